What follows belongs to an exercise in optimizing a design on an open flow for small area; a production flow would make more cautious choices.
Only simulation tests tie the RTL to the original design; equivalence was not proved.
The runs stand in the order in which they began. Some may have run side by side, so a run need not build on the results above it, and the first need not be the original design.
The series may have gaps, and a smaller design here may also do less where the tests do not look.
The clock cells of runs 7 to 13 come from the design's own scripts or RTL, not from TritonCTS.
The flow treats the clock pin as an ideal source. Dropping or thinning the clock tree relies on that and would not hold on a real chip.
Power and IR drop assume default switching activity.

==> design.v <==
`timescale 1ns / 1ps
module baudGenerator
#(
	parameter PRESCALERS = 8,
	parameter WORD = 16
 )
(
	input wire clk_i, rst_i,
	input wire en_i,
	input wire[WORD-1:0] baud_i,
	output reg baudClk_o,
	output wire baudTick_o
);
reg[WORD-1:0] baudCount;
wire baudDone;
assign baudDone = (baudCount == 0);
assign baudTick_o = en_i & baudDone & ~baudClk_o;
always @ (posedge clk_i or posedge rst_i) begin
	if (rst_i) begin
		baudClk_o	<= 0;
		baudCount	<= 0;
	end
	else begin
		casez({baudDone, en_i})
			2'b?0: begin	 
				baudCount <= baud_i;
				baudClk_o <= 0;
			end
			2'b01: begin
				baudCount <= baudCount - 1'b1;
			end
			2'b11: begin
				baudCount <= baud_i;
				baudClk_o <= ~baudClk_o;
			end
		endcase
	end
end
endmodule
`timescale 1ns / 1ps
module fifo 
#(
	parameter WORD = 8,
	parameter DEPTH = 8
 )
(
	input wire clk_i, rst_i,
	input wire wr_i, rd_i,
	input wire[WORD-1:0] data_i,
	output reg full_o, empty_o,
	output reg[$clog2(DEPTH)-1:0] fill_o,
	output reg[WORD-1:0] data_o
);
reg[$clog2(DEPTH)-1:0] rd, wr;
reg[WORD-1:0] buffer[0:DEPTH-1];
wire[$clog2(DEPTH)-1:0] nextWr, nextWrAhead, nextRd;
assign nextWr = wr + 1'b1;
assign nextWrAhead = wr + 2'b10;
assign nextRd = rd + 1'b1;
integer i;
always @ (posedge clk_i, posedge rst_i) begin
	if (rst_i) begin
		data_o <= {WORD{1'b1}};
		for (i = 0; i < DEPTH; i = i + 1)
			buffer[i] <= {WORD{1'b1}};
	end
	else begin
		data_o <= buffer[rd];
		buffer[wr] <= data_i;
	end
end
always @ (posedge clk_i, posedge rst_i) begin
	if (rst_i) begin
		rd 		<= 0;
		wr 		<= 0;
	end
	else begin
		if (wr_i & !full_o)
			wr <= nextWr;
		if (rd_i  & !empty_o)
			rd <= nextRd;
	end
end
always @ (posedge clk_i, posedge rst_i) begin
	if (rst_i) begin
		full_o  <= 0;
		empty_o <= 1;
		fill_o <= 0;
	end
	else begin
		casez({wr_i, rd_i, full_o, empty_o})
		4'b01?0: begin	 
			full_o  <= 1'b0;
			empty_o <= (nextRd == wr);
			fill_o <= fill_o - 1'b1;
		end
		4'b100?: begin	 
			full_o <= (nextWrAhead == rd);
			empty_o <= 1'b0;
			fill_o <= fill_o + 1'b1;
		end
		4'b11?1: begin	 
			full_o  <= 1'b0;
			empty_o <= 1'b0;
			fill_o <= fill_o + 1'b1;
		end
		4'b11?0: begin	 
			full_o  <= full_o;
			empty_o <= 1'b0;
		end
		default: begin 
		end
		endcase
	end
end
endmodule
`timescale 1ns / 1ps
module uartTX
#(
	parameter BAUD_WORD = 16
 )
(
	input wire clk_i, rst_i,
	input wire[BAUD_WORD-1:0] baud_i,
	input wire wr_i,
	input wire[7:0] data_i,
	output reg txDat_o, txEn_o, rdy_o, done_o
);
localparam SHIFT_W = 10;
reg[1:0] state, nextState;
wire[7:0] data_r;
wire full, empty;
reg fifoRd;
wire baudClk, baudTick;
baudGenerator baudGen (
	.clk_i     (clk_i),
	.rst_i     (rst_i),
	.en_i      (1'b1),
	.baud_i    (baud_i),
	.baudClk_o (baudClk),
	.baudTick_o(baudTick)
);
fifo FifoBuffer (
	.clk_i  (clk_i),
	.rst_i  (rst_i),
	.wr_i   (wr_i),
	.rd_i   (fifoRd),
	.data_i (data_i),
	.full_o (full),
	.empty_o(empty),
	.fill_o (),
	.data_o (data_r)
);
reg holdEn, shiftEn;
reg[3:0] bitCounter_r;
reg[SHIFT_W-1:0] hold_r, shift_r;
localparam [1:0] IDLE = 2'd0, SETUP_HOLD = 2'd1, START_SEND = 2'd2, DATA_SEND = 2'd3;
always @ (*) begin
	shiftEn = 0;
	txEn_o 	= 0;
	fifoRd  = 0;
	holdEn 	= 0;
	nextState = IDLE;
	case (state)
		IDLE: begin
			if (~empty) 
				nextState = SETUP_HOLD;
			else
				nextState = IDLE;
		end
		SETUP_HOLD: begin
			fifoRd = 1;
			holdEn = 1;
			nextState = START_SEND;
		end
		START_SEND: begin
			shiftEn = 1;
			if (~done_o)
				nextState = DATA_SEND;
			else
				nextState = START_SEND;
		end
		DATA_SEND: begin
			txEn_o 	= 1;
			casez ({done_o, empty})
				2'b0?:
					nextState = DATA_SEND;
				2'b10:
					nextState = SETUP_HOLD;
				2'b11:
					nextState = IDLE;
			endcase
		end
		default: begin
		  nextState = IDLE;
		end
	endcase  
end
always @ (posedge clk_i or posedge rst_i) begin
	if (rst_i) begin
		state 	<= IDLE;
		hold_r	<= {SHIFT_W{1'b1}};
	end
	else begin
		state 	<= nextState;
		if (holdEn)
			hold_r	<= {1'b1, data_r, 1'b0};
	end
end
always @ (*) begin
	txDat_o = shift_r[0];
	done_o	= (bitCounter_r == 0);
	rdy_o 	= ~full;
end
always @ (posedge clk_i or posedge rst_i) begin
	if (rst_i) begin
		bitCounter_r 	<= 0;
		shift_r			<= {SHIFT_W{1'b1}};
	end
	else if (baudTick) begin
		if (done_o) begin
			if (shiftEn) begin
				shift_r 		<= hold_r;
				bitCounter_r 	<= SHIFT_W;
			end
		end
		else begin
			shift_r <= {1'b1, shift_r[SHIFT_W-1:1]};
			bitCounter_r <= bitCounter_r - 1'b1;
		end
	end
end
endmodule
`timescale 1ns / 1ps
module uartRX
#(
	parameter BAUD_WORD = 16
 )
(
	input wire clk_i, rst_i,
	input wire[BAUD_WORD-1:0] baud_i,
	input wire dat_i, rd_i,
	output wire datEn_o, full_o, holdEn_o,
	output wire[7:0] dat_o,
	output reg[7:0] holdReg_o,
	output reg[1:0] status_o, 
	output reg baudEn_o, empty_o, rx_o
);
reg shiftEn, loadEn;
wire empty;
reg[7:0] shiftReg;
reg[3:0] count;
reg baudEn;
wire baudClk, baudTick;
baudGenerator baudGen (
	.clk_i      (clk_i),
	.rst_i      (rst_i),
	.en_i       (baudEn),
	.baud_i     (baud_i),
	.baudClk_o  (baudClk),
	.baudTick_o (baudTick)
);
fifo FifoBuffer (
	.clk_i  (clk_i),
	.rst_i  (rst_i),
	.wr_i   (loadEn),
	.rd_i   (rd_i),
	.data_i (shiftReg),
	.full_o (full_o),
	.empty_o(empty),
	.fill_o (),
	.data_o (dat_o)
);
assign datEn_o = ~empty;
assign holdEn_o = loadEn;
wire start = ~dat_i;
wire stop = dat_i;
wire done = (count == 0);
localparam [1:0] IDLE = 2'd0, RECV = 2'd1, STOP_RECV = 2'd2, LOAD = 2'd3;
reg[1:0] state, nextState;
always @ (*) begin
	status_o = state; 
	baudEn_o =  baudEn;
	empty_o = empty;
	rx_o = dat_i;
end
always @ (*) begin
	shiftEn = 0;
	loadEn = 0;
	baudEn = 0;
	nextState = IDLE;
	case (state)
		IDLE: begin
			if (start)
				nextState = RECV;
			else
				nextState = IDLE;
		end
		RECV: begin
			baudEn = 1;
			if (done && stop)
				nextState = STOP_RECV;
			else
				nextState = RECV;
		end
		STOP_RECV: begin
			baudEn = 1;
			if (~done)
				nextState = LOAD;
			else
				nextState = STOP_RECV;
		end
		LOAD: begin
			loadEn = 1;
			nextState = IDLE;
		end
	endcase  
end
always @ (posedge clk_i or posedge rst_i) begin
	if (rst_i) begin
		state <= IDLE;
		holdReg_o <= 8'hFF;
	end
	else begin
		state <= nextState;
		if (loadEn)
			holdReg_o <= shiftReg;
	end
end 
always @ (posedge clk_i, posedge rst_i) begin
	if (rst_i) begin
		count <= 0;
		shiftReg <= 8'hFF;
	end
	else if (loadEn) begin
		count <= 0;
	end
	else if (baudTick) begin
		if (~done) begin
			shiftReg <= {dat_i, shiftReg[7:1]};
			count <= count - 1'b1;
		end
		else begin
		  count <= 8;
		end
	end
end
endmodule 
`timescale 1ns / 1ps
module uart 
#(
    parameter CLK_RATE = 100000000,
    parameter BAUD_RATE = 115200
 )
(
    input wire clk_i, rst_i,
    input wire rx_i,
    output wire tx_o,
    output wire[7:0] data_o,
    output wire[1:0] status_o, 
    output wire baudEn_o, empty_o, rx_o
);
wire rxRdy, txRdy;
wire wr = rxRdy;
wire rd = rxRdy & txRdy;
localparam [15:0] BAUD_VAL = CLK_RATE/(BAUD_RATE*2)-1;
uartTX tx (
    .clk_i  (clk_i),
    .rst_i  (rst_i),
    .baud_i (BAUD_VAL),
    .wr_i   (rxRdy),
    .data_i (data_o),
    .txDat_o(tx_o),
    .txEn_o (),
    .rdy_o  (txRdy),
    .done_o ()
);
uartRX rx (
    .clk_i    (clk_i),
    .rst_i    (rst_i),
    .baud_i   (BAUD_VAL),
    .dat_i    (rx_i),
    .rd_i     (rd),
    .datEn_o  (rxRdy),
    .full_o   (),
    .holdEn_o (),
    .dat_o    (data_o),
    .holdReg_o(),
    .status_o (status_o),
    .baudEn_o (baudEn_o),
    .empty_o  (empty_o),
    .rx_o     (rx_o)
);
endmodule
==> run.sh <==
#!/bin/bash
# synth_recipe.tcl (not shown) runs the flow's synth.tcl, then flattens the netlist and writes it again
# the make line also repeats each setting of config.mk as NAME=value (left out here)
make -C /OpenROAD-flow-scripts/flow DESIGN_CONFIG=/design/flow/config.mk WORK_HOME=/design/flow/orfs CLKGATE_MAP_FILE= SYNTH_SCRIPT=/design/flow/synth_recipe.tcl finish
==> config.mk <==
export PLATFORM = sky130hd
export DESIGN_NAME = uart
export DESIGN_NICKNAME = uart
export VERILOG_FILES = /design/flow/design.v
export SDC_FILE = /design/flow/constraint.sdc
export NUM_CORES = 4
export LEC_CHECK = 0
export CAP_MARGIN = 20
export CORE_MARGIN = 2
export CORE_UTILIZATION = 40
export SLEW_MARGIN = 20
==> constraint.sdc <==
create_clock -name core_clock -period 10.0 [get_ports {clk_i}]
set_input_delay 2.0000 -clock core_clock [delete_from_list [all_inputs] [get_ports {clk_i}]]
set_output_delay 2.0000 -clock core_clock [all_outputs]
set_load 0.01 [all_outputs]
==> results of run 1 <==
## metal layers
layer | wire (um) | track usage | share of wire | up-vias
met5 | 0 | 0 | 0 | -
met4 | 513 | 0.04423 | 0.024 | 0
met3 | 624 | 0.02562 | 0.029 | 39
met2 | 10630 | 0.2711 | 0.49 | 78
met1 | 9950 | 0.2090 | 0.46 | 3345
li1 | - | - | - | 3067
## power by group through the flow
stage	logic (mW)	registers (mW)	clock network, mW
4_1_cts	0.213	0.986	1.04
3_3_place_gp	0.211	1.00	0
3_5_place_dp	0.212	1.00	0
2_1_floorplan	0.153	0.993	0
6_report	0.208	0.987	1.01
5_1_grt	0.233	0.989	1.09
## final cells by class
cell class                 count  share of cell area
multi-input combinational    548              0.3707
sequential                   232              0.4936
clock buffer                  37             0.06176
tap                          341             0.03498
clock inverter                13             0.01426
timing repair buffer          18             0.01436
inverter                      30             0.01026
## worst paths after layout
kind | startpoint | to | cells after the start
max | rx_i | rx_o | 2
min | tx.FifoBuffer.data_o[4]$_DFF_PP1_ | tx.hold_r[5]$_DFFE_PP1N_ | 2
max reg2reg | tx.FifoBuffer.rd[2]$_DFFE_PP0N_ | tx.FifoBuffer.data_o[6]$_DFF_PP1_ | 5
min reg2reg | tx.FifoBuffer.data_o[4]$_DFF_PP1_ | tx.hold_r[5]$_DFFE_PP1N_ | 2
max in group asynchronous | rst_i | tx.baudGen.baudCount[4]$_DFF_PP0_ | 3
min in group asynchronous | rst_i | rx.baudGen.baudCount[10]$_DFF_PP0_ | 2
## sequential cells by signal, indices dropped and copies added, names as in the netlist, 2 cells and up, named ones only
name,cells
rx.FifoBuffer.buffer,64
tx.FifoBuffer.buffer,64
rx.baudGen.baudCount,16
tx.baudGen.baudCount,16
tx.hold_r,9
tx.shift_r,9
rx.FifoBuffer.data_o,8
rx.shiftReg,8
tx.FifoBuffer.data_o,8
rx.count,4
tx.bitCounter_r,4
rx.FifoBuffer.rd,3
rx.FifoBuffer.wr,3
tx.FifoBuffer.rd,3
tx.FifoBuffer.wr,3
tx.state,2
## Yosys cell counts (5+ instances only)
library cell and number:
dfstp_2 172, mux2_2 160, nand2_1 73, dfrtp_1 60, nor2_1 56, ha_1 37, inv_1 30, a21oi_1 28
clkbuf_1 28, xor2_1 21, a222oi_1 16, a221oi_1 14, o21ai_0 13, xnor2_1 12, nand3_1 9, mux2_4 7
a41oi_1 6, buf_1 6, nand2b_1 6, nand4_1 6, nor2b_1 6, nor3_1 6, a31oi_1 5, o31ai_1 5
## worst min-delay path: stages, from the launching register on
cell and delay (ns):
dfstp_2 0.36, nand2_1 0.04, nand2_1 0.04
## through the flow
stage                     utilization  setup WS, ns
after floorplan                     -         1.923
after CTS                      0.4562         4.915
after global placement         0.4215         4.929
after detailed placement       0.4215         4.917
after global routing           0.4564         4.874
final                          0.4564         4.911
## logic make-up (layout without fill, tap and decap cells)
group	after synthesis	count (layout)	synth area share
DFF	232	232	0.5577
and+or+nand+nor	197	197	0.09410
muxes	170	170	0.1794
AOI/OAI and AO/OA	111	111	0.07521
buffers and inverters	66	98	0.02399
adders and majority gates	37	37	0.04288
xor gates and xnor gates	33	33	0.02677
==> out/results.ini, run 1 <==
[route]
viasPerCell=5.356
vias=6529
drt_iter0_drc=345
first_pass_iters=5
drt-total-wl_um=21720
drc=0
antenna_left=0
wl_per_cell_um=17.82

[worst_setup_path]
crit_fanout=4
arrival_ns=3.09
cp.buffers_inverters=2
crit_top_cell=clkdlybuf4s50_1
path_class=input pin to primary output
path_delay_family=buffers and inverters
cp-start-kind=input pin
cp.required_ns=8.00
max_stage_delay_ns=0.56
cpMaxStageDelayCell=clkdlybuf4s50_1
path_cells=clkdlybuf4s50_1 -> clkdlybuf4s50_1
rrSetupSlack_ns=7.30
worst_setup_path_end_kind=primary output

[final_layout]
final_cells=1219
final_nets=897
fillCellCount=2381
final_area_um2=12200
drive_above_1_share=0.4510
synthToLayoutAreaGrowth_pct=12.97
multi_input_area_um2=4522
layout_commonest_cell=dfstp_2
n_antenna_cell=0
mostFrequentLayoutCells=dfstp_2 (172), mux2_2 (160), nand2_1 (73), dfrtp_1 (60), nor2_1 (56)
ff_latch_area_um2=6021

[synth]
yosysWarnings=5
dominantRegCellSynth=dfstp_2
ys_seq_area_frac=0.5577
netlist.area_leader.share=0.4186
synth_top_area_cell=dfstp_2
synth_fp_nets=886
synth_top_cells_by_area=dfstp_2 (42%), mux2_2 (17%), dfrtp_1 (14%)
yosys_register_bits=232
ys_async_sr_fraction=1.000
synth_edf_count=0
syn_avg_cell_area_um2=12.76
synth_cell_type_count=54
synthesis.instances=846
syn-cell-area_um2=10800

[floorplanning]
dieArea_um2=28320
num_rows=60
initial_core_util=0.4040
die_height_um=168.3
die_w_um=168.3
ios=17
coreArea_um2=26730

[grt]
antenna_found_initial=0
grt_pass1_wl_um=36300
first_global_vias=6764
globalRouteTotalUtil=0.1585
grt_max_degree=153
grt.overflow.total=0

[power_and_ir_drop]
power_mw=2.208
peakVddDrop_mv=0.1067
power.leakage_nw=5.078
p_int_mw=1.673
switchingPower_uw=535.0
power_frac_clock=0.459
p_seq_frac=0.447
powerDensity_nw_per_um2=181.1
p_comb_frac=0.094
switching_share=0.2423

[sta]
rsz0062_at_grt=no
holdWs_ns=0.4469
hold_violations=0
post-route-min-period_ns=5.089
setup_violations=0
max_slew_margin=0.3517
max_freq_mhz=196.5
finalCritPeriodShare=0.5089
slew_violations=0
finalSetupTns_ns=0
clock_skew_ns=0.01943
worstMarginPinSlew_ns=0.9725

[cts]
clk_latency_ns=0.53
cts-root-buf=clkbuf_16
cts_tree=yes
clockBufferDepth=3
post-cts-setup-buffer-count=0
clock_sinks=232
numCtsBuffers=27
cts_hold_buf=0
ctsHtreeMaxLevel=1
post_cts_resize_count=0
clkSlewWorstSetupHoldPaths_ns=0.06

[place]
hpwlAfterDp_um=13670
post_dp_cell_area_um2=11260
portBuffers=16
dp_cells=1169
globalplace.congestion=0.7381

[outcome]
status=timing/DRC/antenna clean

[job]
maxCapViolations=0

[hold_path]
hold_class=flip-flop to flip-flop

==> run 2: changes to the inputs <==
==> design.v (replaced) <==
`timescale 1ns / 1ps
module baudGenerator
#(
	parameter RX = 0
 )
(
	input wire clk_i, rst_i,
	input wire en_i,
	output wire tick_o
);
localparam [9:0] W = 10'b0001011100;
localparam [9:0] E = 10'b0001011011;
reg[9:0] s;
wire hit = (s[8:0] == W[8:0]);
wire[9:0] nxt = {s[8:0], s[9] ^ s[6] ^ hit};
generate
	if (RX) begin : g_rx
		always @ (posedge clk_i) begin
			if (en_i)
				s <= nxt;
			else
				s <= E;
		end
		assign tick_o = en_i & hit;
	end
	else begin : g_tx
		always @ (posedge clk_i or posedge rst_i) begin
			if (rst_i)
				s <= W;
			else
				s <= nxt;
		end
		assign tick_o = hit;
	end
endgenerate
endmodule
`timescale 1ns / 1ps
module fifo
(
	input wire clk_i, rst_i,
	input wire wr_i, rd_i,
	input wire[7:0] data_i,
	output reg full_o,
	output wire empty_o,
	output reg[7:0] data_o
);
reg[2:0] d;
reg[7:0] s[0:6];
assign empty_o = (d == 3'd0) & ~full_o;
wire wrOk = wr_i & ~full_o;
wire rdOk = rd_i & ~empty_o;
integer i;
always @ (posedge clk_i) begin
	if (wrOk) begin
		s[0] <= data_i;
		for (i = 1; i < 7; i = i + 1)
			s[i] <= s[i-1];
	end
end
always @ (*) begin
	case (d)
		3'd0: data_o = data_i;
		3'd1: data_o = s[0];
		3'd2: data_o = s[1];
		3'd3: data_o = s[2];
		3'd4: data_o = s[3];
		3'd5: data_o = s[4];
		3'd6: data_o = s[5];
		default: data_o = s[6];
	endcase
end
always @ (posedge clk_i, posedge rst_i) begin
	if (rst_i) begin
		d <= 0;
		full_o <= 0;
	end
	else begin
		d <= d + {2'b00, wrOk} - {2'b00, rdOk};
		if (wr_i & ~rd_i)
			full_o <= full_o | (d == 3'd6);
		else if (~wr_i & rd_i & ~empty_o)
			full_o <= 1'b0;
	end
end
endmodule
`timescale 1ns / 1ps
module uartTX
(
	input wire clk_i, rst_i,
	input wire wr_i,
	input wire[7:0] data_i,
	output wire txDat_o, rdy_o
);
localparam [1:0] IDLE = 2'd0, SETUP_HOLD = 2'd1, START_SEND = 2'd2, DATA_SEND = 2'd3;
reg[1:0] state, nextState;
reg[9:0] sh;
wire baudTick;
wire full, empty;
wire[7:0] rdData;
baudGenerator #(.RX(0)) baudGen (
	.clk_i  (clk_i),
	.rst_i  (rst_i),
	.en_i   (1'b1),
	.tick_o (baudTick)
);
fifo FifoBuffer (
	.clk_i  (clk_i),
	.rst_i  (rst_i),
	.wr_i   (wr_i),
	.rd_i   (state == SETUP_HOLD),
	.data_i (data_i),
	.full_o (full),
	.empty_o(empty),
	.data_o (rdData)
);
wire done = (sh == 10'd0);
wire sending = (state == DATA_SEND);
wire load = ((state == IDLE) | (sending & done)) & ~empty;
always @ (*) begin
	case (state)
		IDLE:       nextState = empty ? IDLE : SETUP_HOLD;
		SETUP_HOLD: nextState = START_SEND;
		START_SEND: nextState = baudTick ? DATA_SEND : START_SEND;
		default:    nextState = load ? SETUP_HOLD : DATA_SEND;
	endcase
end
always @ (posedge clk_i or posedge rst_i) begin
	if (rst_i)
		state <= IDLE;
	else
		state <= nextState;
end
always @ (posedge clk_i) begin
	if (load)
		sh <= {1'b1, rdData, 1'b0};
	else if (sending & baudTick)
		sh <= {1'b0, sh[9:1]};
end
assign txDat_o = ~sending | done | sh[0];
assign rdy_o = ~full;
endmodule
`timescale 1ns / 1ps
module uartRX
(
	input wire clk_i, rst_i,
	input wire dat_i, txFull_i,
	output wire datEn_o,
	output reg[7:0] dat_o,
	output reg[1:0] status_o,
	output wire baudEn_o, empty_o, rx_o
);
localparam [1:0] IDLE = 2'd0, RECV = 2'd1, STOP_RECV = 2'd2, LOAD = 2'd3;
reg[1:0] nextState;
reg[3:0] count;
reg[7:0] srD;
reg shiftD, bitD;
reg nonEmpty, keepD;
wire baudTick;
wire baudEn = status_o[0] ^ status_o[1];
wire done = (count == 4'd0);
baudGenerator #(.RX(1)) baudGen (
	.clk_i  (clk_i),
	.rst_i  (rst_i),
	.en_i   (baudEn),
	.tick_o (baudTick)
);
always @ (*) begin
	case (status_o)
		IDLE:      nextState = dat_i ? IDLE : RECV;
		RECV:      nextState = (done & dat_i) ? STOP_RECV : RECV;
		STOP_RECV: nextState = done ? STOP_RECV : LOAD;
		default:   nextState = IDLE;
	endcase
end
always @ (posedge clk_i or posedge rst_i) begin
	if (rst_i)
		status_o <= IDLE;
	else
		status_o <= nextState;
end
always @ (posedge clk_i) begin
	if (status_o == IDLE)
		count <= 4'd0;
	else if (baudTick)
		count <= done ? 4'd8 : count - 1'b1;
end
always @ (posedge clk_i) begin
	bitD <= dat_i;
end
wire keep = nonEmpty & txFull_i;
always @ (posedge clk_i or posedge rst_i) begin
	if (rst_i) begin
		shiftD <= 1'b0;
		srD <= 8'hFF;
		nonEmpty <= 1'b0;
		keepD <= 1'b0;
		dat_o <= 8'hFF;
	end
	else begin
		shiftD <= baudTick & ~done;
		if (shiftD)
			srD <= {bitD, srD[7:1]};
		nonEmpty <= (status_o == LOAD) | keep;
		keepD <= keep;
		if (~keepD)
			dat_o <= srD;
	end
end
assign datEn_o = nonEmpty;
assign baudEn_o = baudEn;
assign empty_o = ~nonEmpty;
assign rx_o = dat_i;
endmodule
`timescale 1ns / 1ps
module uart 
(
    input wire clk_i, rst_i,
    input wire rx_i,
    output wire tx_o,
    output wire[7:0] data_o,
    output wire[1:0] status_o, 
    output wire baudEn_o, empty_o, rx_o
);
wire rxRdy, txRdy;
uartTX tx (
    .clk_i  (clk_i),
    .rst_i  (rst_i),
    .wr_i   (rxRdy),
    .data_i (data_o),
    .txDat_o(tx_o),
    .rdy_o  (txRdy)
);
uartRX rx (
    .clk_i    (clk_i),
    .rst_i    (rst_i),
    .dat_i    (rx_i),
    .txFull_i (~txRdy),
    .datEn_o  (rxRdy),
    .dat_o    (data_o),
    .status_o (status_o),
    .baudEn_o (baudEn_o),
    .empty_o  (empty_o),
    .rx_o     (rx_o)
);
endmodule
==> out/results.ini, run 2 <==
[final_layout]
drive_above_1_share=0.2466  ; was 0.4510
final_cells=508  ; was 1219
synthToLayoutAreaGrowth_pct=17.84  ; was 12.97%
layout_commonest_cell=edfxtp_1  ; was dfstp_2
final_nets=366  ; was 897
n_antenna_cell=0  ; unchanged
mostFrequentLayoutCells=edfxtp_1 (64), dfstp_2 (20), inv_1 (18), o21ai_0 (18)  ; was dfstp_2 (172), mux2_2 (160), nand2_1 (73), dfrtp_1 (60), nor2_1 (56)
largest_reg_flops=56
regMostFlops=tx.FifoBuffer.s

[synth]
synth_top_area_cell=edfxtp_1  ; was dfstp_2
synthesis.instances=327  ; was 846
syn-cell-area_um2=4761  ; was 10800 um^2
syn_avg_cell_area_um2=14.56  ; was 12.76 um^2
ys_async_sr_fraction=0.3136  ; was 1.000
dominantRegCellSynth=edfxtp_1  ; was dfstp_2
netlist.area_leader.share=0.4037  ; was 0.4186
synth_common_cells=edfxtp_1 (64), dfstp_2 (20), inv_1 (19)  ; was dfstp_2 (172), mux2_2 (160), nand2_1 (73)
yosysWarnings=6  ; was 5
synth_edf_count=64  ; was 0
synth_top_cells_by_area=edfxtp_1 (40%), dfstp_2 (11%), dfrtp_1 (8.9%)  ; was dfstp_2 (42%), mux2_2 (17%), dfrtp_1 (14%)
synth_fp_nets=341  ; was 886
yosysMostFrequentCell=edfxtp_1  ; was dfstp_2
yosys_register_bits=118  ; was 232
ys_seq_area_frac=0.6749  ; was 0.5577
synth_cell_type_count=49  ; was 54

[worst_setup_path]
arrival_ns=3.07  ; was 3.09 ns
cp.required_ns=8.00  ; about the same
cp-start-kind=input pin  ; unchanged
worst_setup_path_end_kind=primary output  ; unchanged
path_class=input pin to primary output  ; unchanged
path_depth=2  ; unchanged
max_stage_delay_ns=0.56  ; about the same
cp.buffers_inverters=2  ; unchanged
path_delay_family=buffers and inverters  ; unchanged
path_cells=clkdlybuf4s50_1 -> clkdlybuf4s50_1  ; unchanged
crit_top_cell=clkdlybuf4s50_1  ; unchanged
cpMaxStageDelayCell=clkdlybuf4s50_1  ; unchanged
ff2ff_path_depth=4  ; was 5
crit_fanout=4  ; unchanged

[power_and_ir_drop]
power.leakage_nw=2.079  ; was 5.078 nW
power_frac_clock=0.368  ; was 0.459
p_comb_frac=0.207  ; was 0.094
switching_share=0.2791  ; was 0.2423
p_seq_frac=0.425  ; was 0.447
p_int_mw=1.086  ; was 1.673 mW
powerDensity_nw_per_um2=268.6  ; was 181.1 nW/um^2
peakVddDrop_mv=0.1972  ; was 0.1067 mV
switchingPower_uw=420.6  ; was 535.0 uW

[place]
dp_cells=476  ; was 1169
hpwlAfterDp_um=5230  ; was 13670 um
globalplace.congestion=0.7044  ; was 0.7381
portBuffers=16  ; unchanged

[grt]
antenna_found_initial=0  ; unchanged
globalRouteTotalUtil=0.1417  ; was 0.1585
first_global_vias=2757  ; was 6764
grt_max_degree=57  ; was 153
grt.overflow.total=0  ; unchanged
grt_pass1_wl_um=13940  ; was 36300 um

[route]
first_pass_iters=15  ; was 5
drt_iter0_drc=188  ; was 345
wl_per_cell_um=16.26  ; was 17.82 um
drc=0  ; unchanged
viasPerCell=5.317  ; was 5.356
vias=2701  ; was 6529
drt-total-wl_um=8260  ; was 21720 um
antenna_left=0  ; unchanged

[cts]
clkSlewWorstSetupHoldPaths_ns=0.05  ; was 0.06 ns
clock_sinks=118  ; was 232
cts_tree=yes  ; unchanged
numCtsBuffers=17  ; was 27
cts_hold_buf=0  ; unchanged
clk_latency_ns=0.40  ; was 0.53 ns
ctsHtreeMaxLevel=4  ; was 1
cts-root-buf=clkbuf_16  ; unchanged
post_cts_resize_count=0  ; unchanged
post-cts-setup-buffer-count=0  ; unchanged
clockBufferDepth=2  ; was 3

[sta]
worstMarginPinSlew_ns=0.8747  ; was 0.9725 ns
finalSetupTns_ns=0  ; unchanged
rsz0062_at_grt=no  ; unchanged
clock_skew_ns=0.007204  ; was 0.01943 ns
hold_violations=0  ; unchanged
finalCritPeriodShare=0.5070  ; was 0.5089
max_slew_margin=0.4157  ; was 0.3517
max_freq_mhz=197.2  ; was 196.5 MHz
post-route-min-period_ns=5.070  ; was 5.089 ns
holdWs_ns=0.3670  ; was 0.4469 ns
slew_violations=0  ; unchanged
setup_violations=0  ; unchanged

[job]
maxCapViolations=0  ; unchanged

[floorplanning]
coreArea_um2=11520  ; was 26730 um^2
die_height_um=113.1  ; was 168.3 um
die_w_um=113.1  ; was 168.3 um
ios=17  ; unchanged
dieArea_um2=12790  ; was 28320 um^2
num_rows=39  ; was 60
initial_core_util=0.4134  ; was 0.4040

[hold_path]
holdPathStages=0  ; was 2
hold_class=flip-flop to flip-flop  ; unchanged

[outcome]
status=timing/DRC/antenna clean  ; unchanged

-- run 2: cell types whose count changed after synthesis, moves of 11 or more --
cell      delta
clkbuf_1    -25
nand2_1     -62
dfrtp_1     -43
inv_1       -11
ha_1        -27
a21oi_1     -25
nor2_1      -45
dfstp_2    -152
mux2_2     -143
a222oi_1    -16
dfxtp_1     +17
xor2_1      -20
buf_2       +11
edfxtp_1    +64
-- run 2: power by group through the flow --
stage | combinational [mW] | clock [mW] | sequential, mW
2_1_floorplan | 0.244 | 0 | 0.626
3_3_place_gp | 0.307 | 0 | 0.646
3_5_place_dp | 0.312 | 0 | 0.648
4_1_cts | 0.315 | 0.570 | 0.641
5_1_grt | 0.345 | 0.593 | 0.650
6_report | 0.312 | 0.554 | 0.641
-- run 2: logic make-up (layout without fill, tap and decap cells) --
kind of cell / count (synthesis) / count (layout) / share of synthesized area
AOI/OAI and AO/OA: 59 / 59 / 0.09278
xor gates and xnor gates: 5 / 5 / 0.009198
adders and majority gates: 11 / 11 / 0.03049
buffers and inverters: 34 / 72 / 0.03049
DFF: 118 / 118 / 0.6749
muxes: 25 / 25 / 0.06229
and+or+nand+nor: 75 / 75 / 0.09987
-- run 2: final timing paths --
check	start	slack, ns	to
max reg2reg	tx.FifoBuffer.d[0]$_DFF_PP0_	7.29	tx.sh[6]$_DFFE_PP_
max in group asynchronous	rst_i	7.61	rx.dat_o[1]$_DFFE_PP1N_
min in group asynchronous	rst_i	2.02	tx.baudGen.s[0]$_DFF_PP0_
min	tx.baudGen.s[0]$_DFF_PP0_	0.37	tx.baudGen.s[1]$_DFF_PP0_
min reg2reg	tx.baudGen.s[0]$_DFF_PP0_	0.37	tx.baudGen.s[1]$_DFF_PP0_
max	rx_i	4.93	rx_o
-- run 2: area by class of cell --
class                      instances  area (um^2)
clock buffer                      19        432.9
multi-input combinational        175         1403
clock inverter                    13        113.9
inverter                          19        71.32
tap                              143        178.9
fill                            1016         5906
sequential                       118         3213
timing repair buffer              21        197.7
-- run 2: metrics by stage --
step           power [mW]  instance area, um^2  setup slack [ns]  utilization
3_5_place_dp       0.9605                 5064             4.945       0.4397
5_1_grt             1.588                 5610             4.900       0.4872
4_1_cts             1.526                 5610             4.933       0.4872
6_report            1.507                 5610             4.930       0.4872
3_3_place_gp       0.9529                 5064             4.937       0.4397
2_1_floorplan      0.8701                 4761             5.881            -
-- run 2: routing by layer --
metal | routed length [um] | vias to the layer above | share of wire | track usage
li1 | - | 1292 | - | -
met1 | 4028 | 1341 | 0.49 | 0.1972
met2 | 3790 | 52 | 0.46 | 0.2012
met3 | 288 | 16 | 0.035 | 0.04124
met4 | 152 | 0 | 0.018 | 0.07561
met5 | 0 | - | 0 | 0
==> run 3: changes to the inputs <==
--- a/design.v
+++ b/design.v
@@ -42,44 +42,51 @@
 	input wire[7:0] data_i,
 	output reg full_o,
 	output wire empty_o,
-	output reg[7:0] data_o
-);
-reg[2:0] d;
-reg[7:0] s[0:6];
-assign empty_o = (d == 3'd0) & ~full_o;
-wire wrOk = wr_i & ~full_o;
-wire rdOk = rd_i & ~empty_o;
+	output wire capture_o,
+	output wire[7:0] cap_data_o
+);
+reg[2:0] rd, wr, ph;
+reg pending;
+reg[7:0] ring[0:7];
+wire[2:0] nextPh = ph + 1'b1;
+wire[2:0] nextWr = wr + 1'b1;
+wire[2:0] nextWrAhead = wr + 2'b10;
+wire[2:0] nextRd = rd + 1'b1;
+assign empty_o = (rd == wr) & ~full_o;
 integer i;
 always @ (posedge clk_i) begin
-	if (wrOk) begin
-		s[0] <= data_i;
-		for (i = 1; i < 7; i = i + 1)
-			s[i] <= s[i-1];
-	end
-end
-always @ (*) begin
-	case (d)
-		3'd0: data_o = data_i;
-		3'd1: data_o = s[0];
-		3'd2: data_o = s[1];
-		3'd3: data_o = s[2];
-		3'd4: data_o = s[3];
-		3'd5: data_o = s[4];
-		3'd6: data_o = s[5];
-		default: data_o = s[6];
-	endcase
-end
+	ring[0] <= ring[7];
+	ring[1] <= (ph == wr) ? data_i : ring[0];
+	for (i = 2; i < 8; i = i + 1)
+		ring[i] <= ring[i-1];
+end
+assign capture_o = pending & (nextPh == rd);
+assign cap_data_o = ring[0];
 always @ (posedge clk_i, posedge rst_i) begin
 	if (rst_i) begin
-		d <= 0;
-		full_o <= 0;
+		rd 		<= 0;
+		wr 		<= 0;
+		ph 		<= 0;
+		full_o  <= 0;
+		pending <= 0;
 	end
 	else begin
-		d <= d + {2'b00, wrOk} - {2'b00, rdOk};
-		if (wr_i & ~rd_i)
-			full_o <= full_o | (d == 3'd6);
-		else if (~wr_i & rd_i & ~empty_o)
-			full_o <= 1'b0;
+		ph <= nextPh;
+		if (wr_i & !full_o)
+			wr <= nextWr;
+		if (rd_i & !empty_o)
+			rd <= nextRd;
+		if (rd_i)
+			pending <= 1'b1;
+		else if (capture_o)
+			pending <= 1'b0;
+		casez({wr_i, rd_i, full_o, empty_o})
+		4'b01?0: full_o <= 1'b0;                      
+		4'b100?: full_o <= (nextWrAhead == rd);       
+		4'b11?1: full_o <= 1'b0;                      
+		default: begin
+		end
+		endcase
 	end
 end
 endmodule
@@ -96,7 +103,8 @@
 reg[9:0] sh;
 wire baudTick;
 wire full, empty;
-wire[7:0] rdData;
+wire capture;
+wire[7:0] capData;
 baudGenerator #(.RX(0)) baudGen (
 	.clk_i  (clk_i),
 	.rst_i  (rst_i),
@@ -111,7 +119,8 @@
 	.data_i (data_i),
 	.full_o (full),
 	.empty_o(empty),
-	.data_o (rdData)
+	.capture_o (capture),
+	.cap_data_o(capData)
 );
 wire done = (sh == 10'd0);
 wire sending = (state == DATA_SEND);
@@ -131,10 +140,18 @@
 		state <= nextState;
 end
 always @ (posedge clk_i) begin
-	if (load)
-		sh <= {1'b1, rdData, 1'b0};
+	if (load) begin
+		sh[9] <= 1'b1;
+		sh[0] <= 1'b0;
+	end
+	else if (sending & baudTick) begin
+		sh[9] <= 1'b0;
+		sh[0] <= sh[1];
+	end
+	if (capture)
+		sh[8:1] <= capData;
 	else if (sending & baudTick)
-		sh <= {1'b0, sh[9:1]};
+		sh[8:1] <= sh[9:2];
 end
 assign txDat_o = ~sending | done | sh[0];
 assign rdy_o = ~full;
@@ -158,6 +175,7 @@
 wire baudTick;
 wire baudEn = status_o[0] ^ status_o[1];
 wire done = (count == 4'd0);
+wire keep = nonEmpty & txFull_i;
 baudGenerator #(.RX(1)) baudGen (
 	.clk_i  (clk_i),
 	.rst_i  (rst_i),
@@ -186,14 +204,13 @@
 end
 always @ (posedge clk_i) begin
 	bitD <= dat_i;
-end
-wire keep = nonEmpty & txFull_i;
+	keepD <= keep;
+end
 always @ (posedge clk_i or posedge rst_i) begin
 	if (rst_i) begin
 		shiftD <= 1'b0;
 		srD <= 8'hFF;
 		nonEmpty <= 1'b0;
-		keepD <= 1'b0;
 		dat_o <= 8'hFF;
 	end
 	else begin
@@ -201,7 +218,6 @@
 		if (shiftD)
 			srD <= {bitD, srD[7:1]};
 		nonEmpty <= (status_o == LOAD) | keep;
-		keepD <= keep;
 		if (~keepD)
 			dat_o <= srD;
 	end
==> flow/run.sh (new file) <==
#!/bin/bash
# Standard synthesis, then the standard layout (standard.sh) with three
# changes that only affect buffers, not the design's logic or registers:
#  - port buffers use sky130_fd_sc_hd__buf_1 (instead of the resizer's pick);
#  - clock tree built from sky130_fd_sc_hd__clkbuf_4 without dummy loads;
#  - power recovery (downsizing off the critical paths) after global route.
# Each step's output goes to its own log here; ORFS's per-step logs are under
# orfs/logs/.
set -uo pipefail
bash standard.sh synth > synth.log 2>&1 || exit 1
bash standard.sh \
  'CTS_ARGS=-sink_clustering_enable -repair_clock_nets -dont_use_dummy_load -buf_list sky130_fd_sc_hd__clkbuf_4 -root_buf sky130_fd_sc_hd__clkbuf_4' \
  'BUFFER_PORTS_ARGS=-buffer_cell sky130_fd_sc_hd__buf_1' \
  RECOVER_POWER=100 \
  finish > layout.log 2>&1
==> standard.sh (new file) <==
#!/bin/bash
# synth_recipe.tcl (not shown) runs the flow's synth.tcl, then flattens the netlist and writes it again
# the make line also repeats each setting of config.mk as NAME=value (left out here)
make -C /OpenROAD-flow-scripts/flow DESIGN_CONFIG=/design/flow/config.mk WORK_HOME=/design/flow/orfs CLKGATE_MAP_FILE= SYNTH_SCRIPT=/design/flow/synth_recipe.tcl "${@:-finish}"
removed: run.sh
==> out/results.ini, run 3 <==
[worst_setup_path]
crit_top_cell=buf_1  ; was clkdlybuf4s50_1
path_delay_family=buffers and inverters  ; unchanged
max_stage_delay_ns=0.17  ; was 0.56 ns
cpMaxStageDelayCell=buf_1  ; was clkdlybuf4s50_1
arrival_ns=2.31  ; was 3.07 ns
cp-start-kind=input pin  ; unchanged
crit_fanout=4  ; unchanged
cp.buffers_inverters=2  ; unchanged
worst_setup_path_end_kind=primary output  ; unchanged
path_cells=buf_1 -> buf_1  ; was clkdlybuf4s50_1 -> clkdlybuf4s50_1
path_class=input pin to primary output  ; unchanged
cp.required_ns=8.00  ; about the same

[sta]
clock_skew_ns=0.04093  ; was 0.007204 ns
max_slew_margin=-0.5013  ; was 0.4157
rsz0062_at_grt=no  ; unchanged
holdWs_ns=0.2994  ; was 0.3670 ns
setup_violations=0  ; unchanged
setup_ws_ns=5.691  ; was 4.930 ns
slew_violations=44  ; was 0
hold_violations=0  ; unchanged
finalCritPeriodShare=0.4309  ; was 0.5070
max_freq_mhz=232.0  ; was 197.2 MHz
worstMarginPinSlew_ns=2.252  ; was 0.8747 ns
post-route-min-period_ns=4.309  ; was 5.070 ns
finalSetupTns_ns=0  ; unchanged

[cts]
clkSlewWorstSetupHoldPaths_ns=0.12  ; was 0.05 ns
clock_sinks=133  ; was 118
clk_latency_ns=0.49  ; was 0.40 ns
ctsHtreeMaxLevel=4  ; unchanged
cts_tree=yes  ; unchanged
numCtsBuffers=17  ; unchanged
post_cts_resize_count=0  ; unchanged
post-cts-setup-buffer-count=0  ; unchanged
cts_hold_buf=0  ; unchanged
cts-root-buf=clkbuf_4  ; was clkbuf_16
clockBufferDepth=2  ; unchanged

[place]
hpwlAfterDp_um=3820  ; was 5230 um
globalplace.congestion=0.7223  ; was 0.7044
dp_cells=435  ; was 476
post_dp_cell_area_um2=4389  ; was 5064 um^2
portBuffers=16  ; unchanged
dp_slack_ns=5.690  ; was 4.945 ns

[route]
drc=0  ; unchanged
antenna_left=0  ; unchanged
drt_iter0_drc=65  ; was 188
drt-total-wl_um=5747  ; was 8260 um
first_pass_iters=4  ; was 15
wl_per_cell_um=12.71  ; was 16.26 um
viasPerCell=4.531  ; was 5.317
vias=2048  ; was 2701

[job]
maxCapViolations=1  ; was 0

[power_and_ir_drop]
powerDensity_nw_per_um2=207.0  ; was 268.6 nW/um^2
power.leakage_nw=1.879  ; was 2.079 nW
power_uw=932.4  ; was 1.507 mW
peakVddDrop_mv=0.1070  ; was 0.1972 mV

[synth]
synth_edf_count=8  ; was 64
synth_top_cells_by_area=dfxtp_1 (39%), dfrtp_1 (14%), dfstp_2 (13%)  ; was edfxtp_1 (40%), dfstp_2 (11%), dfrtp_1 (8.9%)
synth_cell_type_count=37  ; was 49
synth_common_cells=dfxtp_1 (82), mux2_2 (34), dfrtp_1 (23)  ; was edfxtp_1 (64), dfstp_2 (20), inv_1 (19)
ys_async_sr_fraction=0.3233  ; was 0.3136
syn-cell-area_um2=4170  ; was 4761 um^2
dominantRegCellSynth=dfxtp_1  ; was edfxtp_1
yosys_register_bits=133  ; was 118
netlist.area_leader.share=0.3936  ; was 0.4037
yosysMostFrequentCell=dfxtp_1  ; was edfxtp_1
yosysWarnings=6  ; unchanged
synth_top_area_cell=dfxtp_1  ; was edfxtp_1
synth_fp_nets=300  ; was 341
synthesis.instances=286  ; was 327
ys_seq_area_frac=0.7153  ; was 0.6749
syn_avg_cell_area_um2=14.58  ; was 14.56 um^2

[grt]
antenna_found_initial=0  ; unchanged
grt.overflow.total=0  ; unchanged
first_global_vias=2072  ; was 2757
globalRouteTotalUtil=0.1156  ; was 0.1417
grt_max_degree=44  ; was 57
grt_pass1_wl_um=9715  ; was 13940 um

[final_layout]
layout_commonest_cell=dfxtp_1  ; was edfxtp_1
drive_above_1_share=0.1962  ; was 0.2466
regMostFlops=tx.FifoBuffer.ring  ; was tx.FifoBuffer.s
final_cells=452  ; was 508
synthToLayoutAreaGrowth_pct=8.011  ; was 17.84%
ff_latch_area_um2=2983  ; was 3213 um^2
final_util=0.4403  ; was 0.4872
final_area_um2=4504  ; was 5610 um^2
multi_input_area_um2=1115  ; was 1403 um^2
n_antenna_cell=0  ; unchanged
largest_reg_flops=64  ; was 56
fillCellCount=934  ; was 1016
final_nets=332  ; was 366
mostFrequentLayoutCells=dfxtp_1 (82), mux2_2 (34), dfrtp_1 (23), clkbuf_4 (17), buf_1 (16)  ; was edfxtp_1 (64), dfstp_2 (20), inv_1 (18), o21ai_0 (18)

[floorplanning]
die_w_um=106.1  ; was 113.1 um
num_rows=37  ; was 39
ios=17  ; unchanged
initial_core_util=0.4076  ; was 0.4134
die_height_um=106.1  ; was 113.1 um
coreArea_um2=10230  ; was 11520 um^2
dieArea_um2=11260  ; was 12790 um^2

[outcome]
status=complete, but fails checks  ; was timing/DRC/antenna clean
so_faults=max-capacitance violations, max-slew violations

[hold_path]
hold_class=flip-flop to flip-flop  ; unchanged

==> run 3: changes by cell type after synthesis, moves of 11 or more <==
cell	change
edfxtp_1	-56
o21ai_0	-15
dfxtp_1	+65
mux2_2	+17
buf_2	-11
==> run 3: power by group <==
part / total [mW] / switching (mW) / internal, mW
clock: 0.224 / 0.146 / 0.0779
sequential: 0.592 / 0.0254 / 0.566
combinational: 0.117 / 0.0658 / 0.0510
total: 0.932 / 0.237 / 0.695
==> run 3: layer usage <==
layer	GRT usage	part of all wire	routed length, um
met5	0	0	0
met4	0.05639	0.013	74
met3	0.05886	0.036	205
met2	0.1712	0.46	2624
met1	0.1390	0.49	2842
==> run 3: cell type report <==
cell class              instances  share of cell area
well taps                     136             0.03778
inverters                      12             0.01000
multi-input cells             137              0.2475
repair buffers                 17             0.01417
flip-flops and latches        133              0.6622
clock buffers                  17             0.02833
==> run 3: logic make-up after synthesis <==
logic type               synth area share
multiplexers                      0.09661
buffers and inverters             0.01530
XOR/XNOR                          0.03780
AO/OA/AOI/OAI                     0.02580
flip-flops                         0.7153
AND/OR/NAND/NOR                   0.07621
adder cells (fa/ha/maj)           0.03300
==> run 3: path summary, 6_finish.rpt <==
| kind | endpoint | cells past startpoint | startpoint | slack, ns |
|---|---|---|---|---|
| max | rx_o | 2 | rx_i | 5.69 |
| min | tx.FifoBuffer.ring[2][3]$_DFF_P_ | 0 | tx.FifoBuffer.ring[1][3]$_DFF_P_ | 0.30 |
| max reg2reg | tx.sh[6]$_DFFE_PP_ | 5 | tx.FifoBuffer.ph[0]$_DFF_PP0_ | 7.78 |
| min reg2reg | tx.FifoBuffer.ring[2][3]$_DFF_P_ | 0 | tx.FifoBuffer.ring[1][3]$_DFF_P_ | 0.30 |
| max in group asynchronous | tx.baudGen.s[5]$_DFF_PP0_ | 3 | rst_i | 6.39 |
| min in group asynchronous | rx.shiftD$_DFF_PP0_ | 3 | rst_i | 2.30 |
==> run 4: changes to the inputs <==
--- a/design.v
+++ b/design.v
@@ -169,8 +169,7 @@
 localparam [1:0] IDLE = 2'd0, RECV = 2'd1, STOP_RECV = 2'd2, LOAD = 2'd3;
 reg[1:0] nextState;
 reg[3:0] count;
-reg[7:0] srD;
-reg shiftD, bitD;
+reg shift1, shift2, bit1, bit2;
 reg nonEmpty, keepD;
 wire baudTick;
 wire baudEn = status_o[0] ^ status_o[1];
@@ -203,23 +202,23 @@
 		count <= done ? 4'd8 : count - 1'b1;
 end
 always @ (posedge clk_i) begin
-	bitD <= dat_i;
+	bit1 <= dat_i;
+	bit2 <= bit1;
 	keepD <= keep;
 end
 always @ (posedge clk_i or posedge rst_i) begin
 	if (rst_i) begin
-		shiftD <= 1'b0;
-		srD <= 8'hFF;
+		shift1 <= 1'b0;
+		shift2 <= 1'b0;
 		nonEmpty <= 1'b0;
 		dat_o <= 8'hFF;
 	end
 	else begin
-		shiftD <= baudTick & ~done;
-		if (shiftD)
-			srD <= {bitD, srD[7:1]};
+		shift1 <= baudTick & ~done;
+		shift2 <= shift1;
 		nonEmpty <= (status_o == LOAD) | keep;
-		if (~keepD)
-			dat_o <= srD;
+		if (shift2 & ~keepD)
+			dat_o <= {bit2, dat_o[7:1]};
 	end
 end
 assign datEn_o = nonEmpty;
==> flow/run.sh (replaced) <==
#!/bin/bash
# Standard synthesis, then the standard layout (standard.sh) with three
# changes that only affect buffers, not the design's logic or registers:
#  - port buffers use sky130_fd_sc_hd__buf_1 (instead of the resizer's pick);
#  - clock tree built from sky130_fd_sc_hd__clkbuf_4 without dummy loads;
# Each step's output goes to its own log here; ORFS's per-step logs are under
# orfs/logs/.
set -uo pipefail
bash standard.sh synth > synth.log 2>&1 || exit 1
bash standard.sh \
  'CTS_ARGS=-sink_clustering_enable -repair_clock_nets -dont_use_dummy_load -buf_list sky130_fd_sc_hd__clkbuf_4 -root_buf sky130_fd_sc_hd__clkbuf_4' \
  'BUFFER_PORTS_ARGS=-buffer_cell sky130_fd_sc_hd__buf_1' \
  finish > layout.log 2>&1
==> out/results.ini, run 4 <==
[route]
first_pass_iters=5  ; was 4
met1_length_um=2653  ; was 2842 um
wl_met2_um=2468  ; was 2624 um
maxUsedRoutingLayer=met4  ; unchanged
wl_met3_um=194  ; was 205 um
drt-total-wl_um=5386  ; was 5747 um
drc=0  ; unchanged
viasPerCell=4.449  ; was 4.531
wl_per_cell_um=12.47  ; was 12.71 um
vias=1922  ; was 2048
drt_iter0_drc=50  ; was 65
antenna_left=0  ; unchanged

[synth]
syn-cell-area_um2=3910  ; was 4170 um^2
syn_avg_cell_area_um2=14.59  ; was 14.58 um^2
yosys_register_bits=127  ; was 133
yosysWarnings=6  ; unchanged
yosys.area_share.adder=0.03520  ; was 0.03300
yosysMostFrequentCell=dfxtp_1  ; unchanged
synth_top_family_by_area=simple AND/OR/NAND/NOR gates  ; was multiplexers
synth_cell_type_count=39  ; was 37
yosys.area_share.simple=0.08320  ; was 0.07621
synth_fp_nets=282  ; was 300
synth-compound-area-share=0.02720  ; was 0.02580
dominantRegCellSynth=dfxtp_1  ; unchanged
synth_common_cells=dfxtp_1 (83), mux2_2 (26), dfrtp_1 (24)  ; was dfxtp_1 (82), mux2_2 (34), dfrtp_1 (23)
ys_seq_area_frac=0.7206  ; was 0.7153
netlist.area_leader.share=0.4250  ; was 0.3936
synth_top_cells_by_area=dfxtp_1 (42%), dfrtp_1 (15%), dfstp_2 (8.1%)  ; was dfxtp_1 (39%), dfrtp_1 (14%), dfstp_2 (13%)
ys_async_sr_fraction=0.2835  ; was 0.3233
synth_edf_count=8  ; unchanged
synthesis.instances=268  ; was 286
synth_xor_area_frac=0.04032  ; was 0.03780
synth_top_area_cell=dfxtp_1  ; unchanged
muxShareOfSynthArea=0.08000  ; was 0.09661

[worst_setup_path]
worstReg2RegStart=rx.status_o[1]$_DFF_PP0_  ; was tx.FifoBuffer.ph[0]$_DFF_PP0_
path_delay_family=buffers and inverters  ; unchanged
arrival_ns=2.34  ; was 2.31 ns
cp-start-kind=input pin  ; unchanged
max_stage_delay_ns=0.17  ; about the same
worst_setup_path_end_kind=primary output  ; unchanged
path_class=input pin to primary output  ; unchanged
path_cells=buf_1 -> buf_1  ; unchanged
crit_top_cell=buf_1  ; unchanged
cp.required_ns=8.00  ; about the same
startpoint=rx_i  ; unchanged
cpMaxStageDelayCell=buf_1  ; unchanged
cp.buffers_inverters=2  ; unchanged
crit_fanout=5  ; was 4

[place]
portBuffers=16  ; unchanged
dp_cells=415  ; was 435
globalplace.congestion=0.7068  ; was 0.7223
hpwlAfterDp_um=3573  ; was 3820 um

[final_layout]
n_antenna_cell=0  ; unchanged
largest_reg_flops=64  ; unchanged
fillCellCount=911  ; was 934
regMostFlops=tx.FifoBuffer.ring  ; unchanged
ff_latch_area_um2=2818  ; was 2983 um^2
final_nets=315  ; was 332
layout_commonest_cell=dfxtp_1  ; unchanged
synthToLayoutAreaGrowth_pct=8.864  ; was 8.011%
multi_input_area_um2=1040  ; was 1115 um^2
mostFrequentLayoutCells=dfxtp_1 (83), mux2_2 (26), dfrtp_1 (24), clkbuf_4 (17), buf_1 (16)  ; was dfxtp_1 (82), mux2_2 (34), dfrtp_1 (23), clkbuf_4 (17), buf_1 (16)
drive_above_1_share=0.1940  ; was 0.1962
final_cells=432  ; was 452

[hold_path]
hold_path.startpoint=tx.FifoBuffer.ring[4][4]$_DFF_P_  ; was tx.FifoBuffer.ring[1][3]$_DFF_P_
hold_class=flip-flop to flip-flop  ; unchanged

[sta]
finalCritPeriodShare=0.4345  ; was 0.4309
finalSetupTns_ns=0  ; unchanged
slew_violations=0  ; was 44
worstMarginPinSlew_ns=0.8284  ; was 2.252 ns
setup_violations=0  ; unchanged
rsz0062_at_grt=no  ; unchanged
holdWs_ns=0.3004  ; was 0.2994 ns
clock_skew_ns=0.04368  ; was 0.04093 ns
max_freq_mhz=230.2  ; was 232.0 MHz
post-route-min-period_ns=4.345  ; was 4.309 ns
max_slew_margin=0.4466  ; was -0.5013
hold_violations=0  ; unchanged

[grt]
antenna_found_initial=0  ; unchanged
grt_pass1_wl_um=9246  ; was 9715 um
first_global_vias=1933  ; was 2072
grt.overflow.total=0  ; unchanged
globalRouteTotalUtil=0.1183  ; was 0.1156
grt_max_degree=37  ; was 44

[cts]
clockBufferDepth=2  ; unchanged
numCtsBuffers=17  ; unchanged
clock_sinks=127  ; was 133
cts_tree=yes  ; unchanged
post_cts_resize_count=0  ; unchanged
clkSlewWorstSetupHoldPaths_ns=0.12  ; about the same
post-cts-setup-buffer-count=0  ; unchanged
cts_hold_buf=0  ; unchanged
ctsHtreeMaxLevel=4  ; unchanged
clk_latency_ns=0.48  ; was 0.49 ns
cts-root-buf=clkbuf_4  ; unchanged

[outcome]
status=timing/DRC/antenna clean  ; was complete, but fails checks

[power_and_ir_drop]
power.leakage_nw=1.754  ; was 1.879 nW
peakVddDrop_mv=0.09203  ; was 0.1070 mV
power_uw=900.8  ; was 932.4 uW
powerDensity_nw_per_um2=211.6  ; was 207.0 nW/um^2

[floorplanning]
ios=17  ; unchanged
num_rows=36  ; was 37
die_w_um=102.9  ; was 106.1 um
die_height_um=102.9  ; was 106.1 um
coreArea_um2=9639  ; was 10230 um^2
initial_core_util=0.4056  ; was 0.4076
dieArea_um2=10580  ; was 11260 um^2

[job]
maxCapViolations=0  ; was 1

## run 4: cell types whose count changed after synthesis, sizes merged, moves of 2 or more
cell / delta
dfstp: -8
mux2: -8
inv: -2
nand2: -2
or3: -2
## run 4: kinds of logic after synthesis
family / Yosys count
muxes: 28
buffers and inverters: 13
adders and majority gates: 11
DFF: 127
AOI/OAI and AO/OA: 16
xor gates and xnor gates: 18
and+or+nand+nor: 55
## run 4: path summary, 6_finish.rpt
path                                               endpoint  slack, ns  cells after the start
min in group asynchronous          rx.status_o[1]$_DFF_PP0_       1.60                      3
min reg2reg                tx.FifoBuffer.ring[5][4]$_DFF_P_       0.30                      0
min                        tx.FifoBuffer.ring[5][4]$_DFF_P_       0.30                      0
max reg2reg                        rx.count[1]$_SDFFE_PN0P_       7.76                      6
max                                                    rx_o       5.66                      2
max in group asynchronous         tx.baudGen.s[2]$_DFF_PP1_       8.00                      3
## run 4: area by class of cell
cell class	count	area share
Inverter	10	0.008818
Timing Repair Buffer	17	0.01587
Clock buffer	17	0.02998
Multi-Input combinational cell	128	0.2443
Tap cell	133	0.03909
Sequential cell	127	0.6620
## run 4: where the power goes
| group | switching, mW | internal (mW) | total, mW |
|---|---|---|---|
| combinational | 0.0622 | 0.0548 | 0.117 |
| clock | 0.140 | 0.0779 | 0.218 |
| sequential | 0.0236 | 0.542 | 0.566 |
## run 4: metal layers
metal  vias to the layer above  track usage
li1                        965            -
met1                       928       0.1521
met2                        23       0.1745
met3                         6      0.05356
met4                         0      0.04858
met5                         -            0
## run 4: through the flow
| stage | setup slack, ns | util | cell area (um^2) |
|---|---|---|---|
| 6_report | 5.655 | 0.4416 | 4257 |
| 3_3_place_gp | 5.680 | 0.4283 | 4129 |
| 2_1_floorplan | 5.881 | - | 3910 |
| 5_1_grt | 5.627 | 0.4416 | 4257 |
| 3_5_place_dp | 5.651 | 0.4283 | 4129 |
| 4_1_cts | 5.651 | 0.4416 | 4257 |
==> run 5: changes to the inputs <==
--- a/design.v
+++ b/design.v
@@ -6,12 +6,14 @@
 (
 	input wire clk_i, rst_i,
 	input wire en_i,
-	output wire tick_o
+	output wire tick_o,
+	output wire tick2_o
 );
 localparam [9:0] W = 10'b0001011100;
 localparam [9:0] E = 10'b0001011011;
 reg[9:0] s;
 wire hit = (s[8:0] == W[8:0]);
+assign tick2_o = ({s[9:2], s[0]} == 9'b01011100_0);
 wire[9:0] nxt = {s[8:0], s[9] ^ s[6] ^ hit};
 generate
 	if (RX) begin : g_rx
@@ -45,48 +47,39 @@
 	output wire capture_o,
 	output wire[7:0] cap_data_o
 );
-reg[2:0] rd, wr, ph;
+reg[2:0] d, q;
 reg pending;
 reg[7:0] ring[0:7];
-wire[2:0] nextPh = ph + 1'b1;
-wire[2:0] nextWr = wr + 1'b1;
-wire[2:0] nextWrAhead = wr + 2'b10;
-wire[2:0] nextRd = rd + 1'b1;
-assign empty_o = (rd == wr) & ~full_o;
+assign empty_o = (d == 3'd0) & ~full_o;
+wire wrOk = wr_i & ~full_o;
+wire rdOk = rd_i & ~empty_o;
 integer i;
 always @ (posedge clk_i) begin
 	ring[0] <= ring[7];
-	ring[1] <= (ph == wr) ? data_i : ring[0];
+	ring[1] <= (q == 3'd0) ? data_i : ring[0];
 	for (i = 2; i < 8; i = i + 1)
 		ring[i] <= ring[i-1];
 end
-assign capture_o = pending & (nextPh == rd);
+assign capture_o = pending & (q == ~d);
 assign cap_data_o = ring[0];
 always @ (posedge clk_i, posedge rst_i) begin
 	if (rst_i) begin
-		rd 		<= 0;
-		wr 		<= 0;
-		ph 		<= 0;
-		full_o  <= 0;
+		d <= 0;
+		q <= 0;
+		full_o <= 0;
 		pending <= 0;
 	end
 	else begin
-		ph <= nextPh;
-		if (wr_i & !full_o)
-			wr <= nextWr;
-		if (rd_i & !empty_o)
-			rd <= nextRd;
+		d <= d + {2'b00, wrOk} - {2'b00, rdOk};
+		q <= q + {2'b00, ~wrOk};
+		if (wr_i & ~rd_i)
+			full_o <= full_o | (d == 3'd6);
+		else if (~wr_i & rd_i & ~empty_o)
+			full_o <= 1'b0;
 		if (rd_i)
 			pending <= 1'b1;
 		else if (capture_o)
 			pending <= 1'b0;
-		casez({wr_i, rd_i, full_o, empty_o})
-		4'b01?0: full_o <= 1'b0;                      
-		4'b100?: full_o <= (nextWrAhead == rd);       
-		4'b11?1: full_o <= 1'b0;                      
-		default: begin
-		end
-		endcase
 	end
 end
 endmodule
@@ -109,7 +102,8 @@
 	.clk_i  (clk_i),
 	.rst_i  (rst_i),
 	.en_i   (1'b1),
-	.tick_o (baudTick)
+	.tick_o (baudTick),
+	.tick2_o()
 );
 fifo FifoBuffer (
 	.clk_i  (clk_i),
@@ -169,17 +163,19 @@
 localparam [1:0] IDLE = 2'd0, RECV = 2'd1, STOP_RECV = 2'd2, LOAD = 2'd3;
 reg[1:0] nextState;
 reg[3:0] count;
-reg shift1, shift2, bit1, bit2;
+reg bit1, bit2;
 reg nonEmpty, keepD;
-wire baudTick;
+wire baudTick, baud2;
 wire baudEn = status_o[0] ^ status_o[1];
-wire done = (count == 4'd0);
+wire done = ~count[3] & ~count[2] & ~count[0];
+wire[3:0] nextCount = {count[2:0], ~(count[3] ^ count[2]) ^ (count[3] & count[0])};
 wire keep = nonEmpty & txFull_i;
 baudGenerator #(.RX(1)) baudGen (
 	.clk_i  (clk_i),
 	.rst_i  (rst_i),
 	.en_i   (baudEn),
-	.tick_o (baudTick)
+	.tick_o (baudTick),
+	.tick2_o(baud2)
 );
 always @ (*) begin
 	case (status_o)
@@ -199,8 +195,9 @@
 	if (status_o == IDLE)
 		count <= 4'd0;
 	else if (baudTick)
-		count <= done ? 4'd8 : count - 1'b1;
-end
+		count <= nextCount;
+end
+wire shift2 = baudEn & baud2 & ~(count[0] & ~count[1] & ~count[3]);
 always @ (posedge clk_i) begin
 	bit1 <= dat_i;
 	bit2 <= bit1;
@@ -208,14 +205,10 @@
 end
 always @ (posedge clk_i or posedge rst_i) begin
 	if (rst_i) begin
-		shift1 <= 1'b0;
-		shift2 <= 1'b0;
 		nonEmpty <= 1'b0;
 		dat_o <= 8'hFF;
 	end
 	else begin
-		shift1 <= baudTick & ~done;
-		shift2 <= shift1;
 		nonEmpty <= (status_o == LOAD) | keep;
 		if (shift2 & ~keepD)
 			dat_o <= {bit2, dat_o[7:1]};
--- a/flow/run.sh
+++ b/flow/run.sh
@@ -1,8 +1,8 @@
 #!/bin/bash
-# Standard synthesis, then the standard layout (standard.sh) with three
+# Standard synthesis, then the standard layout (standard.sh) with two
 # changes that only affect buffers, not the design's logic or registers:
 #  - port buffers use sky130_fd_sc_hd__buf_1 (instead of the resizer's pick);
-#  - clock tree built from sky130_fd_sc_hd__clkbuf_4 without dummy loads;
+#  - clock tree built from sky130_fd_sc_hd__clkbuf_4 without dummy loads.
 # Each step's output goes to its own log here; ORFS's per-step logs are under
 # orfs/logs/.
 set -uo pipefail
==> out/results.ini, run 5 <==
[synth]
synth_edf_count=8  ; unchanged
synth_top_cells_by_area=dfxtp_1 (43%), dfrtp_1 (12%), dfstp_2 (8.2%)  ; was dfxtp_1 (42%), dfrtp_1 (15%), dfstp_2 (8.1%)
syn_avg_cell_area_um2=14.57  ; was 14.59 um^2
dominantRegCellSynth=dfxtp_1  ; unchanged
yosys_register_bits=122  ; was 127
synthesis.instances=265  ; was 268
synth_top_area_cell=dfxtp_1  ; unchanged
yosysWarnings=6  ; unchanged
synth_fp_nets=283  ; was 282
synth_common_cells=dfxtp_1 (83), mux2_2 (25), dfrtp_1 (19)  ; was dfxtp_1 (83), mux2_2 (26), dfrtp_1 (24)
synth_cell_type_count=50  ; was 39
netlist.area_leader.share=0.4305  ; was 0.4250
ys_async_sr_fraction=0.2541  ; was 0.2835
yosysMostFrequentCell=dfxtp_1  ; unchanged
ys_seq_area_frac=0.6976  ; was 0.7206
syn-cell-area_um2=3860  ; was 3910 um^2

[cts]
cts-root-buf=clkbuf_4  ; unchanged
cts_hold_buf=0  ; unchanged
post-cts-setup-buffer-count=0  ; unchanged
numCtsBuffers=17  ; unchanged
ctsHtreeMaxLevel=4  ; unchanged
clkSlewWorstSetupHoldPaths_ns=0.12  ; about the same
clock_sinks=122  ; was 127
clk_latency_ns=0.48  ; about the same
clockBufferDepth=2  ; unchanged
post_cts_resize_count=0  ; unchanged
cts_tree=yes  ; unchanged

[sta]
setup_ws_ns=5.710  ; was 5.655 ns
worstMarginPinSlew_ns=0.7030  ; was 0.8284 ns
finalCritPeriodShare=0.4290  ; was 0.4345
slew_violations=0  ; unchanged
hold_violations=0  ; unchanged
setup_violations=0  ; unchanged
finalSetupTns_ns=0  ; unchanged
rsz0062_at_grt=no  ; unchanged
clock_skew_ns=0.04132  ; was 0.04368 ns
max_freq_mhz=233.1  ; was 230.2 MHz
max_slew_margin=0.5270  ; was 0.4466
post-route-min-period_ns=4.290  ; was 4.345 ns

[power_and_ir_drop]
p_int_uw=675.6  ; was 675.1 uW
p_seq_frac=0.618  ; was 0.628
power_frac_clock=0.227  ; was 0.242
peakVddDrop_mv=0.1061  ; was 0.09203 mV
power.leakage_nw=1.685  ; was 1.754 nW
switchingPower_uw=257.0  ; was 225.7 uW
powerDensity_nw_per_um2=222.0  ; was 211.6 nW/um^2
switching_share=0.2756  ; was 0.2505
p_comb_frac=0.155  ; was 0.130

[worst_setup_path]
cpMaxStageDelayCell=buf_1  ; unchanged
worstReg2RegStart=tx.FifoBuffer.d[1]$_DFF_PP0_  ; was rx.status_o[1]$_DFF_PP0_
crit_fanout=4  ; was 5
path_depth=2  ; unchanged
cp.required_ns=8.00  ; about the same
ff2ff_path_depth=7  ; was 6
worst_setup_path_end_kind=primary output  ; unchanged
path_class=input pin to primary output  ; unchanged
rrSetupSlack_ns=7.64  ; was 7.76 ns
path_delay_family=buffers and inverters  ; unchanged
timing.rr.end=tx.FifoBuffer.d[2]$_DFF_PP0_  ; was rx.count[1]$_SDFFE_PN0P_
path_cells=buf_1 -> buf_1  ; unchanged
crit_top_cell=buf_1  ; unchanged
arrival_ns=2.29  ; was 2.34 ns
max_stage_delay_ns=0.17  ; about the same
cp-start-kind=input pin  ; unchanged
cp.buffers_inverters=2  ; unchanged

[grt]
grt_pass1_wl_um=9156  ; was 9246 um
grt.overflow.total=0  ; unchanged
globalRouteTotalUtil=0.1186  ; was 0.1183
first_global_vias=1989  ; was 1933
grt_max_degree=32  ; was 37
antenna_found_initial=0  ; unchanged

[hold_path]
hold_path.startpoint=tx.FifoBuffer.ring[4][5]$_DFF_P_  ; was tx.FifoBuffer.ring[4][4]$_DFF_P_
holdPathStages=0  ; unchanged
min_to=tx.FifoBuffer.ring[5][5]$_DFF_P_  ; was tx.FifoBuffer.ring[5][4]$_DFF_P_
hold_class=flip-flop to flip-flop  ; unchanged

[floorplanning]
num_rows=35  ; was 36
coreArea_um2=9284  ; was 9639 um^2
dieArea_um2=10450  ; was 10580 um^2
die_w_um=102.2  ; was 102.9 um
die_height_um=102.2  ; was 102.9 um
ios=17  ; unchanged
initial_core_util=0.4158  ; was 0.4056

[outcome]
status=timing/DRC/antenna clean  ; unchanged

[place]
portBuffers=16  ; unchanged
globalplace.congestion=0.7407  ; was 0.7068
dp_slack_ns=5.707  ; was 5.651 ns
hpwlAfterDp_um=3663  ; was 3573 um

[final_layout]
regMostFlops=tx.FifoBuffer.ring  ; unchanged
final_nets=316  ; was 315
n_antenna_cell=0  ; unchanged
final_util=0.4524  ; was 0.4416
synthToLayoutAreaGrowth_pct=8.817  ; was 8.864%
mostFrequentLayoutCells=dfxtp_1 (83), mux2_2 (25), dfrtp_1 (19), clkbuf_4 (17)  ; was dfxtp_1 (83), mux2_2 (26), dfrtp_1 (24), clkbuf_4 (17), buf_1 (16)
ff_latch_area_um2=2693  ; was 2818 um^2
drive_above_1_share=0.2061  ; was 0.1940
fillCellCount=900  ; was 911
largest_reg_flops=64  ; unchanged
layout_commonest_cell=dfxtp_1  ; unchanged
multi_input_area_um2=1091  ; was 1040 um^2

[job]
maxCapViolations=0  ; unchanged

[route]
first_pass_iters=4  ; was 5
wl_per_cell_um=12.94  ; was 12.47 um
drc=0  ; unchanged
drt-total-wl_um=5500  ; was 5386 um
antenna_left=0  ; unchanged
viasPerCell=4.666  ; was 4.449
vias=1983  ; was 1922
drt_iter0_drc=32  ; was 50

## run 5: stage by stage
stage               area (um^2)  hold WS [ns]  std cells  power (mW)
floorplan                  3860        0.3096        265      0.6942
global placement           4073        0.3098        408      0.7299
detailed placement         4073        0.3121        408      0.7337
CTS                        4200        0.2938        425      0.9496
global route               4200        0.2879        425      0.9938
finish                     4200        0.2940        425      0.9327
## run 5: cell families (layout without fill, tap and decap cells)
| kind of cell | count (synthesis) | count (layout) | share of synthesized area |
|---|---|---|---|
| AOI/OAI and AO/OA | 25 | 25 | 0.04765 |
| xor gates and xnor gates | 8 | 8 | 0.01815 |
| adders and majority gates | 15 | 15 | 0.05057 |
| buffers and inverters | 19 | 50 | 0.01977 |
| DFF | 122 | 122 | 0.6976 |
| muxes | 25 | 25 | 0.07293 |
| and+or+nand+nor | 51 | 51 | 0.09335 |
## run 5: final cells by class
class,instances,area share
Sequential cell,122,0.6410
Tap cell,129,0.03843
Multi-Input combinational cell,124,0.2598
Clock buffer,17,0.03038
Inverter,16,0.01430
Timing Repair Buffer,17,0.01609
## run 5: how the worst max path moves through the flow
stage	start	end	slack (ns)
after global routing	rx_i	rx_o	5.67
after detailed placement	rx_i	rx_o	5.71
after floorplan	rx_i	rx_o	5.88
after CTS	rx_i	rx_o	5.70
final	rx_i	rx_o	5.71
after global placement	rx_i	rx_o	5.71
## run 5: layer usage
layer / GRT usage / up-vias / routed length [um]
met5: 0 / - / 0
met4: 0.05641 / 0 / 36
met3: 0.05540 / 4 / 177
met2: 0.1731 / 16 / 2495
met1: 0.1493 / 984 / 2791
li1: - / 979 / -
## run 5: power groups by stage
| stage | Combinational (mW) | Clock (mW) | Sequential, mW |
|---|---|---|---|
| 2_1_floorplan | 0.118 | 0 | 0.576 |
| 3_5_place_dp | 0.148 | 0 | 0.586 |
| 3_3_place_gp | 0.144 | 0 | 0.586 |
| 6_report | 0.145 | 0.212 | 0.576 |
| 5_1_grt | 0.166 | 0.245 | 0.582 |
| 4_1_cts | 0.148 | 0.225 | 0.577 |
==> run 6: changes to the inputs <==
--- a/design.v
+++ b/design.v
@@ -91,7 +91,7 @@
 	input wire[7:0] data_i,
 	output wire txDat_o, rdy_o
 );
-localparam [1:0] IDLE = 2'd0, SETUP_HOLD = 2'd1, START_SEND = 2'd2, DATA_SEND = 2'd3;
+localparam [1:0] IDLE = 2'b00, SETUP_HOLD = 2'b01, START_SEND = 2'b11, DATA_SEND = 2'b10;
 reg[1:0] state, nextState;
 reg[9:0] sh;
 wire baudTick;
@@ -157,16 +157,17 @@
 	input wire dat_i, txFull_i,
 	output wire datEn_o,
 	output reg[7:0] dat_o,
-	output reg[1:0] status_o,
+	output wire[1:0] status_o,
 	output wire baudEn_o, empty_o, rx_o
 );
-localparam [1:0] IDLE = 2'd0, RECV = 2'd1, STOP_RECV = 2'd2, LOAD = 2'd3;
-reg[1:0] nextState;
+localparam [1:0] IDLE = 2'b00, RECV = 2'b10, STOP_RECV = 2'b11, LOAD = 2'b01;
+reg[1:0] state, nextState;
 reg[3:0] count;
 reg bit1, bit2;
 reg nonEmpty, keepD;
 wire baudTick, baud2;
-wire baudEn = status_o[0] ^ status_o[1];
+wire baudEn = state[1];
+assign status_o = {state[0], state[1] ^ state[0]};
 wire done = ~count[3] & ~count[2] & ~count[0];
 wire[3:0] nextCount = {count[2:0], ~(count[3] ^ count[2]) ^ (count[3] & count[0])};
 wire keep = nonEmpty & txFull_i;
@@ -178,7 +179,7 @@
 	.tick2_o(baud2)
 );
 always @ (*) begin
-	case (status_o)
+	case (state)
 		IDLE:      nextState = dat_i ? IDLE : RECV;
 		RECV:      nextState = (done & dat_i) ? STOP_RECV : RECV;
 		STOP_RECV: nextState = done ? STOP_RECV : LOAD;
@@ -187,12 +188,12 @@
 end
 always @ (posedge clk_i or posedge rst_i) begin
 	if (rst_i)
-		status_o <= IDLE;
+		state <= IDLE;
 	else
-		status_o <= nextState;
-end
-always @ (posedge clk_i) begin
-	if (status_o == IDLE)
+		state <= nextState;
+end
+always @ (posedge clk_i) begin
+	if (state == IDLE)
 		count <= 4'd0;
 	else if (baudTick)
 		count <= nextCount;
@@ -209,7 +210,7 @@
 		dat_o <= 8'hFF;
 	end
 	else begin
-		nonEmpty <= (status_o == LOAD) | keep;
+		nonEmpty <= (state == LOAD) | keep;
 		if (shift2 & ~keepD)
 			dat_o <= {bit2, dat_o[7:1]};
 	end
==> out/results.ini, run 6 <==
[grt]
first_global_vias=1837  ; was 1989
grt.overflow.total=0  ; unchanged
globalRouteTotalUtil=0.1166  ; was 0.1186
antenna_found_initial=0  ; unchanged
grt_max_degree=32  ; unchanged
grt_pass1_wl_um=8776  ; was 9156 um

[cts]
post_cts_resize_count=0  ; unchanged
cts_tree=yes  ; unchanged
clock_sinks=122  ; unchanged
cts_hold_buf=0  ; unchanged
cts-root-buf=clkbuf_4  ; unchanged
clkSlewWorstSetupHoldPaths_ns=0.09  ; was 0.12 ns
clk_latency_ns=0.49  ; was 0.48 ns
post-cts-setup-buffer-count=0  ; unchanged
ctsHtreeMaxLevel=4  ; unchanged
clockBufferDepth=2  ; unchanged
numCtsBuffers=17  ; unchanged

[outcome]
status=timing/DRC/antenna clean  ; unchanged

[place]
dp_cells=376  ; was 408
portBuffers=16  ; unchanged
globalplace.congestion=0.7284  ; was 0.7407
post_dp_cell_area_um2=3897  ; was 4073 um^2
hpwlAfterDp_um=3341  ; was 3663 um

[worst_setup_path]
path_cells=buf_1 -> buf_1  ; unchanged
crit_top_cell=buf_1  ; unchanged
max_stage_delay_ns=0.18  ; was 0.17 ns
cp-start-kind=input pin  ; unchanged
worst_setup_path_end_kind=primary output  ; unchanged
cp.required_ns=8.00  ; about the same
rrSetupSlack_ns=7.77  ; was 7.64 ns
timing.rr.end=tx.FifoBuffer.d[2]$_DFF_PP0_  ; unchanged
worstReg2RegStart=tx.FifoBuffer.d[1]$_DFF_PP0_  ; unchanged
path_class=input pin to primary output  ; unchanged
startpoint=rx_i  ; unchanged
cpMaxStageDelayCell=buf_1  ; unchanged
arrival_ns=2.34  ; was 2.29 ns
path_delay_family=buffers and inverters  ; unchanged
crit_fanout=4  ; unchanged
ff2ff_path_depth=8  ; was 7
cp.buffers_inverters=2  ; unchanged

[floorplanning]
ios=17  ; unchanged
initial_core_util=0.4065  ; was 0.4158
num_rows=35  ; unchanged
die_height_um=100.2  ; was 102.2 um
dieArea_um2=10040  ; was 10450 um^2
coreArea_um2=9109  ; was 9284 um^2
die_w_um=100.2  ; was 102.2 um

[sta]
max_slew_margin=0.5195  ; was 0.5270
max_freq_mhz=230.4  ; was 233.1 MHz
clock_skew_ns=0.04277  ; was 0.04132 ns
worstMarginPinSlew_ns=0.7168  ; was 0.7030 ns
slew_violations=0  ; unchanged
setup_violations=0  ; unchanged
rsz0062_at_grt=no  ; unchanged
holdWs_ns=0.3062  ; was 0.2940 ns
finalSetupTns_ns=0  ; unchanged
post-route-min-period_ns=4.341  ; was 4.290 ns
finalCritPeriodShare=0.4341  ; was 0.4290
hold_violations=0  ; unchanged

[synth]
synth_edf_count=8  ; unchanged
yosysWarnings=6  ; unchanged
syn_avg_cell_area_um2=14.81  ; was 14.57 um^2
synth_common_cells=dfxtp_1 (83), mux2_2 (24), dfrtp_1 (19)  ; was dfxtp_1 (83), mux2_2 (25), dfrtp_1 (19)
synthesis.instances=250  ; was 265
yosys_register_bits=122  ; unchanged
synth_fp_nets=263  ; was 283
synth_top_cells_by_area=dfxtp_1 (45%), dfrtp_1 (13%), dfstp_2 (8.5%)  ; was dfxtp_1 (43%), dfrtp_1 (12%), dfstp_2 (8.2%)
ys_async_sr_fraction=0.2541  ; unchanged
netlist.area_leader.share=0.4488  ; was 0.4305
yosysMostFrequentCell=dfxtp_1  ; unchanged
syn-cell-area_um2=3702  ; was 3860 um^2
synth_top_area_cell=dfxtp_1  ; unchanged
ys_seq_area_frac=0.7273  ; was 0.6976
synth_cell_type_count=39  ; was 50
dominantRegCellSynth=dfxtp_1  ; unchanged

[route]
vias=1836  ; was 1983
drt_iter0_drc=44  ; was 32
first_pass_iters=4  ; unchanged
drt-total-wl_um=4999  ; was 5500 um
drc=0  ; unchanged
wl_per_cell_um=12.72  ; was 12.94 um
viasPerCell=4.672  ; was 4.666
antenna_left=0  ; unchanged

[final_layout]
largest_reg_flops=64  ; unchanged
final_cells=393  ; was 425
layout_commonest_cell=dfxtp_1  ; unchanged
regMostFlops=tx.FifoBuffer.ring  ; unchanged
n_antenna_cell=0  ; unchanged
mostFrequentLayoutCells=dfxtp_1 (83), mux2_2 (24), dfrtp_1 (19), clkbuf_4 (17), buf_1 (16)  ; was dfxtp_1 (83), mux2_2 (25), dfrtp_1 (19), clkbuf_4 (17)
final_nets=297  ; was 316
final_area_um2=4025  ; was 4200 um^2
synthToLayoutAreaGrowth_pct=8.719  ; was 8.817%
drive_above_1_share=0.2234  ; was 0.2061

[power_and_ir_drop]
power.leakage_nw=1.676  ; was 1.685 nW
power_uw=935.9  ; was 932.7 uW
powerDensity_nw_per_um2=232.5  ; was 222.0 nW/um^2
peakVddDrop_mv=0.1032  ; was 0.1061 mV

[hold_path]
hold_class=flip-flop to flip-flop  ; unchanged
min_to=tx.FifoBuffer.ring[5][6]$_DFF_P_  ; was tx.FifoBuffer.ring[5][5]$_DFF_P_
hold_path.startpoint=tx.FifoBuffer.ring[4][6]$_DFF_P_  ; was tx.FifoBuffer.ring[4][5]$_DFF_P_
holdPathStages=0  ; unchanged

[job]
maxCapViolations=0  ; unchanged

-- run 6: cell types whose count changed after synthesis, sizes merged, moves of 2 or more --
cell     change
nor2        +10
ha           -5
inv          -4
mux2i        +4
a21oi        -3
nand2        +3
o31ai        -3
a31oi        -2
a41oi        -2
nand2b       -2
nand4bb      -2
nor4         -2
o21bai       -2
-- run 6: cell type report --
type / instances / area (um^2)
fillers: 868 / 5084
flip-flops and latches: 122 / 2693
multi-input cells: 114 / 953.4
well taps: 111 / 138.9
clock buffers: 17 / 127.6
repair buffers: 17 / 67.56
inverters: 12 / 45.04
-- run 6: through the flow --
stage / utilization / setup slack, ns
floorplan: - / 5.881
global placement: 0.4279 / 5.643
detailed placement: 0.4279 / 5.643
CTS: 0.4419 / 5.638
global route: 0.4419 / 5.614
finish: 0.4419 / 5.659
-- run 6: power by group --
group / total (mW) / internal [mW] / leakage [nW] / switching, mW
clock network: 0.211 / 0.0776 / 0.0782 / 0.133
registers: 0.587 / 0.537 / 1.10 / 0.0493
logic: 0.138 / 0.0660 / 0.496 / 0.0721
total: 0.936 / 0.681 / 1.68 / 0.255
-- run 6: cells by family (layout without fill, tap and decap cells) --
logic type      Yosys count  in the layout  share of synthesized area
buf+inv                  14             46                    0.01521
flops                   122            122                     0.7273
simple gates             56             56                    0.09598
compound gates           11             11                    0.02062
xor+xnor                  9              9                    0.02129
mux                      28             28                    0.08381
fa+ha+maj                10             10                    0.03582
-- run 6: how the worst max path moves through the flow --
stage	slack, ns	cells after the start	to
after floorplan	5.88	1	rx_o
after global placement	5.64	2	rx_o
after detailed placement	5.64	2	rx_o
after CTS	5.64	2	rx_o
after global routing	5.61	2	rx_o
final	5.66	2	rx_o
-- run 6: per-layer routing --
layer,global-route usage,vias to the layer above,share of wire
met5,0,-,0
met4,0.06006,0,0.019
met3,0.05641,10,0.037
met2,0.1621,19,0.44
met1,0.1505,894,0.50
li1,-,913,-
==> run 7: changes to the inputs <==
==> flow/run.sh (replaced) <==
#!/bin/bash
# Standard synthesis, then the standard layout (standard.sh) with two
# changes that only affect buffers, not the design's logic or registers:
#  - port buffers use sky130_fd_sc_hd__buf_1 (instead of the resizer's pick);
#  - the clock tree is built by hand (flow/mycts.tcl, run by ORFS's cts.tcl
#    before clock_tree_synthesis, which it then skips): the clock port drives
#    4 sky130_fd_sc_hd__clkbuf_16, each driving one cluster of flip-flops.
# Each step's output goes to its own log here; ORFS's per-step logs are under
# orfs/logs/.
set -uo pipefail
here=$(pwd)
bash standard.sh synth > synth.log 2>&1 || exit 1
bash standard.sh \
  'BUFFER_PORTS_ARGS=-buffer_cell sky130_fd_sc_hd__buf_1' \
  PRE_CTS_TCL=$here/flow/mycts.tcl CLK_LEAVES=4 CLK_LEAF_CELL=sky130_fd_sc_hd__clkbuf_16 \
  finish > layout.log 2>&1
==> flow/mycts.tcl (new file) <==
set nleaf $::env(CLK_LEAVES)
set leaf_cell $::env(CLK_LEAF_CELL)
set block [ord::get_db_block]
set pts {}
foreach pin [get_pins -of_objects [get_nets clk_i] -filter "direction==input"] {
  set bb [[[sta::sta_to_db_pin $pin] getInst] getBBox]
  set x [expr {([$bb xMin] + [$bb xMax]) / 2.0}]
  set y [expr {([$bb yMin] + [$bb yMax]) / 2.0}]
  lappend pts [list $pin $x $y]
}
set n [llength $pts]
puts "manual clock tree: $n sinks, $nleaf leaves of $leaf_cell"
# k-means, seeded by sorting on x+y
set sorted [lsort -real -index 1 $pts]
set centers {}
for {set k 0} {$k < $nleaf} {incr k} {
  set p [lindex $sorted [expr {int(($k + 0.5) * $n / $nleaf)}]]
  lappend centers [list [lindex $p 1] [lindex $p 2]]
}
for {set iter 0} {$iter < 50} {incr iter} {
  set groups {}
  for {set k 0} {$k < $nleaf} {incr k} { lappend groups {} }
  foreach p $pts {
    set best -1; set bd 1e30
    for {set k 0} {$k < $nleaf} {incr k} {
      set c [lindex $centers $k]
      set d [expr {abs([lindex $p 1] - [lindex $c 0]) + abs([lindex $p 2] - [lindex $c 1])}]
      if {$d < $bd} { set bd $d; set best $k }
    }
    lset groups $best [concat [lindex $groups $best] [list $p]]
  }
  set newc {}
  for {set k 0} {$k < $nleaf} {incr k} {
    set g [lindex $groups $k]
    if {[llength $g] == 0} { lappend newc [lindex $centers $k]; continue }
    set sx 0; set sy 0
    foreach p $g { set sx [expr {$sx + [lindex $p 1]}]; set sy [expr {$sy + [lindex $p 2]}] }
    lappend newc [list [expr {$sx / [llength $g]}] [expr {$sy / [llength $g]}]]
  }
  set centers $newc
}
set dbu [$block getDbUnitsPerMicron]
for {set k 0} {$k < $nleaf} {incr k} {
  set g [lindex $groups $k]
  if {[llength $g] == 0} continue
  set loads {}
  foreach p $g { lappend loads [lindex $p 0] }
  set c [lindex $centers $k]
  set loc [list [expr {[lindex $c 0] / $dbu}] [expr {[lindex $c 1] / $dbu}]]
  puts "leaf $k: [llength $g] sinks at $loc"
  set buf [insert_buffer -buffer_cell $leaf_cell -net clk_i -load_pins $loads \
    -location $loc -buffer_name clkleaf_$k -net_name clknet_leaf_$k]
  if {$buf eq "NULL"} { error "leaf buffer $k not inserted" }
  [[[sta::sta_to_db_inst $buf] findITerm X] getNet] setSigType CLOCK
}
set_propagated_clock [all_clocks]
rename clock_tree_synthesis {}
proc clock_tree_synthesis {args} { puts "clock tree built by hand; TritonCTS skipped" }
==> out/results.ini, run 7 <==
[route]
antenna_left=0  ; unchanged
drc=0  ; unchanged
vias=1757  ; was 1836
drt_iter0_drc=38  ; was 44
first_pass_iters=3  ; was 4
drt-total-wl_um=4917  ; was 4999 um
viasPerCell=4.624  ; was 4.672
wl_per_cell_um=12.94  ; was 12.72 um

[synth]
muxShareOfSynthArea=0.08381  ; unchanged
netlist.area_leader.share=0.4488  ; unchanged
ys_async_sr_fraction=0.2541  ; unchanged
synth_edf_count=8  ; unchanged
synth_top_area_cell=dfxtp_1  ; unchanged
yosys.area_share.simple=0.09598  ; unchanged
yosys_register_bits=122  ; unchanged
syn_avg_cell_area_um2=14.81  ; unchanged
synth_top_cells_by_area=dfxtp_1 (45%), dfrtp_1 (13%), dfstp_2 (8.5%)  ; unchanged
synth_fp_nets=263  ; unchanged
synth_cell_type_count=39  ; unchanged
ys_seq_area_frac=0.7273  ; unchanged
yosys.area_share.adder=0.03582  ; unchanged
yosysMostFrequentCell=dfxtp_1  ; unchanged
synth_common_cells=dfxtp_1 (83), mux2_2 (24), dfrtp_1 (19)  ; unchanged
yosysWarnings=6  ; unchanged
dominantRegCellSynth=dfxtp_1  ; unchanged
synth_top_family_by_area=simple AND/OR/NAND/NOR gates  ; unchanged
synthesis.instances=250  ; unchanged
synth-compound-area-share=0.02062  ; unchanged
syn-cell-area_um2=3702  ; unchanged
synth_xor_area_frac=0.02129  ; unchanged

[worst_setup_path]
arrival_ns=2.34  ; about the same
crit_top_cell=buf_1  ; unchanged
cpMaxStageDelayCell=buf_1  ; unchanged
rrSetupSlack_ns=7.77  ; about the same
crit_fanout=4  ; unchanged
worst_setup_path_end_kind=primary output  ; unchanged
path_class=input pin to primary output  ; unchanged
cp.required_ns=8.00  ; about the same
cp.buffers_inverters=2  ; unchanged
path_delay_family=buffers and inverters  ; unchanged
path_cells=buf_1 -> buf_1  ; unchanged
max_stage_delay_ns=0.18  ; about the same
cp-start-kind=input pin  ; unchanged

[sta]
finalSetupTns_ns=0  ; unchanged
setup_violations=0  ; unchanged
slew_violations=0  ; unchanged
max_slew_margin=0.5191  ; was 0.5195
clock_skew_ns=0.02936  ; was 0.04277 ns
worstMarginPinSlew_ns=0.7174  ; was 0.7168 ns
rsz0062_at_grt=no  ; unchanged
post-route-min-period_ns=4.341  ; about the same
max_freq_mhz=230.4  ; about the same
holdWs_ns=0.3383  ; was 0.3062 ns
setup_ws_ns=5.659  ; about the same
finalCritPeriodShare=0.4341  ; about the same
hold_violations=0  ; unchanged

[cts]
post_cts_resize_count=0  ; unchanged
cts_hold_buf=0  ; unchanged
clk_latency_ns=0.17  ; was 0.49 ns
post-cts-setup-buffer-count=0  ; unchanged
clkSlewWorstSetupHoldPaths_ns=0.11  ; was 0.09 ns

[floorplanning]
num_rows=35  ; unchanged
ios=17  ; unchanged
die_height_um=100.2  ; unchanged
coreArea_um2=9109  ; unchanged
die_w_um=100.2  ; unchanged
initial_core_util=0.4065  ; unchanged
dieArea_um2=10040  ; unchanged

[outcome]
status=timing/DRC/antenna clean  ; unchanged

[grt]
grt.overflow.total=0  ; unchanged
grt_max_degree=37  ; was 32
first_global_vias=1717  ; was 1837
antenna_found_initial=0  ; unchanged
grt_pass1_wl_um=8424  ; was 8776 um
globalRouteTotalUtil=0.09926  ; was 0.1166

[place]
globalplace.congestion=0.7284  ; unchanged
portBuffers=16  ; unchanged
dp_slack_ns=5.643  ; unchanged
hpwlAfterDp_um=3341  ; unchanged

[power_and_ir_drop]
switchingPower_uw=235.2  ; was 254.8 uW
p_comb_frac=0.152  ; was 0.148
p_int_uw=677.7  ; was 681.1 uW
switching_share=0.2576  ; was 0.2723
powerDensity_nw_per_um2=228.4  ; was 232.5 nW/um^2
power.leakage_nw=1.647  ; was 1.676 nW
peakVddDrop_mv=0.1140  ; was 0.1032 mV
power_frac_clock=0.206  ; was 0.226
p_seq_frac=0.643  ; was 0.627

[hold_path]
hold_class=flip-flop to flip-flop  ; unchanged

[job]
maxCapViolations=0  ; unchanged

[final_layout]
layout_commonest_cell=dfxtp_1  ; unchanged
final_nets=284  ; was 297
mostFrequentLayoutCells=dfxtp_1 (83), mux2_2 (24), dfrtp_1 (19), buf_1 (16), nor2_1 (13)  ; was dfxtp_1 (83), mux2_2 (24), dfrtp_1 (19), clkbuf_4 (17), buf_1 (16)
n_antenna_cell=0  ; unchanged
synthToLayoutAreaGrowth_pct=7.976  ; was 8.719%
drive_above_1_share=0.1859  ; was 0.2234
largest_reg_flops=64  ; unchanged
regMostFlops=tx.FifoBuffer.ring  ; unchanged

-- run 7: changes by cell type in the layout (fill, tap and decap cells not counted) --
cell / previous run / this run
clkbuf_4: 17 / 0
clkbuf_16: 0 / 4
-- run 7: final timing paths --
path / to / cells after the start / start
setup / recovery: rx_o / 2 / rx_i
min in group asynchronous: rx.state[1]$_DFF_PP0_ / 3 / rst_i
hold reg to reg: tx.FifoBuffer.ring[2][7]$_DFF_P_ / 0 / tx.FifoBuffer.ring[1][7]$_DFF_P_
hold / removal: tx.FifoBuffer.ring[2][7]$_DFF_P_ / 0 / tx.FifoBuffer.ring[1][7]$_DFF_P_
setup reg to reg: tx.FifoBuffer.d[2]$_DFF_PP0_ / 8 / tx.FifoBuffer.d[0]$_DFF_PP0_
max in group asynchronous: tx.baudGen.s[6]$_DFF_PP1_ / 3 / rst_i
-- run 7: area by class of cell, without the clock buffers --
class | count | area [um^2]
fillers | 859 | 5111
repair buffers | 17 | 67.56
multi-input cells | 114 | 953.4
inverters | 12 | 45.04
well taps | 111 | 138.9
flip-flops and latches | 122 | 2693
-- run 7: cells by family after synthesis --
| family | after synthesis |
|---|---|
| AND/OR/NAND/NOR | 56 |
| adder cells (fa/ha/maj) | 10 |
| XOR/XNOR | 9 |
| flip-flops | 122 |
| multiplexers | 28 |
| buffers and inverters | 14 |
| AO/OA/AOI/OAI | 11 |
-- run 7: metal layers --
metal | vias to the layer above | global-route usage | wire [um]
li1 | 878 | - | -
met1 | 864 | 0.1505 | 2565
met2 | 9 | 0.1575 | 2137
met3 | 6 | 0.01323 | 145
met4 | 0 | 0.01159 | 70
met5 | - | 0 | 0
-- run 7: through the flow --
stage | instance area, um^2 | util | std cells | total power [mW]
after floorplan | 3702 | - | 250 | 0.6992
after global placement | 3897 | 0.4279 | 376 | 0.7324
after detailed placement | 3897 | 0.4279 | 376 | 0.7391
after CTS | 3998 | 0.4389 | 380 | 0.9213
after global routing | 3998 | 0.4389 | 380 | 0.9619
final | 3998 | 0.4389 | 380 | 0.9129
-- run 7: power by group through the flow --
stage / clock network (mW) / logic [mW] / registers (mW)
CTS: 0.192 / 0.141 / 0.588
finish: 0.188 / 0.138 / 0.587
global placement: 0 / 0.136 / 0.597
floorplan: 0 / 0.116 / 0.583
detailed placement: 0 / 0.142 / 0.597
global route: 0.208 / 0.159 / 0.594
==> run 8: changes to the inputs <==
--- a/design.v
+++ b/design.v
@@ -162,12 +162,13 @@
 );
 localparam [1:0] IDLE = 2'b00, RECV = 2'b10, STOP_RECV = 2'b11, LOAD = 2'b01;
 reg[1:0] state, nextState;
+reg stat0;
 reg[3:0] count;
 reg bit1, bit2;
 reg nonEmpty, keepD;
 wire baudTick, baud2;
 wire baudEn = state[1];
-assign status_o = {state[0], state[1] ^ state[0]};
+assign status_o = {state[0], stat0};
 wire done = ~count[3] & ~count[2] & ~count[0];
 wire[3:0] nextCount = {count[2:0], ~(count[3] ^ count[2]) ^ (count[3] & count[0])};
 wire keep = nonEmpty & txFull_i;
@@ -187,10 +188,14 @@
 	endcase
 end
 always @ (posedge clk_i or posedge rst_i) begin
-	if (rst_i)
+	if (rst_i) begin
 		state <= IDLE;
-	else
+		stat0 <= 1'b0;
+	end
+	else begin
 		state <= nextState;
+		stat0 <= (nextState == RECV) | (nextState == LOAD);
+	end
 end
 always @ (posedge clk_i) begin
 	if (state == IDLE)
==> out/results.ini, run 8 <==
[outcome]
status=timing/DRC/antenna clean  ; unchanged

[synth]
synth_fp_nets=255  ; was 263
syn_avg_cell_area_um2=14.97  ; was 14.81 um^2
netlist.area_leader.share=0.4512  ; was 0.4488
synthesis.instances=246  ; was 250
yosysMostFrequentCell=dfxtp_1  ; unchanged
synth_edf_count=8  ; unchanged
yosysWarnings=6  ; unchanged
ys_async_sr_fraction=0.2602  ; was 0.2541
yosys_register_bits=123  ; was 122
synth_top_area_cell=dfxtp_1  ; unchanged
ys_seq_area_frac=0.7380  ; was 0.7273
syn-cell-area_um2=3682  ; was 3702 um^2
synth_common_cells=dfxtp_1 (83), mux2_2 (24), dfrtp_1 (20)  ; was dfxtp_1 (83), mux2_2 (24), dfrtp_1 (19)
dominantRegCellSynth=dfxtp_1  ; unchanged
synth_top_cells_by_area=dfxtp_1 (45%), dfrtp_1 (14%), dfstp_2 (8.6%)  ; was dfxtp_1 (45%), dfrtp_1 (13%), dfstp_2 (8.5%)
synth_cell_type_count=40  ; was 39

[route]
wl_per_cell_um=12.55  ; was 12.94 um
drt_iter0_drc=55  ; was 38
drc=0  ; unchanged
drt-total-wl_um=4705  ; was 4917 um
antenna_left=0  ; unchanged
viasPerCell=4.571  ; was 4.624
vias=1714  ; was 1757
first_pass_iters=4  ; was 3

[cts]
clkSlewWorstSetupHoldPaths_ns=0.10  ; was 0.11 ns
cts_hold_buf=0  ; unchanged
clk_latency_ns=0.19  ; was 0.17 ns
post-cts-setup-buffer-count=0  ; unchanged
post_cts_resize_count=0  ; unchanged

[sta]
finalSetupTns_ns=0  ; unchanged
setup_violations=0  ; unchanged
worstMarginPinSlew_ns=0.7573  ; was 0.7174 ns
rsz0062_at_grt=no  ; unchanged
slew_violations=0  ; unchanged
max_slew_margin=0.4924  ; was 0.5191
finalCritPeriodShare=0.4382  ; was 0.4341
max_freq_mhz=228.2  ; was 230.4 MHz
setup_ws_ns=5.618  ; was 5.659 ns
clock_skew_ns=0.03792  ; was 0.02936 ns
post-route-min-period_ns=4.382  ; was 4.341 ns
hold_violations=0  ; unchanged

[floorplanning]
initial_core_util=0.4062  ; was 0.4065
die_height_um=99.95  ; was 100.2 um
num_rows=35  ; unchanged
coreArea_um2=9065  ; was 9109 um^2
die_w_um=99.95  ; was 100.2 um
dieArea_um2=9989  ; was 10040 um^2
ios=17  ; unchanged

[worst_setup_path]
cp.buffers_inverters=2  ; unchanged
path_class=input pin to primary output  ; unchanged
worst_setup_path_end_kind=primary output  ; unchanged
crit_fanout=5  ; was 4
crit_top_cell=buf_1  ; unchanged
arrival_ns=2.38  ; was 2.34 ns
max_stage_delay_ns=0.20  ; was 0.18 ns
path_cells=buf_1 -> buf_1  ; unchanged
path_delay_family=buffers and inverters  ; unchanged
cp.required_ns=8.00  ; about the same
cpMaxStageDelayCell=buf_1  ; unchanged
cp-start-kind=input pin  ; unchanged

[final_layout]
layout_commonest_cell=dfxtp_1  ; unchanged
regMostFlops=tx.FifoBuffer.ring  ; unchanged
synthToLayoutAreaGrowth_pct=7.815  ; was 7.976%
mostFrequentLayoutCells=dfxtp_1 (83), mux2_2 (24), dfrtp_1 (20), buf_1 (16)  ; was dfxtp_1 (83), mux2_2 (24), dfrtp_1 (19), buf_1 (16), nor2_1 (13)
fillCellCount=832  ; was 859
final_nets=275  ; was 284
largest_reg_flops=64  ; unchanged
n_antenna_cell=0  ; unchanged
drive_above_1_share=0.1894  ; was 0.1859

[place]
globalplace.congestion=0.7316  ; was 0.7284
hpwlAfterDp_um=3336  ; was 3341 um
dp_slack_ns=5.606  ; was 5.643 ns
portBuffers=16  ; unchanged

[job]
maxCapViolations=0  ; unchanged

[grt]
globalRouteTotalUtil=0.09863  ; was 0.09926
first_global_vias=1714  ; was 1717
grt_pass1_wl_um=8362  ; was 8424 um
grt.overflow.total=0  ; unchanged
antenna_found_initial=0  ; unchanged
grt_max_degree=38  ; was 37

[hold_path]
hold_class=flip-flop to flip-flop  ; unchanged

-- run 8: cell count changes in the layout (fill, tap and decap cells not counted), moves of 2 or more --
cell	previous run	this run
inv_1	12	10
a21o_1	1	3
nand2b_1	7	5
ha_1	9	5
nor3b_1	0	2
-- run 8: logic make-up after synthesis --
logic type,after synthesis,synth area share
adders and majority gates,6,0.02243
AOI/OAI and AO/OA,13,0.02379
and+or+nand+nor,53,0.09208
xor gates and xnor gates,9,0.02141
buffers and inverters,13,0.01529
DFF,123,0.7380
muxes,29,0.08699
-- run 8: worst paths after layout --
path	start	to	slack, ns	cells past startpoint
worst max-delay path	rx_i	rx_o	5.62	2
worst min-delay path	tx.FifoBuffer.ring[3][2]$_DFF_P_	tx.FifoBuffer.ring[4][2]$_DFF_P_	0.32	0
worst max register to register	tx.FifoBuffer.full_o$_DFFE_PP0P_	tx.FifoBuffer.d[2]$_DFF_PP0_	7.76	8
worst min register to register	tx.FifoBuffer.ring[3][2]$_DFF_P_	tx.FifoBuffer.ring[4][2]$_DFF_P_	0.32	0
max in group asynchronous	rst_i	rx.dat_o[2]$_DFFE_PP1P_	7.79	3
min in group asynchronous	rst_i	rx.stat0$_DFF_PP0_	1.84	3
-- run 8: metrics by stage --
step                hold WS, ns    util  instances  instance area (um^2)
CTS                      0.3275  0.4380        375                  3970
detailed placement       0.3121  0.4269        371                  3870
global placement         0.3104  0.4269        371                  3870
floorplan                0.3096       -        246                  3682
global route             0.3325  0.4380        375                  3970
finish                   0.3199  0.4380        375                  3970
-- run 8: layout make-up, without the clock buffers --
type | instances | area, um^2 | share of cell area
multi-input cells | 110 | 908.4 | 0.2288
flip-flops and latches | 123 | 2718 | 0.6845
repair buffers | 17 | 67.56 | 0.01702
inverters | 10 | 37.54 | 0.009455
well taps | 111 | 138.9 | 0.03498
-- run 8: per-layer routing --
layer	vias to the layer above	wire length [um]	GRT usage
met5	-	0	0
met4	0	51	0.008430
met3	5	112	0.009053
met2	7	2103	0.1564
met1	843	2437	0.1542
li1	859	-	-
-- run 8: worst reg2reg max path, stage by stage (launching register included) --
cell and delay, ns:
dfrtp_1 0.43, nor4_1 0.44, nor2_1 0.11, ha_1 0.29, inv_1 0.04, ha_1 0.18
fa_1 0.38, xnor2_1 0.17, xnor2_1 0.13
Power of run 8 is not shown: the default activity estimate is doubtful for this run.
==> run 9: changes to the inputs <==
==> flow/run.sh (replaced) <==
#!/bin/bash
# Standard synthesis, then the standard layout (standard.sh) with two
# changes that only affect buffers, not the design's logic or registers:
#  - port buffers use sky130_fd_sc_hd__buf_1 (instead of the resizer's pick);
#  - the clock tree is built by hand (flow/mycts.tcl, run by ORFS's cts.tcl
#    before clock_tree_synthesis, which it then skips): the clock port drives
#    4 sky130_fd_sc_hd__buf_12, each driving one cluster of about a quarter
#    of the flip-flops.
# Each step's output goes to its own log here; ORFS's per-step logs are under
# orfs/logs/.
set -uo pipefail
here=$(pwd)
bash standard.sh synth > synth.log 2>&1 || exit 1
bash standard.sh \
  'BUFFER_PORTS_ARGS=-buffer_cell sky130_fd_sc_hd__buf_1' \
  PRE_CTS_TCL=$here/flow/mycts.tcl CLK_LEAVES=4 CLK_LEAF_CELL=sky130_fd_sc_hd__buf_12 \
  finish > layout.log 2>&1
--- a/flow/mycts.tcl
+++ b/flow/mycts.tcl
@@ -17,17 +17,35 @@
   set p [lindex $sorted [expr {int(($k + 0.5) * $n / $nleaf)}]]
   lappend centers [list [lindex $p 1] [lindex $p 2]]
 }
+# balanced k-means: each cluster takes at most ceil(n / nleaf) sinks, assigned
+# greedily in order of distance to the cluster centres
+set cap [expr {($n + $nleaf - 1) / $nleaf}]
 for {set iter 0} {$iter < 50} {incr iter} {
+  set pairs {}
+  set i 0
+  foreach p $pts {
+    for {set k 0} {$k < $nleaf} {incr k} {
+      set c [lindex $centers $k]
+      lappend pairs [list [expr {abs([lindex $p 1] - [lindex $c 0]) + abs([lindex $p 2] - [lindex $c 1])}] $i $k]
+    }
+    incr i
+  }
+  set pairs [lsort -real -index 0 $pairs]
+  set owner [lrepeat $n -1]
+  set sizes [lrepeat $nleaf 0]
+  foreach pr $pairs {
+    lassign $pr d i k
+    if {[lindex $owner $i] >= 0 || [lindex $sizes $k] >= $cap} continue
+    lset owner $i $k
+    lset sizes $k [expr {[lindex $sizes $k] + 1}]
+  }
   set groups {}
   for {set k 0} {$k < $nleaf} {incr k} { lappend groups {} }
+  set i 0
   foreach p $pts {
-    set best -1; set bd 1e30
-    for {set k 0} {$k < $nleaf} {incr k} {
-      set c [lindex $centers $k]
-      set d [expr {abs([lindex $p 1] - [lindex $c 0]) + abs([lindex $p 2] - [lindex $c 1])}]
-      if {$d < $bd} { set bd $d; set best $k }
-    }
-    lset groups $best [concat [lindex $groups $best] [list $p]]
+    set k [lindex $owner $i]
+    lset groups $k [concat [lindex $groups $k] [list $p]]
+    incr i
   }
   set newc {}
   for {set k 0} {$k < $nleaf} {incr k} {
@@ -53,6 +71,17 @@
   if {$buf eq "NULL"} { error "leaf buffer $k not inserted" }
   [[[sta::sta_to_db_inst $buf] findITerm X] getNet] setSigType CLOCK
 }
+if {[info exists ::env(CLK_ROOT_CELL)] && $::env(CLK_ROOT_CELL) ne ""} {
+  # one root buffer between the clock port and the leaf buffers, at their centre
+  set loads [get_pins -of_objects [get_nets clk_i] -filter "direction==input"]
+  set sx 0; set sy 0
+  foreach c $centers { set sx [expr {$sx + [lindex $c 0]}]; set sy [expr {$sy + [lindex $c 1]}] }
+  set loc [list [expr {$sx / $nleaf / $dbu}] [expr {$sy / $nleaf / $dbu}]]
+  set buf [insert_buffer -buffer_cell $::env(CLK_ROOT_CELL) -net clk_i -load_pins $loads \
+    -location $loc -buffer_name clkroot -net_name clknet_root]
+  if {$buf eq "NULL"} { error "root buffer not inserted" }
+  [[[sta::sta_to_db_inst $buf] findITerm X] getNet] setSigType CLOCK
+}
 set_propagated_clock [all_clocks]
 rename clock_tree_synthesis {}
 proc clock_tree_synthesis {args} { puts "clock tree built by hand; TritonCTS skipped" }
==> out/results.ini, run 9 <==
[synth]
synth_top_area_cell=dfxtp_1  ; unchanged
yosysMostFrequentCell=dfxtp_1  ; unchanged
synth_cell_type_count=40  ; unchanged
yosys.area_share.adder=0.02243  ; unchanged
synth_top_cells_by_area=dfxtp_1 (45%), dfrtp_1 (14%), dfstp_2 (8.6%)  ; unchanged
syn_avg_cell_area_um2=14.97  ; unchanged
syn-cell-area_um2=3682  ; unchanged
synth_top_family_by_area=simple AND/OR/NAND/NOR gates  ; unchanged
ys_async_sr_fraction=0.2602  ; unchanged
synth_edf_count=8  ; unchanged
yosys.area_share.simple=0.09208  ; unchanged
muxShareOfSynthArea=0.08699  ; unchanged
synth_xor_area_frac=0.02141  ; unchanged
dominantRegCellSynth=dfxtp_1  ; unchanged
yosys_register_bits=123  ; unchanged
yosysWarnings=6  ; unchanged
ys_seq_area_frac=0.7380  ; unchanged
synth_fp_nets=255  ; unchanged
synth_common_cells=dfxtp_1 (83), mux2_2 (24), dfrtp_1 (20)  ; unchanged
synth-compound-area-share=0.02379  ; unchanged
netlist.area_leader.share=0.4512  ; unchanged
synthesis.instances=246  ; unchanged

[cts]
clk_latency_ns=0.15  ; was 0.19 ns
post_cts_resize_count=0  ; unchanged
clkSlewWorstSetupHoldPaths_ns=0.12  ; was 0.10 ns
cts_hold_buf=0  ; unchanged
post-cts-setup-buffer-count=0  ; unchanged

[floorplanning]
num_rows=35  ; unchanged
initial_core_util=0.4062  ; unchanged
ios=17  ; unchanged
dieArea_um2=9989  ; unchanged
die_w_um=99.95  ; unchanged
coreArea_um2=9065  ; unchanged
die_height_um=99.95  ; unchanged

[outcome]
status=timing/DRC/antenna clean  ; unchanged

[route]
viasPerCell=4.584  ; was 4.571
wl_per_cell_um=12.82  ; was 12.55 um
antenna_left=0  ; unchanged
drt_iter0_drc=69  ; was 55
first_pass_iters=4  ; unchanged
drt-total-wl_um=4808  ; was 4705 um
drc=0  ; unchanged
vias=1719  ; was 1714

[job]
maxCapViolations=0  ; unchanged

[worst_setup_path]
cp.required_ns=8.00  ; about the same
cp.buffers_inverters=2  ; unchanged
cp-start-kind=input pin  ; unchanged
ff2ff_path_depth=8  ; unchanged
path_cells=buf_1 -> buf_1  ; unchanged
path_delay_family=buffers and inverters  ; unchanged
max_stage_delay_ns=0.19  ; was 0.20 ns
cpMaxStageDelayCell=buf_1  ; unchanged
path_depth=2  ; unchanged
crit_fanout=5  ; unchanged
crit_top_cell=buf_1  ; unchanged
path_class=input pin to primary output  ; unchanged
worst_setup_path_end_kind=primary output  ; unchanged
arrival_ns=2.37  ; was 2.38 ns

[final_layout]
regMostFlops=tx.FifoBuffer.ring  ; unchanged
largest_reg_flops=64  ; unchanged
layout_commonest_cell=dfxtp_1  ; unchanged
n_antenna_cell=0  ; unchanged
synthToLayoutAreaGrowth_pct=7.272  ; was 7.815%
final_nets=275  ; unchanged
fillCellCount=830  ; was 832
mostFrequentLayoutCells=dfxtp_1 (83), mux2_2 (24), dfrtp_1 (20), buf_1 (16)  ; unchanged
drive_above_1_share=0.1894  ; unchanged

[grt]
grt_pass1_wl_um=8487  ; was 8362 um
globalRouteTotalUtil=0.1009  ; was 0.09863
grt.overflow.total=0  ; unchanged
first_global_vias=1740  ; was 1714
grt_max_degree=33  ; was 38
antenna_found_initial=0  ; unchanged

[sta]
setup_violations=0  ; unchanged
rsz0062_at_grt=no  ; unchanged
hold_violations=0  ; unchanged
finalCritPeriodShare=0.4368  ; was 0.4382
worstMarginPinSlew_ns=0.7389  ; was 0.7573 ns
max_slew_margin=0.5047  ; was 0.4924
max_freq_mhz=228.9  ; was 228.2 MHz
slew_violations=0  ; unchanged
finalSetupTns_ns=0  ; unchanged
clock_skew_ns=0.01561  ; was 0.03792 ns
post-route-min-period_ns=4.368  ; was 4.382 ns

[place]
portBuffers=16  ; unchanged
globalplace.congestion=0.7316  ; unchanged
hpwlAfterDp_um=3336  ; unchanged

[hold_path]
hold_class=flip-flop to flip-flop  ; unchanged
holdPathStages=0  ; unchanged

run 9: layout make-up, without the clock buffers:
class / count / area [um^2] / share of cell area
timing repair buffer: 17 / 67.56 / 0.01710
inverter: 10 / 37.54 / 0.009503
sequential: 123 / 2718 / 0.6880
tap: 111 / 138.9 / 0.03516
multi-input combinational: 110 / 908.4 / 0.2300
run 9: path summary, 6_finish.rpt:
| kind | to | slack, ns | start |
|---|---|---|---|
| hold reg to reg | tx.FifoBuffer.ring[0][6]$_DFF_P_ | 0.32 | tx.FifoBuffer.ring[7][6]$_DFF_P_ |
| hold / removal | tx.FifoBuffer.ring[0][6]$_DFF_P_ | 0.32 | tx.FifoBuffer.ring[7][6]$_DFF_P_ |
| min in group asynchronous | rx.stat0$_DFF_PP0_ | 1.87 | rst_i |
| max in group asynchronous | rx.dat_o[3]$_DFFE_PP1P_ | 7.78 | rst_i |
| setup / recovery | rx_o | 5.63 | rx_i |
| setup reg to reg | tx.FifoBuffer.d[2]$_DFF_PP0_ | 7.76 | tx.FifoBuffer.full_o$_DFFE_PP0P_ |
run 9: kinds of logic after synthesis:
| group | count (synthesis) |
|---|---|
| DFF | 123 |
| AOI/OAI and AO/OA | 13 |
| and+or+nand+nor | 53 |
| buffers and inverters | 13 |
| xor gates and xnor gates | 9 |
| adders and majority gates | 6 |
| muxes | 29 |
run 9: per-stage QoR:
stage                     std cells  area, um^2  utilization  setup WS [ns]  hold WS, ns
after floorplan                 246        3682            -          5.881       0.3096
after global placement          371        3870       0.4269          5.613       0.3104
after detailed placement        371        3870       0.4269          5.606       0.3121
after CTS                       375        3950       0.4357          5.602       0.3246
after global routing            375        3950       0.4357          5.554       0.3343
final                           375        3950       0.4357          5.632       0.3235
run 9: routing by layer:
layer,up-vias,part of all wire,global-route usage
met5,-,0,0
met4,0,0.012,0.009484
met2,7,0.45,0.1622
li1,858,-,-
met1,848,0.51,0.1546
met3,6,0.027,0.01045
Power of run 9 is not shown: the default activity estimate is doubtful for this run.
==> run 10: changes to the inputs <==
--- a/design.v
+++ b/design.v
@@ -165,13 +165,13 @@
 reg stat0;
 reg[3:0] count;
 reg bit1, bit2;
-reg nonEmpty, keepD;
+reg empty;
 wire baudTick, baud2;
 wire baudEn = state[1];
 assign status_o = {state[0], stat0};
 wire done = ~count[3] & ~count[2] & ~count[0];
 wire[3:0] nextCount = {count[2:0], ~(count[3] ^ count[2]) ^ (count[3] & count[0])};
-wire keep = nonEmpty & txFull_i;
+wire keep = ~empty & txFull_i;
 baudGenerator #(.RX(1)) baudGen (
 	.clk_i  (clk_i),
 	.rst_i  (rst_i),
@@ -207,22 +207,21 @@
 always @ (posedge clk_i) begin
 	bit1 <= dat_i;
 	bit2 <= bit1;
-	keepD <= keep;
 end
 always @ (posedge clk_i or posedge rst_i) begin
 	if (rst_i) begin
-		nonEmpty <= 1'b0;
+		empty <= 1'b1;
 		dat_o <= 8'hFF;
 	end
 	else begin
-		nonEmpty <= (state == LOAD) | keep;
-		if (shift2 & ~keepD)
+		empty <= (state != LOAD) & ~keep;
+		if (shift2 & ~keep)
 			dat_o <= {bit2, dat_o[7:1]};
 	end
 end
-assign datEn_o = nonEmpty;
+assign datEn_o = ~empty;
 assign baudEn_o = baudEn;
-assign empty_o = ~nonEmpty;
+assign empty_o = empty;
 assign rx_o = dat_i;
 endmodule
 `timescale 1ns / 1ps
==> out/results.ini, run 10 <==
[outcome]
status=timing/DRC/antenna clean  ; unchanged

[sta]
finalSetupTns_ns=0  ; unchanged
max_freq_mhz=231.0  ; was 228.9 MHz
rsz0062_at_grt=no  ; unchanged
worstMarginPinSlew_ns=0.7111  ; was 0.7389 ns
hold_violations=0  ; unchanged
post-route-min-period_ns=4.329  ; was 4.368 ns
finalCritPeriodShare=0.4329  ; was 0.4368
max_slew_margin=0.5233  ; was 0.5047
setup_violations=0  ; unchanged
clock_skew_ns=0.01168  ; was 0.01561 ns
slew_violations=0  ; unchanged

[cts]
post_cts_resize_count=0  ; unchanged
post-cts-setup-buffer-count=0  ; unchanged
clk_latency_ns=0.15  ; about the same
clkSlewWorstSetupHoldPaths_ns=0.11  ; was 0.12 ns
cts_hold_buf=0  ; unchanged

[synth]
ys_seq_area_frac=0.7407  ; was 0.7380
synth_common_cells=dfxtp_1 (82), dfrtp_1 (19), mux2_2 (16)  ; was dfxtp_1 (83), mux2_2 (24), dfrtp_1 (20)
yosys_register_bits=122  ; was 123
synth_top_area_cell=dfxtp_1  ; unchanged
synth_top_cells_by_area=dfxtp_1 (45%), dfrtp_1 (13%), dfstp_2 (9.4%)  ; was dfxtp_1 (45%), dfrtp_1 (14%), dfstp_2 (8.6%)
yosysWarnings=6  ; unchanged
syn_avg_cell_area_um2=14.87  ; was 14.97 um^2
yosysMostFrequentCell=dfxtp_1  ; unchanged
synth_cell_type_count=41  ; was 40
dominantRegCellSynth=dfxtp_1  ; unchanged
synth_edf_count=8  ; unchanged
netlist.area_leader.share=0.4505  ; was 0.4512
synth_fp_nets=254  ; was 255
syn-cell-area_um2=3643  ; was 3682 um^2
synthesis.instances=245  ; was 246
ys_async_sr_fraction=0.2623  ; was 0.2602

[worst_setup_path]
crit_top_cell=buf_1  ; unchanged
ff2ff_path_depth=8  ; unchanged
path_delay_family=buffers and inverters  ; unchanged
arrival_ns=2.33  ; was 2.37 ns
rrSetupSlack_ns=7.77  ; was 7.76 ns
worst_setup_path_end_kind=primary output  ; unchanged
max_stage_delay_ns=0.17  ; was 0.19 ns
cpMaxStageDelayCell=buf_1  ; unchanged
cp.required_ns=8.00  ; about the same
cp.buffers_inverters=2  ; unchanged
path_cells=buf_1 -> buf_1  ; unchanged
cp-start-kind=input pin  ; unchanged
path_depth=2  ; unchanged
crit_fanout=5  ; unchanged
path_class=input pin to primary output  ; unchanged

[route]
wl_per_cell_um=12.98  ; was 12.82 um
first_pass_iters=4  ; unchanged
vias=1705  ; was 1719
drc=0  ; unchanged
wl_met3_um=129  ; was 128 um
maxUsedRoutingLayer=met4  ; unchanged
met1_length_um=2335  ; was 2441 um
viasPerCell=4.608  ; was 4.584
antenna_left=0  ; unchanged
drt_iter0_drc=47  ; was 69
wl_met2_um=2287  ; was 2179 um
drt-total-wl_um=4802  ; was 4808 um

[hold_path]
holdPathStages=0  ; unchanged
hold_class=flip-flop to flip-flop  ; unchanged

[final_layout]
final_cells=370  ; was 375
mostFrequentLayoutCells=dfxtp_1 (82), dfrtp_1 (19), mux2_2 (16), buf_1 (16), dfstp_2 (13)  ; was dfxtp_1 (83), mux2_2 (24), dfrtp_1 (20), buf_1 (16)
final_nets=273  ; was 275
layout_commonest_cell=dfxtp_1  ; unchanged
drive_above_1_share=0.1450  ; was 0.1894
synthToLayoutAreaGrowth_pct=7.108  ; was 7.272%
final_util=0.4453  ; was 0.4357
n_antenna_cell=0  ; unchanged
largest_reg_flops=64  ; unchanged
regMostFlops=tx.FifoBuffer.ring  ; unchanged

[grt]
grt_pass1_wl_um=8342  ; was 8487 um
antenna_found_initial=0  ; unchanged
grt.overflow.total=0  ; unchanged
first_global_vias=1771  ; was 1740
globalRouteTotalUtil=0.1004  ; was 0.1009
grt_max_degree=33  ; unchanged

[place]
globalplace.congestion=0.7495  ; was 0.7316
portBuffers=16  ; unchanged
dp_cells=366  ; was 371
hpwlAfterDp_um=3400  ; was 3336 um

[floorplanning]
die_w_um=99.44  ; was 99.95 um
coreArea_um2=8763  ; was 9065 um^2
initial_core_util=0.4158  ; was 0.4062
ios=17  ; unchanged
dieArea_um2=9888  ; was 9989 um^2
num_rows=34  ; was 35
die_height_um=99.44  ; was 99.95 um

[job]
maxCapViolations=0  ; unchanged

-- run 10: cell count changes after synthesis, moves of 2 or more --
cell,delta
and2_1,-2
mux2_1,+8
mux2_2,-8
nand2_1,+2
nand4_2,-2
nor2_1,-2
nor4bb_1,+2
-- run 10: path summary, 6_finish.rpt --
kind / startpoint / end
min: tx.FifoBuffer.ring[6][7]$_DFF_P_ / tx.FifoBuffer.ring[7][7]$_DFF_P_
max reg2reg: tx.FifoBuffer.full_o$_DFFE_PP0P_ / tx.FifoBuffer.d[2]$_DFF_PP0_
max: rx_i / rx_o
min reg2reg: tx.FifoBuffer.ring[6][7]$_DFF_P_ / tx.FifoBuffer.ring[7][7]$_DFF_P_
max in group asynchronous: rst_i / rx.dat_o[2]$_DFFE_PP1P_
min in group asynchronous: rst_i / tx.baudGen.s[5]$_DFF_PP0_
-- run 10: logic make-up after synthesis --
| group | share of synthesized area |
|---|---|
| simple gates | 0.08585 |
| compound gates | 0.02438 |
| flops | 0.7407 |
| fa+ha+maj | 0.02267 |
| xor+xnor | 0.02164 |
| buf+inv | 0.01682 |
| mux | 0.08791 |
-- run 10: metal layers --
layer  GRT usage  vias up
met5           0        -
met4    0.008430        0
met3     0.01265        3
met2      0.1700        7
met1      0.1452      839
li1            -      856
-- run 10: final cells by class, without the clock buffers --
class                      instances  area (um^2)
fill                             803         4861
inverter                          10        37.54
multi-input combinational        109        883.3
sequential                       122         2699
tap                              108        135.1
timing repair buffer              17        67.56
-- run 10: per-stage QoR --
stage | hold slack, ns | setup WS [ns] | cell area, um^2
finish | 0.3342 | 5.671 | 3902
global route | 0.3429 | 5.624 | 3902
CTS | 0.3369 | 5.664 | 3902
detailed placement | 0.3121 | 5.663 | 3822
global placement | 0.3096 | 5.683 | 3822
floorplan | 0.3096 | 5.881 | 3643
Power of run 10 is not shown: the default activity estimate is doubtful for this run.
==> run 11: changes to the inputs <==
--- a/design.v
+++ b/design.v
@@ -67,7 +67,6 @@
 		d <= 0;
 		q <= 0;
 		full_o <= 0;
-		pending <= 0;
 	end
 	else begin
 		d <= d + {2'b00, wrOk} - {2'b00, rdOk};
@@ -76,11 +75,13 @@
 			full_o <= full_o | (d == 3'd6);
 		else if (~wr_i & rd_i & ~empty_o)
 			full_o <= 1'b0;
-		if (rd_i)
-			pending <= 1'b1;
-		else if (capture_o)
-			pending <= 1'b0;
-	end
+	end
+end
+always @ (posedge clk_i) begin
+	if (rd_i)
+		pending <= 1'b1;
+	else if (capture_o)
+		pending <= 1'b0;
 end
 endmodule
 `timescale 1ns / 1ps
@@ -164,7 +165,7 @@
 reg[1:0] state, nextState;
 reg stat0;
 reg[3:0] count;
-reg bit1, bit2;
+reg bitT;
 reg empty;
 wire baudTick, baud2;
 wire baudEn = state[1];
@@ -205,8 +206,8 @@
 end
 wire shift2 = baudEn & baud2 & ~(count[0] & ~count[1] & ~count[3]);
 always @ (posedge clk_i) begin
-	bit1 <= dat_i;
-	bit2 <= bit1;
+	if (baudTick)
+		bitT <= dat_i;
 end
 always @ (posedge clk_i or posedge rst_i) begin
 	if (rst_i) begin
@@ -216,7 +217,7 @@
 	else begin
 		empty <= (state != LOAD) & ~keep;
 		if (shift2 & ~keep)
-			dat_o <= {bit2, dat_o[7:1]};
+			dat_o <= {bitT, dat_o[7:1]};
 	end
 end
 assign datEn_o = ~empty;
==> out/results.ini, run 11 <==
[worst_setup_path]
path_class=input pin to primary output  ; unchanged
cp.required_ns=8.00  ; about the same
path_delay_family=buffers and inverters  ; unchanged
crit_top_cell=buf_1  ; unchanged
cp.buffers_inverters=2  ; unchanged
worst_setup_path_end_kind=primary output  ; unchanged
worstReg2RegStart=tx.FifoBuffer.full_o$_DFFE_PP0P_  ; unchanged
max_stage_delay_ns=0.19  ; was 0.17 ns
cp-start-kind=input pin  ; unchanged
crit_fanout=5  ; unchanged
startpoint=rx_i  ; unchanged
cpMaxStageDelayCell=buf_1  ; unchanged
path_cells=buf_1 -> buf_1  ; unchanged
arrival_ns=2.36  ; was 2.33 ns

[floorplanning]
ios=17  ; unchanged
die_w_um=99.20  ; was 99.44 um
initial_core_util=0.4136  ; was 0.4158
coreArea_um2=8763  ; unchanged
die_height_um=99.20  ; was 99.44 um
num_rows=34  ; unchanged
dieArea_um2=9840  ; was 9888 um^2

[route]
antenna_left=0  ; unchanged
drt-total-wl_um=4676  ; was 4802 um
drt_iter0_drc=57  ; was 47
viasPerCell=4.512  ; was 4.608
wl_per_cell_um=12.67  ; was 12.98 um
drc=0  ; unchanged
first_pass_iters=4  ; unchanged
vias=1665  ; was 1705

[synth]
yosysWarnings=6  ; unchanged
ys_async_sr_fraction=0.2562  ; was 0.2623
yosysMostFrequentCell=dfxtp_1  ; unchanged
syn-cell-area_um2=3625  ; was 3643 um^2
ys_seq_area_frac=0.7404  ; was 0.7407
dominantRegCellSynth=dfxtp_1  ; unchanged
synth_top_area_cell=dfxtp_1  ; unchanged
synth_edf_count=9  ; was 8
syn_avg_cell_area_um2=14.92  ; was 14.87 um^2
synth_fp_nets=252  ; was 254
synthesis.instances=243  ; was 245
netlist.area_leader.share=0.4474  ; was 0.4505
yosys_register_bits=121  ; was 122
synth_cell_type_count=42  ; was 41
synth_common_cells=dfxtp_1 (81), mux2_2 (24), dfrtp_1 (18)  ; was dfxtp_1 (82), dfrtp_1 (19), mux2_2 (16)
synth_top_cells_by_area=dfxtp_1 (45%), dfrtp_1 (12%), dfstp_2 (9.4%)  ; was dfxtp_1 (45%), dfrtp_1 (13%), dfstp_2 (9.4%)

[sta]
worstMarginPinSlew_ns=0.7530  ; was 0.7111 ns
finalCritPeriodShare=0.4365  ; was 0.4329
max_slew_margin=0.4953  ; was 0.5233
finalSetupTns_ns=0  ; unchanged
slew_violations=0  ; unchanged
setup_violations=0  ; unchanged
rsz0062_at_grt=no  ; unchanged
max_freq_mhz=229.1  ; was 231.0 MHz
hold_violations=0  ; unchanged
post-route-min-period_ns=4.365  ; was 4.329 ns
clock_skew_ns=0.01275  ; was 0.01168 ns

[place]
hpwlAfterDp_um=3237  ; was 3400 um
portBuffers=16  ; unchanged
globalplace.congestion=0.7529  ; was 0.7495

[grt]
grt_pass1_wl_um=8217  ; was 8342 um
first_global_vias=1679  ; was 1771
grt.overflow.total=0  ; unchanged
grt_max_degree=32  ; was 33
antenna_found_initial=0  ; unchanged
globalRouteTotalUtil=0.09895  ; was 0.1004

[final_layout]
drive_above_1_share=0.1877  ; was 0.1450
n_antenna_cell=0  ; unchanged
regMostFlops=tx.FifoBuffer.ring  ; unchanged
mostFrequentLayoutCells=dfxtp_1 (81), mux2_2 (24), dfrtp_1 (18), buf_1 (16), dfstp_2 (13)  ; was dfxtp_1 (82), dfrtp_1 (19), mux2_2 (16), buf_1 (16), dfstp_2 (13)
layout_commonest_cell=dfxtp_1  ; unchanged
fillCellCount=798  ; was 803
final_nets=272  ; was 273
synthToLayoutAreaGrowth_pct=7.283  ; was 7.108%
largest_reg_flops=64  ; unchanged

[job]
maxCapViolations=0  ; unchanged

[hold_path]
hold_path.startpoint=tx.FifoBuffer.ring[7][3]$_DFF_P_  ; was tx.FifoBuffer.ring[6][7]$_DFF_P_
hold_class=flip-flop to flip-flop  ; unchanged

[cts]
cts_hold_buf=0  ; unchanged
clkSlewWorstSetupHoldPaths_ns=0.11  ; about the same
clk_latency_ns=0.14  ; was 0.15 ns
post-cts-setup-buffer-count=0  ; unchanged
post_cts_resize_count=0  ; unchanged

[outcome]
status=timing/DRC/antenna clean  ; unchanged

## run 11: cell type report, without the clock buffers
type                    instances  area (um^2)  area share
inverters                      11        41.29     0.01062
multi-input cells             108        880.8      0.2265
flip-flops and latches        121         2684      0.6902
well taps                     108        135.1     0.03475
repair buffers                 17        67.56     0.01737
## run 11: cells by family after synthesis
| group | synth area share |
|---|---|
| buf+inv | 0.01657 |
| compound gates | 0.02831 |
| simple gates | 0.08457 |
| mux | 0.08561 |
| fa+ha+maj | 0.02278 |
| flops | 0.7404 |
| xor+xnor | 0.02175 |
## run 11: final timing paths
check	endpoint	slack, ns	cells past startpoint
worst max-delay path	rx_o	5.64	2
worst min-delay path	tx.FifoBuffer.ring[0][3]$_DFF_P_	0.33	0
worst max register to register	tx.FifoBuffer.d[2]$_DFF_PP0_	7.79	8
worst min register to register	tx.FifoBuffer.ring[0][3]$_DFF_P_	0.33	0
max in group asynchronous	rx.dat_o[5]$_DFFE_PP1P_	7.79	3
min in group asynchronous	tx.FifoBuffer.d[1]$_DFF_PP0_	1.88	3
## run 11: metal layers
metal	vias up	GRT usage	share of wire	wire (um)
met5	-	0	0	0
met1	798	0.1485	0.51	2364
met3	6	0.01124	0.028	133
met2	9	0.1596	0.45	2088
li1	852	-	-	-
met4	0	0.01370	0.019	90
## run 11: through the flow
| stage | util | worst slack, ns | std cells | instance area (um^2) | hold slack [ns] |
|---|---|---|---|---|---|
| 2_1_floorplan | - | 5.881 | 243 | 3625 | 0.3096 |
| 3_3_place_gp | 0.4346 | 5.637 | 365 | 3809 | 0.3097 |
| 3_5_place_dp | 0.4346 | 5.637 | 365 | 3809 | 0.3121 |
| 4_1_cts | 0.4437 | 5.626 | 369 | 3889 | 0.3292 |
| 5_1_grt | 0.4437 | 5.604 | 369 | 3889 | 0.3379 |
| 6_report | 0.4437 | 5.635 | 369 | 3889 | 0.3288 |
Power of run 11 is not shown: the default activity estimate is doubtful for this run.
==> run 12: changes to the inputs <==
--- a/design.v
+++ b/design.v
@@ -40,33 +40,37 @@
 module fifo
 (
 	input wire clk_i, rst_i,
-	input wire wr_i, rd_i,
+	input wire wr_i, rd_i, hold_i,
 	input wire[7:0] data_i,
 	output reg full_o,
 	output wire empty_o,
-	output wire capture_o,
-	output wire[7:0] cap_data_o
+	output wire sendFull_o,
+	output wire fetch_o,
+	output wire[7:0] fetch_data_o
 );
 reg[2:0] d, q;
-reg pending;
+reg lastPend;
 reg[7:0] ring[0:7];
 assign empty_o = (d == 3'd0) & ~full_o;
+assign sendFull_o = (d == 3'd7);
 wire wrOk = wr_i & ~full_o;
 wire rdOk = rd_i & ~empty_o;
+wire inject = ((q == 3'd0) & ~hold_i) | ((q == 3'd7) & lastPend);
 integer i;
 always @ (posedge clk_i) begin
 	ring[0] <= ring[7];
-	ring[1] <= (q == 3'd0) ? data_i : ring[0];
+	ring[1] <= inject ? data_i : ring[0];
 	for (i = 2; i < 8; i = i + 1)
 		ring[i] <= ring[i-1];
 end
-assign capture_o = pending & (q == ~d);
-assign cap_data_o = ring[0];
+assign fetch_o = (q == ~d);
+assign fetch_data_o = ring[0];
 always @ (posedge clk_i, posedge rst_i) begin
 	if (rst_i) begin
 		d <= 0;
 		q <= 0;
 		full_o <= 0;
+		lastPend <= 0;
 	end
 	else begin
 		d <= d + {2'b00, wrOk} - {2'b00, rdOk};
@@ -75,13 +79,11 @@
 			full_o <= full_o | (d == 3'd6);
 		else if (~wr_i & rd_i & ~empty_o)
 			full_o <= 1'b0;
-	end
-end
-always @ (posedge clk_i) begin
-	if (rd_i)
-		pending <= 1'b1;
-	else if (capture_o)
-		pending <= 1'b0;
+		if (wrOk)
+			lastPend <= 1'b1;
+		else if (q == 3'd7)
+			lastPend <= 1'b0;
+	end
 end
 endmodule
 `timescale 1ns / 1ps
@@ -94,11 +96,15 @@
 );
 localparam [1:0] IDLE = 2'b00, SETUP_HOLD = 2'b01, START_SEND = 2'b11, DATA_SEND = 2'b10;
 reg[1:0] state, nextState;
-reg[9:0] sh;
+reg[3:0] pos;
+reg txBit, nextBit;
 wire baudTick;
-wire full, empty;
-wire capture;
-wire[7:0] capData;
+wire full, empty, sendFull;
+wire fetch;
+wire[7:0] fetchData;
+wire done = (pos == 4'd10);
+wire sending = (state == DATA_SEND);
+wire busy = (state == START_SEND) | (sending & ~done);
 baudGenerator #(.RX(0)) baudGen (
 	.clk_i  (clk_i),
 	.rst_i  (rst_i),
@@ -111,14 +117,14 @@
 	.rst_i  (rst_i),
 	.wr_i   (wr_i),
 	.rd_i   (state == SETUP_HOLD),
+	.hold_i (busy & sendFull),
 	.data_i (data_i),
 	.full_o (full),
 	.empty_o(empty),
-	.capture_o (capture),
-	.cap_data_o(capData)
-);
-wire done = (sh == 10'd0);
-wire sending = (state == DATA_SEND);
+	.sendFull_o(sendFull),
+	.fetch_o(fetch),
+	.fetch_data_o(fetchData)
+);
 wire load = ((state == IDLE) | (sending & done)) & ~empty;
 always @ (*) begin
 	case (state)
@@ -135,20 +141,20 @@
 		state <= nextState;
 end
 always @ (posedge clk_i) begin
-	if (load) begin
-		sh[9] <= 1'b1;
-		sh[0] <= 1'b0;
-	end
-	else if (sending & baudTick) begin
-		sh[9] <= 1'b0;
-		sh[0] <= sh[1];
-	end
-	if (capture)
-		sh[8:1] <= capData;
-	else if (sending & baudTick)
-		sh[8:1] <= sh[9:2];
-end
-assign txDat_o = ~sending | done | sh[0];
+	if (sending & fetch)
+		nextBit <= fetchData[pos[2:0]];
+	if (state == START_SEND) begin
+		if (baudTick) begin
+			pos <= 4'd0;
+			txBit <= 1'b0;
+		end
+	end
+	else if (sending & baudTick & ~done) begin
+		pos <= pos + 1'b1;
+		txBit <= pos[3] | nextBit;
+	end
+end
+assign txDat_o = ~sending | done | txBit;
 assign rdy_o = ~full;
 endmodule
 `timescale 1ns / 1ps
==> out/results.ini, run 12 <==
[floorplanning]
die_height_um=98.55  ; was 99.20 um
initial_core_util=0.4121  ; was 0.4136
num_rows=34  ; unchanged
die_w_um=98.55  ; was 99.20 um
ios=17  ; unchanged
coreArea_um2=8678  ; was 8763 um^2
dieArea_um2=9712  ; was 9840 um^2

[worst_setup_path]
cp.buffers_inverters=2  ; unchanged
path_cells=buf_1 -> buf_1  ; unchanged
cp.required_ns=8.00  ; about the same
path_class=input pin to primary output  ; unchanged
arrival_ns=2.33  ; was 2.36 ns
cpMaxStageDelayCell=buf_1  ; unchanged
worst_setup_path_end_kind=primary output  ; unchanged
path_delay_family=buffers and inverters  ; unchanged
cp-start-kind=input pin  ; unchanged
crit_top_cell=buf_1  ; unchanged
max_stage_delay_ns=0.17  ; was 0.19 ns
crit_fanout=5  ; unchanged

[synth]
synth_edf_count=7  ; was 9
netlist.area_leader.share=0.4367  ; was 0.4474
synth_cell_type_count=46  ; was 42
yosysMostFrequentCell=dfxtp_1  ; unchanged
synth_top_area_cell=dfxtp_1  ; unchanged
yosysWarnings=6  ; unchanged
syn-cell-area_um2=3576  ; was 3625 um^2
synthesis.instances=247  ; was 243
synth_common_cells=dfxtp_1 (78), dfrtp_1 (19), mux2_2 (17)  ; was dfxtp_1 (81), mux2_2 (24), dfrtp_1 (18)
dominantRegCellSynth=dfxtp_1  ; unchanged
ys_seq_area_frac=0.7239  ; was 0.7404
ys_async_sr_fraction=0.2735  ; was 0.2562
synth_top_cells_by_area=dfxtp_1 (44%), dfrtp_1 (13%), dfstp_2 (9.6%)  ; was dfxtp_1 (45%), dfrtp_1 (12%), dfstp_2 (9.4%)
yosys_register_bits=117  ; was 121
synth_fp_nets=258  ; was 252
syn_avg_cell_area_um2=14.48  ; was 14.92 um^2

[final_layout]
synthToLayoutAreaGrowth_pct=7.033  ; was 7.283%
largest_reg_flops=64  ; unchanged
mostFrequentLayoutCells=dfxtp_1 (78), dfrtp_1 (19), mux2_2 (17), buf_1 (16), dfstp_2 (13)  ; was dfxtp_1 (81), mux2_2 (24), dfrtp_1 (18), buf_1 (16), dfstp_2 (13)
n_antenna_cell=0  ; unchanged
layout_commonest_cell=dfxtp_1  ; unchanged
drive_above_1_share=0.1603  ; was 0.1877
final_util=0.4410  ; was 0.4437
top_regs=tx.FifoBuffer.ring (64), rx.baudGen.s (10), tx.baudGen.s (10)
regMostFlops=tx.FifoBuffer.ring  ; unchanged
final_nets=275  ; was 272

[route]
drt_iter0_drc=47  ; was 57
drt-total-wl_um=4901  ; was 4676 um
antenna_left=0  ; unchanged
first_pass_iters=4  ; unchanged
vias=1705  ; was 1665
wl_per_cell_um=13.25  ; was 12.67 um
viasPerCell=4.608  ; was 4.512
drc=0  ; unchanged

[hold_path]
hold_class=flip-flop to flip-flop  ; unchanged

[grt]
grt_pass1_wl_um=8280  ; was 8217 um
grt.overflow.total=0  ; unchanged
first_global_vias=1669  ; was 1679
globalRouteTotalUtil=0.1012  ; was 0.09895
antenna_found_initial=0  ; unchanged
grt_max_degree=33  ; was 32

[cts]
post-cts-setup-buffer-count=0  ; unchanged
post_cts_resize_count=0  ; unchanged
clkSlewWorstSetupHoldPaths_ns=0.11  ; about the same
clk_latency_ns=0.15  ; was 0.14 ns
cts_hold_buf=0  ; unchanged

[place]
portBuffers=16  ; unchanged
dp_slack_ns=5.672  ; was 5.637 ns
hpwlAfterDp_um=3350  ; was 3237 um
globalplace.congestion=0.7068  ; was 0.7529

[sta]
worstMarginPinSlew_ns=0.9733  ; was 0.7530 ns
slew_violations=0  ; unchanged
setup_ws_ns=5.668  ; was 5.635 ns
setup_violations=0  ; unchanged
max_freq_mhz=230.8  ; was 229.1 MHz
clock_skew_ns=0.01159  ; was 0.01275 ns
post-route-min-period_ns=4.332  ; was 4.365 ns
rsz0062_at_grt=no  ; unchanged
max_slew_margin=0.3512  ; was 0.4953
hold_violations=0  ; unchanged
finalCritPeriodShare=0.4332  ; was 0.4365
finalSetupTns_ns=0  ; unchanged

[outcome]
status=timing/DRC/antenna clean  ; unchanged

[job]
maxCapViolations=0  ; unchanged

## run 12: worst paths after layout
check,from,end,slack [ns],cells after the start
setup / recovery,rx_i,rx_o,5.67,2
hold / removal,tx.FifoBuffer.ring[3][4]$_DFF_P_,tx.FifoBuffer.ring[4][4]$_DFF_P_,0.32,0
setup reg to reg,tx.FifoBuffer.d[1]$_DFF_PP0_,tx.FifoBuffer.d[2]$_DFF_PP0_,7.73,9
hold reg to reg,tx.FifoBuffer.ring[3][4]$_DFF_P_,tx.FifoBuffer.ring[4][4]$_DFF_P_,0.32,0
max in group asynchronous,rst_i,rx.dat_o[4]$_DFFE_PP1P_,7.77,3
min in group asynchronous,rst_i,tx.FifoBuffer.d[0]$_DFF_PP0_,1.89,3
## run 12: layer usage
layer	share of wire	vias up	wire (um)	GRT usage
met5	0	-	0	0
met4	0.014	0	68	0.01054
met3	0.020	5	100	0.009220
met2	0.44	9	2157	0.1617
met1	0.53	830	2575	0.1565
li1	-	861	-	-
## run 12: cells by family (layout without fill, tap and decap cells)
logic type               after synthesis  after routing  share of synthesized area
XOR/XNOR                              11             11                    0.02694
multiplexers                          22             22                    0.07453
buffers and inverters                 18             33                    0.02134
flip-flops                           117            117                     0.7239
adder cells (fa/ha/maj)                8              8                    0.03009
AO/OA/AOI/OAI                         20             20                    0.03324
AND/OR/NAND/NOR                       51             51                    0.08993
## run 12: layout make-up, without the clock buffers
type / instances / area [um^2]
tap: 108 / 135.1
timing repair buffer: 17 / 67.56
sequential: 117 / 2589
multi-input combinational: 112 / 910.9
inverter: 12 / 45.04
fill: 805 / 4851
## run 12: metrics by stage
| step | area, um^2 | hold slack [ns] | cells |
|---|---|---|---|
| after global placement | 3747 | 0.3097 | 366 |
| after CTS | 3827 | 0.3232 | 370 |
| after global routing | 3827 | 0.3309 | 370 |
| final | 3827 | 0.3241 | 370 |
| after detailed placement | 3747 | 0.3121 | 366 |
| after floorplan | 3576 | 0.3096 | 247 |
Power of run 12 is not shown: the default activity estimate is doubtful for this run.
==> run 13: changes to the inputs <==
--- a/design.v
+++ b/design.v
@@ -70,7 +70,6 @@
 		d <= 0;
 		q <= 0;
 		full_o <= 0;
-		lastPend <= 0;
 	end
 	else begin
 		d <= d + {2'b00, wrOk} - {2'b00, rdOk};
@@ -79,11 +78,13 @@
 			full_o <= full_o | (d == 3'd6);
 		else if (~wr_i & rd_i & ~empty_o)
 			full_o <= 1'b0;
-		if (wrOk)
-			lastPend <= 1'b1;
-		else if (q == 3'd7)
-			lastPend <= 1'b0;
-	end
+	end
+end
+always @ (posedge clk_i) begin
+	if (wrOk)
+		lastPend <= 1'b1;
+	else if (q == 3'd7)
+		lastPend <= 1'b0;
 end
 endmodule
 `timescale 1ns / 1ps
@@ -102,7 +103,10 @@
 wire full, empty, sendFull;
 wire fetch;
 wire[7:0] fetchData;
-wire done = (pos == 4'd10);
+wire[2:0] nextPos = {pos[1:0], ~(pos[2] ^ (pos[1] & ~pos[0]))};
+wire done = pos[3] & (pos[2:0] == 3'b011);
+wire[7:0] bitSel = {fetchData[3], fetchData[4], fetchData[5], fetchData[7],
+                    fetchData[2], fetchData[6], fetchData[1], fetchData[0]};
 wire sending = (state == DATA_SEND);
 wire busy = (state == START_SEND) | (sending & ~done);
 baudGenerator #(.RX(0)) baudGen (
@@ -142,7 +146,7 @@
 end
 always @ (posedge clk_i) begin
 	if (sending & fetch)
-		nextBit <= fetchData[pos[2:0]];
+		nextBit <= bitSel[pos[2:0]];
 	if (state == START_SEND) begin
 		if (baudTick) begin
 			pos <= 4'd0;
@@ -150,7 +154,7 @@
 		end
 	end
 	else if (sending & baudTick & ~done) begin
-		pos <= pos + 1'b1;
+		pos <= {pos[3] | (pos[2:0] == 3'b100), nextPos};
 		txBit <= pos[3] | nextBit;
 	end
 end
==> out/results.ini, run 13 <==
[outcome]
status=timing/DRC/antenna clean  ; unchanged

[route]
drt-total-wl_um=4877  ; was 4901 um
vias=1721  ; was 1705
viasPerCell=4.664  ; was 4.608
first_pass_iters=4  ; unchanged
wl_per_cell_um=13.22  ; was 13.25 um
drt_iter0_drc=52  ; was 47
antenna_left=0  ; unchanged
drc=0  ; unchanged

[worst_setup_path]
max_stage_delay_ns=0.17  ; about the same
path_cells=buf_1 -> buf_1  ; unchanged
path_delay_family=buffers and inverters  ; unchanged
cpMaxStageDelayCell=buf_1  ; unchanged
crit_fanout=4  ; was 5
path_depth=2  ; unchanged
startpoint=rx_i  ; unchanged
timing.rr.end=tx.FifoBuffer.d[2]$_DFF_PP0_  ; unchanged
cp.buffers_inverters=2  ; unchanged
worst_setup_path_end_kind=primary output  ; unchanged
path_class=input pin to primary output  ; unchanged
crit_top_cell=buf_1  ; unchanged
worstReg2RegStart=tx.FifoBuffer.d[1]$_DFF_PP0_  ; unchanged
rrSetupSlack_ns=7.69  ; was 7.73 ns
cp.required_ns=8.00  ; about the same
cp-start-kind=input pin  ; unchanged
cp-endpoint=rx_o  ; unchanged
arrival_ns=2.31  ; was 2.33 ns
ff2ff_path_depth=9  ; unchanged

[synth]
ys_seq_area_frac=0.7266  ; was 0.7239
yosysWarnings=6  ; unchanged
yosysMostFrequentCell=dfxtp_1  ; unchanged
synth_fp_nets=253  ; was 258
synth_common_cells=dfxtp_1 (79), dfrtp_1 (18), mux2_2 (17)  ; was dfxtp_1 (78), dfrtp_1 (19), mux2_2 (17)
synth_top_area_cell=dfxtp_1  ; unchanged
synth_top_cells_by_area=dfxtp_1 (44%), dfrtp_1 (13%), dfstp_2 (9.6%)  ; unchanged
ys_async_sr_fraction=0.2650  ; was 0.2735
synth_edf_count=7  ; unchanged
synthesis.instances=244  ; was 247
synth_cell_type_count=43  ; was 46
dominantRegCellSynth=dfxtp_1  ; unchanged
yosys_register_bits=117  ; unchanged
netlist.area_leader.share=0.4448  ; was 0.4367
syn_avg_cell_area_um2=14.57  ; was 14.48 um^2
syn-cell-area_um2=3556  ; was 3576 um^2

[sta]
max_slew_margin=0.5382  ; was 0.3512
clock_skew_ns=0.01347  ; was 0.01159 ns
post-route-min-period_ns=4.311  ; was 4.332 ns
worstMarginPinSlew_ns=0.6927  ; was 0.9733 ns
finalCritPeriodShare=0.4311  ; was 0.4332
slew_violations=0  ; unchanged
finalSetupTns_ns=0  ; unchanged
rsz0062_at_grt=no  ; unchanged
max_freq_mhz=232.0  ; was 230.8 MHz
setup_violations=0  ; unchanged
hold_violations=0  ; unchanged

[place]
hpwlAfterDp_um=3246  ; was 3350 um
portBuffers=16  ; unchanged
globalplace.congestion=0.7443  ; was 0.7068

[floorplanning]
die_w_um=98.29  ; was 98.55 um
num_rows=34  ; unchanged
dieArea_um2=9660  ; was 9712 um^2
die_height_um=98.29  ; was 98.55 um
coreArea_um2=8678  ; unchanged
initial_core_util=0.4097  ; was 0.4121
ios=17  ; unchanged

[hold_path]
hold_class=flip-flop to flip-flop  ; unchanged

[final_layout]
mostFrequentLayoutCells=dfxtp_1 (79), dfrtp_1 (18), mux2_2 (17), buf_1 (16), dfstp_2 (13)  ; was dfxtp_1 (78), dfrtp_1 (19), mux2_2 (17), buf_1 (16), dfstp_2 (13)
synthToLayoutAreaGrowth_pct=7.319  ; was 7.033%
layout_commonest_cell=dfxtp_1  ; unchanged
drive_above_1_share=0.1686  ; was 0.1603
regMostFlops=tx.FifoBuffer.ring  ; unchanged
largest_reg_flops=64  ; unchanged
final_nets=272  ; was 275
top_regs=tx.FifoBuffer.ring (64), rx.baudGen.s (10), tx.baudGen.s (10)  ; unchanged
n_antenna_cell=0  ; unchanged
final_util=0.4397  ; was 0.4410

[grt]
globalRouteTotalUtil=0.1023  ; was 0.1012
grt_use_met2=0.1617  ; unchanged
use_met1=0.1612  ; was 0.1565
grt.busiest_layer=met2  ; unchanged
antenna_found_initial=0  ; unchanged
grt.overflow.total=0  ; unchanged
met3_usage=0.007158  ; was 0.009220
first_global_vias=1691  ; was 1669
grt_pass1_wl_um=8390  ; was 8280 um
grt_max_degree=32  ; was 33

[job]
maxCapViolations=0  ; unchanged

[cts]
clkSlewWorstSetupHoldPaths_ns=0.10  ; was 0.11 ns
post-cts-setup-buffer-count=0  ; unchanged
clk_latency_ns=0.14  ; was 0.15 ns
post_cts_resize_count=0  ; unchanged
cts_hold_buf=0  ; unchanged

[power_and_ir_drop]
powerDensity_nw_per_um2=230.1
peakVddDrop_mv=0.1647
power.leakage_nw=1.521

run 13: metal layers:
metal | vias up | share of wire
met1 | 849 | 0.53
li1 | 856 | -
met3 | 4 | 0.018
met5 | - | 0
met2 | 12 | 0.44
met4 | 0 | 0.011
run 13: stage by stage:
stage	area [um^2]	instances	worst slack [ns]	total power, mW	hold WS, ns
finish	3816	369	5.689	0.8780	0.3292
global route	3816	369	5.626	0.9315	0.3325
CTS	3816	369	5.688	0.8889	0.3300
detailed placement	3736	365	5.689	0.7146	0.3121
global placement	3736	365	5.705	0.7093	0.3097
floorplan	3556	244	5.881	0.6782	0.3096
run 13: layout make-up, without the clock buffers:
cell class,instances,area [um^2]
fill,803,4862
sequential,117,2584
multi-input combinational,112,908.4
tap,108,135.1
timing repair buffer,17,67.56
inverter,11,41.29
run 13: cell families (layout without fill, tap and decap cells):
| logic type | Yosys count | in the layout | synth area share |
|---|---|---|---|
| fa+ha+maj | 6 | 6 | 0.02322 |
| compound gates | 24 | 24 | 0.04997 |
| flops | 117 | 117 | 0.7266 |
| buf+inv | 15 | 32 | 0.01794 |
| mux | 21 | 21 | 0.07213 |
| simple gates | 51 | 51 | 0.08551 |
| xor+xnor | 10 | 10 | 0.02463 |
run 13: worst min path at each step:
stage,slack [ns],from,depth (start not counted),to
final,0.33,tx.FifoBuffer.ring[4][3]$_DFF_P_,0,tx.FifoBuffer.ring[5][3]$_DFF_P_
after global routing,0.33,tx.FifoBuffer.ring[5][4]$_DFF_P_,0,tx.FifoBuffer.ring[6][4]$_DFF_P_
after CTS,0.33,tx.FifoBuffer.ring[4][3]$_DFF_P_,0,tx.FifoBuffer.ring[5][3]$_DFF_P_
after detailed placement,0.31,tx.FifoBuffer.ring[2][3]$_DFF_P_,0,tx.FifoBuffer.ring[3][3]$_DFF_P_
after global placement,0.31,tx.FifoBuffer.ring[3][4]$_DFF_P_,0,tx.FifoBuffer.ring[4][4]$_DFF_P_
after floorplan,0.31,tx.FifoBuffer.ring[7][0]$_DFF_P_,0,tx.FifoBuffer.ring[0][0]$_DFF_P_
run 13: report_power, final:
part / internal, mW / leakage, nW / total [mW] / switching, mW
Clock: 0.0654 / 0.0376 / 0.177 / 0.111
Sequential: 0.528 / 1.06 / 0.578 / 0.0505
Combinational: 0.0652 / 0.424 / 0.123 / 0.0579
Total: 0.658 / 1.52 / 0.878 / 0.220

[re-timing with driven ports]
The flow's constraints put no driver on any port. The routed layouts listed below were extracted and timed again, unchanged, in two steps. Step 1 (the two cells are an assumption about what drives the block):
set clk [get_ports {clk_i}]
set_driving_cell -lib_cell sky130_fd_sc_hd__clkbuf_16 $clk
set_driving_cell -lib_cell sky130_fd_sc_hd__buf_2 [delete_from_list [all_inputs] $clk]
Step 2, shift: input delay + t, output delay - t, t = (earliest + latest rising clock arrival at the registers) / 2. This alone moves slack from input paths to output paths. Three values: ideal ports, drivers, drivers and shift; two values: the first two.
run	t (ns)	setup WS [ns]	worst hold slack (ns)	worst setup path at the end	pins driven straight from the clock port
run 1	0.571	4.911 / 4.887 / 4.887	0.447 / 0.447 / 0.447	input to output	1
run 2	0.437	4.930 / 4.907 / 4.907	0.367 / 0.367 / 0.367	input to output	1
run 3	0.504	5.691 / 5.667 / 5.667	0.299 / 0.299 / 0.299	input to output	1
run 4	0.481	5.655 / 5.634 / 5.634	0.300 / 0.300 / 0.300	input to output	1
run 5	0.478	5.710 / 5.688 / 5.688	0.294 / 0.294 / 0.294	input to output	1
run 6	0.491	5.659 / 5.632 / 5.632	0.306 / 0.306 / 0.306	input to output	1
run 7	0.234	5.659 / 5.631 / 5.631	0.338 / 0.338 / 0.338	input to output	4
run 8	0.237	5.618 / 5.594 / 5.594	0.320 / 0.320 / 0.320	input to output	4
run 9	0.222	5.632 / 5.608 / 5.608	0.324 / 0.323 / 0.323	input to output	4
run 10	0.220	5.671 / 5.649 / 5.649	0.334 / 0.334 / 0.334	input to output	4
run 11	0.220	5.635 / 5.586 / 5.586	0.329 / 0.329 / 0.329	input to output	4
run 12	0.222	5.668 / 5.647 / 5.647	0.324 / 0.324 / 0.324	input to output	4
run 13	0.217	5.689 / 5.668 / 5.668	0.329 / 0.329 / 0.329	input to output	4
The setup slack of run 11, which loses most, moves by -0.049 ns with the drivers and by -0.049 ns with both steps.
